This design comes from an exercise in tuning for small area on the open sky130 flow, not from production work. At most, simulation tests tie the RTL to the original design; equivalence was not proved. Runs are listed by start time; runs that overlapped did not see each other's results, and the first one shown may already differ from the original design. Not every run is shown, and edits may drop behaviour that the tests do not exercise. Only the layout flow was run in runs 3 to 9; the RTL was not checked for function there. The clock cells of runs 8 to 16 come from the design's own scripts or RTL, not from TritonCTS. The clock port is modelled as an ideal driver, which makes a skipped or thinned clock tree look cheaper than it is; a real chip needs a root buffer or a tree.

`flow/config.mk`:
```
export PLATFORM = sky130hd
export DESIGN_NAME = wifi_tx
export DESIGN_NICKNAME = wifi_tx
export VERILOG_FILES = /design/flow/design.v
export SDC_FILE = /design/flow/constraint.sdc
export NUM_CORES = 4
export LEC_CHECK = 0
export CAP_MARGIN = 20
export CORE_MARGIN = 2
export CORE_UTILIZATION = 40
export SLEW_MARGIN = 20
```
`flow/constraint.sdc`:
```
create_clock -name core_clock -period 5.0 [get_ports {clk}]
set_input_delay 1.0000 -clock core_clock [delete_from_list [all_inputs] [get_ports {clk}]]
set_output_delay 1.0000 -clock core_clock [all_outputs]
set_load 0.01 [all_outputs]
```
`flow/design.v`:
```
module Scrambler(input clk, input rst, input en, input bit_in, output scramb_bit);
	reg [6:0] state;
	wire feedback;
	assign feedback = (state[6] ^ state[3]);
	assign scramb_bit =  (bit_in ^ feedback);
	always @(posedge clk)
	begin
		if (rst == 1'b1) 
			state <=  7'b1010000;   
		else if (en)
			state <= {state[5], state[4],state[3], state[2], state[1], state[0], feedback};
	end
endmodule
module encoder(input clk, input rst, input en, input in_bit, output [1:0] x_encoded);
reg [5:0] state;
    assign x_encoded[1] = in_bit ^ state[0] ^ state[1] ^ state[2] ^ state[5];
    assign x_encoded[0] = in_bit ^ state[1] ^ state[2] ^ state[4] ^ state[5];
always @ (posedge clk, negedge rst) begin
	if(~rst) begin
		state <= 6'd0;
	end
	else if (en) begin
			state[5:1] <= state[4:0];
			state[0] <= in_bit;
		end
	end
endmodule
module Interleaver(Input, Reset, Clock, Output);
    input wire Input;
    input wire Reset;
    input wire Clock;
    output reg Output;
    parameter N_CBPS = 48;
    parameter N_COLS = 16;
    parameter N_ROWS = N_CBPS / 16;
    reg [3:0] j_col_IN;  
    reg [1:0] i_row_IN;  
    reg [47:0] MEM_IN;   
    reg [3:0] j_col_OUT;
    reg [1:0] i_row_OUT;
    reg [47:0] MEM_OUT;  
    reg [7:0] counter;
    always @(posedge Clock, posedge Reset)
    begin
        if (Reset)
        begin     
            j_col_IN <= 4'b0000;
            i_row_IN <= 2'b00;
            MEM_IN <= 48'd0;
            j_col_OUT <= 4'b0000;
            i_row_OUT <= 2'b00;
            MEM_OUT <= 48'd0;
            counter <= 8'h01;
        end
        else
        begin
            counter <= counter + 8'h01;
            if (counter == N_CBPS)
            begin
                MEM_OUT <= MEM_IN;
                j_col_IN <= 4'b0000;
                i_row_IN <= 2'b00;
                j_col_OUT <= 4'b0000;
                i_row_OUT <= 2'b00;
                counter <= 8'h01;
                MEM_OUT[{i_row_IN, j_col_IN}] <= Input;
            end
            else
            begin
                MEM_IN[{i_row_IN, j_col_IN}] <= Input;
                j_col_IN <= j_col_IN + 4'b0001;
                if (j_col_IN == 4'b1111)
                    i_row_IN <= i_row_IN + 2'b01;
                i_row_OUT <= i_row_OUT + 2'b01;
                if (i_row_OUT + 2'b01 == N_ROWS)
                begin
                    j_col_OUT <= j_col_OUT + 4'b0001;
                    i_row_OUT <= 2'b00;
                end 
            end
        end
    end
    always @(posedge Clock, posedge Reset)
    begin
        if (Reset)
            Output <= 1'b0;
        else
            Output <= MEM_OUT[{i_row_OUT, j_col_OUT}];
    end
endmodule
module wifi_tx (
    input  wire clk,
    input  wire rst,         
    input  wire data_in,     
    output wire in_ready,
    output wire tx_bit
);
    reg phase;               
    reg held_bit;            
    wire scramb_bit;
    wire [1:0] coded;
    always @(posedge clk, posedge rst) begin
        if (rst) begin
            phase    <= 1'b0;
            held_bit <= 1'b0;
        end else begin
            phase <= ~phase;
            if (!phase)
                held_bit <= coded[1];
        end
    end
    assign in_ready = ~phase;
    Scrambler u_scr (
        .clk(clk), .rst(rst), .en(~phase),
        .bit_in(data_in), .scramb_bit(scramb_bit)
    );
    encoder u_enc (
        .clk(clk), .rst(~rst), .en(~phase),
        .in_bit(scramb_bit), .x_encoded(coded)
    );
    Interleaver u_int (
        .Input(phase ? held_bit : coded[0]),
        .Reset(rst),
        .Clock(clk),
        .Output(tx_bit)
    );
endmodule
```
`flow/run.sh`:
```
#!/bin/bash
# synth_recipe.tcl (not shown) runs the flow's synth.tcl, then flattens the netlist and writes it again
# the make line also repeats each setting of config.mk as NAME=value (left out here)
make -C /OpenROAD-flow-scripts/flow DESIGN_CONFIG=/design/flow/config.mk WORK_HOME=/design/flow/orfs CLKGATE_MAP_FILE= SYNTH_SCRIPT=/design/flow/synth_recipe.tcl finish
```
==> summary.txt, run 1 <==
Outcome
  – Status: finished clean

Clocking
  – Clk buf depth: 2
  – Num CTS Buffers: 17
  – H-tree depth: 4
  – # clock sinks: 132
  – # Post-CTS Setup Buffers: 0
  – Worst-path clk slew: around 60 ps
  – Resized Gates After CTS: 0
  – CTS root buffer: clkbuf_16
  – Hold buffer count at cts: 0
  – CTS tree: done
  – Later-pin clock latency in the skew report: between 400 and 500 ps

Placement
  – HPWL Detailed: 10800 um
  – Port-buffer cells: 4
  – GP Congestion: approximately 0.85

Yosys
  – Asr flop ratio synth: about 95%
  – Syn_nets: 702
  – Largest family of logic cells by synthesized area: compound AO/OA/AOI/OAI gates
  – Synth area leader: dfrtp_1
  – Synth cell types: 65
  – Number of flops mapped to enable cells by yosys: 0
  – Compound-cell area share of the yosys netlist: a little under a fifth
  – Simple-gate share of the synthesized area: between 10% and 20%
  – XOR/XNOR Fraction of Synth Area: under 10%
  – Mux cell area share after synthesis: ~8.9%
  – FF+latch count, synth: between 100 and 150
  – Post-Syn Area: roughly 6900 um2
  – Yosys top cell area share: between 40% and 50%
  – Adder-cell share of the synthesized area: 1.64%
  – YS warnings: 4
  – Register area share after synthesis: approximately 48%
  – Syn Inst Count: ~700
  – Post-synthesis area per instance: 9.93 um2
  – Primary FF master, synth: dfrtp_1
  – Ranking of synthesized cells by area: dfrtp_1 45%, nand2_1 4.9%, mux4_2 4.3%

Floorplanning
  – Core Area: around 17000 um2
  – FP Rows: 47
  – Die area: 18200 um2
  – Die width: 135 um
  – Chip height: between 100 and 150 um
  – Total I/O pin count: 5
  – Starting Density: roughly 41%

Worst setup path
  – Worst endpoint data arrival time: slightly below 4000 ps
  – Critical Path Sink Type: flip-flop
  – Crit-path max FO: 23
  – Critical Path RT: ~5300 ps
  – Startpoint types: flip-flop
  – Critical path type: flip-flop to flip-flop

Drt
  – WL final: about 17000 um
  – DR iter-0 viols: 554
  – Vias post-DR: around 5300
  – DR WL/cell: 18.7 um
  – Detail Route Antenna Nets: 0
  – Vias per cell: between 5 and 6
  – Drt drc: 0
  – Drt first pass iters: 5

GRT
  – Total GRT Usage: ~20%
  – Vias in the first global route: between 5000 and 6000
  – Largest net degree at the start of global routing: between 70 and 80
  – Antenna violations before repair: 0
  – First-pass GRT wire length: approximately 28000 um
  – Total congestion overflow: 0

Layout
  – Synthesis-to-finish area growth: 10.6%
  – Diodes inserted: 0
  – FILL cells: roughly 1600
  – Layout Nets: roughly 680
  – Most frequent cells in the layout: 124 x dfrtp_1, 89 x nand2_1, 63 x nor2_1
  – Most common cell after layout, fill and taps aside: dfrtp_1
  – Layout cells sized above 1: 12.1%

STA
  – RSZ-0062 raised after global routing: no
  – Final period util: 71.2%
  – Maximum operating frequency: between 0.2 and 0.3 GHz
  – Setup-failing EPs final: 0
  – Worst Tran Pin Value: about 960 ps
  – Fin Clk Skew: about 7.9 ps
  – Final hold viol count: 0
  – Setup TNS: 0 ps
  – Slew margin rel.: between 30% and 40%
  – Shortest period the worst path allows: 3560 ps
  – Max-slew violation count: 0

Worst hold path
  – Hold crit path type: flip-flop to flip-flop

Run
  – # Max-Cap Violations: 0
path summary, 6_finish.rpt:
| path | from | cells past startpoint | to | slack [ps] |
|---|---|---|---|---|
| worst max-delay path | u_int.j_col_IN[0]$_DFF_PP0_ | 8 | u_int.MEM_OUT[6]$_DFFE_PP0P_ | 1440 |
| worst min-delay path | u_scr.state[0]$_SDFFE_PP0N_ | 2 | u_scr.state[0]$_SDFFE_PP0N_ | 470 |
| worst max register to register | u_int.j_col_IN[0]$_DFF_PP0_ | 8 | u_int.MEM_OUT[6]$_DFFE_PP0P_ | 1440 |
| worst min register to register | u_scr.state[0]$_SDFFE_PP0N_ | 2 | u_scr.state[0]$_SDFFE_PP0N_ | 470 |
| max in group asynchronous | rst | 3 | u_int.j_col_OUT[2]$_DFFE_PP0P_ | 2890 |
| min in group asynchronous | rst | 2 | u_int.MEM_IN[10]$_DFFE_PP0N_ | 1300 |
cell usage after synthesis (6+ instances only):
cell	number
inv_1	13
a21oi_1	14
nand4_1	6
ha_1	9
dfrtp_1	124
a22o_1	25
a31oi_1	10
o31ai_1	7
mux2_2	16
xor2_1	7
nand2_1	89
clkbuf_1	38
o41ai_1	8
mux4_2	13
and3_1	6
mux2i_1	14
a22oi_1	17
nor3_1	15
nor2_1	63
o21ai_0	56
xnor2_1	8
nand3_1	19
dfxtp_1	7
and2_1	12
buf_1	7
a221oi_1	9
metrics by stage:
step                setup slack, ps  area [um2]  utilization (%)  hold slack (ps)  cells
global route                   1190        7580             45.5              496    898
floorplan                       637        6850                -              434    690
global placement               1590        6980             42.0              451    866
finish                         1440        7580             45.5              468    898
detailed placement             1510        6980             42.0              459    866
CTS                            1540        7580             45.5              469    898
worst max-delay path, cell delays in order (launching register included):
cell and delay, ps:
dfrtp_1 650, inv_1 240, ha_1 480, nor3b_1 560, nand2_1 310, and3_1 280, and2_1 440, a221oi_1 370
nor2_1 90
layout make-up:
cell class              instances  area (um2)  area share, %
repair buffers                 12         113           1.49
well taps                     220         275           3.63
flip-flops and latches        132        3270           43.1
inverters                      14        55.1          0.726
clock buffers                  20         467           6.16
multi-input cells             488        3270           43.2
clock inverters                12         129           1.70
layer usage:
metal	routed length [um]	GRT usage, %
met4	313	6.20
met5	0	0
met2	8000	29.9
met1	7680	27.7
met3	805	4.65
logic make-up after synthesis:
| family | Yosys count |
|---|---|
| muxes | 43 |
| xor gates and xnor gates | 18 |
| buffers and inverters | 70 |
| adders and majority gates | 9 |
| DFF | 132 |
| AOI/OAI and AO/OA | 181 |
| and+or+nand+nor | 237 |
registers in the layout, summed over array words and instances, names as in the netlist:
signal	flops
u_int.MEM_OUT	48
held_bit	1
phase	1
u_int.j_col_OUT	4
u_int.i_row_OUT	2
u_int.MEM_IN	48
u_int.j_col_IN	4
u_int.counter	8
u_scr.state	7
u_enc.state	6
u_int.i_row_IN	2
u_int.Output	1
Power of run 1 is not shown: the default activity estimate is doubtful for this run.
==> inputs of run 2 (changes only) <==
==> flow/design.v (replaced) <==
module Scrambler(input clk, input rst, input bit_in, output scramb_bit);
	reg [6:0] state;
	wire feedback = state[6] ^ state[3];
	assign scramb_bit = bit_in ^ feedback;
	always @(posedge clk, posedge rst)
	begin
		if (rst)
			state <= 7'b1000000;
		else
			state <= {state[5:0], feedback};
	end
endmodule
module encoder(input clk, input rst, input en, input in_bit, input a_prev,
               output coded);
reg [5:0] state;
    wire a = in_bit ^ state[1] ^ state[2] ^ state[4] ^ state[5];
    wire b = a_prev ^ state[1] ^ state[5];
    assign coded = en ? a : b;
always @(posedge clk, posedge rst) begin
	if (rst)
		state <= 6'd0;
	else if (en)
		state <= {state[4:0], in_bit};
end
endmodule
module Interleaver(input clk, input in_bit, input [1:0] q, input [3:0] b,
                   input valid, output reg out_bit, output first);
    reg [15:0] d0;
    always @(posedge clk)
        d0 <= {d0[14:0], in_bit};
    assign first = d0[0];
    wire sel_s8_1 = (!b[3]);
    reg [7:0] line_s8_1;
    wire out_s8_1 = sel_s8_1 ? d0[15] : line_s8_1[7];
    wire li_s8_1 = sel_s8_1 ? line_s8_1[7] : d0[15];
    always @(posedge clk)
        line_s8_1 <= {line_s8_1[6:0], li_s8_1};
    wire sel_s8_2 = (q == 2'd0 && !b[0] && !b[1] && !b[2]) || (q == 2'd0 && !b[0] && b[1] && b[2]) || (q == 2'd0 && b[0] && b[1] && !b[2]) || (q == 2'd1 && !b[0] && !b[1] && b[2]) || (q == 2'd1 && b[0] && !b[1] && !b[2]) || (q == 2'd1 && b[0] && b[1] && b[2]) || (q == 2'd2 && !b[0] && b[1] && !b[2]) || (q == 2'd2 && b[0] && !b[1] && b[2]);
    reg [7:0] line_s8_2;
    wire out_s8_2 = sel_s8_2 ? out_s8_1 : line_s8_2[7];
    wire li_s8_2 = sel_s8_2 ? line_s8_2[7] : out_s8_1;
    always @(posedge clk)
        line_s8_2 <= {line_s8_2[6:0], li_s8_2};
    wire sel_s4_1 = (!b[2]);
    reg [3:0] line_s4_1;
    wire out_s4_1 = sel_s4_1 ? out_s8_2 : line_s4_1[3];
    wire li_s4_1 = sel_s4_1 ? line_s4_1[3] : out_s8_2;
    always @(posedge clk)
        line_s4_1 <= {line_s4_1[2:0], li_s4_1};
    wire sel_s4_2 = (q == 2'd0 && !b[0] && !b[1]) || (q == 2'd0 && b[0] && b[1]) || (q == 2'd1 && b[0] && !b[1]) || (q == 2'd2 && !b[0] && b[1]);
    reg [3:0] line_s4_2;
    wire out_s4_2 = sel_s4_2 ? out_s4_1 : line_s4_2[3];
    wire li_s4_2 = sel_s4_2 ? line_s4_2[3] : out_s4_1;
    always @(posedge clk)
        line_s4_2 <= {line_s4_2[2:0], li_s4_2};
    wire sel_s2_1 = (!b[1]);
    reg [1:0] line_s2_1;
    wire out_s2_1 = sel_s2_1 ? out_s4_2 : line_s2_1[1];
    wire li_s2_1 = sel_s2_1 ? line_s2_1[1] : out_s4_2;
    always @(posedge clk)
        line_s2_1 <= {line_s2_1[0:0], li_s2_1};
    wire sel_s2_2 = (q == 2'd0 && !b[0]) || (q == 2'd1 && b[0]);
    reg [1:0] line_s2_2;
    wire out_s2_2 = sel_s2_2 ? out_s2_1 : line_s2_2[1];
    wire li_s2_2 = sel_s2_2 ? line_s2_2[1] : out_s2_1;
    always @(posedge clk)
        line_s2_2 <= {line_s2_2[0:0], li_s2_2};
    wire sel_s1_1 = (!b[0]);
    reg line_s1_1;
    wire out_s1_1 = sel_s1_1 ? out_s2_2 : line_s1_1;
    wire li_s1_1 = sel_s1_1 ? line_s1_1 : out_s2_2;
    always @(posedge clk)
        line_s1_1 <= li_s1_1;
    wire sel_s1_2 = (q == 2'd0);
    reg line_s1_2;
    wire out_s1_2 = sel_s1_2 ? out_s1_1 : line_s1_2;
    wire li_s1_2 = sel_s1_2 ? line_s1_2 : out_s1_1;
    always @(posedge clk)
        line_s1_2 <= li_s1_2;
    reg [1:0] d1;
    always @(posedge clk)
        d1 <= {d1[0:0], out_s1_2};
    always @(posedge clk)
        out_bit <= valid & d1[1];
endmodule
module wifi_tx (
    input  wire clk,
    input  wire rst,         
    input  wire data_in,     
    output wire in_ready,
    output wire tx_bit
);
    reg [1:0] q;
    reg [3:0] b;
    reg       valid;         
    always @(posedge clk, posedge rst) begin
        if (rst) begin
            q     <= 2'd0;
            b     <= 4'd0;
            valid <= 1'b0;
        end else begin
            q <= q[1] ? 2'd0 : q + 2'd1;
            b <= b + 4'd1;
            if (q[1] && b == 4'd15)      
                valid <= 1'b1;
        end
    end
    assign in_ready = ~b[0];
    wire scramb_bit;
    wire coded;
    wire a_prev;
    Scrambler u_scr (
        .clk(clk), .rst(rst),
        .bit_in(data_in), .scramb_bit(scramb_bit)
    );
    encoder u_enc (
        .clk(clk), .rst(rst), .en(in_ready),
        .in_bit(scramb_bit), .a_prev(a_prev), .coded(coded)
    );
    Interleaver u_int (
        .clk(clk), .in_bit(coded), .q(q), .b(b),
        .valid(valid), .out_bit(tx_bit), .first(a_prev)
    );
endmodule
==> run 2 against run 1 <==
Net effect:
- still clean
- register-to-register slack better by 1300 ps
- final area shrank 68%
- via count shrank 80%
- first-iteration DRC count is 94% lower
- sequential share of layout area rose by 18 points
- count of clock-buffer cells in the layout down 7
- clock skew shrank 5.3 ps
- critical path type is now flip-flop to output pin
- largest cell class is now flip-flops and latches
- highest routed layer unchanged
==> summary.txt, run 2 <==
Worst hold path
  – Hold crit path type: flip-flop to flip-flop
  – Worst hold start: u_int.line_s8_2[3]$_DFF_P_
  – Hold depth: 0 (-2)
  – Endpoint, Worst Hold: u_int.line_s8_2[4]$_DFF_P_

Yosys
  – Yosys top cell area share: 43.8% (-1.5 points)
  – Asr flop ratio synth: 29.0% (-66 points)
  – Primary FF master, synth: dfxtp_1
  – Syn_nets: 155 (-78%)
  – Syn Inst Count: 151 (-78%)
  – Register area share after synthesis: 70.0% (+22 points)
  – Cell with the most instances after synthesis: dfxtp_1
  – Synth cell types: 40 (-38%)
  – Post-synthesis area per instance: 14.2 um2 (+43%)
  – Ranking of synthesized cells by area: dfxtp_1 44%, dfrtp_1 22%, mux2_2 5.2%
  – YS warnings: 4 (unchanged)
  – FF+latch count, synth: 69 (-48%)
  – Number of flops mapped to enable cells by yosys: 2 (+2)
  – Synth area leader: dfxtp_1
  – Post-Syn Area: 2150 um2 (-69%)
  – Post-synth top cells: 47 x dfxtp_1, 19 x dfrtp_1, 10 x mux2_2, 7 x xnor2_1

STA
  – Final hold viol count: 0 (unchanged)
  – Maximum operating frequency: 0.345 GHz (+23%)
  – Max-slew violation count: 0 (unchanged)
  – Post-route setup slack: 2100 ps (+656 ps)
  – Worst Tran Pin Value: 765 ps (-190 ps)
  – Slew margin rel.: 49.0% (+13 points)
  – Fin Clk Skew: 2.64 ps (-5.30 ps)
  – Final period util: 58.0% (-13 points)
  – Setup TNS: 0 ps (unchanged)
  – Shortest period the worst path allows: 2900 ps (-656 ps)
  – RSZ-0062 raised after global routing: no
  – Setup-failing EPs final: 0 (unchanged)

Worst setup path
  – Startpoint types: flip-flop
  – Critical path type: flip-flop to output pin
  – Worst endpoint data arrival time: 1900 ps (-1960 ps)
  – Reg2Reg Capture Point: u_int.line_s1_2$_DFFE_PP_
  – Launching point of the worst reg2reg path: b[0]$_DFF_PP0_
  – Flop2flop setup slack: 2710 ps (+1270 ps)
  – R2R depth: 5 (-3)
  – Critical Path RT: 4000 ps (-1300 ps)
  – Critical Path Sink Type: output pin
  – Critical path startpoint: b[0]$_DFF_PP0_
  – Crit-path max FO: 23 (unchanged)

Floorplanning
  – FP Rows: 26 (-45%)
  – Total I/O pin count: 5 (unchanged)
  – Die width: 77.3 um (-43%)
  – Core Area: 5140 um2 (-69%)
  – Die area: 5970 um2 (-67%)
  – Chip height: 77.3 um (-43%)
  – Starting Density: 41.8% (+0.60 points)

Drt
  – WL final: 2830 um (-83%)
  – DR WL/cell: 12.1 um (-35%)
  – Detail Route Antenna Nets: 0 (unchanged)
  – Drt drc: 0 (unchanged)
  – Vias post-DR: 1064 (-80%)
  – Drt first pass iters: 4 (-1)
  – DR iter-0 viols: 33 (-94%)
  – Vias per cell: 4.55 (-22%)

GRT
  – Global Route met3 Usage: 7.06% (+2.4 points)
  – Global-route met1 utilization: 13.7% (-14 points)
  – Total congestion overflow: 0 (unchanged)
  – Antenna violations before repair: 0 (unchanged)
  – First-pass GRT wire length: 5040 um (-82%)
  – Vias in the first global route: 1051 (-79%)
  – Most used routing layer: met2
  – M2 GR Usage: 16.1% (-14 points)
  – Largest net degree at the start of global routing: 24 (-67%)
  – Total GRT Usage: 11.4% (-8.2 points)

Layout
  – Largest reg by FF count: u_int.d0
  – Synthesis-to-finish area growth: 13.6%
  – Largest registers: u_int.d0: 16 flops, u_int.line_s8_1: 8 flops, u_int.line_s8_2: 8 flops
  – Max reg flops: 16
  – Layout Nets: 163 (-76%)
  – Most frequent cells in the layout: 47 x dfxtp_1, 19 x dfrtp_1, 11 x clkbuf_8
  – Final instance area: 2440 um2 (-68%)
  – Most common cell after layout, fill and taps aside: dfxtp_1
  – Diodes inserted: 0 (unchanged)
  – Layout cells sized above 1: 20.1% (+8.0 points)

Outcome
  – Status: finished clean

Clocking
  – Hold buffer count at cts: 0 (unchanged)
  – CTS root buffer: clkbuf_8
  – Resized Gates After CTS: 0 (unchanged)
  – Later-pin clock latency in the skew report: 330 ps (-90 ps)
  – Num CTS Buffers: 9 (-8)
  – Worst-path clk slew: 70 ps (about the same)
  – CTS tree: done
  – H-tree depth: 3 (-1)
  – Clk buf depth: 2 (unchanged)
  – # Post-CTS Setup Buffers: 0 (unchanged)
  – # clock sinks: 69 (-48%)

Run
  – # Max-Cap Violations: 0 (unchanged)

Placement
  – Area post-placement: 2240 um2 (-68%)
  – GP Congestion: 0.725 (-15%)
  – Port-buffer cells: 4 (unchanged)
  – Place WS: 2480 ps (+962 ps)
  – HPWL Detailed: 1710 um (-84%)
==> run 2: changes by cell type after synthesis, sizes merged, moves of 13 or more <==
cell and change:
a21oi -15, a22o -25, a22oi -17, buf -13
clkbuf -36, dfrtp -105, dfxtp +40, mux4 -13
nand2 -85, nand3 -16, nor2 -58, nor3 -14
o21ai -54
==> run 2: per-stage QoR <==
stage	util [%]	hold WS [ps]	std cells
5_1_grt	47.4	330	234
3_3_place_gp	43.5	310	218
2_1_floorplan	-	310	151
3_5_place_dp	43.5	313	218
6_report	47.4	328	234
4_1_cts	47.4	329	234
==> run 2: worst max-delay path, stage by stage (launching register included) <==
cell             delay, ps
dfrtp_1                840
inv_1                  200
clkdlybuf4s50_1        530
==> run 2: worst max-delay path by stage <==
stage,end,slack [ps],cells past startpoint
finish,in_ready,2100,2
global route,in_ready,1930,2
CTS,in_ready,2080,2
detailed placement,in_ready,2480,2
global placement,in_ready,2530,2
floorplan,u_int.line_s1_2$_DFFE_PP_,3240,5
==> run 2: routing by layer <==
metal / part of all wire [%] / up-vias
li1: - / 525
met1: 49 / 514
met2: 43 / 18
met3: 6.0 / 7
met4: 2.0 / 0
met5: 0 / -
==> run 2: cell type report <==
cell class | instances | area, um2
fillers | 474 | 2700
inverters | 5 | 18.8
repair buffers | 4 | 40.0
clock inverters | 3 | 43.8
flip-flops and latches | 69 | 1500
multi-input cells | 70 | 587
clock buffers | 13 | 159
well taps | 70 | 87.6
==> run 2: cells by family after synthesis <==
logic type,after synthesis,synth area share [%]
fa+ha+maj,1,0.583
buf+inv,12,2.68
simple gates,25,6.88
xor+xnor,11,4.49
mux,16,8.74
compound gates,17,6.64
flops,69,70.0
Power of run 2 is not shown: the default activity estimate is doubtful for this run.
==> inputs of run 3 (changes only) <==
--- a/flow/design.v
+++ b/flow/design.v
@@ -2,7 +2,7 @@
 	reg [6:0] state;
 	wire feedback = state[6] ^ state[3];
 	assign scramb_bit = bit_in ^ feedback;
-	always @(posedge clk, posedge rst)
+	always @(posedge clk)
 	begin
 		if (rst)
 			state <= 7'b1000000;
@@ -16,7 +16,7 @@
     wire a = in_bit ^ state[1] ^ state[2] ^ state[4] ^ state[5];
     wire b = a_prev ^ state[1] ^ state[5];
     assign coded = en ? a : b;
-always @(posedge clk, posedge rst) begin
+always @(posedge clk) begin
 	if (rst)
 		state <= 6'd0;
 	else if (en)
@@ -93,7 +93,7 @@
     reg [1:0] q;
     reg [3:0] b;
     reg       valid;         
-    always @(posedge clk, posedge rst) begin
+    always @(posedge clk) begin
         if (rst) begin
             q     <= 2'd0;
             b     <= 4'd0;
--- a/flow/config.mk
+++ b/flow/config.mk
@@ -8,4 +8,7 @@
 export CAP_MARGIN = 20
 export CORE_MARGIN = 2
 export CORE_UTILIZATION = 40
+export CTS_BUF_LIST = sky130_fd_sc_hd__clkbuf_8
+export CTS_CLUSTER_DIAMETER = 500
+export CTS_CLUSTER_SIZE = 40
 export SLEW_MARGIN = 20
==> run 3 against run 2 <==
Net effect:
- via count is 5.4% higher
- sequential share of layout area is 3.0 points lower
- count of clock-buffer cells in the layout is 1 lower
- final cell count is 6.8% higher
- area after synthesis is 1.6% lower
- setup slack better by 64 ps
- global-route usage is 0.70 points lower
- die area is 1.5% lower
- hold slack worse by 1.8 ps
- flip-flop and latch count stayed put
- maximum frequency is 2.2% higher
- routed wire length is 7.7% lower
- critical path type unchanged
- highest routed layer unchanged
==> summary.txt, run 3 <==
Outcome
  – Status: finished clean

Worst setup path
  – Critical path type: flip-flop to output pin
  – Flop2flop setup slack: 2600 ps (-110 ps)
  – Critical path, cell by cell: inv_1 -> clkdlybuf4s50_1
  – CP max-delay cell: dfxtp_1
  – Critical Path RT: 4000 ps (about the same)
  – Worst endpoint data arrival time: 1840 ps (-60 ps)
  – Reg2Reg Capture Point: u_int.line_s1_1$_DFFE_PP_
  – Worst stage delay on the critical path: 910 ps (+70 ps)
  – Startpoint types: flip-flop
  – Critical Path Sink Type: output pin
  – R2R depth: 5 (unchanged)
  – Crit-path max FO: 25 (+8.7%)
  – Launching point of the worst reg2reg path: b[0]$_SDFF_PP0_

Yosys
  – FF+latch count, synth: 69 (unchanged)
  – Post-synthesis area per instance: 12.6 um2 (-11%)
  – Yosys top cell area share: 63.5% (+20 points)
  – Primary FF master, synth: dfxtp_1
  – Syn Inst Count: 167 (+11%)
  – Cell with the most instances after synthesis: dfxtp_1
  – Post-Syn Area: 2110 um2 (-1.6%)
  – Post-synth top cells: 67 x dfxtp_1, 15 x nor2_1, 9 x mux2i_1, 8 x mux2_2, 8 x nand2_1
  – Ranking of synthesized cells by area: dfxtp_1 64%, mux2i_1 4.3%, mux2_2 4.3%
  – Register area share after synthesis: 66.4% (-3.6 points)
  – Synth area leader: dfxtp_1
  – Asr flop ratio synth: 0% (-29 points)
  – Syn_nets: 174 (+12%)
  – Synth cell types: 35 (-13%)
  – YS warnings: 4 (unchanged)
  – Number of flops mapped to enable cells by yosys: 2 (unchanged)

Clocking
  – CTS root buffer: clkbuf_8
  – # Post-CTS Setup Buffers: 0 (unchanged)
  – CTS tree: done
  – H-tree depth: 3 (unchanged)
  – Worst-path clk slew: 70 ps (about the same)
  – Num CTS Buffers: 9 (unchanged)
  – Hold buffer count at cts: 0 (unchanged)
  – Clk buf depth: 2 (unchanged)
  – # clock sinks: 69 (unchanged)
  – Later-pin clock latency in the skew report: 330 ps (about the same)
  – Resized Gates After CTS: 0 (unchanged)

Layout
  – Most frequent cells in the layout: 67 x dfxtp_1, 15 x nor2_1, 12 x clkbuf_8
  – Synthesis-to-finish area growth: 13.2%
  – Max reg flops: 16 (unchanged)
  – Largest registers: u_int.d0: 16 flops, u_int.line_s8_1: 8 flops, u_int.line_s8_2: 8 flops
  – Most common cell after layout, fill and taps aside: dfxtp_1
  – Diodes inserted: 0 (unchanged)
  – Largest reg by FF count: u_int.d0
  – Layout cells sized above 1: 16.1% (-4.0 points)
  – FILL cells: 484 (+2.1%)
  – Layout Nets: 182 (+12%)

Run
  – # Max-Cap Violations: 0 (unchanged)

Floorplanning
  – Total I/O pin count: 5 (unchanged)
  – Chip height: 76.7 um (-0.78%)
  – Die width: 76.7 um (-0.78%)
  – Core Area: 5110 um2 (-0.63%)
  – FP Rows: 26 (unchanged)
  – Die area: 5880 um2 (-1.5%)
  – Starting Density: 41.4% (-0.42 points)

Worst hold path
  – Hold crit path type: flip-flop to flip-flop
  – Worst hold start: u_int.d0[5]$_DFF_P_
  – Hold depth: 0 (unchanged)
  – Endpoint, Worst Hold: u_int.d0[6]$_DFF_P_

STA
  – Max-slew violation count: 0 (unchanged)
  – Maximum operating frequency: 0.352 GHz (+2.2%)
  – RSZ-0062 raised after global routing: no
  – Final hold viol count: 0 (unchanged)
  – Slew margin rel.: 40.5% (-8.5 points)
  – Fin Clk Skew: 3.03 ps (+0.394 ps)
  – Worst Tran Pin Value: 891 ps (+126 ps)
  – Setup-failing EPs final: 0 (unchanged)
  – Final period util: 56.8% (-1.3 points)
  – Shortest period the worst path allows: 2840 ps (-63.8 ps)
  – Setup TNS: 0 ps (unchanged)

Drt
  – Drt first pass iters: 2 (-2)
  – WL final: 2610 um (-7.7%)
  – Drt drc: 0 (unchanged)
  – Vias per cell: 4.48 (-1.4%)
  – Detail Route Antenna Nets: 0 (unchanged)
  – DR WL/cell: 10.4 um (-14%)
  – DR iter-0 viols: 36 (+9.1%)
  – Vias post-DR: 1121 (+5.4%)

GRT
  – Vias in the first global route: 1057 (+0.57%)
  – First-pass GRT wire length: 4740 um (-5.9%)
  – Total GRT Usage: 10.7% (-0.70 points)
  – Total congestion overflow: 0 (unchanged)
  – Largest net degree at the start of global routing: 26 (+8.3%)
  – Antenna violations before repair: 0 (unchanged)

Placement
  – GP Congestion: 0.757 (+4.3%)
  – HPWL Detailed: 1700 um (-0.81%)
  – Port-buffer cells: 4 (unchanged)
run 3: stage by stage:
step                      setup WS, ps  std cells  util [%]  hold WS [ps]  area, um2
after floorplan                   2810        167         -           310       2110
after global placement            2530        234      42.7           310       2180
after detailed placement          2520        234      42.7           312       2180
after CTS                         2130        250      46.8           326       2390
after global routing              1950        250      46.8           328       2390
final                             2160        250      46.8           326       2390
run 3: final cells by class:
class	count	area, um2	share of cell area [%]
Multi-Input combinational cell	85	629	26.3
Timing Repair Buffer	4	40.0	1.67
Clock inverter	4	45.0	1.88
Clock buffer	12	165	6.91
Tap cell	70	87.6	3.66
Inverter	6	22.5	0.942
Sequential cell	69	1400	58.6
run 3: routing by layer:
metal	routed length, um	track usage [%]	share of wire [%]
met2	1170	14.9	45
met5	0	0	0
met1	1230	12.5	47
met4	58	6.00	2.2
met3	143	6.71	5.5
run 3: cell families (layout without fill, tap and decap cells):
family	Yosys count	in the layout	synth area share, %
buffers and inverters	13	26	3.85
adder cells (fa/ha/maj)	4	4	2.37
multiplexers	17	17	8.53
AND/OR/NAND/NOR	39	39	9.18
XOR/XNOR	9	9	3.73
flip-flops	69	69	66.4
AO/OA/AOI/OAI	16	16	5.98
run 3: worst max path at each step:
| stage | end | cells past startpoint | slack [ps] | start |
|---|---|---|---|---|
| floorplan | u_int.line_s1_1$_DFFE_PP_ | 8 | 2810 | q[1]$_SDFF_PP0_ |
| global placement | in_ready | 2 | 2530 | b[0]$_SDFF_PP0_ |
| detailed placement | in_ready | 2 | 2520 | b[0]$_SDFF_PP0_ |
| CTS | in_ready | 2 | 2130 | b[0]$_SDFF_PP0_ |
| global route | in_ready | 2 | 1950 | b[0]$_SDFF_PP0_ |
| finish | in_ready | 2 | 2160 | b[0]$_SDFF_PP0_ |
run 3: worst max-delay path, delay by kind of cell, from the launching register on:
family / cells / cell delay, ps
flops: 1 / 910
buf+inv: 2 / 600
Power of run 3 is not shown: the default activity estimate is doubtful for this run.
==> inputs of run 4 (changes only) <==
--- a/flow/config.mk
+++ b/flow/config.mk
@@ -8,7 +8,7 @@
 export CAP_MARGIN = 20
 export CORE_MARGIN = 2
 export CORE_UTILIZATION = 40
-export CTS_BUF_LIST = sky130_fd_sc_hd__clkbuf_8
+export CTS_BUF_LIST = sky130_fd_sc_hd__clkbuf_16
 export CTS_CLUSTER_DIAMETER = 500
-export CTS_CLUSTER_SIZE = 40
+export CTS_CLUSTER_SIZE = 70
 export SLEW_MARGIN = 20
==> run 4 against run 3 <==
Net effect:
- still clean on timing, DRC and antenna
- non-clock buffer count is the same
- area after synthesis unchanged
- flip-flop and latch count did not move
- routed wire length grew 1.6%
- first-iteration DRC count increased by 50%
- count of clock-buffer cells in the layout down 3
==> summary.txt, run 4 <==
Outcome
  – Status: finished clean

Worst hold path
  – Hold crit path type: flip-flop to flip-flop
  – Hold depth: 0 (unchanged)
  – Worst hold start: u_int.d0[5]$_DFF_P_
  – Endpoint, Worst Hold: u_int.d0[6]$_DFF_P_

Worst setup path
  – Reg2Reg Capture Point: u_int.line_s1_1$_DFFE_PP_
  – R2R depth: 5 (unchanged)
  – Critical Path Sink Type: output pin
  – Launching point of the worst reg2reg path: b[0]$_SDFF_PP0_
  – Startpoint types: flip-flop
  – Critical Path RT: 4000 ps (about the same)
  – Crit-path max FO: 25 (unchanged)
  – Critical path type: flip-flop to output pin
  – Worst endpoint data arrival time: 1830 ps (about the same)
  – Flop2flop setup slack: 2590 ps (about the same)

GRT
  – Total congestion overflow: 0 (unchanged)
  – Total GRT Usage: 11.1% (+0.38 points)
  – Antenna violations before repair: 0 (unchanged)
  – Largest net degree at the start of global routing: 26 (unchanged)
  – First-pass GRT wire length: 4830 um (+1.9%)
  – Vias in the first global route: 1064 (+0.66%)

Drt
  – Drt drc: 0 (unchanged)
  – DR WL/cell: 10.6 um (+1.6%)
  – Vias per cell: 4.42 (-1.3%)
  – Drt first pass iters: 4 (+2)
  – Vias post-DR: 1106 (-1.3%)
  – DR iter-0 viols: 54 (+50%)
  – WL final: 2650 um (+1.6%)
  – Detail Route Antenna Nets: 0 (unchanged)

Layout
  – Synthesis-to-finish area growth: 16.6%
  – Most common cell after layout, fill and taps aside: dfxtp_1
  – Layout cells sized above 1: 14.4% (-1.7 points)
  – Most frequent cells in the layout: 67 x dfxtp_1, 15 x nor2_1, 9 x mux2i_1, 9 x clkbuf_16
  – Max reg flops: 16 (unchanged)
  – Largest registers: u_int.d0: 16 flops, u_int.line_s8_1: 8 flops, u_int.line_s8_2: 8 flops
  – Layout Nets: 182 (unchanged)
  – Core Util, Final: 48.2% (+1.4 points)
  – Largest reg by FF count: u_int.d0
  – Diodes inserted: 0 (unchanged)

STA
  – Shortest period the worst path allows: 2830 ps (-8.53 ps)
  – RSZ-0062 raised after global routing: no
  – Slew margin rel.: 39.7% (-0.76 points)
  – Setup TNS: 0 ps (unchanged)
  – Final hold viol count: 0 (unchanged)
  – Post-route setup slack: 2170 ps (+8.53 ps)
  – Fin Hold WS: 324 ps (-2.50 ps)
  – Final period util: 56.6% (-0.17 points)
  – Setup-failing EPs final: 0 (unchanged)
  – Max-slew violation count: 0 (unchanged)
  – Worst Tran Pin Value: 903 ps (+11.4 ps)
  – Fin Clk Skew: 3.29 ps (+0.253 ps)
  – Maximum operating frequency: 0.353 GHz (+0.30%)

Yosys
  – Register area share after synthesis: 66.4% (unchanged)
  – FF+latch count, synth: 69 (unchanged)
  – Syn Inst Count: 167 (unchanged)
  – Cell with the most instances after synthesis: dfxtp_1
  – Yosys top cell area share: 63.5% (unchanged)
  – Synth area leader: dfxtp_1
  – Post-synthesis area per instance: 12.6 um2 (unchanged)
  – Primary FF master, synth: dfxtp_1
  – Syn_nets: 174 (unchanged)
  – Ranking of synthesized cells by area: dfxtp_1 64%, mux2i_1 4.3%, mux2_2 4.3%
  – Number of flops mapped to enable cells by yosys: 2 (unchanged)
  – Post-synth top cells: 67 x dfxtp_1, 15 x nor2_1, 9 x mux2i_1, 8 x mux2_2, 8 x nand2_1
  – Post-Syn Area: 2110 um2 (unchanged)
  – Synth cell types: 35 (unchanged)
  – Asr flop ratio synth: 0% (unchanged)
  – YS warnings: 4 (unchanged)

Floorplanning
  – Total I/O pin count: 5 (unchanged)
  – Chip height: 76.7 um (unchanged)
  – Die area: 5880 um2 (unchanged)
  – Die width: 76.7 um (unchanged)
  – FP Rows: 26 (unchanged)
  – Core Area: 5110 um2 (unchanged)
  – Starting Density: 41.4% (unchanged)

Placement
  – GP Congestion: 0.757 (unchanged)
  – Place WS: 2520 ps (unchanged)
  – Port-buffer cells: 4 (unchanged)
  – HPWL Detailed: 1700 um (unchanged)

Run
  – # Max-Cap Violations: 0 (unchanged)

Clocking
  – Num CTS Buffers: 9 (unchanged)
  – Clk buf depth: 2 (unchanged)
  – Later-pin clock latency in the skew report: 320 ps (about the same)
  – Resized Gates After CTS: 0 (unchanged)
  – H-tree depth: 3 (unchanged)
  – Hold buffer count at cts: 0 (unchanged)
  – CTS root buffer: clkbuf_16
  – Worst-path clk slew: 50 ps (-20 ps)
  – # clock sinks: 69 (unchanged)
  – # Post-CTS Setup Buffers: 0 (unchanged)
  – CTS tree: done
-- run 4: final cells by class --
cell class	count	area, um2
fillers	475	2650
flip-flops and latches	69	1400
multi-input cells	85	629
clock buffers	9	225
well taps	70	87.6
clock inverters	7	56.3
repair buffers	4	40.0
inverters	6	22.5
-- run 4: cells by family (layout without fill, tap and decap cells) --
| family | after synthesis | in the layout | share of synthesized area [%] |
|---|---|---|---|
| buf+inv | 13 | 26 | 3.85 |
| mux | 17 | 17 | 8.53 |
| simple gates | 39 | 39 | 9.18 |
| flops | 69 | 69 | 66.4 |
| xor+xnor | 9 | 9 | 3.73 |
| fa+ha+maj | 4 | 4 | 2.37 |
| compound gates | 16 | 16 | 5.98 |
-- run 4: worst max path at each step --
stage                     from                         to  slack (ps)  depth (start not counted)
2_1_floorplan  q[1]$_SDFF_PP0_  u_int.line_s1_1$_DFFE_PP_        2810                          8
3_3_place_gp   b[0]$_SDFF_PP0_                   in_ready        2530                          2
3_5_place_dp   b[0]$_SDFF_PP0_                   in_ready        2520                          2
4_1_cts        b[0]$_SDFF_PP0_                   in_ready        2150                          2
5_1_grt        b[0]$_SDFF_PP0_                   in_ready        1980                          2
6_report       b[0]$_SDFF_PP0_                   in_ready        2170                          2
-- run 4: through the flow --
step | cell area (um2) | cells
2_1_floorplan | 2110 | 167
3_3_place_gp | 2180 | 234
3_5_place_dp | 2180 | 234
4_1_cts | 2460 | 250
5_1_grt | 2460 | 250
6_report | 2460 | 250
-- run 4: per-layer routing --
| metal | share of wire [%] | global-route usage, % | vias to the layer above |
|---|---|---|---|
| met3 | 5.6 | 7.06 | 7 |
| met4 | 2.5 | 7.09 | 0 |
| met1 | 47 | 12.7 | 508 |
| li1 | - | - | 574 |
| met5 | 0 | 0 | - |
| met2 | 44 | 15.2 | 17 |
-- run 4: critical path, cell delays in order (launching register included) --
cell and delay [ps]:
dfxtp_1 910, inv_1 90, clkdlybuf4s50_1 510
Power of run 4 is not shown: the default activity estimate is doubtful for this run.
==> inputs of run 5 (changes only) <==
--- a/flow/config.mk
+++ b/flow/config.mk
@@ -8,7 +8,5 @@
 export CAP_MARGIN = 20
 export CORE_MARGIN = 2
 export CORE_UTILIZATION = 40
-export CTS_BUF_LIST = sky130_fd_sc_hd__clkbuf_16
-export CTS_CLUSTER_DIAMETER = 500
-export CTS_CLUSTER_SIZE = 70
+export CTS_BUF_LIST = sky130_fd_sc_hd__clkbuf_4
 export SLEW_MARGIN = 20
==> run 5 against run 4 <==
Net effect:
- first-iteration DRC count decreased by 22%
- die area unchanged
- critical path depth is the same
- final cell count did not move
==> summary.txt, run 5 <==
Floorplanning
  – FP Rows: 26 (unchanged)
  – Die width: 76.7 um (unchanged)
  – Total I/O pin count: 5 (unchanged)
  – Die area: 5880 um2 (unchanged)
  – Starting Density: 41.4% (unchanged)
  – Core Area: 5110 um2 (unchanged)
  – Chip height: 76.7 um (unchanged)

GRT
  – Total congestion overflow: 0 (unchanged)
  – Largest net degree at the start of global routing: 26 (unchanged)
  – Antenna violations before repair: 0 (unchanged)
  – Vias in the first global route: 1049 (-1.4%)
  – Total GRT Usage: 10.8% (-0.28 points)
  – First-pass GRT wire length: 4740 um (-1.9%)

Worst hold path
  – Hold depth: 0 (unchanged)
  – Endpoint, Worst Hold: u_int.d0[6]$_DFF_P_
  – Hold crit path type: flip-flop to flip-flop
  – Worst hold start: u_int.d0[5]$_DFF_P_

Layout
  – Synthesis-to-finish area growth: 9.30%
  – Core Util, Final: 45.2% (-3.0 points)
  – Layout Nets: 182 (unchanged)
  – Max reg flops: 16 (unchanged)
  – Diodes inserted: 0 (unchanged)
  – Layout cells sized above 1: 15.0% (+0.56 points)
  – Largest registers: u_int.d0: 16 flops, u_int.line_s8_1: 8 flops, u_int.line_s8_2: 8 flops
  – Most frequent cells in the layout: 67 x dfxtp_1, 15 x nor2_1, 10 x clkbuf_4
  – Most common cell after layout, fill and taps aside: dfxtp_1
  – FILL cells: 494 (+4.0%)
  – Largest reg by FF count: u_int.d0

Drt
  – DR iter-0 viols: 42 (-22%)
  – Drt first pass iters: 4 (unchanged)
  – Drt drc: 0 (unchanged)
  – Detail Route Antenna Nets: 0 (unchanged)
  – Vias post-DR: 1104 (-0.18%)
  – WL final: 2640 um (-0.41%)
  – DR WL/cell: 10.6 um (-0.41%)
  – Vias per cell: 4.42 (-0.18%)

Yosys
  – Number of flops mapped to enable cells by yosys: 2 (unchanged)
  – Asr flop ratio synth: 0% (unchanged)
  – Yosys top cell area share: 63.5% (unchanged)
  – Post-Syn Area: 2110 um2 (unchanged)
  – Register area share after synthesis: 66.4% (unchanged)
  – Synth area leader: dfxtp_1
  – Ranking of synthesized cells by area: dfxtp_1 64%, mux2i_1 4.3%, mux2_2 4.3%
  – Syn Inst Count: 167 (unchanged)
  – YS warnings: 4 (unchanged)
  – FF+latch count, synth: 69 (unchanged)
  – Primary FF master, synth: dfxtp_1
  – Cell with the most instances after synthesis: dfxtp_1
  – Post-synth top cells: 67 x dfxtp_1, 15 x nor2_1, 9 x mux2i_1, 8 x mux2_2, 8 x nand2_1
  – Post-synthesis area per instance: 12.6 um2 (unchanged)
  – Syn_nets: 174 (unchanged)
  – Synth cell types: 35 (unchanged)

Worst setup path
  – Flop2flop setup slack: 2580 ps (about the same)
  – Startpoint types: flip-flop
  – Launching point of the worst reg2reg path: b[0]$_SDFF_PP0_
  – Critical path type: flip-flop to output pin
  – Critical Path RT: 4000 ps (about the same)
  – CP max-delay cell: dfxtp_1
  – Worst stage delay on the critical path: 930 ps (+20 ps)
  – Reg2Reg Capture Point: u_int.line_s1_1$_DFFE_PP_
  – Critical path, cell by cell: inv_1 -> clkdlybuf4s50_1
  – Worst endpoint data arrival time: 1920 ps (+90 ps)
  – Worst Path Buf+Inv: 2 (unchanged)
  – Crit-path max FO: 25 (unchanged)
  – Critical Path Sink Type: output pin
  – R2R depth: 5 (unchanged)
  – CP delay by family, top: flip-flops

STA
  – Fin Clk Skew: 7.36 ps (+4.07 ps)
  – Worst Tran Pin Value: 908 ps (+5.52 ps)
  – Setup-failing EPs final: 0 (unchanged)
  – Final hold viol count: 0 (unchanged)
  – Setup TNS: 0 ps (unchanged)
  – Maximum operating frequency: 0.342 GHz (-3.2%)
  – Final period util: 58.5% (+1.9 points)
  – Slew margin rel.: 39.4% (-0.37 points)
  – Max-slew violation count: 0 (unchanged)
  – Shortest period the worst path allows: 2920 ps (+94.4 ps)
  – RSZ-0062 raised after global routing: no

Clocking
  – CTS root buffer: clkbuf_4
  – CTS tree: done
  – # Post-CTS Setup Buffers: 0 (unchanged)
  – Clk buf depth: 2 (unchanged)
  – Hold buffer count at cts: 0 (unchanged)
  – Resized Gates After CTS: 0 (unchanged)
  – Later-pin clock latency in the skew report: 400 ps (+80 ps)
  – H-tree depth: 3 (unchanged)
  – Num CTS Buffers: 9 (unchanged)
  – # clock sinks: 69 (unchanged)
  – Worst-path clk slew: 100 ps (+50 ps)

Placement
  – HPWL Detailed: 1700 um (unchanged)
  – GP Congestion: 0.757 (unchanged)
  – Port-buffer cells: 4 (unchanged)

Run
  – # Max-Cap Violations: 0 (unchanged)

Outcome
  – Status: finished clean
## run 5: cell type report
cell class | instances | area (um2) | area share [%]
repair buffers | 4 | 40.0 | 1.73
well taps | 70 | 87.6 | 3.79
clock inverters | 6 | 52.6 | 2.28
flip-flops and latches | 69 | 1400 | 60.7
multi-input cells | 85 | 629 | 27.3
inverters | 6 | 22.5 | 0.976
clock buffers | 10 | 75.1 | 3.25
## run 5: cells by family (layout without fill, tap and decap cells)
family | Yosys count | in the layout | synth area share, %
compound gates | 16 | 16 | 5.98
xor+xnor | 9 | 9 | 3.73
fa+ha+maj | 4 | 4 | 2.37
buf+inv | 13 | 26 | 3.85
flops | 69 | 69 | 66.4
mux | 17 | 17 | 8.53
simple gates | 39 | 39 | 9.18
## run 5: worst max path at each step
stage	cells past startpoint	startpoint	to	slack (ps)
after floorplan	8	q[1]$_SDFF_PP0_	u_int.line_s1_1$_DFFE_PP_	2810
after global placement	2	b[0]$_SDFF_PP0_	in_ready	2530
after detailed placement	2	b[0]$_SDFF_PP0_	in_ready	2520
after CTS	2	b[0]$_SDFF_PP0_	in_ready	2040
after global routing	2	b[0]$_SDFF_PP0_	in_ready	1860
final	2	b[0]$_SDFF_PP0_	in_ready	2080
## run 5: per-stage QoR
step                cells  area, um2  setup slack, ps  hold slack, ps
floorplan             167       2110             2810             310
detailed placement    234       2180             2520             312
finish                250       2310             2080             327
global placement      234       2180             2530             310
global route          250       2310             1860             329
CTS                   250       2310             2040             331
## run 5: routing by layer
layer  share of wire, %  GRT usage [%]  wire [um]
met5                  0              0          0
met4                1.7           4.91         45
met3                5.5           7.76        146
met2                 46           15.2       1210
met1                 47           12.4       1240
## run 5: worst register-to-register path, delay by kind of cell (launching register included)
kind / cells / cell delay [ps]
AOI/OAI and AO/OA: 3 / 840
DFF: 1 / 930
muxes: 1 / 180
and+or+nand+nor: 1 / 230
Power of run 5 is not shown: the default activity estimate is doubtful for this run.
==> inputs of run 6 (changes only) <==
==> flow/flow/run.sh (new file) <==
#!/bin/bash
# The standard layout, except that the clock tree is a single clock buffer
# driving every register (see cts_single.tcl), and the ports are buffered
# with the smallest buffer.
set -euo pipefail
here=$(pwd)
export CTS_GROUPS=4
export CTS_CELL=sky130_fd_sc_hd__clkbuf_8
export PRE_CTS_TCL="$here/flow/cts_single.tcl"
export BUFFER_PORTS_ARGS="-buffer_cell sky130_fd_sc_hd__buf_1"
bash standard.sh > "$here/standard.log" 2>&1
==> flow/flow/cts_single.tcl (new file) <==
# Sourced by ORFS's cts.tcl just before it runs clock_tree_synthesis: replace
# that command with a flat clock tree. The clock pins are split into
# CTS_GROUPS groups by location (k-means), and each group gets one buffer of
# type CTS_CELL, driven straight from the clock port and placed at the
# middle of its group (the detailed placement that follows in cts.tcl
# legalises it).
set cts_groups 4
set cts_cell sky130_fd_sc_hd__clkbuf_8
if { [info exists ::env(CTS_GROUPS)] } { set cts_groups $::env(CTS_GROUPS) }
if { [info exists ::env(CTS_CELL)] } { set cts_cell $::env(CTS_CELL) }

rename clock_tree_synthesis orfs_clock_tree_synthesis
proc clock_tree_synthesis { args } {
  global cts_groups cts_cell
  set block [ord::get_db_block]
  set clk_port [lindex [get_property [lindex [all_clocks] 0] sources] 0]
  set clk_net [$block findNet [get_full_name $clk_port]]
  set master [[ord::get_db] findMaster $cts_cell]

  set sinks {}
  foreach it [$clk_net getITerms] {
    set loc [[$it getInst] getLocation]
    lappend sinks [list $it [lindex $loc 0] [lindex $loc 1]]
  }
  set n [llength $sinks]
  set k $cts_groups
  # k-means, seeded with sinks spread along the sorted x order
  set sorted [lsort -integer -index 1 $sinks]
  set cx {}
  set cy {}
  for { set g 0 } { $g < $k } { incr g } {
    set s [lindex $sorted [expr {int(($g + 0.5) * $n / $k)}]]
    lappend cx [lindex $s 1]
    lappend cy [lindex $s 2]
  }
  for { set iter 0 } { $iter < 50 } { incr iter } {
    set assign {}
    foreach s $sinks {
      set best 0
      set bd -1
      for { set g 0 } { $g < $k } { incr g } {
        set d [expr {abs([lindex $s 1] - [lindex $cx $g]) + abs([lindex $s 2] - [lindex $cy $g])}]
        if { $bd < 0 || $d < $bd } { set bd $d; set best $g }
      }
      lappend assign $best
    }
    for { set g 0 } { $g < $k } { incr g } {
      set sx 0; set sy 0; set m 0
      foreach s $sinks a $assign {
        if { $a == $g } {
          set sx [expr {$sx + [lindex $s 1]}]
          set sy [expr {$sy + [lindex $s 2]}]
          incr m
        }
      }
      if { $m > 0 } {
        lset cx $g [expr {$sx / $m}]
        lset cy $g [expr {$sy / $m}]
      }
    }
  }
  for { set g 0 } { $g < $k } { incr g } {
    set buf [odb::dbInst_create $block $master clkbuf_root_$g]
    set net [odb::dbNet_create $block clk_root_$g]
    $net setSigType CLOCK
    set m 0
    foreach s $sinks a $assign {
      if { $a == $g } {
        set it [lindex $s 0]
        $it disconnect
        $it connect $net
        incr m
      }
    }
    [$buf findITerm A] connect $clk_net
    [$buf findITerm X] connect $net
    $buf setLocation [lindex $cx $g] [lindex $cy $g]
    $buf setPlacementStatus PLACED
    puts "cts_single: clkbuf_root_$g ($cts_cell) drives $m clock pins"
  }
  set_propagated_clock [all_clocks]
}
==> flow/standard.sh (new file) <==
#!/bin/bash
# synth_recipe.tcl (not shown) runs the flow's synth.tcl, then flattens the netlist and writes it again
# the make line also repeats each setting of config.mk as NAME=value (left out here)
make -C /OpenROAD-flow-scripts/flow DESIGN_CONFIG=/design/flow/config.mk WORK_HOME=/design/flow/orfs CLKGATE_MAP_FILE= SYNTH_SCRIPT=/design/flow/synth_recipe.tcl "${@:-finish}"
--- a/flow/config.mk
+++ b/flow/config.mk
@@ -8,5 +8,4 @@
 export CAP_MARGIN = 20
 export CORE_MARGIN = 2
 export CORE_UTILIZATION = 40
-export CTS_BUF_LIST = sky130_fd_sc_hd__clkbuf_4
 export SLEW_MARGIN = 20
removed: flow/run.sh
==> run 6 against run 5 <==
Net effect:
- the flow now stops in clock tree synthesis
- area after synthesis is the same
- synthesized cell count unchanged
==> summary.txt, run 6 <==
Yosys
  – Post-synthesis area per instance: 12.6 um2 (unchanged)
  – YS warnings: 4 (unchanged)
  – Post-synth top cells: 67 x dfxtp_1, 15 x nor2_1, 9 x mux2i_1, 8 x mux2_2, 8 x nand2_1
  – Ranking of synthesized cells by area: dfxtp_1 64%, mux2i_1 4.3%, mux2_2 4.3%
  – Asr flop ratio synth: 0% (unchanged)
  – Yosys top cell area share: 63.5% (unchanged)
  – Primary FF master, synth: dfxtp_1
  – Syn Inst Count: 167 (unchanged)
  – Post-Syn Area: 2110 um2 (unchanged)
  – Synth cell types: 35 (unchanged)
  – Cell with the most instances after synthesis: dfxtp_1
  – Synth area leader: dfxtp_1
  – Syn_nets: 174 (unchanged)
  – Register area share after synthesis: 66.4% (unchanged)
  – Number of flops mapped to enable cells by yosys: 2 (unchanged)
  – FF+latch count, synth: 69 (unchanged)

Floorplanning
  – Chip height: 76.7 um (unchanged)
  – Starting Density: 41.4% (unchanged)
  – FP Rows: 26 (unchanged)
  – Total I/O pin count: 5 (unchanged)
  – Die width: 76.7 um (unchanged)

Placement
  – HPWL Detailed: 1740 um (+2.4%)
  – Port-buffer cells: 4 (unchanged)
  – GP Congestion: 0.810 (+7.0%)

Outcome
  – Err: Error: cts.tcl, 36 can't read "cts_cell": no such variable
  – Status: aborted with a tool error
  – Fail Step: clock tree synthesis
run 6: cell counts after synthesis:
No cell type changed its count.
run 6: cells by family after synthesis:
kind of cell	Yosys count	synth area share [%]
XOR/XNOR	9	3.73
multiplexers	17	8.53
AND/OR/NAND/NOR	39	9.18
AO/OA/AOI/OAI	16	5.98
buffers and inverters	13	3.85
adder cells (fa/ha/maj)	4	2.37
flip-flops	69	66.4
run 6: worst max-delay path by stage:
stage	from	endpoint	slack [ps]
2_1_floorplan	q[1]$_SDFF_PP0_	u_int.line_s1_1$_DFFE_PP_	2810
3_3_place_gp	b[0]$_SDFF_PP0_	u_int.line_s1_1$_DFFE_PP_	2650
3_5_place_dp	b[0]$_SDFF_PP0_	u_int.line_s1_1$_DFFE_PP_	2590
run 6: metrics by stage:
step / area [um2] / worst slack (ps) / hold WS (ps) / std cells / utilization [%]
after floorplan: 2110 / 2810 / 310 / 167 / -
after global placement: 2160 / 2650 / 310 / 234 / 42.2
after detailed placement: 2160 / 2590 / 312 / 234 / 42.2
==> inputs of run 7 (changes only) <==
--- a/flow/flow/run.sh
+++ b/flow/flow/run.sh
@@ -4,8 +4,8 @@
 # with the smallest buffer.
 set -euo pipefail
 here=$(pwd)
-export CTS_GROUPS=4
-export CTS_CELL=sky130_fd_sc_hd__clkbuf_8
+export CTS_GROUPS=3
+export CTS_CELL=sky130_fd_sc_hd__clkbuf_16
 export PRE_CTS_TCL="$here/flow/cts_single.tcl"
 export BUFFER_PORTS_ARGS="-buffer_cell sky130_fd_sc_hd__buf_1"
 bash standard.sh > "$here/standard.log" 2>&1
==> run 7 against run 6 <==
Net effect:
- the run again fails in clock tree synthesis
- synthesized cell count did not move
- area after synthesis unchanged
==> summary.txt, run 7 <==
Yosys
  – FF+latch count, synth: 69 (unchanged)
  – Syn_nets: 174 (unchanged)
  – Cell with the most instances after synthesis: dfxtp_1
  – Yosys top cell area share: 63.5% (unchanged)
  – Number of flops mapped to enable cells by yosys: 2 (unchanged)
  – Syn Inst Count: 167 (unchanged)
  – Synth area leader: dfxtp_1
  – Post-synthesis area per instance: 12.6 um2 (unchanged)
  – Ranking of synthesized cells by area: dfxtp_1 64%, mux2i_1 4.3%, mux2_2 4.3%
  – Synth cell types: 35 (unchanged)
  – Register area share after synthesis: 66.4% (unchanged)
  – Asr flop ratio synth: 0% (unchanged)
  – Primary FF master, synth: dfxtp_1
  – Post-Syn Area: 2110 um2 (unchanged)
  – YS warnings: 4 (unchanged)
  – Post-synth top cells: 67 x dfxtp_1, 15 x nor2_1, 9 x mux2i_1, 8 x mux2_2, 8 x nand2_1

Outcome
  – Fail Step: clock tree synthesis
  – Err: Error: cts.tcl, 36 can't read "cts_cell": no such variable
  – Status: aborted with a tool error

Placement
  – HPWL Detailed: 1740 um (unchanged)
  – Area post-placement: 2160 um2 (unchanged)
  – GP Congestion: 0.810 (unchanged)
  – Port-buffer cells: 4 (unchanged)

Floorplanning
  – FP Rows: 26 (unchanged)
  – Total I/O pin count: 5 (unchanged)
  – Starting Density: 41.4% (unchanged)
  – Chip height: 76.7 um (unchanged)
  – Die width: 76.7 um (unchanged)
==> run 7: cells by family after synthesis <==
| logic type | after synthesis | share of synthesized area, % |
|---|---|---|
| muxes | 17 | 8.53 |
| xor gates and xnor gates | 9 | 3.73 |
| adders and majority gates | 4 | 2.37 |
| AOI/OAI and AO/OA | 16 | 5.98 |
| and+or+nand+nor | 39 | 9.18 |
| DFF | 69 | 66.4 |
| buffers and inverters | 13 | 3.85 |
==> run 7: how the worst max path moves through the flow <==
stage	end	slack (ps)	cells after the start
floorplan	u_int.line_s1_1$_DFFE_PP_	2810	8
global placement	u_int.line_s1_1$_DFFE_PP_	2650	5
detailed placement	u_int.line_s1_1$_DFFE_PP_	2590	5
==> run 7: stage by stage <==
stage,utilization [%],cells,setup WS [ps]
global placement,42.2,234,2650
detailed placement,42.2,234,2590
floorplan,-,167,2810
==> inputs of run 8 (changes only) <==
--- a/flow/design.v
+++ b/flow/design.v
@@ -10,25 +10,23 @@
 			state <= {state[5:0], feedback};
 	end
 endmodule
-module encoder(input clk, input rst, input en, input in_bit, input a_prev,
-               output coded);
-reg [5:0] state;
-    wire a = in_bit ^ state[1] ^ state[2] ^ state[4] ^ state[5];
-    wire b = a_prev ^ state[1] ^ state[5];
-    assign coded = en ? a : b;
-always @(posedge clk) begin
-	if (rst)
-		state <= 6'd0;
-	else if (en)
-		state <= {state[4:0], in_bit};
-end
+module encoder(input en, input in_bit, input [13:0] hist, output coded);
+    wire common = hist[3] ^ hist[4] ^ hist[11] ^ hist[12];
+    assign coded = common ^ (en ? (in_bit ^ hist[8] ^ hist[13])
+                                : (hist[0] ^ hist[2] ^ hist[5] ^ hist[6] ^ hist[9]));
 endmodule
-module Interleaver(input clk, input in_bit, input [1:0] q, input [3:0] b,
-                   input valid, output reg out_bit, output first);
+module Interleaver(input clk, input rst, input in_bit, input [1:0] q,
+                   input [3:0] b, input valid, output reg out_bit,
+                   output [13:0] hist);
     reg [15:0] d0;
+    always @(posedge clk, posedge rst)
+        if (rst)
+            d0[13:0] <= 14'd0;
+        else
+            d0[13:0] <= {d0[12:0], in_bit};
     always @(posedge clk)
-        d0 <= {d0[14:0], in_bit};
-    assign first = d0[0];
+        d0[15:14] <= d0[14:13];
+    assign hist = d0[13:0];
     wire sel_s8_1 = (!b[3]);
     reg [7:0] line_s8_1;
     wire out_s8_1 = sel_s8_1 ? d0[15] : line_s8_1[7];
@@ -108,17 +106,16 @@
     assign in_ready = ~b[0];
     wire scramb_bit;
     wire coded;
-    wire a_prev;
+    wire [13:0] hist;
     Scrambler u_scr (
         .clk(clk), .rst(rst),
         .bit_in(data_in), .scramb_bit(scramb_bit)
     );
     encoder u_enc (
-        .clk(clk), .rst(rst), .en(in_ready),
-        .in_bit(scramb_bit), .a_prev(a_prev), .coded(coded)
+        .en(in_ready), .in_bit(scramb_bit), .hist(hist), .coded(coded)
     );
     Interleaver u_int (
-        .clk(clk), .in_bit(coded), .q(q), .b(b),
-        .valid(valid), .out_bit(tx_bit), .first(a_prev)
+        .clk(clk), .rst(rst), .in_bit(coded), .q(q), .b(b),
+        .valid(valid), .out_bit(tx_bit), .hist(hist)
     );
 endmodule
--- a/flow/flow/run.sh
+++ b/flow/flow/run.sh
@@ -4,8 +4,8 @@
 # with the smallest buffer.
 set -euo pipefail
 here=$(pwd)
-export CTS_GROUPS=3
-export CTS_CELL=sky130_fd_sc_hd__clkbuf_16
+export CTS_GROUPS=4
+export CTS_CELL=sky130_fd_sc_hd__clkbuf_8
 export PRE_CTS_TCL="$here/flow/cts_single.tcl"
 export BUFFER_PORTS_ARGS="-buffer_cell sky130_fd_sc_hd__buf_1"
 bash standard.sh > "$here/standard.log" 2>&1
--- a/flow/flow/cts_single.tcl
+++ b/flow/flow/cts_single.tcl
@@ -4,14 +4,13 @@
 # type CTS_CELL, driven straight from the clock port and placed at the
 # middle of its group (the detailed placement that follows in cts.tcl
 # legalises it).
-set cts_groups 4
-set cts_cell sky130_fd_sc_hd__clkbuf_8
-if { [info exists ::env(CTS_GROUPS)] } { set cts_groups $::env(CTS_GROUPS) }
-if { [info exists ::env(CTS_CELL)] } { set cts_cell $::env(CTS_CELL) }
-
-rename clock_tree_synthesis orfs_clock_tree_synthesis
-proc clock_tree_synthesis { args } {
-  global cts_groups cts_cell
+# (This file is sourced inside a proc, hence the global names.)
+rename ::clock_tree_synthesis ::orfs_clock_tree_synthesis
+proc ::clock_tree_synthesis { args } {
+  set cts_groups 4
+  set cts_cell sky130_fd_sc_hd__clkbuf_8
+  if { [info exists ::env(CTS_GROUPS)] } { set cts_groups $::env(CTS_GROUPS) }
+  if { [info exists ::env(CTS_CELL)] } { set cts_cell $::env(CTS_CELL) }
   set block [ord::get_db_block]
   set clk_port [lindex [get_property [lindex [all_clocks] 0] sources] 0]
   set clk_net [$block findNet [get_full_name $clk_port]]
==> run 8 against run 7 <==
Net effect:
- area after synthesis decreased by 5.6%
- the run now finishes clean
- synthesized cell count shrank 6.6%
==> summary.txt, run 8 <==
Drt
  – WL final: roughly 2800 um
  – Drt first pass iters: 4
  – DR WL/cell: approximately 12 um
  – Detail Route Antenna Nets: 0
  – Vias per cell: approximately 4.7
  – Vias post-DR: 1061
  – Drt drc: 0
  – DR iter-0 viols: 26

Yosys
  – Asr flop ratio synth: 22.2% (+22 points)
  – Synth area leader: dfxtp_1
  – Post-synth top cells: 47 x dfxtp_1, 14 x dfrtp_1, 9 x xnor2_1, 8 x nor2_1
  – Post-synthesis area per instance: 12.8 um2 (+1.0%)
  – FF+latch count, synth: 63 (-8.7%)
  – YS warnings: 3 (-1)
  – Syn Inst Count: 156 (-6.6%)
  – Cell with the most instances after synthesis: dfxtp_1
  – Primary FF master, synth: dfxtp_1
  – Number of flops mapped to enable cells by yosys: 2 (unchanged)
  – Ranking of synthesized cells by area: dfxtp_1 47%, dfrtp_1 18%, xnor2_1 4.0%
  – Syn_nets: 163 (-6.3%)
  – Post-Syn Area: 1990 um2 (-5.6%)
  – Synth cell types: 37 (+5.7%)
  – Yosys top cell area share: 47.2% (-16 points)
  – Register area share after synthesis: 67.8% (+1.4 points)

GRT
  – Vias in the first global route: roughly 1100
  – Antenna violations before repair: 0
  – Total GRT Usage: between 10% and 20%
  – Total congestion overflow: 0
  – First-pass GRT wire length: 4910 um
  – Largest net degree at the start of global routing: 21

Worst hold path
  – Hold crit path type: flip-flop to flip-flop

Layout
  – Largest registers: u_int.d0: 16 flops, u_int.line_s8_1: 8 flops, u_int.line_s8_2: 8 flops
  – Largest reg by FF count: u_int.d0
  – Synthesis-to-finish area growth: 6.91%
  – Most common cell after layout, fill and taps aside: dfxtp_1
  – Layout cells sized above 1: 6.88%
  – Max reg flops: 16
  – Most frequent cells in the layout: 47 x dfxtp_1, 14 x dfrtp_1, 9 x xnor2_1
  – Layout Nets: roughly 170
  – Core Util, Final: 44.8%
  – Diodes inserted: 0

Floorplanning
  – Die area: 5560 um2
  – Core Area: 4750 um2
  – Chip height: 74.6 um (-2.7%)
  – Total I/O pin count: 5 (unchanged)
  – Die width: 74.6 um (-2.7%)
  – FP Rows: 25 (-3.8%)
  – Starting Density: 41.9% (+0.57 points)

Worst setup path
  – Worst endpoint data arrival time: between 2000 and 2500 ps
  – Critical path type: flip-flop to flip-flop
  – Startpoint types: flip-flop
  – Critical Path RT: between 4000 and 5000 ps
  – CP max-delay cell: dfxtp_1
  – Critical Path Sink Type: flip-flop
  – Crit-path max FO: 18
  – Worst stage delay on the critical path: between 700 and 800 ps
  – Critical path, cell by cell: xor2_1 -> nor2_1 -> o31a_1 -> a221oi_2 -> o21ai_0

Clocking
  – Hold buffer count at cts: 0
  – Resized Gates After CTS: 0
  – Later-pin clock latency in the skew report: 160 ps
  – # Post-CTS Setup Buffers: 0
  – Worst-path clk slew: between 100 and 150 ps

STA
  – Setup TNS: 0 ps
  – Worst Tran Pin Value: between 600 and 700 ps
  – Maximum operating frequency: about 0.46 GHz
  – RSZ-0062 raised after global routing: no
  – Fin Hold WS: between 300 and 400 ps
  – Final hold viol count: 0
  – Shortest period the worst path allows: roughly 2200 ps
  – Max-slew violation count: 0
  – Final period util: about 44%
  – Post-route setup slack: between 2000 and 3000 ps
  – Setup-failing EPs final: 0
  – Slew margin rel.: just under 60%
  – Fin Clk Skew: approximately 36 ps

Placement
  – HPWL Detailed: 1870 um (+7.7%)
  – Place WS: 2760 ps (+172 ps)
  – GP Congestion: 0.879 (+8.6%)
  – Port-buffer cells: 4 (unchanged)

Outcome
  – Status: finished clean

Run
  – # Max-Cap Violations: 0
run 8: cell types whose count changed after synthesis, sizes merged, moves of 3 or more:
cell and change:
dfxtp -20, dfrtp +14, mux2i -7, nor2 -7, a21oi +5, mux2 -5, and3 +4, nand2 -4
o21ai +4, nand2b +3
run 8: cell families (layout without fill, tap and decap cells):
family                   after synthesis  after routing  share of synthesized area (%)
flip-flops                            63             63                           67.8
AND/OR/NAND/NOR                       33             33                           8.91
AO/OA/AOI/OAI                         26             26                           9.10
adder cells (fa/ha/maj)                4              4                           2.51
buffers and inverters                 11             15                           2.13
multiplexers                           5              5                           2.70
XOR/XNOR                              14             14                           6.84
run 8: final timing paths:
check	from	endpoint	slack, ps	depth (start not counted)
worst max-delay path	b[0]$_SDFF_PP0_	u_int.line_s1_2$_DFFE_PP_	2810	5
worst min-delay path	u_int.line_s2_1[0]$_DFF_P_	u_int.line_s2_1[1]$_DFF_P_	330	0
worst max register to register	b[0]$_SDFF_PP0_	u_int.line_s1_2$_DFFE_PP_	2810	5
worst min register to register	u_int.line_s2_1[0]$_DFF_P_	u_int.line_s2_1[1]$_DFF_P_	330	0
max in group asynchronous	rst	u_int.d0[1]$_DFF_PP0_	3550	2
min in group asynchronous	rst	u_int.d0[9]$_DFF_PP0_	1090	2
run 8: critical path, delay by kind of cell (launching register included):
family	cells	cell delay, ps
XOR/XNOR	1	290
AO/OA/AOI/OAI	3	760
flip-flops	1	740
AND/OR/NAND/NOR	1	100
run 8: metal layers:
metal  track usage [%]  vias up  part of all wire, %  wire length (um)
met4              2.78        0                  3.3                93
li1                  -      528                    -                 -
met5                 0        -                    0                 0
met3              1.63        8                  4.0               112
met1              14.9      508                   48              1340
met2              18.2       17                   45              1250
run 8: per-stage QoR:
step,area [um2],instances
after floorplan,1990,156
after global placement,2080,223
after detailed placement,2080,223
after CTS,2130,227
after global routing,2130,227
final,2130,227
run 8: layout make-up:
type | count | area (um2)
flip-flops and latches | 63 | 1350
fillers | 464 | 2620
multi-input cells | 82 | 599
well taps | 67 | 83.8
inverters | 7 | 26.3
repair buffers | 4 | 15.0
plain buffers | 4 | 55.1
Power of run 8 is not shown: the default activity estimate is doubtful for this run.
==> inputs of run 9 (changes only) <==
--- a/flow/flow/run.sh
+++ b/flow/flow/run.sh
@@ -4,8 +4,8 @@
 # with the smallest buffer.
 set -euo pipefail
 here=$(pwd)
-export CTS_GROUPS=4
-export CTS_CELL=sky130_fd_sc_hd__clkbuf_8
+export CTS_GROUPS=3
+export CTS_CELL=sky130_fd_sc_hd__clkbuf_16
 export PRE_CTS_TCL="$here/flow/cts_single.tcl"
 export BUFFER_PORTS_ARGS="-buffer_cell sky130_fd_sc_hd__buf_1"
 bash standard.sh > "$here/standard.log" 2>&1
==> run 9 against run 8 <==
Net effect:
- sequential share of layout area decreased by 0.59 points
- setup slack improved by 37 ps
- critical endpoint is now u_int.line_s1_1$_DFFE_PP_
- flip-flop and latch count unchanged
- still clean on timing, DRC and antenna
- core utilization increased by 0.42 points
- register-to-register slack improved by 40 ps
==> summary.txt, run 9 <==
Outcome
  – Status: finished clean

Floorplanning
  – Chip height: 74.6 um (unchanged)
  – Die area: 5560 um2 (unchanged)
  – FP Rows: 25 (unchanged)
  – Core Area: 4750 um2 (unchanged)
  – Die width: 74.6 um (unchanged)
  – Total I/O pin count: 5 (unchanged)
  – Starting Density: 41.9% (unchanged)

Run
  – # Max-Cap Violations: 0 (unchanged)

GRT
  – Vias in the first global route: 1052 (-1.5%)
  – Total GRT Usage: 10.7% (-0.20 points)
  – Total congestion overflow: 0 (unchanged)
  – Antenna violations before repair: 0 (unchanged)
  – First-pass GRT wire length: 4810 um (-2.1%)
  – Largest net degree at the start of global routing: 25 (+19%)

STA
  – Slew margin rel.: 59.8% (+1.6 points)
  – Fin Hold WS: 322 ps (-4.25 ps)
  – Fin Clk Skew: 15.0 ps (-21.2 ps)
  – Worst Tran Pin Value: 602 ps (-23.4 ps)
  – Setup TNS: 0 ps (unchanged)
  – Setup-failing EPs final: 0 (unchanged)
  – RSZ-0062 raised after global routing: no
  – Maximum operating frequency: 0.465 GHz (+1.7%)
  – Final hold viol count: 0 (unchanged)
  – Final period util: 43.0% (-0.74 points)
  – Max-slew violation count: 0 (unchanged)
  – Shortest period the worst path allows: 2150 ps (-37.1 ps)

Clocking
  – Resized Gates After CTS: 0 (unchanged)
  – # Post-CTS Setup Buffers: 0 (unchanged)
  – Worst-path clk slew: 90 ps (-20 ps)
  – Hold buffer count at cts: 0 (unchanged)
  – Later-pin clock latency in the skew report: 150 ps (about the same)

Layout
  – Multi-input logic area: 599 um2 (unchanged)
  – FILL cells: 461 (-0.65%)
  – Max reg flops: 16 (unchanged)
  – Layout cells sized above 1: 6.29% (-0.59 points)
  – Largest registers: u_int.d0: 16 flops, u_int.line_s8_1: 8 flops, u_int.line_s8_2: 8 flops
  – Synthesis-to-finish area growth: 7.91%
  – Most frequent cells in the layout: 47 x dfxtp_1, 14 x dfrtp_1, 9 x xnor2_1
  – Layout Nets: 168 (-0.59%)
  – Sequential cell area: 1350 um2 (unchanged)
  – Post-Layout Cell Count: 226 (-0.44%)
  – Most common cell after layout, fill and taps aside: dfxtp_1
  – Diodes inserted: 0 (unchanged)
  – Final instance area: 2150 um2 (+0.94%)
  – Largest reg by FF count: u_int.d0

Worst setup path
  – Critical Path Sink Type: flip-flop
  – Critical path type: flip-flop to flip-flop
  – Worst stage delay on the critical path: 710 ps (-30 ps)
  – Startpoint types: flip-flop
  – Worst Path Buf+Inv: 0 (unchanged)
  – CP delay by family, top: compound AO/OA/AOI/OAI gates
  – Crit-path max FO: 18 (unchanged)
  – Critical Path RT: 4890 ps (+20 ps)
  – CP max-delay cell: dfxtp_1
  – Critical path, cell by cell: xor2_1 -> nor2_1 -> o31a_1 -> a221oi_2 -> o31ai_1
  – Worst endpoint data arrival time: 2040 ps (-20 ps)

Yosys
  – Syn Inst Count: 156 (unchanged)
  – Adder-cell share of the synthesized area: 2.51% (unchanged)
  – Simple-gate share of the synthesized area: 8.91% (unchanged)
  – XOR/XNOR Fraction of Synth Area: 6.84% (unchanged)
  – Primary FF master, synth: dfxtp_1
  – Post-Syn Area: 1990 um2 (unchanged)
  – Yosys top cell area share: 47.2% (unchanged)
  – Synth cell types: 37 (unchanged)
  – Ranking of synthesized cells by area: dfxtp_1 47%, dfrtp_1 18%, xnor2_1 4.0%
  – Asr flop ratio synth: 22.2% (unchanged)
  – Largest family of logic cells by synthesized area: compound AO/OA/AOI/OAI gates
  – YS warnings: 3 (unchanged)
  – Register area share after synthesis: 67.8% (unchanged)
  – Cell with the most instances after synthesis: dfxtp_1
  – Compound-cell area share of the yosys netlist: 9.10% (unchanged)
  – Post-synthesis area per instance: 12.8 um2 (unchanged)
  – Post-synth top cells: 47 x dfxtp_1, 14 x dfrtp_1, 9 x xnor2_1, 8 x nor2_1
  – Number of flops mapped to enable cells by yosys: 2 (unchanged)
  – Syn_nets: 163 (unchanged)
  – Mux cell area share after synthesis: 2.70% (unchanged)
  – Synth area leader: dfxtp_1
  – FF+latch count, synth: 63 (unchanged)

Placement
  – Port-buffer cells: 4 (unchanged)
  – GP Congestion: 0.879 (unchanged)
  – HPWL Detailed: 1870 um (unchanged)
  – Placed cells: 223 (unchanged)
  – Area post-placement: 2080 um2 (unchanged)

Drt
  – Vias per cell: 4.62 (-1.2%)
  – Detail Route Antenna Nets: 0 (unchanged)
  – Drt first pass iters: 4 (unchanged)
  – Vias post-DR: 1044 (-1.6%)
  – WL final: 2690 um (-3.7%)
  – DR iter-0 viols: 37 (+42%)
  – Drt drc: 0 (unchanged)
  – DR WL/cell: 11.9 um (-3.3%)

Worst hold path
  – Hold crit path type: flip-flop to flip-flop
==> run 9: cell counts after synthesis <==
Identical to the previous run, type by type.
==> run 9: cell type report <==
cell class              instances  area share (%)
inverters                       7            1.22
well taps                      67            3.90
repair buffers                  4           0.698
plain buffers                   3            3.49
flip-flops and latches         63            62.8
multi-input cells              82            27.9
==> run 9: worst paths after layout <==
kind                                             from                    endpoint  slack, ps  cells after the start
max in group asynchronous                         rst       u_int.d0[3]$_DFF_PP0_       3540                      2
max                                   b[0]$_SDFF_PP0_   u_int.line_s1_1$_DFFE_PP_       2850                      5
min reg2reg                u_int.line_s8_2[1]$_DFF_P_  u_int.line_s8_2[2]$_DFF_P_        320                      0
max reg2reg                           b[0]$_SDFF_PP0_   u_int.line_s1_1$_DFFE_PP_       2850                      5
min in group asynchronous                         rst       u_int.d0[2]$_DFF_PP0_       1110                      2
min                        u_int.line_s8_2[1]$_DFF_P_  u_int.line_s8_2[2]$_DFF_P_        320                      0
==> run 9: logic make-up (layout without fill, tap and decap cells) <==
family,Yosys count,count (layout)
xor gates and xnor gates,14,14
and+or+nand+nor,33,33
adders and majority gates,4,4
AOI/OAI and AO/OA,26,26
buffers and inverters,11,14
DFF,63,63
muxes,5,5
==> run 9: metrics by stage <==
| step | worst slack [ps] | util (%) |
|---|---|---|
| 2_1_floorplan | 3100 | - |
| 3_3_place_gp | 2860 | 43.7 |
| 3_5_place_dp | 2760 | 43.7 |
| 4_1_cts | 2860 | 45.2 |
| 5_1_grt | 2690 | 45.2 |
| 6_report | 2850 | 45.2 |
==> run 9: worst register-to-register path: stages, from the launching register on <==
cell,delay [ps]
dfxtp_1,710
xor2_1,300
nor2_1,110
o31a_1,310
a221oi_2,330
o31ai_1,140
==> run 9: routing by layer <==
metal  vias to the layer above  share of wire [%]  track usage, %
met3                         5                3.4            1.76
met5                         -                  0               0
met4                         0                3.0            2.58
met2                         9                 45            17.4
li1                        527                  -               -
met1                       503                 49            15.0
Power of run 9 is not shown: the default activity estimate is doubtful for this run.
==> inputs of run 10 (changes only) <==
--- a/flow/design.v
+++ b/flow/design.v
@@ -2,7 +2,7 @@
 	reg [6:0] state;
 	wire feedback = state[6] ^ state[3];
 	assign scramb_bit = bit_in ^ feedback;
-	always @(posedge clk)
+	always @(posedge clk, posedge rst)
 	begin
 		if (rst)
 			state <= 7'b1000000;
==> flow/flow/run.sh (replaced) <==
#!/bin/bash
# The standard layout (standard.sh), except for the clock tree and the
# port buffers:
# - clock tree: four clkbuf_8 driven straight from the clock port, each
#   driving a quarter of the clock pins (cts_single.tcl replaces ORFS's
#   clock_tree_synthesis);
# - ports: buffered with buf_1 rather than the buffer ORFS picks.
# The whole output of the standard flow goes to standard.log here; ORFS's
# per-step logs are under orfs/logs/.
set -euo pipefail
here=$(pwd)
export CTS_GROUPS=4
export CTS_CELL=sky130_fd_sc_hd__clkbuf_8
export PRE_CTS_TCL="$here/flow/cts_single.tcl"
export BUFFER_PORTS_ARGS="-buffer_cell sky130_fd_sc_hd__buf_1"
bash standard.sh > "$here/standard.log" 2>&1
==> flow/flow/cts_single.tcl (replaced) <==
# Sourced by ORFS's cts.tcl just before it runs clock_tree_synthesis: replace
# that command with a flat clock tree. The clock pins are split into
# CTS_GROUPS equal groups by location, and each group gets one buffer of
# type CTS_CELL, driven straight from the clock port and placed at the
# middle of its group (the detailed placement that follows in cts.tcl
# legalises it).
# (This file is sourced inside a proc, hence the global names.)
rename ::clock_tree_synthesis ::orfs_clock_tree_synthesis
proc ::clock_tree_synthesis { args } {
  set cts_groups 4
  set cts_cell sky130_fd_sc_hd__clkbuf_8
  if { [info exists ::env(CTS_GROUPS)] } { set cts_groups $::env(CTS_GROUPS) }
  if { [info exists ::env(CTS_CELL)] } { set cts_cell $::env(CTS_CELL) }
  set block [ord::get_db_block]
  set clk_port [lindex [get_property [lindex [all_clocks] 0] sources] 0]
  set clk_net [$block findNet [get_full_name $clk_port]]
  set master [[ord::get_db] findMaster $cts_cell]

  set sinks {}
  foreach it [$clk_net getITerms] {
    set loc [[$it getInst] getLocation]
    lappend sinks [list $it [lindex $loc 0] [lindex $loc 1]]
  }
  # recursive bisection into cts_groups (a power of two) groups of equal
  # size: split along x, then along y, and so on
  set groups [list $sinks]
  set axis 1
  while { [llength $groups] < $cts_groups } {
    set next {}
    foreach grp $groups {
      set sorted [lsort -integer -index $axis $grp]
      set h [expr {[llength $sorted] / 2}]
      lappend next [lrange $sorted 0 [expr {$h - 1}]] [lrange $sorted $h end]
    }
    set groups $next
    set axis [expr {3 - $axis}]
  }
  set k [llength $groups]
  set assign {}
  set cx {}
  set cy {}
  foreach grp $groups {
    set sx 0; set sy 0
    foreach s $grp {
      set sx [expr {$sx + [lindex $s 1]}]
      set sy [expr {$sy + [lindex $s 2]}]
    }
    lappend cx [expr {$sx / [llength $grp]}]
    lappend cy [expr {$sy / [llength $grp]}]
  }
  set sinks {}
  set g 0
  foreach grp $groups {
    foreach s $grp { lappend sinks $s; lappend assign $g }
    incr g
  }
  for { set g 0 } { $g < $k } { incr g } {
    set buf [odb::dbInst_create $block $master clkbuf_root_$g]
    set net [odb::dbNet_create $block clk_root_$g]
    $net setSigType CLOCK
    set m 0
    foreach s $sinks a $assign {
      if { $a == $g } {
        set it [lindex $s 0]
        $it disconnect
        $it connect $net
        incr m
      }
    }
    [$buf findITerm A] connect $clk_net
    [$buf findITerm X] connect $net
    $buf setLocation [lindex $cx $g] [lindex $cy $g]
    $buf setPlacementStatus PLACED
    puts "cts_single: clkbuf_root_$g ($cts_cell) drives $m clock pins"
  }
  set_propagated_clock [all_clocks]
}
==> run 10 against run 9 <==
Net effect:
- final area is 1.3% lower
- highest routed layer unchanged
- register-to-register slack better by 20 ps
- flip-flop and latch count stayed put
- global-route usage is 0.65 points lower
- still clean on timing, DRC and antenna
- critical endpoint is now u_int.line_s1_2$_DFFE_PP_
- critical path type unchanged
==> summary.txt, run 10 <==
Drt
  – Drt drc: 0 (unchanged)
  – Vias per cell: 4.65 (+0.66%)
  – DR WL/cell: 11.6 um (-2.2%)
  – WL final: 2560 um (-4.8%)
  – Drt first pass iters: 4 (unchanged)
  – Vias post-DR: 1023 (-2.0%)
  – DR iter-0 viols: 78 (+110%)
  – Detail Route Antenna Nets: 0 (unchanged)

Clocking
  – Hold buffer count at cts: 0 (unchanged)
  – Later-pin clock latency in the skew report: 150 ps (about the same)
  – Worst-path clk slew: 90 ps (about the same)
  – # Post-CTS Setup Buffers: 0 (unchanged)
  – Resized Gates After CTS: 0 (unchanged)

Yosys
  – Post-synthesis area per instance: 13.4 um2 (+4.8%)
  – YS warnings: 3 (unchanged)
  – Yosys top cell area share: 40.4% (-6.8 points)
  – Primary FF master, synth: dfxtp_1
  – Cell with the most instances after synthesis: dfxtp_1
  – Register area share after synthesis: 70.0% (+2.2 points)
  – Asr flop ratio synth: 33.3% (+11 points)
  – Post-synth top cells: 40 x dfxtp_1, 20 x dfrtp_1, 9 x xnor2_1, 8 x nor2_1, 7 x inv_1
  – Number of flops mapped to enable cells by yosys: 2 (unchanged)
  – Ranking of synthesized cells by area: dfxtp_1 40%, dfrtp_1 25%, xnor2_1 4.0%
  – Synth cell types: 37 (unchanged)
  – Syn Inst Count: 148 (-5.1%)
  – Synth area leader: dfxtp_1
  – Post-Syn Area: 1980 um2 (-0.56%)
  – FF+latch count, synth: 63 (unchanged)
  – Syn_nets: 155 (-4.9%)

Floorplanning
  – FP Rows: 25 (unchanged)
  – Chip height: 74.4 um (-0.27%)
  – Starting Density: 41.7% (-0.24 points)
  – Total I/O pin count: 5 (unchanged)
  – Core Area: 4750 um2 (unchanged)
  – Die area: 5530 um2 (-0.54%)
  – Die width: 74.4 um (-0.27%)

Layout
  – Layout cells sized above 1: 7.19% (+0.90 points)
  – Most common cell after layout, fill and taps aside: dfxtp_1
  – Diodes inserted: 0 (unchanged)
  – Layout Nets: 162 (-3.6%)
  – Synthesis-to-finish area growth: 7.13%
  – Largest registers: u_int.d0: 16 flops, u_int.line_s8_1: 8 flops, u_int.line_s8_2: 8 flops
  – Most frequent cells in the layout: 40 x dfxtp_1, 20 x dfrtp_1, 9 x xnor2_1
  – Core Util, Final: 44.7% (-0.58 points)
  – Largest reg by FF count: u_int.d0
  – Post-Layout Cell Count: 220 (-2.7%)
  – Max reg flops: 16 (unchanged)

Worst setup path
  – Worst endpoint data arrival time: 2030 ps (about the same)
  – Critical path type: flip-flop to flip-flop
  – Critical Path RT: 4900 ps (about the same)
  – Launching point of the worst reg2reg path: b[0]$_SDFF_PP0_
  – Critical path startpoint: b[0]$_SDFF_PP0_
  – R2R depth: 5 (unchanged)
  – Startpoint types: flip-flop
  – Crit-path max FO: 18 (unchanged)
  – Critical Path Sink Type: flip-flop

STA
  – Shortest period the worst path allows: 2130 ps (-23.7 ps)
  – Slew margin rel.: 50.7% (-9.1 points)
  – Max-slew violation count: 0 (unchanged)
  – Maximum operating frequency: 0.470 GHz (+1.1%)
  – Fin Hold WS: 323 ps (+0.704 ps)
  – Setup-failing EPs final: 0 (unchanged)
  – Worst Tran Pin Value: 739 ps (+137 ps)
  – Fin Clk Skew: 7.71 ps (-7.32 ps)
  – Final period util: 42.5% (-0.47 points)
  – RSZ-0062 raised after global routing: no
  – Setup TNS: 0 ps (unchanged)
  – Final hold viol count: 0 (unchanged)

Placement
  – Placed cells: 216 (-3.1%)
  – GP Congestion: 0.867 (-1.4%)
  – Port-buffer cells: 4 (unchanged)
  – HPWL Detailed: 1770 um (-5.5%)

GRT
  – Vias in the first global route: 995 (-5.4%)
  – Largest net degree at the start of global routing: 23 (-8.0%)
  – First-pass GRT wire length: 4490 um (-6.6%)
  – Total congestion overflow: 0 (unchanged)
  – Total GRT Usage: 10.1% (-0.65 points)
  – Antenna violations before repair: 0 (unchanged)

Worst hold path
  – Hold crit path type: flip-flop to flip-flop
  – Hold depth: 0 (unchanged)
  – Worst hold start: u_int.d0[14]$_DFF_P_

Run
  – # Max-Cap Violations: 0 (unchanged)

Outcome
  – Status: finished clean
## run 10: changes by cell type after synthesis
cell / delta
and2_1: -1
dfstp_2: +1
dfxtp_1: -7
dfrtp_1: +6
clkbuf_1: -1
or2_2: -1
nor2b_1: -5
## run 10: kinds of logic (layout without fill, tap and decap cells)
family	count (synthesis)	count (layout)	synth area share, %
flip-flops	63	63	70.0
AO/OA/AOI/OAI	26	26	9.15
AND/OR/NAND/NOR	26	26	6.75
XOR/XNOR	14	14	6.88
buffers and inverters	10	15	1.96
multiplexers	5	5	2.71
adder cells (fa/ha/maj)	4	4	2.53
## run 10: metal layers
layer  track usage [%]  vias to the layer above  routed length, um
met4              2.58                        0                 86
li1                  -                      511                  -
met3              1.63                        6                117
met1              14.6                      492               1240
met5                 0                        -                  0
met2              15.7                       14               1110
## run 10: layout make-up
| class | count | area (um2) |
|---|---|---|
| plain buffers | 4 | 55.1 |
| fillers | 448 | 2630 |
| inverters | 7 | 26.3 |
| multi-input cells | 75 | 556 |
| flip-flops and latches | 63 | 1390 |
| well taps | 67 | 83.8 |
| repair buffers | 4 | 15.0 |
## run 10: final timing paths
path                       slack [ps]                   endpoint
setup / recovery                 2870  u_int.line_s1_2$_DFFE_PP_
hold / removal                    320       u_int.d0[15]$_DFF_P_
setup reg to reg                 2870  u_int.line_s1_2$_DFFE_PP_
hold reg to reg                   320       u_int.d0[15]$_DFF_P_
max in group asynchronous        3470      u_int.d0[2]$_DFF_PP0_
min in group asynchronous        1060   u_scr.state[0]$_DFF_PP0_
## run 10: worst max-delay path, cell delays in order, from the launching register on
cell and delay (ps):
dfxtp_1 690, xor2_1 290, nor2_1 110, o31a_1 310
a221oi_2 330, o21ai_0 140
## run 10: stage by stage
| step | area [um2] | worst slack (ps) |
|---|---|---|
| final | 2120 | 2870 |
| after global routing | 2120 | 2720 |
| after CTS | 2120 | 2880 |
| after detailed placement | 2070 | 2890 |
| after global placement | 2070 | 2840 |
| after floorplan | 1980 | 3100 |
Power of run 10 is not shown: the default activity estimate is doubtful for this run.
==> inputs of run 11 (changes only) <==
--- a/flow/config.mk
+++ b/flow/config.mk
@@ -5,6 +5,7 @@
 export SDC_FILE = /design/flow/constraint.sdc
 export NUM_CORES = 4
 export LEC_CHECK = 0
+export ABC_AREA = 1
 export CAP_MARGIN = 20
 export CORE_MARGIN = 2
 export CORE_UTILIZATION = 40
==> run 11 against run 10 <==
Net effect:
- still clean
- critical path type is now flip-flop to output pin
- first-iteration DRC count down 68%
- register-to-register slack better by 130 ps
- highest routed layer unchanged
- setup slack better by 130 ps
- routed wire length down 2.3%
==> summary.txt, run 11 <==
Outcome
  – Status: finished clean

Clocking
  – Resized Gates After CTS: 0 (unchanged)
  – Later-pin clock latency in the skew report: 150 ps (about the same)
  – Hold buffer count at cts: 0 (unchanged)
  – Worst-path clk slew: 90 ps (about the same)
  – # Post-CTS Setup Buffers: 0 (unchanged)

Yosys
  – Post-synthesis area per instance: 11.9 um2 (-11%)
  – Ranking of synthesized cells by area: dfxtp_1 41%, dfrtp_1 25%, nand2_1 4.6%
  – Syn_nets: 173 (+12%)
  – Post-synth top cells: 40 x dfxtp_1, 24 x nand2_1, 20 x dfrtp_1, 16 x inv_1, 9 x xnor2_1
  – Asr flop ratio synth: 33.3% (unchanged)
  – Synth area leader: dfxtp_1
  – Synth cell types: 25 (-32%)
  – Cell with the most instances after synthesis: dfxtp_1
  – Syn Inst Count: 166 (+12%)
  – FF+latch count, synth: 63 (unchanged)
  – Register area share after synthesis: 70.2% (+0.22 points)
  – YS warnings: 3 (unchanged)
  – Post-Syn Area: 1980 um2 (-0.32%)
  – Primary FF master, synth: dfxtp_1
  – Yosys top cell area share: 40.5% (+0.13 points)
  – Number of flops mapped to enable cells by yosys: 2 (unchanged)

Layout
  – Largest reg by FF count: u_int.d0
  – Most common cell after layout, fill and taps aside: dfxtp_1
  – Multi-input logic area: 497 um2 (-11%)
  – Sequential cell area: 1390 um2 (unchanged)
  – FILL cells: 457 (+2.0%)
  – Max reg flops: 16 (unchanged)
  – Largest registers: u_int.d0: 16 flops, u_int.line_s8_1: 8 flops, u_int.line_s8_2: 8 flops
  – Diodes inserted: 0 (unchanged)
  – Post-Layout Cell Count: 240 (+9.1%)
  – Synthesis-to-finish area growth: 7.22% (about the same)
  – Layout cells sized above 1: 12.7% (+5.5 points)
  – Layout Nets: 182 (+12%)
  – Most frequent cells in the layout: 40 x dfxtp_1, 24 x nand2_1, 20 x dfrtp_1

Worst setup path
  – Critical Path RT: 4000 ps (-900 ps)
  – CP delay by family, top: flip-flops
  – Startpoint types: flip-flop
  – Critical path type: flip-flop to output pin
  – Worst stage delay on the critical path: 610 ps (-80 ps)
  – Critical path, cell by cell: inv_6 -> buf_1
  – Critical Path Sink Type: output pin
  – Worst Path Buf+Inv: 2 (+2)
  – Worst endpoint data arrival time: 1000 ps (-1030 ps)
  – Crit-path max FO: 10 (-8)
  – CP max-delay cell: dfxtp_1

STA
  – Final hold viol count: 0 (unchanged)
  – Maximum operating frequency: 0.501 GHz (+6.6%)
  – RSZ-0062 raised after global routing: no
  – Post-route setup slack: 3010 ps (+132 ps)
  – Slew margin rel.: 51.6% (+0.94 points)
  – Setup-failing EPs final: 0 (unchanged)
  – Fin Clk Skew: 2.97 ps (-4.74 ps)
  – Max-slew violation count: 0 (unchanged)
  – Final period util: 39.9% (-2.6 points)
  – Setup TNS: 0 ps (unchanged)
  – Shortest period the worst path allows: 2000 ps (-132 ps)
  – Worst Tran Pin Value: 725 ps (-14.0 ps)

Placement
  – Port-buffer cells: 4 (unchanged)
  – Place WS: 2780 ps (-106 ps)
  – Placed cells: 236 (+9.3%)
  – HPWL Detailed: 1840 um (+3.9%)
  – GP Congestion: 0.742 (-14%)

GRT
  – Total congestion overflow: 0 (unchanged)
  – First-pass GRT wire length: 4630 um (+3.1%)
  – Largest net degree at the start of global routing: 23 (unchanged)
  – Total GRT Usage: 10.2% (+0.13 points)
  – Vias in the first global route: 1100 (+11%)
  – Antenna violations before repair: 0 (unchanged)

Run
  – # Max-Cap Violations: 0 (unchanged)

Floorplanning
  – Die area: 5520 um2 (-0.30%)
  – Chip height: 74.3 um (-0.15%)
  – Core Area: 4750 um2 (unchanged)
  – Die width: 74.3 um (-0.15%)
  – Starting Density: 41.6% (-0.13 points)
  – FP Rows: 25 (unchanged)
  – Total I/O pin count: 5 (unchanged)

Drt
  – Vias post-DR: 1023 (unchanged)
  – Met3 Wirelength: 72 um (-38%)
  – Drt first pass iters: 4 (unchanged)
  – DR iter-0 viols: 25 (-68%)
  – Drt drc: 0 (unchanged)
  – DR WL/cell: 10.4 um (-10%)
  – Met1 WL: 1240 um (-0.16%)
  – Metal2 WL: 1140 um (+2.8%)
  – Detail Route Antenna Nets: 0 (unchanged)
  – WL final: 2500 um (-2.3%)
  – Top sig layer: met4
  – Vias per cell: 4.26 (-8.3%)

Worst hold path
  – Hold crit path type: flip-flop to flip-flop
==> run 11: stage by stage <==
step           cell area, um2  hold slack, ps  utilization (%)
6_report                 2120             332             44.6
3_3_place_gp             2060             312             43.4
5_1_grt                  2120             343             44.6
4_1_cts                  2120             335             44.6
3_5_place_dp             2060             313             43.4
2_1_floorplan            1980             310                -
==> run 11: cell type report <==
class / count / share of cell area, %
sequential: 63 / 65.5
multi-input combinational: 82 / 23.4
tap: 67 / 3.96
inverter: 20 / 3.78
timing repair buffer: 4 / 0.709
buffer: 4 / 2.60
==> run 11: final timing paths <==
kind / from / to / slack, ps / cells past startpoint
min: u_int.line_s8_2[5]$_DFF_P_ / u_int.line_s8_2[6]$_DFF_P_ / 330 / 0
max: b[0]$_SDFF_PP0_ / in_ready / 3010 / 2
min reg2reg: u_int.line_s8_2[5]$_DFF_P_ / u_int.line_s8_2[6]$_DFF_P_ / 330 / 0
min in group asynchronous: rst / u_int.d0[0]$_DFF_PP0_ / 1060 / 2
max reg2reg: q[1]$_SDFF_PP0_ / u_int.line_s1_2$_DFFE_PP_ / 3010 / 13
max in group asynchronous: rst / u_scr.state[0]$_DFF_PP0_ / 3490 / 2
==> run 11: worst register-to-register path, stage by stage (launching register included) <==
cell     delay (ps)
dfxtp_1         420
inv_1            90
ha_1            260
nand2_1          90
nand3_1          90
nand3_1         130
nand2_2          80
nand2_2          70
nand3_2          70
nand3_2          80
nand3_2          80
nand3_2          80
nand3_2          70
and2_1          140
==> run 11: per-layer routing <==
layer	global-route usage (%)	up-vias
met5	0	-
met4	2.18	0
met3	1.22	3
met2	17.5	7
met1	14.0	482
li1	-	531
==> run 11: cells by family after synthesis <==
| kind of cell | count (synthesis) | share of synthesized area, % |
|---|---|---|
| compound gates | 10 | 2.79 |
| xor+xnor | 11 | 4.88 |
| fa+ha+maj | 4 | 2.53 |
| buf+inv | 21 | 4.62 |
| flops | 63 | 70.2 |
| simple gates | 57 | 14.9 |
Power of run 11 is not shown: the default activity estimate is doubtful for this run.
==> inputs of run 12 (changes only) <==
==> flow/flow/run.sh (replaced) <==
#!/bin/bash
# The standard layout (standard.sh), with three changes:
# - synthesis: the standard flow's synthesis script, but ABC maps the logic for area with
#   area.abc (no buffering or upsizing there) instead of ORFS's ABC script
#   (see abc_hook.tcl);
# - clock tree: four clkbuf_8 driven straight from the clock port, each
#   driving a quarter of the clock pins (cts_single.tcl replaces ORFS's
#   clock_tree_synthesis);
# - ports: buffered with buf_1 rather than the buffer ORFS picks.
# The whole output of the standard flow goes to standard.log here; ORFS's
# per-step logs are under orfs/logs/.
set -euo pipefail
here=$(pwd)
{ head -n 1 synth_recipe.tcl; cat flow/abc_hook.tcl; tail -n +2 synth_recipe.tcl; } > synth_area.tcl
export WIFI_ABC_SCRIPT="$here/flow/area.abc"
export CTS_GROUPS=4
export CTS_CELL=sky130_fd_sc_hd__clkbuf_8
export PRE_CTS_TCL="$here/flow/cts_single.tcl"
export BUFFER_PORTS_ARGS="-buffer_cell sky130_fd_sc_hd__buf_1"
bash standard.sh SYNTH_SCRIPT="$here/synth_area.tcl" finish > "$here/standard.log" 2>&1
==> flow/flow/abc_hook.tcl (new file) <==
# Inserted into the standard flow's synthesis script (after its first line) by run.sh:
# make ORFS's synthesis map the logic with WIFI_ABC_SCRIPT (area.abc)
# instead of ORFS's ABC script. synth_preamble.tcl builds the abc command's
# arguments in abc_args; whenever it sets them, point -script at ours.
# Only the combinational mapping changes; the flip-flops are mapped before
# ABC runs and stay as the standard synthesis makes them.
proc wifi_abc_hook { name1 name2 op } {
  upvar #0 abc_args a
  set i [lsearch -exact $a -script]
  if { $i >= 0 } {
    lset a [expr {$i + 1}] $::env(WIFI_ABC_SCRIPT)
  }
}
trace add variable ::abc_args write wifi_abc_hook
==> flow/flow/area.abc (new file) <==
strash
dch -f
amap
topo
--- a/flow/config.mk
+++ b/flow/config.mk
@@ -5,7 +5,6 @@
 export SDC_FILE = /design/flow/constraint.sdc
 export NUM_CORES = 4
 export LEC_CHECK = 0
-export ABC_AREA = 1
 export CAP_MARGIN = 20
 export CORE_MARGIN = 2
 export CORE_UTILIZATION = 40
==> run 12 against run 11 <==
Net effect:
- clock skew rose by 5.6 ps
- global-route usage fell by 0.35 points
- final cell count fell by 16%
- maximum frequency fell by 43%
- routed wire length fell by 5.3%
- via count fell by 7.0%
- setup slack got worse by 1500 ps
- critical path type is now flip-flop to flip-flop
- critical path depth rose by 11
- area after synthesis fell by 7.5%
- flip-flop and latch count did not move
- hold slack got worse by 1.8 ps
- still clean
- highest routed layer unchanged
==> summary.txt, run 12 <==
Worst setup path
  – Critical Path RT: 4910 ps (+910 ps)
  – Critical path, cell by cell: clkinv_1 -> o22ai_1 -> clkinv_1 -> a222oi_1 -> clkinv_1 -> o22a_1 -> o22a_1 -> o22ai_1 -> nor2_1 -> a21oi_1 -> o22ai_1 -> o22ai_1 -> clkinv_1
  – Startpoint types: flip-flop
  – Crit-path max FO: 11 (+1)
  – Worst endpoint data arrival time: 3400 ps (+2400 ps)
  – Critical Path Sink Type: flip-flop
  – Critical path type: flip-flop to flip-flop
  – R2R depth: 13 (unchanged)
  – Worst stage delay on the critical path: 580 ps (-30 ps)
  – CP max-delay cell: dfxtp_1

Outcome
  – Status: finished clean

Drt
  – Met3 Wirelength: 51 um (-29%)
  – Vias post-DR: 951 (-7.0%)
  – WL final: 2370 um (-5.3%)
  – Vias per cell: 4.73 (+11%)
  – DR WL/cell: 11.8 um (+13%)
  – Detail Route Antenna Nets: 0 (unchanged)
  – Met1 WL: 1190 um (-4.2%)
  – Drt drc: 0 (unchanged)
  – Metal2 WL: 1070 um (-6.4%)
  – DR iter-0 viols: 49 (+96%)
  – Drt first pass iters: 6 (+2)
  – Top sig layer: met4

Placement
  – Port-buffer cells: 4 (unchanged)
  – GP Congestion: 0.820 (+11%)
  – Placed cells: 197 (-17%)
  – HPWL Detailed: 1680 um (-8.6%)
  – Place WS: 1490 ps (-1290 ps)

Yosys
  – Register area share after synthesis: 76.0% (+5.7 points)
  – Primary FF master, synth: dfxtp_1
  – Asr flop ratio synth: 33.3% (unchanged)
  – Post-synth top cells: 40 x dfxtp_1, 20 x dfrtp_1, 16 x nor2_1, 13 x a21oi_1, 13 x clkinv_1
  – Synth area leader: dfxtp_1
  – Syn Inst Count: 141 (-15%)
  – Post-synthesis area per instance: 13.0 um2 (+8.9%)
  – Syn_nets: 148 (-14%)
  – Cell with the most instances after synthesis: dfxtp_1
  – Synth cell types: 20 (-20%)
  – Number of flops mapped to enable cells by yosys: 2 (unchanged)
  – YS warnings: 3 (unchanged)
  – Yosys top cell area share: 43.8% (+3.3 points)
  – FF+latch count, synth: 63 (unchanged)
  – Post-Syn Area: 1830 um2 (-7.5%)
  – Ranking of synthesized cells by area: dfxtp_1 44%, dfrtp_1 27%, a21oi_1 3.6%

STA
  – RSZ-0062 raised after global routing: no
  – Setup-failing EPs final: 0 (unchanged)
  – Max-slew violation count: 0 (unchanged)
  – Post-route setup slack: 1500 ps (-1500 ps)
  – Slew margin rel.: 52.4% (+0.73 points)
  – Setup TNS: 0 ps (unchanged)
  – Final period util: 69.9% (+30 points)
  – Maximum operating frequency: 0.286 GHz (-43%)
  – Worst Tran Pin Value: 710 ps (-14.6 ps)
  – Final hold viol count: 0 (unchanged)
  – Shortest period the worst path allows: 3500 ps (+1500 ps)
  – Fin Clk Skew: 8.53 ps (+5.57 ps)

Layout
  – Diodes inserted: 0 (unchanged)
  – Multi-input logic area: 390 um2 (-21%)
  – Layout cells sized above 1: 3.36% (-9.4 points)
  – FILL cells: 408 (-11%)
  – Layout Nets: 158 (-13%)
  – Max reg flops: 16 (unchanged)
  – Most common cell after layout, fill and taps aside: dfxtp_1
  – Most frequent cells in the layout: 40 x dfxtp_1, 20 x dfrtp_1, 16 x nor2_1
  – Core Util, Final: 44.7% (+0.20 points)
  – Largest registers: u_int.d0: 16 flops, u_int.line_s8_1: 8 flops, u_int.line_s8_2: 8 flops
  – Sequential cell area: 1390 um2 (unchanged)
  – Post-Layout Cell Count: 201 (-16%)
  – Largest reg by FF count: u_int.d0
  – Synthesis-to-finish area growth: 7.40%

GRT
  – First-pass GRT wire length: 4190 um (-9.5%)
  – Vias in the first global route: 932 (-15%)
  – Largest net degree at the start of global routing: 23 (unchanged)
  – Total congestion overflow: 0 (unchanged)
  – Antenna violations before repair: 0 (unchanged)
  – Total GRT Usage: 9.83% (-0.35 points)

Run
  – # Max-Cap Violations: 0 (unchanged)

Clocking
  – Worst-path clk slew: 90 ps (about the same)
  – Hold buffer count at cts: 0 (unchanged)
  – Later-pin clock latency in the skew report: 150 ps (about the same)
  – Resized Gates After CTS: 0 (unchanged)
  – # Post-CTS Setup Buffers: 0 (unchanged)

Worst hold path
  – Hold crit path type: flip-flop to flip-flop
  – Hold depth: 0 (unchanged)

Floorplanning
  – Die width: 71.6 um (-3.6%)
  – Total I/O pin count: 5 (unchanged)
  – Starting Density: 41.7% (+0.11 points)
  – Die area: 5120 um2 (-7.1%)
  – Core Area: 4380 um2 (-7.8%)
  – Chip height: 71.6 um (-3.6%)
  – FP Rows: 24 (-4.0%)
[run 12: path summary, 6_finish.rpt]
check | from | to | slack [ps]
min reg2reg | u_int.line_s8_2[4]$_DFF_P_ | u_int.line_s8_2[5]$_DFF_P_ | 330
max in group asynchronous | rst | u_scr.state[6]$_DFF_PP1_ | 3630
min | u_int.line_s8_2[4]$_DFF_P_ | u_int.line_s8_2[5]$_DFF_P_ | 330
max | b[0]$_SDFF_PP0_ | u_int.line_s1_2$_DFFE_PP_ | 1500
min in group asynchronous | rst | u_int.d0[13]$_DFF_PP0_ | 1010
max reg2reg | b[0]$_SDFF_PP0_ | u_int.line_s1_2$_DFFE_PP_ | 1500
[run 12: logic make-up (layout without fill, tap and decap cells)]
group,count (synthesis),after routing,share of synthesized area [%]
flip-flops,63,63,76.0
AND/OR/NAND/NOR,26,26,6.10
adder cells (fa/ha/maj),4,4,2.74
AO/OA/AOI/OAI,35,35,12.5
buffers and inverters,13,21,2.67
[run 12: routing by layer]
metal  vias to the layer above  GRT usage (%)
li1                        499              -
met5                         -              0
met2                         7           17.0
met1                       440           13.7
met3                         5          0.844
met4                         0           1.89
[run 12: per-stage QoR]
stage               cell area, um2  hold WS [ps]
finish                        1960           330
global route                  1960           335
CTS                           1960           330
detailed placement            1910           312
global placement              1910           310
floorplan                     1830           310
[run 12: cell type report]
type / count / area share, %
Buffer: 4 / 2.81
Inverter: 13 / 2.49
Multi-Input combinational cell: 65 / 19.9
Sequential cell: 63 / 70.7
Tap cell: 52 / 3.32
Timing Repair Buffer: 4 / 0.765
[run 12: worst max-delay path, delay by kind of cell (launching register included)]
kind            cells  cell delay [ps]
simple gates        1               60
compound gates      8             1890
flops               1              580
buf+inv             4              720
Power of run 12 is not shown: the default activity estimate is doubtful for this run.
==> inputs of run 13 (changes only) <==
--- a/flow/design.v
+++ b/flow/design.v
@@ -1,13 +1,17 @@
 module Scrambler(input clk, input rst, input bit_in, output scramb_bit);
-	reg [6:0] state;
+	reg [6:0] st;
+	wire [6:0] state = st ^ 7'b0101010;
 	wire feedback = state[6] ^ state[3];
 	assign scramb_bit = bit_in ^ feedback;
-	always @(posedge clk, posedge rst)
+	always @(posedge clk)
 	begin
-		if (rst)
-			state <= 7'b1000000;
-		else
-			state <= {state[5:0], feedback};
+		st[0] <= ~rst & feedback;
+		st[1] <= rst | ~st[0];
+		st[2] <= ~rst & ~st[1];
+		st[3] <= rst | ~st[2];
+		st[4] <= ~rst & ~st[3];
+		st[5] <= rst | ~st[4];
+		st[6] <= rst | ~st[5];       
 	end
 endmodule
 module encoder(input en, input in_bit, input [13:0] hist, output coded);
@@ -18,15 +22,25 @@
 module Interleaver(input clk, input rst, input in_bit, input [1:0] q,
                    input [3:0] b, input valid, output reg out_bit,
                    output [13:0] hist);
-    reg [15:0] d0;
-    always @(posedge clk, posedge rst)
-        if (rst)
-            d0[13:0] <= 14'd0;
-        else
-            d0[13:0] <= {d0[12:0], in_bit};
-    always @(posedge clk)
+    reg [15:0] d0;    
+    always @(posedge clk) begin
+        d0[0] <= ~rst & in_bit;
+        d0[1] <= rst | ~d0[0];
+        d0[2] <= ~rst & ~d0[1];
+        d0[3] <= rst | ~d0[2];
+        d0[4] <= ~rst & ~d0[3];
+        d0[5] <= rst | ~d0[4];
+        d0[6] <= ~rst & ~d0[5];
+        d0[7] <= rst | ~d0[6];
+        d0[8] <= ~rst & ~d0[7];
+        d0[9] <= rst | ~d0[8];
+        d0[10] <= ~rst & ~d0[9];
+        d0[11] <= rst | ~d0[10];
+        d0[12] <= ~rst & ~d0[11];
+        d0[13] <= rst | ~d0[12];
         d0[15:14] <= d0[14:13];
-    assign hist = d0[13:0];
+    end
+    assign hist = d0[13:0] ^ 14'h2aaa;
     wire sel_s8_1 = (!b[3]);
     reg [7:0] line_s8_1;
     wire out_s8_1 = sel_s8_1 ? d0[15] : line_s8_1[7];
@@ -79,7 +93,7 @@
     always @(posedge clk)
         d1 <= {d1[0:0], out_s1_2};
     always @(posedge clk)
-        out_bit <= valid & d1[1];
+        out_bit <= valid & ~d1[1];    
 endmodule
 module wifi_tx (
     input  wire clk,
@@ -97,8 +111,9 @@
             b     <= 4'd0;
             valid <= 1'b0;
         end else begin
-            q <= q[1] ? 2'd0 : q + 2'd1;
-            b <= b + 4'd1;
+            q <= {q[0], ~(q[1] | q[0])};
+            b <= {b[3] ^ (b[2] & b[1] & b[0]), b[2] ^ (b[1] & b[0]),
+                  b[1] ^ b[0], ~b[0]};
             if (q[1] && b == 4'd15)      
                 valid <= 1'b1;
         end
==> run 13 against run 12 <==
Net effect:
- still clean
- core utilization down 0.69 points
- flip-flop and latch count unchanged
- synthesized cell count up 14%
- final area down 3.6%
- setup slack better by 81 ps
- largest cell class unchanged
==> summary.txt, run 13 <==
Placement
  – GP Congestion: 0.778 (-5.1%)
  – Place WS: 1630 ps (+140 ps)
  – Port-buffer cells: 4 (unchanged)
  – HPWL Detailed: 1890 um (+13%)
  – Placed cells: 217 (+10%)

Clocking
  – Hold buffer count at cts: 0 (unchanged)
  – Later-pin clock latency in the skew report: 150 ps (about the same)
  – Worst-path clk slew: 100 ps (about the same)
  – # Post-CTS Setup Buffers: 0 (unchanged)
  – Resized Gates After CTS: 0 (unchanged)

Yosys
  – FF+latch count, synth: 63 (unchanged)
  – Ranking of synthesized cells by area: dfxtp_1 70%, nor2_1 5.3%, nand2_1 4.1%
  – Asr flop ratio synth: 0% (-33 points)
  – Syn Inst Count: 161 (+14%)
  – Cell with the most instances after synthesis: dfxtp_1
  – Post-synthesis area per instance: 10.9 um2 (-16%)
  – Syn_nets: 165 (+11%)
  – Primary FF master, synth: dfxtp_1
  – Post-synth top cells: 61 x dfxtp_1, 25 x nor2_1, 19 x nand2_1, 14 x clkinv_1, 11 x o22ai_1
  – YS warnings: 3 (unchanged)
  – Post-Syn Area: 1760 um2 (-3.8%)
  – Number of flops mapped to enable cells by yosys: 2 (unchanged)
  – Synth cell types: 16 (-20%)
  – Register area share after synthesis: 72.9% (-3.0 points)
  – Synth area leader: dfxtp_1
  – Yosys top cell area share: 69.5% (+26 points)

STA
  – Slew margin rel.: 50.2% (-2.1 points)
  – Final period util: 68.3% (-1.6 points)
  – Fin Clk Skew: 8.56 ps (+0.0204 ps)
  – Post-route setup slack: 1590 ps (+81.5 ps)
  – Final hold viol count: 0 (unchanged)
  – Setup TNS: 0 ps (unchanged)
  – Worst Tran Pin Value: 747 ps (+36.4 ps)
  – Max-slew violation count: 0 (unchanged)
  – Shortest period the worst path allows: 3410 ps (-81.5 ps)
  – RSZ-0062 raised after global routing: no
  – Maximum operating frequency: 0.293 GHz (+2.4%)
  – Setup-failing EPs final: 0 (unchanged)

Layout
  – Layout Nets: 175 (+11%)
  – Largest reg by FF count: u_int.d0
  – Synthesis-to-finish area growth: 7.69%
  – Most common cell after layout, fill and taps aside: dfxtp_1
  – Layout cells sized above 1: 2.37% (-0.99 points)
  – FILL cells: 422 (+3.4%)
  – Largest registers: u_int.d0: 16 flops, u_int.line_s8_1: 8 flops, u_int.line_s8_2: 8 flops
  – Diodes inserted: 0 (unchanged)
  – Multi-input logic area: 423 um2 (+8.3%)
  – Max reg flops: 16 (unchanged)
  – Most frequent cells in the layout: 61 x dfxtp_1, 25 x nor2_1, 19 x nand2_1
  – Post-Layout Cell Count: 221 (+10%)
  – Sequential cell area: 1280 um2 (-7.7%)

Worst hold path
  – Worst hold start: u_int.line_s8_1[0]$_DFF_P_
  – Endpoint, Worst Hold: u_int.line_s8_1[1]$_DFF_P_
  – Hold depth: 0 (unchanged)
  – Hold crit path type: flip-flop to flip-flop

GRT
  – Largest net degree at the start of global routing: 18 (-22%)
  – First-pass GRT wire length: 4580 um (+9.4%)
  – Antenna violations before repair: 0 (unchanged)
  – Total congestion overflow: 0 (unchanged)
  – Vias in the first global route: 1053 (+13%)
  – Total GRT Usage: 10.9% (+1.1 points)

Worst setup path
  – CP max-delay cell: dfxtp_1
  – R2R depth: 13 (unchanged)
  – Worst stage delay on the critical path: 530 ps (-50 ps)
  – Worst Path Buf+Inv: 4 (unchanged)
  – CP delay by family, top: compound AO/OA/AOI/OAI gates
  – Critical path type: flip-flop to flip-flop
  – CP most frequent cell: o22ai_1
  – Critical Path RT: 4910 ps (about the same)
  – Crit-path max FO: 11 (unchanged)
  – Reg2Reg Capture Point: u_int.line_s1_2$_DFFE_PP_
  – Critical Path Sink Type: flip-flop
  – Startpoint types: flip-flop
  – Flop2flop setup slack: 1590 ps (+80 ps)
  – Critical path, cell by cell: clkinv_1 -> o22ai_1 -> clkinv_1 -> a222oi_1 -> clkinv_1 -> o22ai_1 -> o22ai_1 -> o22ai_1 -> nor2_1 -> a21oi_1 -> o22ai_1 -> o22ai_1 -> clkinv_1
  – Launching point of the worst reg2reg path: b[0]$_SDFF_PP0_
  – Worst endpoint data arrival time: 3330 ps (-70 ps)

Drt
  – DR WL/cell: 11.8 um (-0.26%)
  – WL final: 2600 um (+9.7%)
  – Drt first pass iters: 4 (-2)
  – Vias post-DR: 1037 (+9.0%)
  – Detail Route Antenna Nets: 0 (unchanged)
  – DR iter-0 viols: 37 (-24%)
  – Drt drc: 0 (unchanged)
  – Vias per cell: 4.69 (-0.83%)

Floorplanning
  – Core Area: 4290 um2 (-2.1%)
  – FP Rows: 24 (unchanged)
  – Die area: 4940 um2 (-3.6%)
  – Total I/O pin count: 5 (unchanged)
  – Die width: 70.3 um (-1.8%)
  – Chip height: 70.3 um (-1.8%)
  – Starting Density: 40.9% (-0.76 points)

Run
  – # Max-Cap Violations: 0 (unchanged)

Outcome
  – Status: finished clean
run 13: changes by cell type in the layout (fill, tap and decap cells not counted), moves of 5 or more:
cell     before  now
nor2_1       16   25
o21ai_0       4    9
nand2_1       4   19
dfrtp_1      20    0
dfxtp_1      40   61
a21oi_1      13    8
run 13: cell families (layout without fill, tap and decap cells):
| kind of cell | Yosys count | count (layout) | share of synthesized area (%) |
|---|---|---|---|
| and+or+nand+nor | 47 | 47 | 10.4 |
| adders and majority gates | 1 | 1 | 0.712 |
| xor gates and xnor gates | 1 | 1 | 0.499 |
| buffers and inverters | 14 | 22 | 2.99 |
| DFF | 63 | 63 | 72.9 |
| AOI/OAI and AO/OA | 35 | 35 | 12.5 |
run 13: layer usage:
layer  track usage [%]  part of all wire, %
met1              14.8                   46
met2              18.7                   47
met3              2.02                  5.5
met4              1.50                  1.5
met5                 0                    0
run 13: layout make-up:
| cell class | instances | share of cell area, % |
|---|---|---|
| sequential | 63 | 67.7 |
| buffer | 4 | 2.91 |
| multi-input combinational | 84 | 22.4 |
| timing repair buffer | 4 | 0.794 |
| inverter | 14 | 2.78 |
| tap | 52 | 3.44 |
run 13: worst max-delay path by stage:
stage                    startpoint                        end  slack [ps]  cells past startpoint
floorplan           b[0]$_SDFF_PP0_  u_int.line_s1_2$_DFFE_PP_        2040                     13
global placement    b[0]$_SDFF_PP0_  u_int.line_s1_2$_DFFE_PP_        1940                     13
detailed placement  b[0]$_SDFF_PP0_  u_int.line_s1_2$_DFFE_PP_        1630                     13
CTS                 b[0]$_SDFF_PP0_  u_int.line_s1_2$_DFFE_PP_        1610                     13
global route        b[0]$_SDFF_PP0_  u_int.line_s1_2$_DFFE_PP_        1100                     13
finish              b[0]$_SDFF_PP0_  u_int.line_s1_2$_DFFE_PP_        1590                     13
run 13: through the flow:
step                      area, um2  utilization, %  hold WS, ps
after detailed placement       1840            42.8          312
after global routing           1890            44.1          342
final                          1890            44.1          331
after global placement         1840            42.8          310
after CTS                      1890            44.1          333
after floorplan                1760               -          310
Power of run 13 is not shown: the default activity estimate is doubtful for this run.
==> inputs of run 14 (changes only) <==
--- a/flow/flow/run.sh
+++ b/flow/flow/run.sh
@@ -13,8 +13,8 @@
 here=$(pwd)
 { head -n 1 synth_recipe.tcl; cat flow/abc_hook.tcl; tail -n +2 synth_recipe.tcl; } > synth_area.tcl
 export WIFI_ABC_SCRIPT="$here/flow/area.abc"
-export CTS_GROUPS=4
-export CTS_CELL=sky130_fd_sc_hd__clkbuf_8
+export CTS_GROUPS=2
+export CTS_CELL=sky130_fd_sc_hd__clkbuf_16
 export PRE_CTS_TCL="$here/flow/cts_single.tcl"
 export BUFFER_PORTS_ARGS="-buffer_cell sky130_fd_sc_hd__buf_1"
 bash standard.sh SYNTH_SCRIPT="$here/synth_area.tcl" finish > "$here/standard.log" 2>&1
==> run 14 against run 13 <==
Net effect:
- core utilization decreased by 0.12 points
- routed wire length shrank 3.2%
- register-to-register slack hardly changed
- still clean on timing, DRC and antenna
- sequential share of layout area rose by 0.18 points
- global-route usage fell by 0.40 points
- maximum frequency down 0.16%
- area after synthesis did not move
- first-iteration DRC count shrank 19%
- die area unchanged
- critical path depth is the same
- hold slack better by 1.7 ps
==> summary.txt, run 14 <==
Drt
  – Detail Route Antenna Nets: 0 (unchanged)
  – Drt drc: 0 (unchanged)
  – Vias per cell: 4.71 (+0.43%)
  – Met3 Wirelength: 114 um (-20%)
  – Drt first pass iters: 4 (unchanged)
  – Metal2 WL: 1190 um (-2.1%)
  – Vias post-DR: 1032 (-0.48%)
  – DR iter-0 viols: 30 (-19%)
  – WL final: 2510 um (-3.2%)
  – DR WL/cell: 11.5 um (-2.3%)
  – Met1 WL: 1190 um (-0.91%)
  – Top sig layer: met4

Yosys
  – Mux cell area share after synthesis: 0% (unchanged)
  – Syn_nets: 165 (unchanged)
  – Syn Inst Count: 161 (unchanged)
  – Register area share after synthesis: 72.9% (unchanged)
  – Cell with the most instances after synthesis: dfxtp_1
  – Synth area leader: dfxtp_1
  – Compound-cell area share of the yosys netlist: 12.5% (unchanged)
  – FF+latch count, synth: 63 (unchanged)
  – Ranking of synthesized cells by area: dfxtp_1 70%, nor2_1 5.3%, nand2_1 4.1%
  – Yosys top cell area share: 69.5% (unchanged)
  – Asr flop ratio synth: 0% (unchanged)
  – Post-synthesis area per instance: 10.9 um2 (unchanged)
  – Simple-gate share of the synthesized area: 10.4% (unchanged)
  – Post-synth top cells: 61 x dfxtp_1, 25 x nor2_1, 19 x nand2_1, 14 x clkinv_1, 11 x o22ai_1
  – Largest family of logic cells by synthesized area: compound AO/OA/AOI/OAI gates
  – Number of flops mapped to enable cells by yosys: 2 (unchanged)
  – Synth cell types: 16 (unchanged)
  – Adder-cell share of the synthesized area: 0.712% (unchanged)
  – Primary FF master, synth: dfxtp_1
  – XOR/XNOR Fraction of Synth Area: 0.499% (unchanged)
  – Post-Syn Area: 1760 um2 (unchanged)
  – YS warnings: 3 (unchanged)

STA
  – Setup TNS: 0 ps (unchanged)
  – Maximum operating frequency: 0.292 GHz (-0.16%)
  – Setup-failing EPs final: 0 (unchanged)
  – Final hold viol count: 0 (unchanged)
  – Fin Clk Skew: 8.66 ps (+0.105 ps)
  – Final period util: 68.4% (+0.11 points)
  – Slew margin rel.: 48.8% (-1.4 points)
  – Max-slew violation count: 0 (unchanged)
  – RSZ-0062 raised after global routing: no
  – Worst Tran Pin Value: 768 ps (+21.1 ps)
  – Shortest period the worst path allows: 3420 ps (+5.46 ps)

Layout
  – Layout cells sized above 1: 1.20% (-1.2 points)
  – Max reg flops: 16 (unchanged)
  – Largest reg by FF count: u_int.d0
  – Sequential cell area: 1280 um2 (unchanged)
  – Final instance area: 1890 um2 (-0.26%)
  – FILL cells: 421 (-0.24%)
  – Core Util, Final: 43.9% (-0.12 points)
  – Synthesis-to-finish area growth: 7.41%
  – Largest registers: u_int.d0: 16 flops, u_int.line_s8_1: 8 flops, u_int.line_s8_2: 8 flops
  – Most common cell after layout, fill and taps aside: dfxtp_1
  – Layout Nets: 173 (-1.1%)
  – Diodes inserted: 0 (unchanged)
  – Most frequent cells in the layout: 61 x dfxtp_1, 25 x nor2_1, 19 x nand2_1
  – Multi-input logic area: 423 um2 (unchanged)

Floorplanning
  – Chip height: 70.3 um (unchanged)
  – Die area: 4940 um2 (unchanged)
  – Total I/O pin count: 5 (unchanged)
  – Die width: 70.3 um (unchanged)
  – Core Area: 4290 um2 (unchanged)
  – Starting Density: 40.9% (unchanged)
  – FP Rows: 24 (unchanged)

Worst setup path
  – CP max-delay cell: dfxtp_1
  – Worst stage delay on the critical path: 540 ps (about the same)
  – CP most frequent cell: o22ai_1
  – Critical path, cell by cell: clkinv_1 -> o22ai_1 -> clkinv_1 -> a222oi_1 -> clkinv_1 -> o22ai_1 -> o22ai_1 -> o22ai_1 -> nor2_1 -> a21oi_1 -> o22ai_1 -> o22ai_1 -> clkinv_1
  – Critical path type: flip-flop to flip-flop
  – Critical Path Sink Type: flip-flop
  – Critical Path RT: 4930 ps (+20 ps)
  – Worst Path Buf+Inv: 4 (unchanged)
  – Worst endpoint data arrival time: 3350 ps (+20 ps)
  – Crit-path max FO: 11 (unchanged)
  – Flop2flop setup slack: 1580 ps (about the same)
  – Startpoint types: flip-flop
  – CP delay by family, top: compound AO/OA/AOI/OAI gates

Clocking
  – # Post-CTS Setup Buffers: 0 (unchanged)
  – Later-pin clock latency in the skew report: 170 ps (+20 ps)
  – Worst-path clk slew: 110 ps (about the same)
  – Resized Gates After CTS: 0 (unchanged)
  – Hold buffer count at cts: 0 (unchanged)

GRT
  – Antenna violations before repair: 0 (unchanged)
  – Total congestion overflow: 0 (unchanged)
  – Largest net degree at the start of global routing: 33 (+15)
  – Vias in the first global route: 1026 (-2.6%)
  – Total GRT Usage: 10.5% (-0.40 points)
  – First-pass GRT wire length: 4460 um (-2.6%)

Placement
  – Area post-placement: 1840 um2 (unchanged)
  – GP Congestion: 0.778 (unchanged)
  – HPWL Detailed: 1890 um (unchanged)
  – Port-buffer cells: 4 (unchanged)

Worst hold path
  – Hold crit path type: flip-flop to flip-flop

Outcome
  – Status: finished clean

Run
  – # Max-Cap Violations: 0 (unchanged)
[run 14: final cells by class]
type | instances | share of cell area (%)
Buffer | 2 | 2.65
Inverter | 14 | 2.79
Multi-Input combinational cell | 84 | 22.4
Sequential cell | 63 | 67.9
Tap cell | 52 | 3.45
Timing Repair Buffer | 4 | 0.796
[run 14: per-stage QoR]
stage | std cells | hold slack [ps] | setup slack [ps]
floorplan | 161 | 310 | 2040
global placement | 217 | 310 | 1940
detailed placement | 217 | 312 | 1630
CTS | 219 | 338 | 1600
global route | 219 | 346 | 1090
finish | 219 | 333 | 1580
[run 14: worst paths after layout]
check / from / end / cells past startpoint
setup / recovery: b[0]$_SDFF_PP0_ / u_int.line_s1_2$_DFFE_PP_ / 13
setup reg to reg: b[0]$_SDFF_PP0_ / u_int.line_s1_2$_DFFE_PP_ / 13
hold reg to reg: u_int.line_s4_1[0]$_DFF_P_ / u_int.line_s4_1[1]$_DFF_P_ / 0
hold / removal: u_int.line_s4_1[0]$_DFF_P_ / u_int.line_s4_1[1]$_DFF_P_ / 0
[run 14: per-layer routing]
| metal | vias up | track usage [%] |
|---|---|---|
| li1 | 551 | - |
| met5 | - | 0 |
| met1 | 468 | 14.4 |
| met4 | 0 | 0.641 |
| met2 | 9 | 18.6 |
| met3 | 4 | 1.44 |
[run 14: cell families after synthesis]
group                    Yosys count
buffers and inverters             14
XOR/XNOR                           1
flip-flops                        63
adder cells (fa/ha/maj)            1
AO/OA/AOI/OAI                     35
AND/OR/NAND/NOR                   47
Power of run 14 is not shown: the default activity estimate is doubtful for this run.
==> inputs of run 15 (changes only) <==
--- a/flow/design.v
+++ b/flow/design.v
@@ -92,8 +92,11 @@
     reg [1:0] d1;
     always @(posedge clk)
         d1 <= {d1[0:0], out_s1_2};
-    always @(posedge clk)
-        out_bit <= valid & ~d1[1];    
+    always @(posedge clk, posedge rst)
+        if (rst)
+            out_bit <= 1'b0;
+        else
+            out_bit <= valid & ~d1[1];    
 endmodule
 module wifi_tx (
     input  wire clk,
--- a/flow/flow/run.sh
+++ b/flow/flow/run.sh
@@ -13,8 +13,8 @@
 here=$(pwd)
 { head -n 1 synth_recipe.tcl; cat flow/abc_hook.tcl; tail -n +2 synth_recipe.tcl; } > synth_area.tcl
 export WIFI_ABC_SCRIPT="$here/flow/area.abc"
-export CTS_GROUPS=2
-export CTS_CELL=sky130_fd_sc_hd__clkbuf_16
+export CTS_GROUPS=4
+export CTS_CELL=sky130_fd_sc_hd__clkbuf_8
 export PRE_CTS_TCL="$here/flow/cts_single.tcl"
 export BUFFER_PORTS_ARGS="-buffer_cell sky130_fd_sc_hd__buf_1"
 bash standard.sh SYNTH_SCRIPT="$here/synth_area.tcl" finish > "$here/standard.log" 2>&1
==> run 15 against run 14 <==
Net effect:
- hold slack lost 6.3 ps
- highest routed layer unchanged
- sequential share of layout area fell by 0.095 points
- final area grew 0.53%
- core utilization grew 0.23 points
- maximum frequency grew 0.75%
- clock skew is 1.7 ps lower
- area after synthesis grew 0.28%
- largest cell class unchanged
- first-iteration DRC count rose by 43%
- critical path depth did not move
- register-to-register slack gained 30 ps
- global-route usage down 0.21 points
==> summary.txt, run 15 <==
Outcome
  – Status: finished clean

STA
  – RSZ-0062 raised after global routing: no
  – Max-slew violation count: 0 (unchanged)
  – Fin Clk Skew: 6.92 ps (-1.74 ps)
  – Maximum operating frequency: 0.295 GHz (+0.75%)
  – Worst Tran Pin Value: 717 ps (-50.8 ps)
  – Setup-failing EPs final: 0 (unchanged)
  – Setup TNS: 0 ps (unchanged)
  – Final hold viol count: 0 (unchanged)
  – Slew margin rel.: 52.2% (+3.4 points)
  – Shortest period the worst path allows: 3390 ps (-25.5 ps)
  – Final period util: 67.9% (-0.51 points)

Yosys
  – Post-synth top cells: 60 x dfxtp_1, 25 x nor2_1, 19 x nand2_1, 14 x clkinv_1, 11 x o22ai_1
  – Synth area leader: dfxtp_1
  – Post-Syn Area: 1760 um2 (+0.28%)
  – Adder-cell share of the synthesized area: 0.710% (-0.0020 points)
  – Yosys top cell area share: 68.2% (-1.3 points)
  – Largest family of logic cells by synthesized area: compound AO/OA/AOI/OAI gates
  – Simple-gate share of the synthesized area: 10.4% (-0.030 points)
  – Register area share after synthesis: 73.0% (+0.077 points)
  – Syn Inst Count: 161 (unchanged)
  – Asr flop ratio synth: 1.59% (+1.6 points)
  – Synth cell types: 17 (+1)
  – Post-synthesis area per instance: 10.9 um2 (+0.28%)
  – YS warnings: 3 (unchanged)
  – Primary FF master, synth: dfxtp_1
  – Compound-cell area share of the yosys netlist: 12.4% (-0.035 points)
  – FF+latch count, synth: 63 (unchanged)
  – XOR/XNOR Fraction of Synth Area: 0.497% (-0.0014 points)
  – Mux cell area share after synthesis: 0% (unchanged)
  – Cell with the most instances after synthesis: dfxtp_1
  – Syn_nets: 165 (unchanged)
  – Ranking of synthesized cells by area: dfxtp_1 68%, nor2_1 5.3%, nand2_1 4.0%
  – Number of flops mapped to enable cells by yosys: 2 (unchanged)

Layout
  – Layout Nets: 175 (+1.2%)
  – Most common cell after layout, fill and taps aside: dfxtp_1
  – Largest registers: u_int.d0: 16 flops, u_int.line_s8_1: 8 flops, u_int.line_s8_2: 8 flops
  – Final instance area: 1900 um2 (+0.53%)
  – Largest reg by FF count: u_int.d0
  – Max reg flops: 16 (unchanged)
  – Most frequent cells in the layout: 60 x dfxtp_1, 25 x nor2_1, 19 x nand2_1
  – Diodes inserted: 0 (unchanged)
  – Layout cells sized above 1: 2.37% (+1.2 points)
  – Synthesis-to-finish area growth: 7.67%
  – Core Util, Final: 44.2% (+0.23 points)

Drt
  – DR WL/cell: 11.0 um (-3.9%)
  – Drt first pass iters: 4 (unchanged)
  – Vias post-DR: 1058 (+2.5%)
  – Detail Route Antenna Nets: 0 (unchanged)
  – Drt drc: 0 (unchanged)
  – WL final: 2440 um (-3.0%)
  – DR iter-0 viols: 43 (+43%)
  – Vias per cell: 4.79 (+1.6%)

Worst setup path
  – CP max-delay cell: dfxtp_1
  – Worst endpoint data arrival time: 3310 ps (-40 ps)
  – Critical Path Sink Type: flip-flop
  – Critical path type: flip-flop to flip-flop
  – CP delay by family, top: compound AO/OA/AOI/OAI gates
  – Critical Path RT: 4910 ps (-20 ps)
  – Startpoint types: flip-flop
  – Worst stage delay on the critical path: 540 ps (about the same)
  – Worst Path Buf+Inv: 4 (unchanged)
  – R2R depth: 13 (unchanged)
  – Crit path depth: 13 (unchanged)
  – CP most frequent cell: o22ai_1
  – Crit-path max FO: 11 (unchanged)
  – Critical path, cell by cell: clkinv_1 -> o22ai_1 -> clkinv_1 -> a222oi_1 -> clkinv_1 -> o22ai_1 -> o22ai_1 -> o22ai_1 -> nor2_1 -> a21oi_1 -> o22ai_1 -> o22ai_1 -> clkinv_1

GRT
  – Antenna violations before repair: 0 (unchanged)
  – Largest net degree at the start of global routing: 18 (-45%)
  – Total GRT Usage: 10.3% (-0.21 points)
  – First-pass GRT wire length: 4330 um (-2.9%)
  – Total congestion overflow: 0 (unchanged)
  – Vias in the first global route: 1014 (-1.2%)

Floorplanning
  – Total I/O pin count: 5 (unchanged)
  – Die width: 70.4 um (+0.14%)
  – Die area: 4950 um2 (+0.27%)
  – Chip height: 70.4 um (+0.14%)
  – Core Area: 4290 um2 (unchanged)
  – Starting Density: 41.0% (+0.12 points)
  – FP Rows: 24 (unchanged)

Clocking
  – Worst-path clk slew: 90 ps (-20 ps)
  – Later-pin clock latency in the skew report: 150 ps (-20 ps)
  – Resized Gates After CTS: 0 (unchanged)
  – Hold buffer count at cts: 0 (unchanged)
  – # Post-CTS Setup Buffers: 0 (unchanged)

Placement
  – GP Congestion: 0.880 (+13%)
  – Area post-placement: 1840 um2 (+0.27%)
  – HPWL Detailed: 1750 um (-7.7%)
  – Port-buffer cells: 4 (unchanged)

Run
  – # Max-Cap Violations: 0 (unchanged)

Worst hold path
  – Hold crit path type: flip-flop to flip-flop
  – Hold depth: 0 (unchanged)
==> run 15: cell count changes in the layout (fill, tap and decap cells not counted) <==
cell       change
dfxtp_1        -1
clkbuf_8       +4
dfrtp_1        +1
clkbuf_16      -2
==> run 15: final timing paths <==
kind | startpoint | end | slack [ps]
setup reg to reg | b[0]$_SDFF_PP0_ | u_int.line_s1_2$_DFFE_PP_ | 1610
max in group asynchronous | rst | u_int.out_bit$_DFF_PP0_ | 3700
hold / removal | u_int.line_s4_1[1]$_DFF_P_ | u_int.line_s4_1[2]$_DFF_P_ | 330
setup / recovery | b[0]$_SDFF_PP0_ | u_int.line_s1_2$_DFFE_PP_ | 1610
hold reg to reg | u_int.line_s4_1[1]$_DFF_P_ | u_int.line_s4_1[2]$_DFF_P_ | 330
min in group asynchronous | rst | u_int.out_bit$_DFF_PP0_ | 1100
==> run 15: logic make-up (layout without fill, tap and decap cells) <==
family	Yosys count	count (layout)
AOI/OAI and AO/OA	35	35
xor gates and xnor gates	1	1
adders and majority gates	1	1
buffers and inverters	14	22
DFF	63	63
and+or+nand+nor	47	47
==> run 15: cell type report <==
type / instances / area (um2)
fill: 422 / 2400
sequential: 63 / 1290
multi-input combinational: 84 / 423
tap: 52 / 65.1
buffer: 4 / 55.1
inverter: 14 / 52.6
timing repair buffer: 4 / 15.0
==> run 15: per-stage QoR <==
step	hold slack (ps)	cells	setup slack, ps
after floorplan	310	161	2040
after global placement	310	217	1910
after CTS	331	221	1630
after detailed placement	313	217	1650
final	327	221	1610
after global routing	337	221	1140
==> run 15: worst reg2reg max path, stage by stage, from the launching register on <==
cell and delay, ps:
dfxtp_1 540, clkinv_1 250, o22ai_1 320, clkinv_1 170
a222oi_1 520, clkinv_1 180, o22ai_1 200, o22ai_1 120
o22ai_1 200, nor2_1 60, a21oi_1 180, o22ai_1 110
o22ai_1 220, clkinv_1 80
==> run 15: routing by layer <==
layer	global-route usage (%)	part of all wire (%)
met1	14.5	51
met2	17.1	43
met3	0.866	2.7
met4	2.78	3.0
met5	0	0
Power of run 15 is not shown: the default activity estimate is doubtful for this run.
==> inputs of run 16 (changes only) <==
==> flow/flow/run.sh (replaced) <==
#!/bin/bash
# The standard layout (standard.sh), with three changes:
# - synthesis: the standard flow's synthesis script, but ABC maps the logic for area with
#   area.abc (no buffering or upsizing there) instead of ORFS's ABC script
#   (see abc_hook.tcl);
# - clock tree: two clkbuf_16 driven straight from the clock port, each
#   driving half of the clock pins (cts_single.tcl replaces ORFS's
#   clock_tree_synthesis);
# - ports: buffered with buf_1 rather than the buffer ORFS picks.
# The whole output of the standard flow goes to standard.log here; ORFS's
# per-step logs are under orfs/logs/.
set -euo pipefail
here=$(pwd)
{ head -n 1 synth_recipe.tcl; cat flow/abc_hook.tcl; tail -n +2 synth_recipe.tcl; } > synth_area.tcl
export WIFI_ABC_SCRIPT="$here/flow/area.abc"
export CTS_GROUPS=2
export CTS_CELL=sky130_fd_sc_hd__clkbuf_16
export PRE_CTS_TCL="$here/flow/cts_single.tcl"
export BUFFER_PORTS_ARGS="-buffer_cell sky130_fd_sc_hd__buf_1"
bash standard.sh SYNTH_SCRIPT="$here/synth_area.tcl" finish > "$here/standard.log" 2>&1
--- a/flow/flow/cts_single.tcl
+++ b/flow/flow/cts_single.tcl
@@ -7,8 +7,8 @@
 # (This file is sourced inside a proc, hence the global names.)
 rename ::clock_tree_synthesis ::orfs_clock_tree_synthesis
 proc ::clock_tree_synthesis { args } {
-  set cts_groups 4
-  set cts_cell sky130_fd_sc_hd__clkbuf_8
+  set cts_groups 2
+  set cts_cell sky130_fd_sc_hd__clkbuf_16
   if { [info exists ::env(CTS_GROUPS)] } { set cts_groups $::env(CTS_GROUPS) }
   if { [info exists ::env(CTS_CELL)] } { set cts_cell $::env(CTS_CELL) }
   set block [ord::get_db_block]
==> run 16 against run 15 <==
Net effect:
- final cell count decreased by 0.90%
- clock skew is 3.4 ps lower
- routed wire length down 0.53%
- hold slack better by 9.6 ps
- first-iteration DRC count decreased by 14%
- global-route usage decreased by 0.21 points
- core utilization is 0.12 points lower
- critical path depth did not move
- sequential share of layout area increased by 0.18 points
- critical path type unchanged
- largest cell class unchanged
==> summary.txt, run 16 <==
STA
  – Worst Tran Pin Value: 714 ps (-3.36 ps)
  – Final hold viol count: 0 (unchanged)
  – Post-route setup slack: 1600 ps (-1.58 ps)
  – RSZ-0062 raised after global routing: no
  – Slew margin rel.: 52.4% (+0.22 points)
  – Shortest period the worst path allows: 3400 ps (+1.58 ps)
  – Setup-failing EPs final: 0 (unchanged)
  – Maximum operating frequency: 0.294 GHz (about the same)
  – Max-slew violation count: 0 (unchanged)
  – Fin Hold WS: 336 ps (+9.62 ps)
  – Final period util: 67.9% (about the same)
  – Setup TNS: 0 ps (unchanged)
  – Fin Clk Skew: 3.50 ps (-3.42 ps)

Drt
  – Drt first pass iters: 4 (unchanged)
  – Vias post-DR: 1047 (-1.0%)
  – DR iter-0 viols: 37 (-14%)
  – WL final: 2430 um (-0.53%)
  – Drt drc: 0 (unchanged)
  – Vias per cell: 4.78 (-0.14%)
  – Detail Route Antenna Nets: 0 (unchanged)
  – DR WL/cell: 11.1 um (+0.38%)

Worst hold path
  – Hold crit path type: flip-flop to flip-flop
  – Worst hold start: u_int.line_s2_2[0]$_DFF_P_
  – Hold depth: 0 (unchanged)

Layout
  – Post-Layout Cell Count: 219 (-0.90%)
  – Synthesis-to-finish area growth: 7.39%
  – Most common cell after layout, fill and taps aside: dfxtp_1
  – Layout Nets: 173 (-1.1%)
  – Most frequent cells in the layout: 60 x dfxtp_1, 25 x nor2_1, 19 x nand2_1
  – Largest registers: u_int.d0: 16 flops, u_int.line_s8_1: 8 flops, u_int.line_s8_2: 8 flops
  – Diodes inserted: 0 (unchanged)
  – Max reg flops: 16 (unchanged)
  – Largest reg by FF count: u_int.d0
  – Layout cells sized above 1: 1.20% (-1.2 points)

Run
  – # Max-Cap Violations: 0 (unchanged)

Worst setup path
  – Critical path, cell by cell: clkinv_1 -> o22ai_1 -> clkinv_1 -> a222oi_1 -> clkinv_1 -> o22ai_1 -> o22ai_1 -> o22ai_1 -> nor2_1 -> a21oi_1 -> o22ai_1 -> o22ai_1 -> clkinv_1
  – Startpoint types: flip-flop
  – Critical Path RT: 4920 ps (about the same)
  – R2R depth: 13 (unchanged)
  – Crit path depth: 13 (unchanged)
  – CP delay by family, top: compound AO/OA/AOI/OAI gates
  – CP most frequent cell: o22ai_1
  – Crit-path max FO: 11 (unchanged)
  – Launching point of the worst reg2reg path: b[0]$_SDFF_PP0_
  – Critical path type: flip-flop to flip-flop
  – Worst endpoint data arrival time: 3320 ps (about the same)
  – Worst stage delay on the critical path: 550 ps (about the same)
  – CP max-delay cell: dfxtp_1
  – Critical Path Sink Type: flip-flop
  – Critical path startpoint: b[0]$_SDFF_PP0_
  – Worst Path Buf+Inv: 4 (unchanged)

Yosys
  – Yosys top cell area share: 68.2% (unchanged)
  – Largest family of logic cells by synthesized area: compound AO/OA/AOI/OAI gates
  – Register area share after synthesis: 73.0% (unchanged)
  – Number of flops mapped to enable cells by yosys: 2 (unchanged)
  – Synth cell types: 17 (unchanged)
  – Adder-cell share of the synthesized area: 0.710% (unchanged)
  – Compound-cell area share of the yosys netlist: 12.4% (unchanged)
  – Synth area leader: dfxtp_1
  – Post-synth top cells: 60 x dfxtp_1, 25 x nor2_1, 19 x nand2_1, 14 x clkinv_1, 11 x o22ai_1
  – Simple-gate share of the synthesized area: 10.4% (unchanged)
  – Post-synthesis area per instance: 10.9 um2 (unchanged)
  – Post-Syn Area: 1760 um2 (unchanged)
  – Asr flop ratio synth: 1.59% (unchanged)
  – Syn Inst Count: 161 (unchanged)
  – XOR/XNOR Fraction of Synth Area: 0.497% (unchanged)
  – Primary FF master, synth: dfxtp_1
  – Ranking of synthesized cells by area: dfxtp_1 68%, nor2_1 5.3%, nand2_1 4.0%
  – Syn_nets: 165 (unchanged)
  – FF+latch count, synth: 63 (unchanged)
  – Mux cell area share after synthesis: 0% (unchanged)
  – YS warnings: 3 (unchanged)
  – Cell with the most instances after synthesis: dfxtp_1

Clocking
  – # Post-CTS Setup Buffers: 0 (unchanged)
  – Hold buffer count at cts: 0 (unchanged)
  – Resized Gates After CTS: 0 (unchanged)
  – Later-pin clock latency in the skew report: 160 ps (about the same)
  – Worst-path clk slew: 100 ps (about the same)

GRT
  – Largest net degree at the start of global routing: 33 (+15)
  – Antenna violations before repair: 0 (unchanged)
  – First-pass GRT wire length: 4280 um (-1.3%)
  – Total GRT Usage: 10.1% (-0.21 points)
  – Vias in the first global route: 1009 (-0.49%)
  – Total congestion overflow: 0 (unchanged)

Outcome
  – Status: finished clean

Floorplanning
  – Core Area: 4290 um2 (unchanged)
  – FP Rows: 24 (unchanged)
  – Die area: 4950 um2 (unchanged)
  – Total I/O pin count: 5 (unchanged)
  – Chip height: 70.4 um (unchanged)
  – Die width: 70.4 um (unchanged)
  – Starting Density: 41.0% (unchanged)

Placement
  – Placed cells: 217 (unchanged)
  – GP Congestion: 0.880 (unchanged)
  – Port-buffer cells: 4 (unchanged)
  – Place WS: 1650 ps (unchanged)
  – HPWL Detailed: 1750 um (unchanged)
## run 16: cell counts after synthesis
No cell type changed its count.
## run 16: layer usage
layer	vias up	track usage, %	share of wire, %
met4	0	1.92	2.3
li1	551	-	-
met3	5	0.866	2.8
met2	9	17.5	45
met5	-	0	0
met1	482	13.9	50
## run 16: final timing paths
| path | end | slack (ps) |
|---|---|---|
| setup / recovery | u_int.line_s1_2$_DFFE_PP_ | 1600 |
| hold / removal | u_int.line_s2_2[1]$_DFF_P_ | 340 |
| setup reg to reg | u_int.line_s1_2$_DFFE_PP_ | 1600 |
| hold reg to reg | u_int.line_s2_2[1]$_DFF_P_ | 340 |
| max in group asynchronous | u_int.out_bit$_DFF_PP0_ | 3720 |
| min in group asynchronous | u_int.out_bit$_DFF_PP0_ | 1070 |
## run 16: metrics by stage
step | instance area, um2 | utilization (%)
floorplan | 1760 | -
global placement | 1840 | 42.9
finish | 1890 | 44.1
detailed placement | 1840 | 42.9
global route | 1890 | 44.1
CTS | 1890 | 44.1
## run 16: area by class of cell
type | count | area [um2]
Sequential cell | 63 | 1290
Inverter | 14 | 52.6
Buffer | 2 | 50.0
Multi-Input combinational cell | 84 | 423
Timing Repair Buffer | 4 | 15.0
Fill cell | 420 | 2400
Tap cell | 52 | 65.1
## run 16: kinds of logic (layout without fill, tap and decap cells)
| kind of cell | count (synthesis) | after routing |
|---|---|---|
| AOI/OAI and AO/OA | 35 | 35 |
| xor gates and xnor gates | 1 | 1 |
| adders and majority gates | 1 | 1 |
| buffers and inverters | 14 | 20 |
| DFF | 63 | 63 |
| and+or+nand+nor | 47 | 47 |
## run 16: worst reg2reg max path: cells and delay by family, from the launching register on
kind	cells	cell delay [ps]
AOI/OAI and AO/OA	8	1860
buffers and inverters	4	680
DFF	1	550
and+or+nand+nor	1	60
Power of run 16 is not shown: the default activity estimate is doubtful for this run.

static timing again, ports no longer ideal:
Ports are ideal in the flow. The routed layouts listed here were re-timed in OpenROAD. Step 1: set_driving_cell puts a clkbuf_16 on clk and a buf_2 on each other input, an assumption about the parent block. Step 2, shift: input delay + t, output delay - t, t = (earliest + latest rising clock arrival at the registers) / 2. This alone moves slack from input paths to output paths. a / b / c = ideal / step 1 / step 2; a / b = the first two.
run	t, ns	setup slack, ns	hold WS [ns]	worst setup path after step 2	cell pins on the clock port's net
run 1	0.461	1.442 / 1.442 / 1.438	0.468 / 0.468 / 0.468	input to register	1
run 2	0.357	2.098 / 2.070 / 2.428	0.328 / 0.328 / 0.328	register to output	1
run 3	0.358	2.162 / 2.136 / 2.494	0.326 / 0.326 / 0.326	register to output	1
run 4	0.353	2.170 / 2.138 / 2.491	0.324 / 0.324 / 0.324	register to output	1
run 5	0.415	2.076 / 2.051 / 2.467	0.327 / 0.327 / 0.327	register to output	1
run 8	0.201	2.813 / 2.813 / 2.813	0.327 / 0.327 / 0.327	register to register	4
run 9	0.201	2.850 / 2.850 / 2.800	0.322 / 0.322 / 0.322	input to register	3
run 10	0.202	2.873 / 2.829 / 2.873	0.323 / 0.323 / 0.323	register to register	4
run 11	0.198	3.005 / 2.953 / 2.843	0.332 / 0.332 / 0.332	input to register	4
run 12	0.197	1.504 / 1.504 / 1.504	0.330 / 0.330 / 0.330	register to register	4
run 13	0.202	1.585 / 1.585 / 1.585	0.331 / 0.331 / 0.331	register to register	4
run 14	0.206	1.580 / 1.580 / 1.580	0.333 / 0.333 / 0.333	register to register	2
run 15	0.198	1.605 / 1.605 / 1.605	0.327 / 0.327 / 0.327	register to register	4
run 16	0.210	1.603 / 1.603 / 1.603	0.336 / 0.336 / 0.336	register to register	2
After both steps every run listed still meets setup and hold. For run 11, which loses most, drivers alone change the setup slack by -0.052 ns; drivers and shift together by -0.162 ns.
